Background: an optimization exercise with open tools, aiming at small area. Do not read the settings as production practice. RTL that was checked went through simulation tests only; none was proved equivalent to the original. The runs stand in the order in which they began. Some may have run side by side, so a run need not build on the results above it, and the first need not be the original design. Some runs may be left out. An edit can pass the tests and still lose a function that they never use. Only the layout flow was run in runs 3 to 6; the RTL was not checked for function there. No activity file was given, so power comes from the tool's default toggle rates.

`flow/design.v`:
```
module clkdiv(CLK, RST, CLK_DIV);
	input CLK;
	input RST;
	output CLK_DIV;
	reg [31:0]counter;
	wire CLK_DIV;
	parameter divider = 32'd1;
	always @(posedge CLK)
	begin
		if(RST)
			counter <= 0;
		else if(counter == 0)
			counter <= divider;
		else
			counter <= counter - 1;
	end
	assign CLK_DIV = (counter == 1);
endmodule
module uart_tx(CLK, RST, TX_START, TX_DATA, TX_BUSY, TX_PIN);
	input CLK;
	input RST;
	input TX_START;
	input[7:0] TX_DATA;
	output TX_PIN;
	output TX_BUSY;
	reg[3:0] state;
	reg[7:0] tx_buf;
	wire tx_ready;
	assign tx_ready = (state == 0);
	assign TX_BUSY = ~tx_ready;
	wire uart_clk;
	clkdiv uart_div(.CLK(CLK), .RST(RST), .CLK_DIV(uart_clk));
	defparam uart_div.divider = 32'd434;  
	always @(posedge CLK) begin
		if(RST) begin
			tx_buf <= 0;
			state <= 0;
		end else if(tx_ready && TX_START) begin
			tx_buf <= TX_DATA;  
			state <= 4'b0110;
		end else if(uart_clk && state >= 4'b0110) begin
			if(state[3] & uart_clk)
				tx_buf <= (tx_buf >> 1);  
			state <= state + 1;
		end
	end
	assign TX_PIN = (state <= 4'b10 | state == 4'b0110) | (state[3] & tx_buf[0]);
endmodule
module uart_rx(CLK, RST, RX_DATA, RX_RECV, RX_PIN);
	localparam OVERSAMPLING = 16;
	localparam OVERSAMPLING_LOG = 4;  
	input CLK;
	input RST;
	input RX_PIN;
	output reg[7:0] RX_DATA;
	output reg RX_RECV;
	wire clk_oversample;
	reg[4:0] state;
	reg[2:0] filter;
	reg[31:0] counter;
	reg rx_filtered;
	reg[OVERSAMPLING_LOG-1:0] oversample_cnt;
	wire sample = clk_oversample && (oversample_cnt == OVERSAMPLING-1);
	clkdiv oversample_div(.CLK(CLK), .RST(RST), .CLK_DIV(clk_oversample));
	defparam oversample_div.divider = 32'd27;  
	always @(posedge CLK)
	begin
		if(RST) begin
			filter <= 0;
			rx_filtered <= 0;
			oversample_cnt <= 0;
		end else if(clk_oversample) begin
			if(RX_PIN && filter != 3'b111)
				filter <= filter + 3'b1;
			else if(!RX_PIN && filter != 3'b00)
				filter <= filter - 3'b1;
			if(filter == 3'b111)
				rx_filtered <= 1;
			else if(filter == 3'b000)
				rx_filtered <= 0;
			oversample_cnt <= state == 0 ? 4'd8 : oversample_cnt + 4'd1;
		end
	end
	always @(posedge CLK)
	begin
		if(RST) begin
			counter <= 0;
			state <= 0;
			RX_DATA <= 0;
		end else if(counter < 32'd2000000)
			counter <= counter +1;
		else if(state == 5'b00000 && rx_filtered == 0)
			state <= 5'b00111;
		else if(sample) begin
			if(state < 5'b10000)
				state <= state + 1;
			else
				state <= 5'b00000;
			if(state[3])
				RX_DATA <= { rx_filtered, RX_DATA[7:1]};
		end
		RX_RECV <= !RST && (sample && state == 5'b10000 && rx_filtered);
	end
endmodule
module hex_num(HPIN, VAL);
	localparam[6:0] H0 = 7'b0000001;
	localparam[6:0] H1 = 7'b1000000;
	localparam[6:0] H2 = 7'b0001000;
	localparam[6:0] V0 = 7'b0100000;
	localparam[6:0] V1 = 7'b0000010;
	localparam[6:0] V2 = 7'b0010000;
	localparam[6:0] V3 = 7'b0000100;
	output[6:0] HPIN;
	input[3:0] VAL;
	reg[6:0] disp_val;
	assign HPIN = ~disp_val;
	always @(*)
	begin
		case(VAL)
			4'd0: disp_val = (H0 | H2 | V0 | V1 | V2 | V3);
			4'd1: disp_val = (V1 | V3);
			4'd2: disp_val = (H0 | H1 | H2 | V1 | V2);
			4'd3: disp_val = (H0 | H1 | H2 | V1 | V3);
			4'd4: disp_val = (H1 | V0 | V1 | V3);
			4'd5: disp_val = (H0 | H1 | H2 | V0 | V3);
			4'd6: disp_val = (H1 | H2 | V0 | V2 | V3);
			4'd7: disp_val = (H0 | V1 | V3);
			4'd8: disp_val = (H0 | H1 | H2 | V0 | V1 | V2 | V3);
			4'd9: disp_val = (H0 | H1 | H2 | V0 | V1 | V3);
			4'd10: disp_val = (H1);  
			default: disp_val = 0;
		endcase
	end
endmodule
module rs232_interface_top(CLOCK_50, RST, UART_TXD, UART_RXD, LEDG,LEDR, KEY, SW, HEX0, HEX1, HEX2, HEX3, HEX4, HEX5, HEX6, HEX7);
	localparam ST_WAITING = 0;
	localparam ST_SEND    = 1;
	localparam PKTST_START = 0;
	localparam PKTST_CMD   = 1;
	localparam PKTST_LEN   = 2;
	localparam PKTST_DATA  = 3;
	localparam[7:0] CMD_KEY = 0;
	localparam[7:0] CMD_SW = 1;
	localparam[7:0] CMD_LEDG = 2;
	localparam[7:0] CMD_LEDR = 3;
	localparam[7:0] CMD_SET_HEX = 4;
	input CLOCK_50;
	input RST;
	output UART_TXD;
	input UART_RXD;
	output[7:0] LEDG;
	output[17:0] LEDR;
	input [4:0] KEY;
	input [17:0] SW;
	output[6:0] HEX0;
	output[6:0] HEX1;
	output[6:0] HEX2;
	output[6:0] HEX3;
	output[6:0] HEX4;
	output[6:0] HEX5;
	output[6:0] HEX6;
	output[6:0] HEX7;
	reg[7:0] tx_out;
	wire tx_busy;
	reg tx_start;
	wire[7:0] rx_in;
	wire rx_recv;
	reg[1:0] state;
	reg[4:0] last_key;
	reg[17:0] last_sw;
	reg[7:0] ledg_vals;
	reg[17:0] ledr_vals;
	reg[31:0] hex_vals;
	reg[1:0] send_st;
	reg[7:0] send_cmd;
	reg[31:0] send_data;
	reg[7:0] send_len;
	reg[127:0] recv_buf;
	reg[4:0] recv_cnt;
	reg[1:0] recv_state;
	reg[7:0] recv_cur_cmd;
	reg[7:0] recv_cur_len;
	reg[7:0] recv_cur_read;
	reg[17:0] recv_cur_data;    
	uart_tx tx(.CLK(CLOCK_50), .RST(RST), .TX_START(tx_start), .TX_DATA(tx_out), .TX_BUSY(tx_busy), .TX_PIN(UART_TXD));
	uart_rx rx(.CLK(CLOCK_50), .RST(RST), .RX_DATA(rx_in), .RX_RECV(rx_recv), .RX_PIN(UART_RXD));
	hex_num h0(HEX0, hex_vals[3:0]);
	hex_num h1(HEX1, hex_vals[7:4]);
	hex_num h2(HEX2, hex_vals[11:8]);
	hex_num h3(HEX3, hex_vals[15:12]);
	hex_num h4(HEX4, hex_vals[19:16]);
	hex_num h5(HEX5, hex_vals[23:20]);
	hex_num h6(HEX6, hex_vals[27:24]);
	hex_num h7(HEX7, hex_vals[31:28]);
	assign LEDG = ledg_vals;
	assign LEDR = ledr_vals;
	wire recv_pop = (state == ST_WAITING) && (recv_cnt != 0);
	wire recv_push = rx_recv && (recv_pop || recv_cnt != 5'd16);
	wire[7:0] recv_byte = recv_buf >> {recv_cnt - 5'd1, 3'b000};
	wire[17:0] recv_cur_data_nxt = {recv_cur_data[9:0], recv_byte};
	wire[7:0] send_len_nxt = (send_st == PKTST_DATA) ? send_len - 8'd1 : send_len;
	task start_send;
	input[7:0] cmd, len;
	input[31:0] data;
	begin
		send_len <= len;
		send_data <= data;
		send_cmd <= cmd;
		state <= ST_SEND;
	end
	endtask
	task handle_pkt;
	input[7:0] cmd, len;
	input[17:0] data;
	begin
		case(cmd)
		CMD_LEDG: ledg_vals <= data[7:0];
		CMD_LEDR: ledr_vals <= data[17:0];
		CMD_SET_HEX:
			case(data[15:8])
				0: hex_vals[3:0] <= data[3:0];
				1: hex_vals[7:4] <= data[3:0];
				2: hex_vals[11:8] <= data[3:0];
				3: hex_vals[15:12] <= data[3:0];
				4: hex_vals[19:16] <= data[3:0];
				5: hex_vals[23:20] <= data[3:0];
				6: hex_vals[27:24] <= data[3:0];
				7: hex_vals[31:28] <= data[3:0];
			endcase
		endcase
	end
	endtask
	task handle_recv_byte;
	begin
		case(recv_state)
		PKTST_CMD: recv_cur_cmd <= recv_byte;
		PKTST_LEN: recv_cur_len <= recv_byte;
		PKTST_DATA: begin
				recv_cur_data <= recv_cur_data_nxt;
				recv_cur_read <= recv_cur_read + 1;
			end
		endcase
		if(recv_state != PKTST_DATA && (recv_state != PKTST_START || recv_byte == 8'hff))
			recv_state <= recv_state + 1;
		if(recv_state == PKTST_DATA && recv_cur_read+1 >= recv_cur_len) begin
			handle_pkt(recv_cur_cmd, recv_cur_len, recv_cur_data_nxt);
			recv_state <= PKTST_START;
			recv_cur_read <= 0;
			recv_cur_data <= 0;
		end
	end
	endtask
	always @(posedge CLOCK_50)
	begin
		if(RST) begin
			tx_out <= 0;
			tx_start <= 0;
			state <= ST_WAITING;
			last_key <= 0;
			last_sw <= 0;
			ledg_vals <= 0;
			ledr_vals <= 0;
			hex_vals <= 0;
			send_st <= PKTST_START;
			send_cmd <= 0;
			send_data <= 0;
			send_len <= 0;
			recv_buf <= 0;
			recv_cnt <= 0;
			recv_state <= PKTST_START;
			recv_cur_cmd <= 0;
			recv_cur_len <= 0;
			recv_cur_read <= 0;
			recv_cur_data <= 0;
		end else begin
		if(!tx_busy && tx_start)
			tx_start <= 0;
		if(recv_push)
			recv_buf <= (recv_buf << 8) | rx_in;
		recv_cnt <= recv_cnt + recv_push - recv_pop;
		case(state)
		ST_WAITING:
			if(recv_cnt > 0) begin
				handle_recv_byte();              
			end else if(last_key != KEY) begin  
				start_send(CMD_KEY, 1, ~KEY);
				last_key <= KEY;
			end else if(last_sw != SW) begin    
				start_send(CMD_SW, 3, SW);
				last_sw <= SW;
			end
		ST_SEND:
			if(!tx_busy && !tx_start) begin
				case(send_st)
				PKTST_START: tx_out <= 8'hff;
				PKTST_CMD: tx_out <= send_cmd;
				PKTST_LEN: tx_out <= send_len;
				PKTST_DATA:
				begin
					tx_out <= send_data[7:0];
					send_data <= send_data >> 8;
				end
				endcase
				send_len <= send_len_nxt;
				tx_start <= 1;
				if(send_st >= PKTST_LEN && send_len_nxt == 0) begin
					send_st <= PKTST_START;
					state <= ST_WAITING;
				end else if(send_st != PKTST_DATA)
					send_st <= send_st + 1;
			end
		default:
			state <= ST_WAITING;
		endcase
		end
	end
endmodule
```
`flow/run.sh`:
```
#!/bin/bash
# synth_recipe.tcl (not shown) runs the flow's synth.tcl, then flattens the netlist and writes it again
# the make line also repeats each setting of config.mk as NAME=value (left out here)
make -C /OpenROAD-flow-scripts/flow DESIGN_CONFIG=/design/flow/config.mk WORK_HOME=/design/flow/orfs CLKGATE_MAP_FILE= SYNTH_SCRIPT=/design/flow/synth_recipe.tcl finish
```
`flow/config.mk`:
```
export PLATFORM = sky130hd
export DESIGN_NAME = rs232_interface_top
export DESIGN_NICKNAME = rs232_interface_top
export VERILOG_FILES = /design/flow/design.v
export SDC_FILE = /design/flow/constraint.sdc
export NUM_CORES = 4
export LEC_CHECK = 0
export CAP_MARGIN = 20
export CORE_MARGIN = 2
export CORE_UTILIZATION = 40
export SLEW_MARGIN = 20
```
`flow/constraint.sdc`:
```
create_clock -name core_clock -period 20.0 [get_ports {CLOCK_50}]
set_input_delay 4.0000 -clock core_clock [delete_from_list [all_inputs] [get_ports {CLOCK_50}]]
set_output_delay 4.0000 -clock core_clock [all_outputs]
set_load 0.01 [all_outputs]
```
==> impl_metrics.tcl, run 1 <==
set metrics [dict create \
    status "no timing/DRC/antenna violations" \
    skew_ns 0.0295 \
    met2WireLength_mm 23.0 \
    finalHoldWorstSlack_ns 0.446 \
    core_region_area_um2 54800 \
    postCtsSetupRepairBufs 0 \
    drc_errors 0 \
    fp.dieArea_um2 57000 \
    port_buffers 108 \
    synthDominantCellAreaShare_pct 43.3 \
    detailedRoute.firstIterationViolations 1228 \
    crit_path_max_incr_delay_ns 0.54 \
    dp_worst_setup_slack_ns 13.05 \
    async_flop_share_pct 0 \
    setup_ws_ns 13.73 \
    final_core_util_pct 46.4 \
    globalplace.congestion 0.798 \
    worstSkewPairLatency_ns 0.61 \
    clock_tree.root_cell "clkbuf_16" \
    hp-class "register to register" \
    clk_transition_reported_paths_ns 0.06 \
    synth.most_common_cell "dfxtp_1" \
    yosysSeqAreaShare_pct 43.3 \
    power.leakage_uw 0.0100 \
    cts-hold-fix-buffers 0 \
    most_area_consuming_cells_after_synthesis "dfxtp_1, nand2_1, a21oi_1" \
    critical_path_peak_fanout 4 \
    clockPowerShare_pct 31.7 \
    cts.sinks 477 \
    path_class "register to primary output" \
    synthDominantAreaCellType "dfxtp_1" \
    tritoncts_clock_tree "done" \
    grt_pass1_wl_mm 83.6 \
    combinationalPowerShare_pct 34.0 \
    grt_util_all_layers_pct 17.4 \
    fmaxAchievable_mhz 159 \
    p_seq_share_pct 34.2 \
    yosysUniqueCellTypes 69 \
    dieHeight_um 239 \
    dr_wl_met3_mm 2.14 \
    metal_1_wl_mm 24.9 \
    layout-area-overhead-vs-synth_pct 15.3 \
    report.final.slew_viol_count 0 \
    detail_route.vias_per_cell 5.26 \
    power_report.internal_total_uw 2080 \
    floorplan.initialDensity_pct 40.2 \
    pin_count_of_the_biggest_net_entering_global_routing 144 \
    worst_path_dominant_cell_family "buffers and inverters" \
    drtAntennaViolNets 0 \
    io-pin-count 109 \
    power.ir.vdd_worst_mv 0.0835 \
    synth_edf_count 0 \
    net_count_after_synthesis 2746 \
    antenna_violations_before_repair 0 \
    num_antenna_cells 0 \
    drt-total-wl_mm 51.0 \
    detail_route.wl_per_cell_um 15.0 \
    grt_setup_unrepaired "false" \
    setup_viol 0 \
    totalNegativeSetupSlack_ns 0 \
    htree_levels 2 \
    postSynthRegisterBits 477 \
    mappedNetlistArea_um2 22000 \
    power.net_switching_uw 1190 \
    fillCellCount 5176 \
    switching_power_share_of_the_total_pct 36.4 \
    power_per_cell_area_nw_per_um2 129 \
    slew_headroom_pct 21.0 \
    layout-drive-gt1-share_pct 6.09 \
    synth_common_cells "dfxtp_1, nand2_1, nor2_1" \
    row_count 86 \
    timing.critical_path.to_type "primary output" \
    crit_path_top_delay_cell "clkdlybuf4s50_1" \
    timing_hold_violations_final 0 \
    synth.yosys.warnings 6 \
    finalWorstPathRequiredPeriod_ns 6.27 \
    dp.final_hpwl_mm 33.0 \
    max_slew.worst_pin.slew_ns 1.18 \
    syn-instance-count 2637 \
    worst_path_buffer_plus_inverter_count 2 \
    worstSetupStartpointType "register" \
    post_cts_repair_resize_count 0 \
    detailedRoute.firstPassIterationCount 5 \
    final_min_period_over_clock_period_pct 31.4 \
    cp_cell_sequence "inv_1 > ha_1 > nor3_1 > a21oi_1 > mux2_2 > clkdlybuf4s50_1" \
    drv_cap 0 \
    final_net_count 2761 \
    cts.path.max_buffers 3 \
    routed.top_layer "met4" \
    cts_buffers 52 \
    die_w_um 239 \
    post_synth.cell_area_avg_um2 8.36 \
    grt_pass1_vias 16900 \
    via_total_after_detailed_routing 17900 \
    synth_flop_cell "dfxtp_1" \
    cp_data_arrival_time_ns 2.27 \
    gr-total-overflow 0 \
    crit_required_ns 16.00 \
]
[layout by cell type (no fill, tap or decap), types with 41 or more instances in the layout]
cell,synthesis,routed
clkdlybuf4s50_1,0,107
xnor2_1,56,56
nor2_1,255,255
ha_1,81,80
nor3_1,76,76
mux2i_1,110,110
a21oi_1,242,242
clkbuf_16,0,52
nand3_1,57,57
nor3b_1,46,45
xor2_1,55,55
dfxtp_1,477,476
o22ai_1,41,41
inv_1,131,131
o21ai_0,67,65
nand2_1,393,393
[worst register-to-register path, cell delays in order, from the launching register on]
cell      delay [ns]
dfxtp_1         0.39
inv_1           0.12
ha_2            0.67
buf_4           0.63
nor3b_1         0.11
mux2i_1         0.16
o211ai_1        0.13
nor2_1          0.90
o211ai_1        0.25
a21oi_1         0.72
mux2_2          0.43
o22ai_1         0.12
[metal layers]
| metal | GRT usage, % | up-vias |
|---|---|---|
| met5 | 0 | - |
| met4 | 4.92 | 0 |
| met3 | 2.55 | 64 |
| met2 | 28.1 | 320 |
| met1 | 24.2 | 8476 |
| li1 | - | 9012 |
[path summary, 6_finish.rpt]
check | start | endpoint | slack [ns] | cells after the start
worst max-delay path | tx.state[0] | UART_TXD | 13.73 | 6
worst min-delay path | recv_buf[96] | recv_buf[104] | 0.45 | 2
worst max register to register | recv_cnt[1] | h6.disp_val[0] | 15.29 | 11
worst min register to register | recv_buf[96] | recv_buf[104] | 0.45 | 2
[power groups by stage]
stage               sequential, uW  combinational, uW  clock [uW]
floorplan                     1120                825           0
global placement              1140               1090           0
detailed placement            1140               1110           0
CTS                           1120               1120        1070
global route                  1130               1240        1110
finish                        1120               1110        1040
[registers in the layout, indices dropped and copies added (netlist names), 8 cells and up]
register	flops
hex_vals	32
ledr_vals	18
tx.uart_div.counter	32
recv_cur_read	8
ledg_vals	8
rx.counter	32
recv_cur_cmd	8
rx.RX_DATA	8
recv_buf	128
recv_cur_data	10
tx_out	8
send_data	20
recv_cur_len	8
tx.tx_buf	8
send_len	8
last_sw	18
rx.oversample_div.counter	32
[area by class of cell]
| cell class | count | area (um2) | area share [%] |
|---|---|---|---|
| multi-input combinational | 1859 | 11300 | 44.7 |
| clock buffer | 74 | 1530 | 6.04 |
| sequential | 477 | 9550 | 37.6 |
| inverter | 132 | 495 | 1.95 |
| timing repair buffer | 130 | 1250 | 4.94 |
| tap | 704 | 881 | 3.47 |
| clock inverter | 22 | 350 | 1.38 |
[stage by stage]
stage | total power [uW] | cell area, um2 | cells
final | 3280 | 25400 | 3398
after CTS | 3310 | 25400 | 3397
after detailed placement | 2250 | 23500 | 3301
after global placement | 2220 | 23500 | 3301
after global routing | 3480 | 25400 | 3398
after floorplan | 1940 | 22000 | 2637
[logic make-up (layout without fill, tap and decap cells)]
logic type	after synthesis	count (layout)	share of synthesized area (%)
adders and majority gates	83	83	4.78
muxes	139	139	6.90
DFF	477	477	43.3
AOI/OAI and AO/OA	495	495	13.4
and+or+nand+nor	1029	1029	21.7
xor gates and xnor gates	113	113	4.61
buffers and inverters	301	358	5.34
==> run 2, diff against run 1 <==
==> flow/design.v (replaced) <==
module clkdiv(CLK, RST, CLK_DIV, CNT);
	parameter divider = 1;
	parameter W = 1;
	input CLK;
	input RST;
	output CLK_DIV;
	output [W-1:0] CNT;
	reg [W-1:0] counter;
	always @(posedge CLK)
	begin
		if(RST)
			counter <= 0;
		else if(counter == 0)
			counter <= divider;
		else
			counter <= counter - 1'b1;
	end
	assign CNT = counter;
	assign CLK_DIV = (counter == 1);
endmodule
module uart_tx(CLK, RST, TX_START, TX_DATA, TX_BUSY, TX_PIN, DIV_PULSE, DIV_CNT);
	input CLK;
	input RST;
	input TX_START;
	input[7:0] TX_DATA;
	output TX_PIN;
	output TX_BUSY;
	output DIV_PULSE;
	output [8:0] DIV_CNT;
	reg[3:0] state;
	wire tx_ready = (state == 0);
	assign TX_BUSY = ~tx_ready;
	wire uart_clk;
	clkdiv #(.divider(434), .W(9)) uart_div(.CLK(CLK), .RST(RST), .CLK_DIV(uart_clk), .CNT(DIV_CNT));
	assign DIV_PULSE = uart_clk;
	always @(posedge CLK) begin
		if(RST)
			state <= 0;
		else if(tx_ready && TX_START)
			state <= 4'b0110;
		else if(uart_clk && !tx_ready)
			state <= state + 1'b1;
	end
	assign TX_PIN = tx_ready | (state == 4'b0110) | (state[3] & TX_DATA[state[2:0]]);
endmodule
module uart_rx(CLK, RST, RX_DATA, RX_RECV, RX_PIN, TXDIV_PULSE, TXDIV_CNT);
	input CLK;
	input RST;
	input RX_PIN;
	input TXDIV_PULSE;
	input [8:0] TXDIV_CNT;
	output reg[7:0] RX_DATA;
	output reg RX_RECV;
	wire tick;
	reg[3:0] state;
	reg[2:0] filter;
	reg rx_filtered;
	reg[3:0] oversample_cnt;
	reg[12:0] pulses;
	reg started;
	wire sample = tick && (oversample_cnt == 4'd15);
	clkdiv #(.divider(27), .W(5)) oversample_div(.CLK(CLK), .RST(RST), .CLK_DIV(tick), .CNT());
	always @(posedge CLK)
	begin
		if(RST) begin
			filter <= 0;
			rx_filtered <= 0;
		end else if(tick) begin
			if(RX_PIN && filter != 3'b111)
				filter <= filter + 3'b1;
			else if(!RX_PIN && filter != 3'b000)
				filter <= filter - 3'b1;
			if(filter == 3'b111)
				rx_filtered <= 1;
			else if(filter == 3'b000)
				rx_filtered <= 0;
		end
	end
	always @(posedge CLK)
		if(tick)
			oversample_cnt <= state == 0 ? 4'd8 : oversample_cnt + 4'd1;
	always @(posedge CLK)
	begin
		if(RST) begin
			pulses <= 0;
			started <= 0;
		end else begin
			if(TXDIV_PULSE)
				pulses <= pulses + 1'b1;
			if(pulses == 13'd4597 && TXDIV_CNT == 9'd131)
				started <= 1;
		end
	end
	always @(posedge CLK)
	begin
		if(RST)
			state <= 0;
		else if(!started)
			state <= state;
		else if(state == 0) begin
			if(!rx_filtered)
				state <= 1;
		end else if(sample)
			state <= (state == 4'd10) ? 4'd0 : state + 4'd1;
	end
	always @(posedge CLK)
		if(sample && state >= 4'd2 && state <= 4'd9)
			RX_DATA <= {rx_filtered, RX_DATA[7:1]};
	always @(posedge CLK)
		RX_RECV <= !RST && sample && state == 4'd10 && rx_filtered;
endmodule
module hex_num(HPIN, VAL);
	output[6:0] HPIN;
	input[3:0] VAL;
	localparam[15:0] SEG0 = 16'b0000_0011_1010_1101;  
	localparam[15:0] SEG1 = 16'b0000_0011_1001_1111;  
	localparam[15:0] SEG2 = 16'b0000_0011_1111_1011;  
	localparam[15:0] SEG3 = 16'b0000_0011_0110_1101;  
	localparam[15:0] SEG4 = 16'b0000_0001_0100_0101;  
	localparam[15:0] SEG5 = 16'b0000_0011_0111_0001;  
	localparam[15:0] SEG6 = 16'b0000_0111_0111_1100;  
	assign HPIN = ~{SEG6[VAL], SEG5[VAL], SEG4[VAL], SEG3[VAL], SEG2[VAL], SEG1[VAL], SEG0[VAL]};
endmodule
module rs232_interface_top(CLOCK_50, RST, UART_TXD, UART_RXD, LEDG,LEDR, KEY, SW, HEX0, HEX1, HEX2, HEX3, HEX4, HEX5, HEX6, HEX7);
	localparam PKTST_START = 0;
	localparam PKTST_CMD   = 1;
	localparam PKTST_LEN   = 2;
	localparam PKTST_DATA  = 3;
	localparam RC_OTHER = 0;
	localparam RC_LEDG  = 1;
	localparam RC_LEDR  = 2;
	localparam RC_HEX   = 3;
	localparam DEPTH = 7;
	input CLOCK_50;
	input RST;
	output UART_TXD;
	input UART_RXD;
	output[7:0] LEDG;
	output[17:0] LEDR;
	input [4:0] KEY;
	input [17:0] SW;
	output[6:0] HEX0;
	output[6:0] HEX1;
	output[6:0] HEX2;
	output[6:0] HEX3;
	output[6:0] HEX4;
	output[6:0] HEX5;
	output[6:0] HEX6;
	output[6:0] HEX7;
	reg[7:0] tx_out;
	wire tx_busy;
	reg tx_start;
	wire[7:0] rx_in;
	wire rx_recv;
	wire txdiv_pulse;
	wire[8:0] txdiv_cnt;
	reg sending;
	reg[4:0] last_key;
	reg[17:0] last_sw;
	reg[7:0] ledg_vals;
	reg[17:0] ledr_vals;
	reg[31:0] hex_vals;
	reg send_sw;           
	reg[2:0] send_idx;     
	reg[7:0] recv_buf[0:DEPTH-1];
	reg[2:0] recv_cnt;
	reg[1:0] recv_state;
	reg[1:0] recv_cur_cmd;
	reg[7:0] recv_left;    
	reg[9:0] recv_cur_data;
	uart_tx tx(.CLK(CLOCK_50), .RST(RST), .TX_START(tx_start), .TX_DATA(tx_out), .TX_BUSY(tx_busy), .TX_PIN(UART_TXD),
		.DIV_PULSE(txdiv_pulse), .DIV_CNT(txdiv_cnt));
	uart_rx rx(.CLK(CLOCK_50), .RST(RST), .RX_DATA(rx_in), .RX_RECV(rx_recv), .RX_PIN(UART_RXD),
		.TXDIV_PULSE(txdiv_pulse), .TXDIV_CNT(txdiv_cnt));
	hex_num h0(HEX0, hex_vals[3:0]);
	hex_num h1(HEX1, hex_vals[7:4]);
	hex_num h2(HEX2, hex_vals[11:8]);
	hex_num h3(HEX3, hex_vals[15:12]);
	hex_num h4(HEX4, hex_vals[19:16]);
	hex_num h5(HEX5, hex_vals[23:20]);
	hex_num h6(HEX6, hex_vals[27:24]);
	hex_num h7(HEX7, hex_vals[31:28]);
	assign LEDG = ledg_vals;
	assign LEDR = ledr_vals;
	wire recv_pop = !sending && (recv_cnt != 0);
	wire[7:0] recv_byte = recv_buf[recv_cnt - 3'd1];
	wire[17:0] data_nxt = {recv_cur_data, recv_byte};
	integer i;
	always @(posedge CLOCK_50)
		if(rx_recv) begin
			recv_buf[0] <= rx_in;
			for(i = 1; i < DEPTH; i = i + 1)
				recv_buf[i] <= recv_buf[i-1];
		end
	reg[7:0] send_byte;
	always @(*)
		case(send_idx)
			3'd0: send_byte = 8'hff;
			3'd1: send_byte = {7'b0, send_sw};
			3'd2: send_byte = {6'b0, send_sw, 1'b1};
			3'd3: send_byte = send_sw ? last_sw[7:0] : {3'b111, ~last_key};
			3'd4: send_byte = last_sw[15:8];
			default: send_byte = {6'b0, last_sw[17:16]};
		endcase
	wire send_last = send_sw ? (send_idx == 3'd5) : (send_idx == 3'd3);
	wire send_step = sending && !tx_busy && !tx_start;
	always @(posedge CLOCK_50)
		if(send_step)
			tx_out <= send_byte;
	always @(posedge CLOCK_50)
	begin
		if(RST) begin
			tx_start <= 0;
			sending <= 0;
			last_key <= 0;
			last_sw <= 0;
			send_idx <= 0;
			recv_cnt <= 0;
			recv_state <= PKTST_START;
			recv_cur_data <= 0;
			ledg_vals <= 0;
			ledr_vals <= 0;
			hex_vals <= 0;
		end else begin
			tx_start <= send_step;
			recv_cnt <= recv_cnt + rx_recv - recv_pop;
			if(!sending) begin
				if(recv_cnt != 0) begin
					case(recv_state)
					PKTST_START:
						if(recv_byte == 8'hff)
							recv_state <= PKTST_CMD;
					PKTST_CMD: begin
						recv_state <= PKTST_LEN;
					end
					PKTST_LEN: begin
						recv_state <= PKTST_DATA;
					end
					PKTST_DATA:
						if(recv_left[7:1] == 0) begin
							recv_state <= PKTST_START;
							recv_cur_data <= 0;
							case(recv_cur_cmd)
							RC_LEDG: ledg_vals <= recv_byte;
							RC_LEDR: ledr_vals <= data_nxt;
							RC_HEX:
								if(recv_cur_data[7:3] == 0)
									case(recv_cur_data[2:0])
									0: hex_vals[3:0] <= recv_byte[3:0];
									1: hex_vals[7:4] <= recv_byte[3:0];
									2: hex_vals[11:8] <= recv_byte[3:0];
									3: hex_vals[15:12] <= recv_byte[3:0];
									4: hex_vals[19:16] <= recv_byte[3:0];
									5: hex_vals[23:20] <= recv_byte[3:0];
									6: hex_vals[27:24] <= recv_byte[3:0];
									7: hex_vals[31:28] <= recv_byte[3:0];
									endcase
							endcase
						end else
							recv_cur_data <= data_nxt[9:0];
					endcase
				end else if(last_key != KEY) begin
					sending <= 1;
					last_key <= KEY;
				end else if(last_sw != SW) begin
					sending <= 1;
					last_sw <= SW;
				end
			end else if(send_step) begin
				send_idx <= send_idx + 1'b1;
				if(send_last) begin
					send_idx <= 0;
					sending <= 0;
				end
			end
		end
	end
	always @(posedge CLOCK_50)
	begin
		if(!sending && recv_cnt == 0 && last_key != KEY)
			send_sw <= 0;
		else if(!sending && recv_cnt == 0 && last_sw != SW)
			send_sw <= 1;
		if(recv_pop && recv_state == PKTST_CMD)
			recv_cur_cmd <= (recv_byte == 8'd2) ? RC_LEDG :
			                (recv_byte == 8'd3) ? RC_LEDR :
			                (recv_byte == 8'd4) ? RC_HEX : RC_OTHER;
		if(recv_pop && recv_state == PKTST_LEN)
			recv_left <= recv_byte;
		else if(recv_pop && recv_state == PKTST_DATA)
			recv_left <= recv_left - 1'b1;
	end
endmodule
==> run 2 against run 1 <==
Sequential share of layout area up 2.3 points. Routed wire length down 52%. Clock-buffer cell count down 40. Global-route usage down 1.4 points. Synthesized area down 48%. Synthesized cell count down 55%. Worst setup slack worse by 0.072 ns. Critical endpoint unchanged. Sequential power down 48%. First-iteration DRC count down 52%.
==> impl_metrics.tcl, run 2 <==
set metrics [dict create \
    status "no timing/DRC/antenna violations" \
    cts.path.max_buffers 3 \
    final_core_util_pct 48.7 \
    antenna_violations_before_repair 0 \
    crit_required_ns 16.00 \
    slew_headroom_pct 36.8 \
    async_flop_share_pct 0 \
    fmaxAchievable_mhz 158 \
    cts.sinks 229 \
    final_min_period_over_clock_period_pct 31.7 \
    yosysUniqueCellTypes 77 \
    row_count 61 \
    hp-class "register to register" \
    core_region_area_um2 28000 \
    power_per_cell_area_nw_per_um2 99.8 \
    clock_tree.root_cell "clkbuf_16" \
    clk_transition_reported_paths_ns 0.06 \
    synthDominantAreaCellType "dfxtp_1" \
    drt-total-wl_mm 24.3 \
    floorplan.initialDensity_pct 40.9 \
    postCtsSetupRepairBufs 0 \
    grt_setup_unrepaired "false" \
    post_cts_repair_resize_count 0 \
    dp.final_hpwl_mm 17.0 \
    totalNegativeSetupSlack_ns 0 \
    syn-instance-count 1176 \
    finalWorstPathRequiredPeriod_ns 6.35 \
    worstSkewPairLatency_ns 0.51 \
    biggestRegsByFlops "recv_buf: 56 flops, hex_vals: 32 flops" \
    yosysSeqAreaShare_pct 47.5 \
    post_synth.cell_area_avg_um2 9.75 \
    grt_pass1_vias 8069 \
    cts_buffers 25 \
    grt_pass1_wl_mm 40.6 \
    tritoncts_clock_tree "done" \
    registers.top_by_ff_count "recv_buf" \
    postSynthRegisterBits 229 \
    detail_route.wl_per_cell_um 14.6 \
    largest_register_ffs 56 \
    grt_util_all_layers_pct 16.0 \
    synth_edf_count 86 \
    fillCellCount 2609 \
    port_buffers 108 \
    layout-area-overhead-vs-synth_pct 19.1 \
    pin_count_of_the_biggest_net_entering_global_routing 74 \
    num_antenna_cells 0 \
    layout-drive-gt1-share_pct 5.91 \
    detailedRoute.firstPassIterationCount 5 \
    net_count_after_synthesis 1267 \
    power.ir.vdd_worst_mv 0.0745 \
    critical_path_peak_fanout 6 \
    power.leakage_uw 0.00526 \
    mappedNetlistArea_um2 11500 \
    synth.most_common_cell "nor2_1" \
    via_total_after_detailed_routing 8457 \
    synthDominantCellAreaShare_pct 25.0 \
    most_area_consuming_cells_after_synthesis "dfxtp_1, edfxtp_1, ha_1" \
    cp_data_arrival_time_ns 2.35 \
    die_w_um 173 \
    synth_common_cells "nor2_1, dfxtp_1, nand2_1" \
    report.final.slew_viol_count 0 \
    synth_flop_cell "dfxtp_1" \
    drv_cap 0 \
    drc_errors 0 \
    dieHeight_um 173 \
    worstSetupStartpointType "register" \
    globalplace.congestion 0.794 \
    gr-total-overflow 0 \
    io-pin-count 109 \
    path_class "register to primary output" \
    layout_commonest_cell "nor2_1" \
    final_net_count 1359 \
    skew_ns 0.00899 \
    fp.dieArea_um2 30000 \
    timing.critical_path.to_type "primary output" \
    drtAntennaViolNets 0 \
    cts-hold-fix-buffers 0 \
    final_cell_mix "nor2_1, dfxtp_1, nand2_1" \
    setup_viol 0 \
    max_slew.worst_pin.slew_ns 0.943 \
    synth.yosys.warnings 6 \
    detailedRoute.firstIterationViolations 586 \
    htree_levels 1 \
    timing_hold_violations_final 0 \
    detail_route.vias_per_cell 5.08 \
]
## run 2: cell count changes in the layout (fill, tap and decap cells not counted), moves of 78 or more
cell | before | now
a21oi_1 | 242 | 70
dfxtp_1 | 476 | 142
edfxtp_1 | 0 | 86
inv_1 | 131 | 53
nand2_1 | 393 | 120
nor2_1 | 255 | 151
## run 2: routing by layer
metal	up-vias	wire (um)	track usage, %
li1	4284	-	-
met1	4028	12000	22.2
met2	110	11200	26.9
met3	35	644	1.97
met4	0	485	3.53
met5	-	0	0
## run 2: through the flow
step | cells | worst slack, ns | hold WS (ns) | cell area (um2) | total power, uW
after CTS | 1665 | 13.64 | 0.423 | 13700 | 1380
final | 1665 | 13.65 | 0.421 | 13700 | 1360
after floorplan | 1176 | 14.50 | 0.400 | 11500 | 824
after detailed placement | 1619 | 13.92 | 0.409 | 12800 | 908
after global routing | 1665 | 13.53 | 0.451 | 13700 | 1440
after global placement | 1619 | 13.93 | 0.421 | 12800 | 904
## run 2: logic make-up after synthesis
kind of cell,synth area share (%)
multiplexers,7.74
AO/OA/AOI/OAI,11.0
buffers and inverters,4.20
adder cells (fa/ha/maj),7.23
XOR/XNOR,4.58
AND/OR/NAND/NOR,17.8
flip-flops,47.5
## run 2: layout make-up
cell class | count | area, um2 | area share [%]
clock inverters | 12 | 163 | 1.19
well taps | 378 | 473 | 3.46
flip-flops and latches | 229 | 5450 | 39.9
clock buffers | 34 | 669 | 4.90
multi-input cells | 840 | 5540 | 40.6
inverters | 53 | 199 | 1.46
repair buffers | 119 | 1160 | 8.50
## run 2: worst paths after layout
path	start	end	slack (ns)	cells after the start
max	tx.state[0]	UART_TXD	13.65	6
min	rx.RX_DATA[0]	recv_buf[0][0]	0.42	0
max reg2reg	recv_cnt[2]	recv_cnt[2]	16.84	11
min reg2reg	rx.RX_DATA[0]	recv_buf[0][0]	0.42	0
## run 2: power breakdown
part | internal (uW) | switching (uW) | leakage, uW
combinational | 129 | 191 | 0.00292
clock | 286 | 179 | 0.000402
sequential | 529 | 49.0 | 0.00193
total | 943 | 419 | 0.00526
## run 2: worst max-delay path, stage by stage, from the launching register on
cell and delay, ns:
dfxtp_1 0.46, mux4_2 0.53, nand2_1 0.08, nand2_1 0.05, nand2_1 0.06, o211ai_1 0.14, clkdlybuf4s50_1 0.52
==> run 3, diff against run 2 <==
--- a/flow/design.v
+++ b/flow/design.v
@@ -1,21 +1,20 @@
 module clkdiv(CLK, RST, CLK_DIV, CNT);
-	parameter divider = 1;
-	parameter W = 1;
+	parameter W = 5;
+	parameter TAP = 2;            
+	parameter [W-1:0] LAST = 0;
 	input CLK;
 	input RST;
 	output CLK_DIV;
 	output [W-1:0] CNT;
-	reg [W-1:0] counter;
-	always @(posedge CLK)
-	begin
-		if(RST)
-			counter <= 0;
-		else if(counter == 0)
-			counter <= divider;
+	reg [W-1:0] state;
+	assign CLK_DIV = (state == LAST);
+	always @(posedge CLK)
+	begin
+		if(RST || CLK_DIV)
+			state <= {W{1'b1}};
 		else
-			counter <= counter - 1'b1;
-	end
-	assign CNT = counter;
-	assign CLK_DIV = (counter == 1);
+			state <= {state[W-2:0], state[W-1] ^ state[TAP]};
+	end
+	assign CNT = state;
 endmodule
 module uart_tx(CLK, RST, TX_START, TX_DATA, TX_BUSY, TX_PIN, DIV_PULSE, DIV_CNT);
@@ -32,5 +31,5 @@
 	assign TX_BUSY = ~tx_ready;
 	wire uart_clk;
-	clkdiv #(.divider(434), .W(9)) uart_div(.CLK(CLK), .RST(RST), .CLK_DIV(uart_clk), .CNT(DIV_CNT));
+	clkdiv #(.W(9), .TAP(4), .LAST(9'h093)) uart_div(.CLK(CLK), .RST(RST), .CLK_DIV(uart_clk), .CNT(DIV_CNT));
 	assign DIV_PULSE = uart_clk;
 	always @(posedge CLK) begin
@@ -57,8 +56,9 @@
 	reg rx_filtered;
 	reg[3:0] oversample_cnt;
-	reg[12:0] pulses;
+	reg[7:0] together;
+	wire[4:0] tick_cnt;
 	reg started;
 	wire sample = tick && (oversample_cnt == 4'd15);
-	clkdiv #(.divider(27), .W(5)) oversample_div(.CLK(CLK), .RST(RST), .CLK_DIV(tick), .CNT());
+	clkdiv #(.W(5), .TAP(2), .LAST(5'h19)) oversample_div(.CLK(CLK), .RST(RST), .CLK_DIV(tick), .CNT(tick_cnt));
 	always @(posedge CLK)
 	begin
@@ -83,10 +83,10 @@
 	begin
 		if(RST) begin
-			pulses <= 0;
+			together <= 0;
 			started <= 0;
 		end else begin
-			if(TXDIV_PULSE)
-				pulses <= pulses + 1'b1;
-			if(pulses == 13'd4597 && TXDIV_CNT == 9'd131)
+			if(tick && TXDIV_PULSE)
+				together <= together + 1'b1;
+			if(together == 8'd164 && tick_cnt == 5'h14 && TXDIV_CNT == 9'h18e)
 				started <= 1;
 		end
--- a/flow/config.mk
+++ b/flow/config.mk
@@ -8,4 +8,6 @@
 export CAP_MARGIN = 20
 export CORE_MARGIN = 2
-export CORE_UTILIZATION = 40
+export CORE_UTILIZATION = 70
+export CTS_BUF_LIST = sky130_fd_sc_hd__clkbuf_4
+export PLACE_DENSITY = 0.8
 export SLEW_MARGIN = 20
==> run 3 against run 2 <==
Global-route usage grew 13 points. First-iteration DRC count shrank 7.0%. Utilization grew 34 points. Largest cell class is now flip-flops and latches. Sequential power shrank 9.7%.
==> impl_metrics.tcl, run 3 <==
set metrics [dict create \
    skew_ns 0.0395 \
    finalPower_uw 1150 \
    post_cts_repair_resize_count 0 \
    grt_pass1_vias 8073 \
    synthDominantCellAreaShare_pct 24.9 \
    row_count 46 \
    yosysSeqAreaShare_pct 48.2 \
    detailedRoute.firstPassIterationCount 7 \
    drv_cap 0 \
    status "no timing/DRC/antenna violations" \
    critical_path_peak_fanout 6 \
    synthDominantAreaCellType "dfxtp_1" \
    dp.final_hpwl_mm 16.0 \
    power.ir.vdd_worst_mv 0.0806 \
    net_count_after_synthesis 1248 \
    synth_edf_count 86 \
    clock_tree.root_cell "clkbuf_4" \
    setup_viol 0 \
    timing.critical_path.to_type "primary output" \
    report.final.slew_viol_count 0 \
    drc_errors 0 \
    yosysUniqueCellTypes 62 \
    power_per_cell_area_nw_per_um2 89.3 \
    port_buffers 108 \
    async_flop_share_pct 0 \
    htree_levels 2 \
    layout-area-overhead-vs-synth_pct 16.2 \
    mappedNetlistArea_um2 11100 \
    gr-total-overflow 0 \
    layout-drive-gt1-share_pct 9.70 \
    cts.path.max_buffers 3 \
    drtAntennaViolNets 0 \
    totalNegativeSetupSlack_ns 0 \
    largest_register_ffs 56 \
    max_slew.worst_pin.slew_ns 1.06 \
    postCtsSetupRepairBufs 0 \
    biggestRegsByFlops "recv_buf: 56 flops, hex_vals: 32 flops" \
    synth_common_cells "dfxtp_1, nor2_1, nand2_1" \
    grt_setup_unrepaired "false" \
    worstSkewPairLatency_ns 0.68 \
    layout_commonest_cell "dfxtp_1" \
    globalplace.congestion 0.879 \
    clk_transition_reported_paths_ns 0.07 \
    synth.most_common_cell "dfxtp_1" \
    floorplan.initialDensity_pct 70.8 \
    tritoncts_clock_tree "done" \
    final_min_period_over_clock_period_pct 32.6 \
    die_w_um 130 \
    detail_route.vias_per_cell 5.67 \
    cp_data_arrival_time_ns 2.52 \
    via_total_after_detailed_routing 8703 \
    core_region_area_um2 15700 \
    power.leakage_uw 0.00473 \
    fillCellCount 1079 \
    hp-class "register to register" \
    setup.worst_path.start "tx.state[0]" \
    detail_route.wl_per_cell_um 15.7 \
    grt_pass1_wl_mm 38.9 \
    multi_input_area_um2 5270 \
    grt_util_met3_pct 5.17 \
    final_cell_mix "dfxtp_1, nor2_1, nand2_1" \
    synth_flop_cell "dfxtp_1" \
    cts_buffers 55 \
    drt-total-wl_mm 24.1 \
    hold-path-cell-count 0 \
    number_of_cells_traversed_by_the_worst_register_to_register_path 6 \
    synth.yosys.warnings 6 \
    detailedRoute.firstIterationViolations 545 \
    path_class "register to primary output" \
    dieHeight_um 130 \
    final_net_count 1365 \
    placed_cells_incl_taps 1438 \
    worstSetupStartpointType "register" \
    timing_hold_violations_final 0 \
    postSynthRegisterBits 224 \
    fp.dieArea_um2 16900 \
    registers.top_by_ff_count "recv_buf" \
    grt_util_met1_pct 36.9 \
    worst_r2r_start "recv_cnt[1]" \
    seq_area_um2 5350 \
    most_area_consuming_cells_after_synthesis "dfxtp_1, edfxtp_1, ha_1" \
    top_usage_layer "met2" \
    grt_util_all_layers_pct 28.7 \
    cts.sinks 224 \
    antenna_violations_before_repair 1 \
    post_synth.cell_area_avg_um2 9.54 \
    gr-usage-met2_pct 49.0 \
    io-pin-count 109 \
    pin_count_of_the_biggest_net_entering_global_routing 90 \
    finalWorstPathRequiredPeriod_ns 6.52 \
    cts-hold-fix-buffers 0 \
    final_core_util_pct 82.3 \
    fmaxAchievable_mhz 153 \
    crit_required_ns 16.00 \
    number_of_standard_cells_in_the_layout_taps_in_and_fillers_out 1536 \
    slew_headroom_pct 28.9 \
    hold_path_startpoint "rx.RX_DATA[0]" \
    syn-instance-count 1162 \
]
run 3: cell count changes in the layout (fill, tap and decap cells not counted), moves of 10 or more:
| cell | before | now |
|---|---|---|
| o21ai_0 | 71 | 104 |
| clkbuf_16 | 25 | 0 |
| a21oi_1 | 70 | 99 |
| nor2_1 | 151 | 130 |
| clkbuf_4 | 0 | 86 |
| or2_2 | 1 | 11 |
| mux2i_1 | 74 | 48 |
run 3: where the power goes:
group / total (uW) / switching, uW / internal [uW]
logic: 251 / 161 / 89.6
clock network: 378 / 184 / 194
registers: 522 / 23.4 / 498
total: 1150 / 368 / 782
run 3: logic make-up after synthesis:
logic type	Yosys count	synth area share, %
XOR/XNOR	50	3.95
buffers and inverters	100	4.29
flip-flops	224	48.2
AO/OA/AOI/OAI	258	13.1
AND/OR/NAND/NOR	420	18.8
multiplexers	50	4.74
adder cells (fa/ha/maj)	60	6.91
run 3: per-layer routing:
layer	routed length [um]	up-vias	part of all wire, %
li1	-	4314	-
met3	1270	51	5.3
met5	0	-	0
met1	10300	4096	43
met2	12000	242	50
met4	550	0	2.3
run 3: cell type report:
type                       count  share of cell area, %
tap                          216                   2.10
antenna                        1                 0.0194
inverter                      45                   1.31
sequential                   224                   41.5
multi-input combinational    838                   40.9
clock inverter                11                  0.388
clock buffer                  86                   5.01
timing repair buffer         115                   8.78
run 3: worst paths after layout:
kind | slack [ns] | endpoint
setup / recovery | 13.48 | UART_TXD
hold / removal | 0.42 | recv_buf[0][0]
setup reg to reg | 16.92 | ledr_vals[15]
hold reg to reg | 0.42 | recv_buf[0][0]
run 3: per-stage QoR:
step | hold WS (ns) | area, um2 | worst slack (ns)
after CTS | 0.419 | 12900 | 13.44
after floorplan | 0.400 | 11100 | 14.74
final | 0.420 | 12900 | 13.48
after detailed placement | 0.407 | 12200 | 13.86
after global placement | 0.412 | 12200 | 13.92
after global routing | 0.442 | 12900 | 13.31
run 3: worst max-delay path: stages (launching register included):
cell	delay (ns)
dfxtp_1	0.49
inv_1	0.13
ha_1	0.25
nor2b_1	0.14
a211oi_1	0.24
a31oi_1	0.10
clkdlybuf4s50_1	0.50
==> run 4, diff against run 3 <==
--- a/flow/config.mk
+++ b/flow/config.mk
@@ -8,6 +8,4 @@
 export CAP_MARGIN = 20
 export CORE_MARGIN = 2
-export CORE_UTILIZATION = 70
-export CTS_BUF_LIST = sky130_fd_sc_hd__clkbuf_4
-export PLACE_DENSITY = 0.8
+export CORE_UTILIZATION = 40
 export SLEW_MARGIN = 20
==> run 4 against run 3 <==
Still clean on timing, DRC and antenna. Utilization is 33 points lower. Sequential cell count stayed put. Synthesized area stayed put. Non-clock buffer count is 2 higher. Final cell count is 6.9% higher. Sequential share of layout area is 1.3 points lower. First-iteration DRC count is 10% higher. Clock-buffer cell count is 53 lower. Largest cell class unchanged. Largest power group unchanged.
==> impl_metrics.tcl, run 4 <==
set metrics [dict create \
    cts_buffers 25 \
    registers.top_by_ff_count "recv_buf" \
    layout_commonest_cell "dfxtp_1" \
    cp_data_arrival_time_ns 2.36 \
    syn-instance-count 1162 \
    seq_area_um2 5350 \
    synth_common_cells "dfxtp_1, nor2_1, nand2_1" \
    layout.cell_area.non_filler_um2 13300 \
    fmaxAchievable_mhz 157 \
    async_flop_share_pct 0 \
    grt_pass1_wl_mm 40.7 \
    power.ir.vdd_worst_mv 0.0686 \
    core_region_area_um2 27100 \
    net_count_after_synthesis 1248 \
    synth_edf_count 86 \
    finalWorstPathRequiredPeriod_ns 6.36 \
    mappedNetlistArea_um2 11100 \
    worstSetupStartpointType "register" \
    floorplan.initialDensity_pct 40.9 \
    crit_path_max_incr_delay_ns 0.51 \
    post_cts_repair_resize_count 0 \
    power.leakage_uw 0.00477 \
    fp.dieArea_um2 29100 \
    crit_required_ns 16.00 \
    crit_path_top_delay_cell "clkdlybuf4s50_1" \
    largest_register_ffs 56 \
    drt-total-wl_mm 24.3 \
    synth_flop_cell "dfxtp_1" \
    drtAntennaViolNets 0 \
    drv_cap 0 \
    synthDominantCellAreaShare_pct 24.9 \
    detailedRoute.firstIterationViolations 602 \
    cts-hold-fix-buffers 0 \
    die_w_um 170 \
    synthDominantAreaCellType "dfxtp_1" \
    multi_input_area_um2 5270 \
    synth.most_common_cell "dfxtp_1" \
    num_antenna_cells 0 \
    timing.critical_path.to_type "primary output" \
    detail_route.wl_per_cell_um 14.8 \
    clock_tree.root_cell "clkbuf_16" \
    via_total_after_detailed_routing 8396 \
    dieHeight_um 170 \
    detailedRoute.firstPassIterationCount 5 \
    finalPower_uw 1260 \
    totalNegativeSetupSlack_ns 0 \
    globalplace.congestion 0.795 \
    timing_hold_violations_final 0 \
    io-pin-count 109 \
    worstSkewPairLatency_ns 0.53 \
    setup_viol 0 \
    row_count 60 \
    biggestRegsByFlops "recv_buf: 56 flops, hex_vals: 32 flops" \
    max_slew.worst_pin.slew_ns 1.03 \
    final_net_count 1337 \
    pin_count_of_the_biggest_net_entering_global_routing 96 \
    skew_ns 0.0107 \
    most_area_consuming_cells_after_synthesis "dfxtp_1, edfxtp_1, ha_1" \
    dp.final_hpwl_mm 16.2 \
    worst_path_dominant_cell_family "buffers and inverters" \
    clk_transition_reported_paths_ns 0.06 \
    fillCellCount 2535 \
    antenna_violations_before_repair 0 \
    cp_cell_sequence "inv_1 > ha_1 > nor2b_1 > a211oi_1 > a31oi_1 > clkdlybuf4s50_1" \
    slew_headroom_pct 30.5 \
    final_cell_mix "dfxtp_1, nor2_1, nand2_1" \
    report.final.slew_viol_count 0 \
    final_min_period_over_clock_period_pct 31.8 \
    grt_util_all_layers_pct 16.8 \
    post_synth.cell_area_avg_um2 9.54 \
    htree_levels 1 \
    cts.sinks 224 \
    postCtsSetupRepairBufs 0 \
    detail_route.vias_per_cell 5.11 \
    worst_path_buffer_plus_inverter_count 2 \
    port_buffers 108 \
    yosysSeqAreaShare_pct 48.2 \
    cts.path.max_buffers 3 \
    path_class "register to primary output" \
    yosysUniqueCellTypes 62 \
    layout-area-overhead-vs-synth_pct 19.8 \
    tritoncts_clock_tree "done" \
    postSynthRegisterBits 224 \
    gr-total-overflow 0 \
    hp-class "register to register" \
    status "no timing/DRC/antenna violations" \
    grt_setup_unrepaired "false" \
    synth.yosys.warnings 6 \
    drc_errors 0 \
    layout-drive-gt1-share_pct 6.77 \
    critical_path_peak_fanout 6 \
    grt_pass1_vias 8114 \
    dpl-instance-area_um2 12400 \
    power_per_cell_area_nw_per_um2 94.7 \
]
-- run 4: cell count changes in the layout (fill, tap and decap cells not counted), moves of 2 or more --
cell,delta
clkbuf_4,-86
clkbuf_16,+28
clkinv_1,-6
clkbuf_8,+5
clkinv_2,+5
buf_4,+2
inv_4,+2
-- run 4: cell families after synthesis --
kind of cell | count (synthesis) | share of synthesized area (%)
flip-flops | 224 | 48.2
AND/OR/NAND/NOR | 420 | 18.8
XOR/XNOR | 50 | 3.95
adder cells (fa/ha/maj) | 60 | 6.91
multiplexers | 50 | 4.74
buffers and inverters | 100 | 4.29
AO/OA/AOI/OAI | 258 | 13.1
-- run 4: stage by stage --
stage | hold WS, ns | utilization (%) | cells | setup WS (ns)
2_1_floorplan | 0.400 | - | 1162 | 14.74
3_3_place_gp | 0.403 | 45.8 | 1596 | 13.37
3_5_place_dp | 0.407 | 45.8 | 1596 | 13.47
4_1_cts | 0.429 | 49.0 | 1642 | 13.62
5_1_grt | 0.440 | 49.0 | 1642 | 13.48
6_report | 0.424 | 49.0 | 1642 | 13.64
-- run 4: worst reg2reg max path, cell delays in order, from the launching register on --
cell     delay [ns]
dfxtp_1        0.86
nor3_2         0.13
nor2_2         0.38
nand2_1        0.44
nor4b_4        0.85
nand2_1        0.16
a21oi_1        0.15
-- run 4: path summary, 6_finish.rpt --
check                startpoint              to  slack (ns)  cells past startpoint
setup / recovery    tx.state[0]        UART_TXD       13.64                      6
hold / removal    rx.RX_DATA[0]  recv_buf[0][0]        0.42                      0
setup reg to reg    recv_cnt[1]   ledr_vals[13]       16.98                      6
hold reg to reg   rx.RX_DATA[0]  recv_buf[0][0]        0.42                      0
-- run 4: where the power goes --
| group | switching, uW | total [uW] | internal [uW] |
|---|---|---|---|
| sequential | 22.2 | 521 | 499 |
| clock | 191 | 478 | 287 |
| combinational | 167 | 259 | 92.7 |
-- run 4: per-layer routing --
layer,wire length [um],global-route usage [%],vias to the layer above
met5,0,0,-
met1,11600,23.5,3939
met3,1160,2.41,34
met4,391,3.27,0
met2,11100,27.9,181
li1,-,-,4242
-- run 4: final cells by class --
type                            instances  area share (%)
Clock inverter                         13           0.866
Tap cell                              372            3.50
Inverter                               45            1.27
Sequential cell                       224            40.2
Clock buffer                           33            5.79
Multi-Input combinational cell        838            39.7
Timing Repair Buffer                  117            8.63
==> run 5, diff against run 4 <==
==> flow/flow/run.sh (new file) <==
#!/bin/bash
# The standard layout (standard.sh, unchanged synthesis, floorplan, power grid and
# tap cells), with two placement/CTS choices passed as ORFS variables:
#  - port buffers are buf_1 cells (buffer_ports -buffer_cell), the smallest buffer;
#  - the clock tree uses clkbuf_4 cells, larger sink clusters and no dummy loads.
set -euo pipefail
export BUFFER_PORTS_ARGS="-buffer_cell sky130_fd_sc_hd__buf_1"
export CTS_ARGS="-sink_clustering_enable -repair_clock_nets -buf_list sky130_fd_sc_hd__clkbuf_8 -sink_clustering_size 16 -sink_clustering_max_diameter 40 -dont_use_dummy_load"
bash standard.sh > standard_flow.log 2>&1
==> flow/standard.sh (new file) <==
#!/bin/bash
# synth_recipe.tcl (not shown) runs the flow's synth.tcl, then flattens the netlist and writes it again
# the make line also repeats each setting of config.mk as NAME=value (left out here)
make -C /OpenROAD-flow-scripts/flow DESIGN_CONFIG=/design/flow/config.mk WORK_HOME=/design/flow/orfs CLKGATE_MAP_FILE= SYNTH_SCRIPT=/design/flow/synth_recipe.tcl "${@:-finish}"
--- a/flow/config.mk
+++ b/flow/config.mk
@@ -8,4 +8,5 @@
 export CAP_MARGIN = 20
 export CORE_MARGIN = 2
-export CORE_UTILIZATION = 40
+export CORE_UTILIZATION = 70
+export PLACE_DENSITY = 0.8
 export SLEW_MARGIN = 20
removed: flow/run.sh
==> run 5 against run 4 <==
Via count up 0.48%. Sequential cell count unchanged. Critical endpoint unchanged. Final cell count down 11%. Clock skew up 0.088 ns. Critical path depth unchanged. Non-clock buffer count down 2. Highest routed layer unchanged. Critical path type unchanged. Total power down 18%.
==> impl_metrics.tcl, run 5 <==
set metrics [dict create \
    drv_cap 0 \
    syn-instance-count 1162 \
    htree_levels 1 \
    io-pin-count 109 \
    max_slew.worst_pin.slew_ns 1.12 \
    synthDominantCellAreaShare_pct 24.9 \
    mappedNetlistArea_um2 11100 \
    layout_commonest_cell "dfxtp_1" \
    async_flop_share_pct 0 \
    setup_ws_ns 13.98 \
    critical_path_peak_fanout 6 \
    power.ir.vdd_worst_mv 0.0867 \
    path_class "register to primary output" \
    largest_register_ffs 56 \
    die_w_um 130 \
    port_buffers 108 \
    synth_flop_cell "dfxtp_1" \
    dieHeight_um 130 \
    drc_errors 0 \
    hold-path-cell-count 0 \
    post_synthesis_mux_area_share_pct 4.74 \
    most_area_consuming_cells_after_synthesis "dfxtp_1, edfxtp_1, ha_1" \
    final_cell_mix "dfxtp_1, nor2_1, nand2_1" \
    main_combinational_cell_family_by_area_after_synthesis "simple AND/OR/NAND/NOR gates" \
    totalNegativeSetupSlack_ns 0 \
    core_region_area_um2 15700 \
    row_count 46 \
    final_net_count 1338 \
    cts_buffers 28 \
    report.final.slew_viol_count 0 \
    yosysUniqueCellTypes 62 \
    cts.sinks 224 \
    detailedRoute.firstPassIterationCount 5 \
    yosysSeqAreaShare_pct 48.2 \
    gr-total-overflow 0 \
    pin_count_of_the_biggest_net_entering_global_routing 113 \
    power.leakage_uw 0.00426 \
    synth.yosys.warnings 6 \
    layout-area-overhead-vs-synth_pct 7.32 \
    drtAntennaViolNets 0 \
    clk_transition_reported_paths_ns 0.06 \
    biggestRegsByFlops "recv_buf: 56 flops, hex_vals: 32 flops" \
    timing_hold_violations_final 0 \
    hold_path_startpoint "recv_buf[4][2]" \
    timing.critical_path.to_type "primary output" \
    synthDominantAreaCellType "dfxtp_1" \
    synth_edf_count 86 \
    clock_tree.root_cell "clkbuf_8" \
    grt_setup_unrepaired "false" \
    worstHoldEndpoint "recv_buf[5][2]" \
    status "no timing/DRC/antenna violations" \
    dp_worst_setup_slack_ns 14.30 \
    power_per_cell_area_nw_per_um2 86.9 \
    r2r-end "ledr_vals[16]" \
    net_count_after_synthesis 1248 \
    floorplan.initialDensity_pct 70.8 \
    grt_pass1_vias 7500 \
    globalplace.congestion 0.836 \
    detail_route.wl_per_cell_um 15.4 \
    drt-total-wl_mm 22.5 \
    skew_ns 0.0990 \
    finalWorstPathRequiredPeriod_ns 6.02 \
    detail_route.vias_per_cell 5.75 \
    hp-class "register to register" \
    synth_fa_ha_area_share_pct 6.91 \
    timing.reg2reg.setup_slack_ns 16.96 \
    fp.dieArea_um2 16900 \
    post_synth.cell_area_avg_um2 9.54 \
    synth_common_cells "dfxtp_1, nor2_1, nand2_1" \
    dp.final_hpwl_mm 15.2 \
    slew_headroom_pct 25.4 \
    worstSkewPairLatency_ns 0.58 \
    cts.path.max_buffers 3 \
    detailedRoute.firstIterationViolations 522 \
    grt_util_all_layers_pct 26.3 \
    postCtsSetupRepairBufs 0 \
    post_cts_repair_resize_count 0 \
    number_of_cells_traversed_by_the_worst_register_to_register_path 6 \
    cp_data_arrival_time_ns 2.02 \
    fmaxAchievable_mhz 166 \
    grt_pass1_wl_mm 36.2 \
    worstSetupStartpointType "register" \
    layout-drive-gt1-share_pct 5.28 \
    registers.top_by_ff_count "recv_buf" \
    worst_r2r_start "recv_cnt[1]" \
    postSynthRegisterBits 224 \
    post_synth_xor_xnor_area_pct 3.95 \
    num_antenna_cells 0 \
    setup_viol 0 \
    synth.most_common_cell "dfxtp_1" \
    via_total_after_detailed_routing 8436 \
    synth_compound_gate_area_share_pct 13.1 \
    tritoncts_clock_tree "done" \
    finalHoldWorstSlack_ns 0.432 \
    post_synth_and_or_nand_nor_area_fraction_pct 18.8 \
    cts-hold-fix-buffers 0 \
    antenna_violations_before_repair 0 \
    final_min_period_over_clock_period_pct 30.1 \
    crit_required_ns 16.00 \
]
run 5: cell families after synthesis:
group,Yosys count
muxes,50
xor gates and xnor gates,50
DFF,224
AOI/OAI and AO/OA,258
and+or+nand+nor,420
buffers and inverters,100
adders and majority gates,60
run 5: area by class of cell:
cell class | instances | area [um2]
repair buffers | 115 | 462
well taps | 216 | 270
inverters | 45 | 169
flip-flops and latches | 224 | 5350
multi-input cells | 838 | 5270
clock buffers | 28 | 385
fillers | 1175 | 3750
run 5: report_power, final:
| group | switching [uW] | internal, uW |
|---|---|---|
| clock network | 145 | 123 |
| logic | 159 | 85.6 |
| registers | 23.4 | 499 |
| total | 327 | 708 |
run 5: critical path, stage by stage, from the launching register on:
cell and delay [ns]:
dfxtp_1 0.47, inv_1 0.13, ha_1 0.25, nor2b_1 0.14, a211oi_1 0.22, a31oi_1 0.09
buf_1 0.15
run 5: layer usage:
| metal | global-route usage, % | vias to the layer above | part of all wire (%) |
|---|---|---|---|
| li1 | - | 4210 | - |
| met1 | 37.3 | 3931 | 45 |
| met2 | 42.7 | 241 | 47 |
| met3 | 3.61 | 54 | 5.1 |
| met4 | 7.84 | 0 | 2.6 |
| met5 | 0 | - | 0 |
run 5: stage by stage:
step | total power, uW | cell area, um2 | utilization [%] | std cells
2_1_floorplan | 717 | 11100 | - | 1162
3_3_place_gp | 769 | 11500 | 73.6 | 1438
3_5_place_dp | 774 | 11500 | 73.6 | 1438
4_1_cts | 1040 | 11900 | 76.0 | 1466
5_1_grt | 1090 | 11900 | 76.0 | 1466
6_report | 1030 | 11900 | 76.0 | 1466
run 5: worst max-delay path by stage:
stage           startpoint           to  slack, ns  depth (start not counted)
2_1_floorplan        SW[8]      sending      14.74                          7
3_3_place_gp           RST  send_idx[2]      14.36                          4
3_5_place_dp         SW[6]  last_sw[16]      14.30                          8
4_1_cts        tx.state[0]     UART_TXD      13.95                          6
5_1_grt        tx.state[0]     UART_TXD      13.82                          6
6_report       tx.state[0]     UART_TXD      13.98                          6
==> run 6, diff against run 5 <==
--- a/flow/flow/run.sh
+++ b/flow/flow/run.sh
@@ -6,4 +6,4 @@
 set -euo pipefail
 export BUFFER_PORTS_ARGS="-buffer_cell sky130_fd_sc_hd__buf_1"
-export CTS_ARGS="-sink_clustering_enable -repair_clock_nets -buf_list sky130_fd_sc_hd__clkbuf_8 -sink_clustering_size 16 -sink_clustering_max_diameter 40 -dont_use_dummy_load"
+export CTS_ARGS="-sink_clustering_enable -repair_clock_nets -buf_list sky130_fd_sc_hd__clkbuf_4 -sink_clustering_size 10 -sink_clustering_max_diameter 30 -dont_use_dummy_load"
 bash standard.sh > standard_flow.log 2>&1
==> run 6 against run 5 <==
Still clean. Final area decreased by 0.76%. Final cell count increased by 0.82%. Synthesized cell count unchanged. Sequential cell count unchanged. Maximum frequency decreased by 0.66%. Critical endpoint unchanged.
==> impl_metrics.tcl, run 6 <==
set metrics [dict create \
    status "no timing/DRC/antenna violations" \
    path_class "register to primary output" \
    worstSkewPairLatency_ns 0.63 \
    postCtsSetupRepairBufs 0 \
    crit_required_ns 16.00 \
    fillCellCount 1196 \
    layout-area-overhead-vs-synth_pct 6.51 \
    worstSetupStartpointType "register" \
    power.leakage_uw 0.00423 \
    clk_transition_reported_paths_ns 0.08 \
    layout-drive-gt1-share_pct 6.11 \
    fp.dieArea_um2 16900 \
    registers.top_by_ff_count "recv_buf" \
    antenna_violations_before_repair 1 \
    mappedNetlistArea_um2 11100 \
    cp_data_arrival_time_ns 2.06 \
    globalplace.congestion 0.836 \
    drv_cap 0 \
    power_per_cell_area_nw_per_um2 84.5 \
    synth_edf_count 86 \
    drt-total-wl_mm 22.5 \
    final_cell_mix "dfxtp_1, nor2_1, nand2_1" \
    yosysUniqueCellTypes 62 \
    power.ir.vdd_worst_mv 0.0764 \
    grt_pass1_wl_mm 36.3 \
    slew_headroom_pct 25.0 \
    setup_viol 0 \
    final_net_count 1349 \
    grt_pass1_vias 7564 \
    totalNegativeSetupSlack_ns 0 \
    dp.final_hpwl_mm 15.2 \
    synth.most_common_cell "dfxtp_1" \
    post_synth.cell_area_avg_um2 9.54 \
    synth.yosys.warnings 6 \
    cts-hold-fix-buffers 0 \
    detailedRoute.firstPassIterationCount 7 \
    most_area_consuming_cells_after_synthesis "dfxtp_1, edfxtp_1, ha_1" \
    row_count 46 \
    detail_route.wl_per_cell_um 15.2 \
    max_slew.worst_pin.slew_ns 1.12 \
    clock_tree.root_cell "clkbuf_4" \
    grt_setup_unrepaired "false" \
    post_cts_repair_resize_count 0 \
    dp_worst_setup_slack_ns 14.30 \
    floorplan.initialDensity_pct 70.8 \
    synth_common_cells "dfxtp_1, nor2_1, nand2_1" \
    report.final.slew_viol_count 0 \
    via_total_after_detailed_routing 8502 \
    grt_util_all_layers_pct 26.5 \
    dieHeight_um 130 \
    synthDominantCellAreaShare_pct 24.9 \
    port_buffers 108 \
    detail_route.vias_per_cell 5.75 \
    yosysSeqAreaShare_pct 48.2 \
    timing.critical_path.to_type "primary output" \
    async_flop_share_pct 0 \
    final_min_period_over_clock_period_pct 30.3 \
    biggestRegsByFlops "recv_buf: 56 flops, hex_vals: 32 flops" \
    skew_ns 0.0793 \
    cts.path.max_buffers 3 \
    drc_errors 0 \
    cts_buffers 39 \
    synthDominantAreaCellType "dfxtp_1" \
    hp-class "register to register" \
    pin_count_of_the_biggest_net_entering_global_routing 113 \
    tritoncts_clock_tree "done" \
    synth_flop_cell "dfxtp_1" \
    postSynthRegisterBits 224 \
    die_w_um 130 \
    largest_register_ffs 56 \
    finalWorstPathRequiredPeriod_ns 6.06 \
    critical_path_peak_fanout 6 \
    net_count_after_synthesis 1248 \
    setup_ws_ns 13.94 \
    gr-total-overflow 0 \
    syn-instance-count 1162 \
    layout_commonest_cell "dfxtp_1" \
    cts.sinks 224 \
    drtAntennaViolNets 0 \
    io-pin-count 109 \
    detailedRoute.firstIterationViolations 510 \
    htree_levels 2 \
    core_region_area_um2 15700 \
    fmaxAchievable_mhz 165 \
    timing_hold_violations_final 0 \
]
## run 6: cell counts after synthesis
No cell type changed its count.
## run 6: final cells by class
type	instances	area [um2]	share of cell area [%]
Clock buffer	39	293	2.48
Sequential cell	224	5350	45.3
Timing Repair Buffer	115	462	3.91
Tap cell	216	270	2.29
Inverter	45	169	1.43
Multi-Input combinational cell	838	5270	44.6
Antenna cell	1	2.50	0.0212
## run 6: final timing paths
check,slack (ns),cells after the start,startpoint,endpoint
worst min-delay path,0.40,0,recv_buf[3][3],recv_buf[4][3]
worst max register to register,16.92,5,recv_cnt[1],ledr_vals[7]
worst max-delay path,13.94,6,tx.state[0],UART_TXD
worst min register to register,0.40,0,recv_buf[3][3],recv_buf[4][3]
## run 6: cells by family after synthesis
| logic type | synth area share [%] |
|---|---|
| AND/OR/NAND/NOR | 18.8 |
| XOR/XNOR | 3.95 |
| buffers and inverters | 4.29 |
| adder cells (fa/ha/maj) | 6.91 |
| flip-flops | 48.2 |
| multiplexers | 4.74 |
| AO/OA/AOI/OAI | 13.1 |
## run 6: worst max-delay path, cell delays in order, from the launching register on
cell	delay, ns
dfxtp_1	0.48
inv_1	0.13
ha_1	0.25
nor2b_1	0.14
a211oi_1	0.22
a31oi_1	0.09
buf_1	0.15
## run 6: power breakdown
part / total [uW] / internal [uW] / leakage, uW / switching (uW)
combinational: 246 / 85.6 / 0.00217 / 160
clock: 230 / 89.6 / 0.000179 / 141
sequential: 522 / 498 / 0.00189 / 23.7
total: 998 / 673 / 0.00423 / 325
## run 6: metrics by stage
stage | hold WS [ns] | util (%) | cells | instance area [um2] | total power (uW)
floorplan | 0.400 | - | 1162 | 11100 | 717
global placement | 0.411 | 73.6 | 1438 | 11500 | 769
detailed placement | 0.417 | 73.6 | 1438 | 11500 | 774
CTS | 0.410 | 75.4 | 1477 | 11800 | 1000
global route | 0.410 | 75.4 | 1478 | 11800 | 1050
finish | 0.404 | 75.4 | 1478 | 11800 | 998
## run 6: per-layer routing
layer  GRT usage, %  wire, um  vias up
li1               -         -     4254
met1           36.5     10100     3978
met2           43.3     10700      232
met3           4.18      1210       38
met4           8.79       476        0
met5              0         0        -
==> run 7, diff against run 6 <==
--- a/flow/design.v
+++ b/flow/design.v
@@ -43,5 +43,5 @@
 	assign TX_PIN = tx_ready | (state == 4'b0110) | (state[3] & TX_DATA[state[2:0]]);
 endmodule
-module uart_rx(CLK, RST, RX_DATA, RX_RECV, RX_PIN, TXDIV_PULSE, TXDIV_CNT);
+module uart_rx(CLK, RST, RX_DATA, RX_RECV, RX_FIRST, RX_PIN, TXDIV_PULSE, TXDIV_CNT);
 	input CLK;
 	input RST;
@@ -51,4 +51,5 @@
 	output reg[7:0] RX_DATA;
 	output reg RX_RECV;
+	output RX_FIRST;       
 	wire tick;
 	reg[3:0] state;
@@ -82,13 +83,15 @@
 	always @(posedge CLK)
 	begin
-		if(RST) begin
-			together <= 0;
+		if(RST)
 			started <= 0;
-		end else begin
-			if(tick && TXDIV_PULSE)
-				together <= together + 1'b1;
-			if(together == 8'd164 && tick_cnt == 5'h14 && TXDIV_CNT == 9'h18e)
-				started <= 1;
-		end
+		else if(together == 8'h45 && tick_cnt == 5'h14 && TXDIV_CNT == 9'h18e)
+			started <= 1;
+	end
+	always @(posedge CLK)
+	begin
+		if(RST)
+			together <= 8'hff;
+		else if(tick && TXDIV_PULSE)
+			together <= {together[6:0], together[7] ^ together[5] ^ together[4] ^ together[3]};
 	end
 	always @(posedge CLK)
@@ -104,4 +107,5 @@
 			state <= (state == 4'd10) ? 4'd0 : state + 4'd1;
 	end
+	assign RX_FIRST = sample && state == 4'd2;
 	always @(posedge CLK)
 		if(sample && state >= 4'd2 && state <= 4'd9)
@@ -110,15 +114,24 @@
 		RX_RECV <= !RST && sample && state == 4'd10 && rx_filtered;
 endmodule
+module hex_code(CODE, VAL);
+	output[3:0] CODE;
+	input[3:0] VAL;
+	localparam[15:0] E0 = 16'b0000001110001101;
+	localparam[15:0] E1 = 16'b1111110101000101;
+	localparam[15:0] E2 = 16'b1111110010011110;
+	localparam[15:0] E3 = 16'b1111100010000011;
+	assign CODE = {E3[VAL], E2[VAL], E1[VAL], E0[VAL]};
+endmodule
 module hex_num(HPIN, VAL);
 	output[6:0] HPIN;
-	input[3:0] VAL;
-	localparam[15:0] SEG0 = 16'b0000_0011_1010_1101;  
-	localparam[15:0] SEG1 = 16'b0000_0011_1001_1111;  
-	localparam[15:0] SEG2 = 16'b0000_0011_1111_1011;  
-	localparam[15:0] SEG3 = 16'b0000_0011_0110_1101;  
-	localparam[15:0] SEG4 = 16'b0000_0001_0100_0101;  
-	localparam[15:0] SEG5 = 16'b0000_0011_0111_0001;  
-	localparam[15:0] SEG6 = 16'b0000_0111_0111_1100;  
-	assign HPIN = ~{SEG6[VAL], SEG5[VAL], SEG4[VAL], SEG3[VAL], SEG2[VAL], SEG1[VAL], SEG0[VAL]};
+	input[3:0] VAL;    
+	localparam[15:0] S0 = 16'b1010101110101011;  
+	localparam[15:0] S1 = 16'b1011101010111010;  
+	localparam[15:0] S2 = 16'b0011111100111111;  
+	localparam[15:0] S3 = 16'b0000111110101111;  
+	localparam[15:0] S4 = 16'b1000110010001100;  
+	localparam[15:0] S5 = 16'b0000111100011111;  
+	localparam[15:0] S6 = 16'b0000000011111111;  
+	assign HPIN = ~{S6[VAL], S5[VAL], S4[VAL], S3[VAL], S2[VAL], S1[VAL], S0[VAL]};
 endmodule
 module rs232_interface_top(CLOCK_50, RST, UART_TXD, UART_RXD, LEDG,LEDR, KEY, SW, HEX0, HEX1, HEX2, HEX3, HEX4, HEX5, HEX6, HEX7);
@@ -131,5 +144,6 @@
 	localparam RC_LEDR  = 2;
 	localparam RC_HEX   = 3;
-	localparam DEPTH = 7;
+	localparam DEPTH = 6;
+	localparam[3:0] HEX_CODE0 = 4'd11;    
 	input CLOCK_50;
 	input RST;
@@ -153,4 +167,5 @@
 	wire[7:0] rx_in;
 	wire rx_recv;
+	wire rx_first;
 	wire txdiv_pulse;
 	wire[8:0] txdiv_cnt;
@@ -160,9 +175,11 @@
 	reg[7:0] ledg_vals;
 	reg[17:0] ledr_vals;
-	reg[31:0] hex_vals;
+	reg[31:0] hex_vals;    
+	wire[3:0] hex_new;     
 	reg send_sw;           
 	reg[2:0] send_idx;     
 	reg[7:0] recv_buf[0:DEPTH-1];
-	reg[2:0] recv_cnt;
+	reg[2:0] recv_cnt;     
+	reg recv_pend;         
 	reg[1:0] recv_state;
 	reg[1:0] recv_cur_cmd;
@@ -171,6 +188,18 @@
 	uart_tx tx(.CLK(CLOCK_50), .RST(RST), .TX_START(tx_start), .TX_DATA(tx_out), .TX_BUSY(tx_busy), .TX_PIN(UART_TXD),
 		.DIV_PULSE(txdiv_pulse), .DIV_CNT(txdiv_cnt));
-	uart_rx rx(.CLK(CLOCK_50), .RST(RST), .RX_DATA(rx_in), .RX_RECV(rx_recv), .RX_PIN(UART_RXD),
+	uart_rx rx(.CLK(CLOCK_50), .RST(RST), .RX_DATA(rx_in), .RX_RECV(rx_recv), .RX_FIRST(rx_first), .RX_PIN(UART_RXD),
 		.TXDIV_PULSE(txdiv_pulse), .TXDIV_CNT(txdiv_cnt));
+	hex_code hc(hex_new, recv_byte[3:0]);
+	wire hex_write = recv_pop && recv_state == PKTST_DATA && recv_left[7:1] == 0 &&
+		recv_cur_cmd == RC_HEX && recv_cur_data[7:3] == 0;
+	wire[3:0] hex_d = RST ? HEX_CODE0 : hex_new;
+	genvar g;
+	generate
+		for(g = 0; g < 8; g = g + 1) begin : digit
+			always @(posedge CLOCK_50)
+				if(RST || (hex_write && recv_cur_data[2:0] == g))
+					hex_vals[4*g+3:4*g] <= hex_d;
+		end
+	endgenerate
 	hex_num h0(HEX0, hex_vals[3:0]);
 	hex_num h1(HEX1, hex_vals[7:4]);
@@ -183,10 +212,12 @@
 	assign LEDG = ledg_vals;
 	assign LEDR = ledr_vals;
-	wire recv_pop = !sending && (recv_cnt != 0);
-	wire[7:0] recv_byte = recv_buf[recv_cnt - 3'd1];
+	wire recv_any = (recv_cnt != 0) || recv_pend;
+	wire recv_pop = !sending && recv_any;
+	wire[7:0] recv_byte = (recv_cnt == 0) ? rx_in : recv_buf[recv_cnt - 3'd1];
+	wire recv_move = rx_first && recv_pend && !(recv_pop && recv_cnt == 0);
 	wire[17:0] data_nxt = {recv_cur_data, recv_byte};
 	integer i;
 	always @(posedge CLOCK_50)
-		if(rx_recv) begin
+		if(recv_move) begin
 			recv_buf[0] <= rx_in;
 			for(i = 1; i < DEPTH; i = i + 1)
@@ -215,16 +246,18 @@
 			last_key <= 0;
 			last_sw <= 0;
-			send_idx <= 0;
 			recv_cnt <= 0;
+			recv_pend <= 0;
 			recv_state <= PKTST_START;
-			recv_cur_data <= 0;
 			ledg_vals <= 0;
 			ledr_vals <= 0;
-			hex_vals <= 0;
 		end else begin
 			tx_start <= send_step;
-			recv_cnt <= recv_cnt + rx_recv - recv_pop;
+			recv_cnt <= recv_cnt + recv_move - (recv_pop && recv_cnt != 0);
+			if(rx_recv)
+				recv_pend <= 1;
+			else if(rx_first || (recv_pop && recv_cnt == 0))
+				recv_pend <= 0;
 			if(!sending) begin
-				if(recv_cnt != 0) begin
+				if(recv_any) begin
 					case(recv_state)
 					PKTST_START:
@@ -240,23 +273,9 @@
 						if(recv_left[7:1] == 0) begin
 							recv_state <= PKTST_START;
-							recv_cur_data <= 0;
 							case(recv_cur_cmd)
 							RC_LEDG: ledg_vals <= recv_byte;
 							RC_LEDR: ledr_vals <= data_nxt;
-							RC_HEX:
-								if(recv_cur_data[7:3] == 0)
-									case(recv_cur_data[2:0])
-									0: hex_vals[3:0] <= recv_byte[3:0];
-									1: hex_vals[7:4] <= recv_byte[3:0];
-									2: hex_vals[11:8] <= recv_byte[3:0];
-									3: hex_vals[15:12] <= recv_byte[3:0];
-									4: hex_vals[19:16] <= recv_byte[3:0];
-									5: hex_vals[23:20] <= recv_byte[3:0];
-									6: hex_vals[27:24] <= recv_byte[3:0];
-									7: hex_vals[31:28] <= recv_byte[3:0];
-									endcase
 							endcase
-						end else
-							recv_cur_data <= data_nxt[9:0];
+						end
 					endcase
 				end else if(last_key != KEY) begin
@@ -268,9 +287,6 @@
 				end
 			end else if(send_step) begin
-				send_idx <= send_idx + 1'b1;
-				if(send_last) begin
-					send_idx <= 0;
+				if(send_last)
 					sending <= 0;
-				end
 			end
 		end
@@ -278,7 +294,15 @@
 	always @(posedge CLOCK_50)
 	begin
-		if(!sending && recv_cnt == 0 && last_key != KEY)
+		if(!sending)
+			send_idx <= 0;
+		else if(send_step)
+			send_idx <= send_idx + 1'b1;
+		if(recv_pop && recv_state == PKTST_LEN)
+			recv_cur_data <= 0;
+		else if(recv_pop && recv_state == PKTST_DATA)
+			recv_cur_data <= data_nxt[9:0];
+		if(!sending && !recv_any && last_key != KEY)
 			send_sw <= 0;
-		else if(!sending && recv_cnt == 0 && last_sw != SW)
+		else if(!sending && !recv_any && last_sw != SW)
 			send_sw <= 1;
 		if(recv_pop && recv_state == PKTST_CMD)
==> run 7 against run 6 <==
Combinational power increased by 46%. Worst hold slack improved by 0.014 ns. Synthesized cell count decreased by 24%. Die area decreased by 11%. Critical path depth unchanged. Clock skew decreased by 0.0086 ns. Routed wire length decreased by 15%. Clock power decreased by 3%. Via count decreased by 18%.
==> impl_metrics.tcl, run 7 <==
set metrics [dict create \
    via_total_after_detailed_routing 6979 \
    num_antenna_cells 0 \
    post_synthesis_mux_area_share_pct 8.00 \
    worstSetupStartpointType "register" \
    floorplan.initialDensity_pct 71.1 \
    synth.yosys.warnings 6 \
    most_area_consuming_cells_after_synthesis "edfxtp_1, dfxtp_1, mux2i_1" \
    crit_required_ns 16.00 \
    drv_cap 0 \
    cts_buffers 38 \
    finalWorstPathRequiredPeriod_ns 5.91 \
    detailedRoute.firstIterationViolations 484 \
    core_region_area_um2 13800 \
    clk_transition_reported_paths_ns 0.10 \
    postCtsSetupRepairBufs 0 \
    detail_route.vias_per_cell 5.91 \
    power_per_cell_area_nw_per_um2 109 \
    registers.top_by_ff_count "recv_buf" \
    detail_route.wl_per_cell_um 16.3 \
    hold_path_startpoint "tx.uart_div.state[7]" \
    final_net_count 1050 \
    worst_path_dominant_cell_family "flip-flops" \
    tritoncts_clock_tree "done" \
    cts-hold-fix-buffers 0 \
    dp_worst_setup_slack_ns 13.77 \
    pin_count_of_the_biggest_net_entering_global_routing 87 \
    post_synth_and_or_nand_nor_area_fraction_pct 14.1 \
    r2r-end "recv_cnt[2]" \
    grt_util_all_layers_pct 25.6 \
    report.final.slew_viol_count 0 \
    synth_common_cells "edfxtp_1, dfxtp_1, nor2_1" \
    seq_area_um2 5450 \
    critical_path_peak_fanout 5 \
    io-pin-count 109 \
    synth.most_common_cell "edfxtp_1" \
    setup_ws_ns 14.09 \
    layout-drive-gt1-share_pct 8.30 \
    dp.final_hpwl_mm 13.5 \
    post_synth.cell_area_avg_um2 11.0 \
    drtAntennaViolNets 0 \
    final_cell_mix "edfxtp_1, buf_1, dfxtp_1" \
    detailedRoute.firstPassIterationCount 5 \
    max_slew.worst_pin.slew_ns 1.02 \
    worstHoldEndpoint "tx.uart_div.state[8]" \
    globalplace.congestion 0.864 \
    async_flop_share_pct 0 \
    grt_pass1_wl_mm 30.4 \
    status "no timing/DRC/antenna violations" \
    worst_path_buffer_plus_inverter_count 2 \
    fillCellCount 974 \
    antenna_violations_before_repair 0 \
    cp_cell_sequence "inv_1 > ha_1 > nor2b_1 > a211oi_1 > a31oi_1 > buf_1" \
    mappedNetlistArea_um2 9790 \
    worst_r2r_start "recv_cnt[1]" \
    net_count_after_synthesis 936 \
    clock_tree.root_cell "clkbuf_4" \
    fmaxAchievable_mhz 169 \
    number_of_cells_traversed_by_the_worst_register_to_register_path 13 \
    totalNegativeSetupSlack_ns 0 \
    slew_headroom_pct 31.9 \
    final_min_period_over_clock_period_pct 29.6 \
    post_synth_xor_xnor_area_pct 4.03 \
    cp_data_arrival_time_ns 1.91 \
    row_count 43 \
    synth_flop_cell "edfxtp_1" \
    hp-class "register to register" \
    cts.path.max_buffers 3 \
    crit_path_max_incr_delay_ns 0.45 \
    path_class "register to primary output" \
    timing_hold_violations_final 0 \
    cts.sinks 217 \
    htree_levels 2 \
    multi_input_area_um2 3860 \
    synthDominantCellAreaShare_pct 33.8 \
    gr-total-overflow 0 \
    synth_edf_count 110 \
    setup_viol 0 \
    syn-instance-count 888 \
    crit_path_top_delay_cell "dfxtp_1" \
    dieHeight_um 122 \
    synth_compound_gate_area_share_pct 10.3 \
    power.ir.vdd_worst_mv 0.0784 \
    power.leakage_uw 0.00399 \
    biggestRegsByFlops "recv_buf: 48 flops, hex_vals: 32 flops" \
    postSynthRegisterBits 217 \
    worstSkewPairLatency_ns 0.63 \
    port_buffers 108 \
    yosysUniqueCellTypes 74 \
    layout-area-overhead-vs-synth_pct 7.26 \
    synth_fa_ha_area_share_pct 2.97 \
    drt-total-wl_mm 19.2 \
    synthDominantAreaCellType "edfxtp_1" \
    skew_ns 0.0707 \
    timing.critical_path.to_type "primary output" \
    hold-path-cell-count 1 \
    yosysSeqAreaShare_pct 55.6 \
    largest_register_ffs 48 \
    die_w_um 122 \
    timing.reg2reg.setup_slack_ns 16.16 \
    layout_commonest_cell "edfxtp_1" \
    grt_setup_unrepaired "false" \
    fp.dieArea_um2 14900 \
    drc_errors 0 \
    grt_pass1_vias 6327 \
    post_cts_repair_resize_count 0 \
    main_combinational_cell_family_by_area_after_synthesis "simple AND/OR/NAND/NOR gates" \
]
[run 7: cell count changes in the layout (fill, tap and decap cells not counted), moves of 9 or more]
cell	delta
a22o_1	+9
a21oi_1	-58
nand2_1	-64
o21ai_1	+14
dfxtp_1	-30
ha_1	-38
mux2i_1	+10
edfxtp_1	+24
nand2b_1	-22
nor2_1	-33
o21ai_0	-74
a21boi_0	-12
[run 7: worst reg2reg max path: stages, from the launching register on]
cell	delay (ns)
dfxtp_1	0.94
inv_1	0.27
nand2_1	0.24
o21ai_0	0.15
nor4_2	0.18
buf_4	0.53
inv_1	0.12
ha_1	0.30
inv_1	0.04
ha_1	0.18
fa_1	0.37
xnor2_1	0.21
xnor2_1	0.14
nor2_1	0.05
[run 7: power breakdown]
group	internal (uW)	switching (uW)	total [uW]
Sequential	525	41.3	566
Combinational	128	230	358
Clock	87.4	136	224
[run 7: worst max-delay path by stage]
stage / from / to / slack (ns) / depth (start not counted)
after floorplan: rx.oversample_div.state[4] / recv_cnt[2] / 12.67 / 11
after global placement: SW[17] / last_sw[10] / 13.84 / 8
after detailed placement: SW[3] / last_sw[9] / 13.77 / 8
after CTS: tx.state[0] / UART_TXD / 14.01 / 6
after global routing: tx.state[0] / UART_TXD / 13.93 / 6
final: tx.state[0] / UART_TXD / 14.09 / 6
[run 7: metrics by stage]
stage	hold slack (ns)	instance area, um2	total power [uW]	instances	util [%]
5_1_grt	0.415	10500	1210	1180	76.2
2_1_floorplan	0.407	9790	839	888	-
4_1_cts	0.420	10500	1150	1180	76.2
6_report	0.418	10500	1150	1180	76.2
3_3_place_gp	0.423	10200	914	1142	74.1
3_5_place_dp	0.423	10200	932	1142	74.1
[run 7: cells by family after synthesis]
logic type,after synthesis
buf+inv,98
compound gates,151
xor+xnor,45
mux,71
simple gates,284
flops,217
fa+ha+maj,22
[run 7: layer usage]
metal | GRT usage (%) | vias to the layer above | share of wire, %
met1 | 35.2 | 3321 | 44
met2 | 41.4 | 236 | 47
met3 | 5.16 | 37 | 6.3
met4 | 7.83 | 0 | 1.9
li1 | - | 3385 | -
met5 | 0 | - | 0
[run 7: cell type report]
class	count	area share, %
Clock buffer	38	2.72
Sequential cell	217	51.9
Multi-Input combinational cell	573	36.8
Inverter	56	2.00
Timing Repair Buffer	116	4.45
Tap cell	180	2.15
==> run 8, diff against run 7 <==
--- a/flow/config.mk
+++ b/flow/config.mk
@@ -6,4 +6,5 @@
 export NUM_CORES = 4
 export LEC_CHECK = 0
+export ABC_AREA = 1
 export CAP_MARGIN = 20
 export CORE_MARGIN = 2
==> run 8 against run 7 <==
Critical path depth unchanged. Utilization up 0.83 points. Global-route usage up 0.36 points. First-iteration DRC count up 1.9%. Total power up 13%. Via count up 9.7%. Largest cell class unchanged. Largest power group unchanged. Highest routed layer unchanged.
==> impl_metrics.tcl, run 8 <==
set metrics [dict create \
    setup_viol 0 \
    drc_errors 0 \
    synth_flop_cell "edfxtp_1" \
    postCtsSetupRepairBufs 0 \
    status "no timing/DRC/antenna violations" \
    layout-area-overhead-vs-synth_pct 7.66 \
    globalplace.congestion 0.870 \
    port_buffers 108 \
    syn-instance-count 1102 \
    seq_area_um2 5450 \
    crit_path_max_incr_delay_ns 0.47 \
    yosysSeqAreaShare_pct 54.8 \
    final_cell_mix "nand2_1, inv_1, nor2_1" \
    fillCellCount 1077 \
    power.leakage_uw 0.00457 \
    skew_ns 0.0807 \
    final_min_period_over_clock_period_pct 30.6 \
    antenna_violations_before_repair 1 \
    clk_transition_reported_paths_ns 0.10 \
    detailedRoute.firstPassIterationCount 5 \
    finalWorstPathRequiredPeriod_ns 6.11 \
    tritoncts_clock_tree "done" \
    finalPower_uw 1290 \
    detail_route.vias_per_cell 5.47 \
    async_flop_share_pct 0 \
    power_per_cell_area_nw_per_um2 121 \
    floorplan.initialDensity_pct 71.6 \
    net_count_after_synthesis 1150 \
    drv_cap 0 \
    synth.yosys.warnings 6 \
    timing_hold_violations_final 0 \
    most_area_consuming_cells_after_synthesis "edfxtp_1, dfxtp_1, nand2_1" \
    synthDominantAreaCellType "edfxtp_1" \
    htree_levels 2 \
    timing.critical_path.to_type "primary output" \
    synth_edf_count 110 \
    layout-drive-gt1-share_pct 6.64 \
    io-pin-count 109 \
    biggestRegsByFlops "recv_buf: 48 flops, hex_vals: 32 flops" \
    dp_worst_setup_slack_ns 14.32 \
    drtAntennaViolNets 0 \
    multi_input_area_um2 3660 \
    via_total_after_detailed_routing 7653 \
    path_class "register to primary output" \
    core_region_area_um2 13900 \
    largest_register_ffs 48 \
    detail_route.wl_per_cell_um 14.0 \
    synth.most_common_cell "nand2_1" \
    cts.sinks 217 \
    post_synth.cell_area_avg_um2 9.01 \
    hp-class "register to register" \
    totalNegativeSetupSlack_ns 0 \
    drt-total-wl_mm 19.6 \
    layout_commonest_cell "nand2_1" \
    dieHeight_um 123 \
    synth_common_cells "nand2_1, inv_1, nor2_1" \
    cp_data_arrival_time_ns 2.11 \
    fmaxAchievable_mhz 164 \
    row_count 43 \
    mappedNetlistArea_um2 9930 \
    post_cts_repair_resize_count 0 \
    cts_buffers 40 \
    setup_ws_ns 13.89 \
    registers.top_by_ff_count "recv_buf" \
    cts-hold-fix-buffers 0 \
    yosysUniqueCellTypes 53 \
    cp_cell_sequence "inv_1 > nor2_1 > nor3_1 > o311ai_0 > nand3_1 > buf_1" \
    grt_pass1_vias 6819 \
    slew_headroom_pct 34.4 \
    cts.path.max_buffers 3 \
    die_w_um 123 \
    synthDominantCellAreaShare_pct 33.2 \
    final_net_count 1269 \
    worstSetupStartpointType "register" \
    worstSkewPairLatency_ns 0.64 \
    finalHoldWorstSlack_ns 0.433 \
    max_slew.worst_pin.slew_ns 0.974 \
    report.final.slew_viol_count 0 \
    detailedRoute.firstIterationViolations 493 \
    grt_util_all_layers_pct 25.9 \
    crit_required_ns 16.00 \
    grt_setup_unrepaired "false" \
    pin_count_of_the_biggest_net_entering_global_routing 75 \
    grt_pass1_wl_mm 31.3 \
    dp.final_hpwl_mm 13.5 \
    postSynthRegisterBits 217 \
    gr-total-overflow 0 \
    fp.dieArea_um2 15200 \
    power.ir.vdd_worst_mv 0.0734 \
    crit_path_top_delay_cell "dfxtp_1" \
    critical_path_peak_fanout 8 \
    clock_tree.root_cell "clkbuf_4" \
]
-- run 8: cell type report --
class / instances / share of cell area (%)
flip-flops and latches: 217 / 50.9
multi-input cells: 686 / 34.3
inverters: 163 / 5.74
repair buffers: 113 / 4.14
clock buffers: 40 / 2.81
well taps: 180 / 2.11
diodes: 1 / 0.0234
-- run 8: path summary, 6_finish.rpt --
kind	start	endpoint	slack, ns	cells past startpoint
worst max-delay path	tx.state[0]	UART_TXD	13.89	6
worst min-delay path	recv_buf[0][5]	recv_buf[1][5]	0.43	0
worst max register to register	recv_cnt[0]	hex_vals[7]	16.44	9
worst min register to register	recv_buf[0][5]	recv_buf[1][5]	0.43	0
-- run 8: report_power, final --
part / leakage [uW] / internal (uW) / switching (uW) / total (uW)
combinational: 0.00252 / 139 / 310 / 450
sequential: 0.00187 / 551 / 61.0 / 612
clock: 0.000184 / 91.7 / 138 / 230
-- run 8: cells by family (layout without fill, tap and decap cells) --
family                   Yosys count  in the layout  share of synthesized area, %
AND/OR/NAND/NOR                  427            427                          19.1
flip-flops                       217            217                          54.8
AO/OA/AOI/OAI                    206            206                          12.0
buffers and inverters            199            316                          8.43
XOR/XNOR                          31             31                          2.73
adder cells (fa/ha/maj)           22             22                          2.92
other                              0              1                             0
-- run 8: through the flow --
| stage | util, % | area [um2] | std cells |
|---|---|---|---|
| 5_1_grt | 77.1 | 10700 | 1400 |
| 6_report | 77.1 | 10700 | 1400 |
| 2_1_floorplan | - | 9930 | 1102 |
| 3_5_place_dp | 74.8 | 10400 | 1359 |
| 4_1_cts | 77.0 | 10700 | 1399 |
| 3_3_place_gp | 74.8 | 10400 | 1359 |
-- run 8: critical path: cells and delay by family, from the launching register on --
kind / cells / cell delay [ns]
AOI/OAI and AO/OA: 1 / 0.34
and+or+nand+nor: 3 / 0.35
buffers and inverters: 2 / 0.35
DFF: 1 / 0.47
-- run 8: per-layer routing --
layer  vias up  share of wire (%)  GRT usage, %  routed length (um)
met1      3498                 44          34.9                8660
met4         0                2.1          9.73                 414
met5         -                  0             0                   0
met2       214                 48          41.7                9380
met3        40                5.6          5.30                1090
li1       3901                  -             -                   -
==> run 9, diff against run 8 <==
--- a/flow/flow/run.sh
+++ b/flow/flow/run.sh
@@ -6,4 +6,4 @@
 set -euo pipefail
 export BUFFER_PORTS_ARGS="-buffer_cell sky130_fd_sc_hd__buf_1"
-export CTS_ARGS="-sink_clustering_enable -repair_clock_nets -buf_list sky130_fd_sc_hd__clkbuf_4 -sink_clustering_size 10 -sink_clustering_max_diameter 30 -dont_use_dummy_load"
+export CTS_ARGS="-sink_clustering_enable -repair_clock_nets -buf_list sky130_fd_sc_hd__clkbuf_4 -sink_clustering_size 12 -sink_clustering_max_diameter 40 -dont_use_dummy_load"
 bash standard.sh > standard_flow.log 2>&1
==> run 9 against run 8 <==
Utilization is 0.61 points lower. Clock skew is 0.020 ns higher. Non-clock buffer count stayed put. Sequential share of layout area is 0.41 points higher. Via count is 1.1% lower. Synthesized cell count stayed put. Routed wire length is 1.0% lower. Die area stayed put. First-iteration DRC count is 5.3% lower. Global-route usage is 0.58 points lower.
==> impl_metrics.tcl, run 9 <==
set metrics [dict create \
    finalPower_uw 1260 \
    floorplan.initialDensity_pct 71.6 \
    net_count_after_synthesis 1150 \
    worstSkewPairLatency_ns 0.68 \
    via_total_after_detailed_routing 7567 \
    max_slew.worst_pin.slew_ns 0.986 \
    drv_cap 0 \
    largest_register_ffs 48 \
    drc_errors 0 \
    layout_commonest_cell "nand2_1" \
    power_report.internal_total_uw 756 \
    synth.yosys.warnings 6 \
    num_antenna_cells 0 \
    crit_path_top_delay_cell "dfxtp_1" \
    dpl-instance-area_um2 10400 \
    core_region_area_um2 13900 \
    timing_hold_violations_final 0 \
    combinationalPowerShare_pct 35.8 \
    power_per_cell_area_nw_per_um2 119 \
    grt_pass1_vias 6672 \
    clock_tree.root_cell "clkbuf_4" \
    worst_r2r_start "recv_cnt[0]" \
    most_area_consuming_cells_after_synthesis "edfxtp_1, dfxtp_1, nand2_1" \
    synth_edf_count 110 \
    hp-class "register to register" \
    cp_cell_sequence "inv_1 > nor2_1 > nor3_1 > o311ai_0 > nand3_1 > buf_1" \
    die_w_um 123 \
    final_cell_mix "nand2_1, inv_1, nor2_1" \
    detail_route.vias_per_cell 5.45 \
    r2r-end "hex_vals[19]" \
    critical_path_peak_fanout 8 \
    power.ir.vdd_worst_mv 0.0896 \
    fillCellCount 1088 \
    yosysUniqueCellTypes 53 \
    detailedRoute.firstIterationViolations 467 \
    dieHeight_um 123 \
    timing.critical_path.to_type "primary output" \
    fp.dieArea_um2 15200 \
    status "no timing/DRC/antenna violations" \
    post_synth.cell_area_avg_um2 9.01 \
    setup_ws_ns 13.86 \
    layout.cell_area.non_filler_um2 10600 \
    synth.most_common_cell "nand2_1" \
    postCtsSetupRepairBufs 0 \
    post_cts_repair_resize_count 0 \
    registers.top_by_ff_count "recv_buf" \
    final_net_count 1258 \
    power.leakage_uw 0.00452 \
    cp_data_arrival_time_ns 2.14 \
    grt_setup_unrepaired "false" \
    crit_required_ns 16.00 \
    yosysSeqAreaShare_pct 54.8 \
    grt_util_all_layers_pct 25.3 \
    dp.final_hpwl_mm 13.5 \
    power.net_switching_uw 502 \
    number_of_cells_traversed_by_the_worst_register_to_register_path 9 \
    layout-area-overhead-vs-synth_pct 6.80 \
    p_seq_share_pct 48.5 \
    setup_viol 0 \
    drtAntennaViolNets 0 \
    clockPowerShare_pct 15.7 \
    final_min_period_over_clock_period_pct 30.7 \
    syn-instance-count 1102 \
    cts-hold-fix-buffers 0 \
    cts.path.max_buffers 3 \
    layout-drive-gt1-share_pct 5.79 \
    pin_count_of_the_biggest_net_entering_global_routing 75 \
    synthDominantCellAreaShare_pct 33.2 \
    fmaxAchievable_mhz 163 \
    finalWorstPathRequiredPeriod_ns 6.14 \
    report.final.slew_viol_count 0 \
    tritoncts_clock_tree "done" \
    finalHoldWorstSlack_ns 0.412 \
    drt-total-wl_mm 19.3 \
    antenna_violations_before_repair 0 \
    slew_headroom_pct 33.6 \
    synth_flop_cell "edfxtp_1" \
    biggestRegsByFlops "recv_buf: 48 flops, hex_vals: 32 flops" \
    htree_levels 1 \
    mappedNetlistArea_um2 9930 \
    grt_pass1_wl_mm 31.1 \
    timing.reg2reg.setup_slack_ns 16.44 \
    worstSetupStartpointType "register" \
    totalNegativeSetupSlack_ns 0 \
    gr-total-overflow 0 \
    skew_ns 0.101 \
    port_buffers 108 \
    postSynthRegisterBits 217 \
    detail_route.wl_per_cell_um 13.9 \
    worstHoldEndpoint "recv_pend" \
    synthDominantAreaCellType "edfxtp_1" \
    cts.sinks 217 \
    async_flop_share_pct 0 \
    clk_transition_reported_paths_ns 0.12 \
    hold-path-cell-count 2 \
    crit_path_max_incr_delay_ns 0.46 \
    dp_worst_setup_slack_ns 14.32 \
    synth_common_cells "nand2_1, inv_1, nor2_1" \
    cts_buffers 29 \
    hold_path_startpoint "rx.RX_RECV" \
    io-pin-count 109 \
    globalplace.congestion 0.870 \
    row_count 43 \
    switching_power_share_of_the_total_pct 39.9 \
    detailedRoute.firstPassIterationCount 5 \
    path_class "register to primary output" \
]
==> run 9: changes by cell type in the layout (fill, tap and decap cells not counted) <==
| cell | before | now |
|---|---|---|
| clkbuf_4 | 40 | 29 |
| diode_2 | 1 | 0 |
==> run 9: worst max path at each step <==
stage / startpoint / to / slack (ns) / cells past startpoint
after floorplan: RST / hex_vals[13] / 14.69 / 5
after global placement: RST / hex_vals[29] / 14.36 / 5
after detailed placement: SW[11] / last_sw[15] / 14.32 / 8
after CTS: tx.state[0] / UART_TXD / 13.85 / 6
after global routing: tx.state[0] / UART_TXD / 13.75 / 6
final: tx.state[0] / UART_TXD / 13.86 / 6
==> run 9: cell type report <==
| type | count | area, um2 | share of cell area (%) |
|---|---|---|---|
| tap | 180 | 225 | 2.12 |
| inverter | 163 | 614 | 5.79 |
| clock buffer | 29 | 218 | 2.05 |
| timing repair buffer | 113 | 443 | 4.17 |
| multi-input combinational | 686 | 3660 | 34.5 |
| sequential | 217 | 5450 | 51.3 |
==> run 9: power groups by stage <==
stage	Clock, uW	Sequential (uW)	Combinational [uW]
6_report	197	611	451
5_1_grt	220	620	516
4_1_cts	203	611	450
3_5_place_dp	0	621	448
3_3_place_gp	0	619	436
2_1_floorplan	0	594	347
==> run 9: metrics by stage <==
stage | instances | util (%)
final | 1388 | 76.4
after global routing | 1388 | 76.4
after CTS | 1388 | 76.4
after detailed placement | 1359 | 74.8
after global placement | 1359 | 74.8
after floorplan | 1102 | -
==> run 9: cells by family (layout without fill, tap and decap cells) <==
group / after synthesis / after routing / synth area share, %
AND/OR/NAND/NOR: 427 / 427 / 19.1
flip-flops: 217 / 217 / 54.8
adder cells (fa/ha/maj): 22 / 22 / 2.92
buffers and inverters: 199 / 305 / 8.43
AO/OA/AOI/OAI: 206 / 206 / 12.0
XOR/XNOR: 31 / 31 / 2.73
==> run 9: routing by layer <==
metal	part of all wire, %	track usage (%)	vias to the layer above
met2	48	41.6	178
li1	-	-	3873
met1	46	35.2	3488
met3	4.5	3.74	28
met4	1.7	7.67	0
met5	0	0	-
==> run 9: critical path: cells and delay by family, from the launching register on <==
kind                   cells  cell delay [ns]
AOI/OAI and AO/OA          1             0.34
DFF                        1             0.46
buffers and inverters      2             0.35
and+or+nand+nor            3             0.34
==> run 10, diff against run 9 <==
--- a/flow/flow/run.sh
+++ b/flow/flow/run.sh
@@ -6,4 +6,4 @@
 set -euo pipefail
 export BUFFER_PORTS_ARGS="-buffer_cell sky130_fd_sc_hd__buf_1"
-export CTS_ARGS="-sink_clustering_enable -repair_clock_nets -buf_list sky130_fd_sc_hd__clkbuf_4 -sink_clustering_size 12 -sink_clustering_max_diameter 40 -dont_use_dummy_load"
+export CTS_ARGS="-sink_clustering_enable -repair_clock_nets -buf_list sky130_fd_sc_hd__clkbuf_2 -sink_clustering_size 6 -sink_clustering_max_diameter 20 -dont_use_dummy_load"
 bash standard.sh > standard_flow.log 2>&1
--- a/flow/config.mk
+++ b/flow/config.mk
@@ -6,5 +6,4 @@
 export NUM_CORES = 4
 export LEC_CHECK = 0
-export ABC_AREA = 1
 export CAP_MARGIN = 20
 export CORE_MARGIN = 2
==> run 10 against run 9 <==
Routed wire length grew 1.0%. Register-to-register slack lost 0.30 ns. Sequential share of layout area grew 0.32 points. Largest cell class unchanged. Largest power group unchanged.
==> impl_metrics.tcl, run 10 <==
set metrics [dict create \
    layout-area-overhead-vs-synth_pct 7.75 \
    fp.dieArea_um2 14900 \
    hp-class "register to register" \
    dp.final_hpwl_mm 13.5 \
    registers.top_by_ff_count "recv_buf" \
    drtAntennaViolNets 0 \
    largest_register_ffs 48 \
    power.net_switching_uw 426 \
    worstSetupStartpointType "register" \
    report.final.slew_viol_count 0 \
    antenna_violations_before_repair 1 \
    core_region_area_um2 13800 \
    async_flop_share_pct 0 \
    synth.yosys.warnings 6 \
    synthDominantAreaCellType "edfxtp_1" \
    critical_path_peak_fanout 5 \
    post_synth.cell_area_avg_um2 11.0 \
    yosysUniqueCellTypes 74 \
    postCtsSetupRepairBufs 0 \
    row_count 43 \
    yosysSeqAreaShare_pct 55.6 \
    timing.critical_path.to_type "primary output" \
    mappedNetlistArea_um2 9790 \
    synth.most_common_cell "edfxtp_1" \
    most_area_consuming_cells_after_synthesis "edfxtp_1, dfxtp_1, mux2i_1" \
    clk_transition_reported_paths_ns 0.09 \
    cts.path.max_buffers 3 \
    biggestRegsByFlops "recv_buf: 48 flops, hex_vals: 32 flops" \
    clock_tree.root_cell "clkbuf_2" \
    timing_hold_violations_final 0 \
    net_count_after_synthesis 936 \
    finalWorstPathRequiredPeriod_ns 6.03 \
    crit_required_ns 16.00 \
    final_cell_mix "edfxtp_1, buf_1, dfxtp_1" \
    worst_path_dominant_cell_family "flip-flops" \
    cts.sinks 217 \
    floorplan.initialDensity_pct 71.1 \
    cts_buffers 66 \
    drv_cap 0 \
    power_report.internal_total_uw 739 \
    grt_pass1_wl_mm 31.3 \
    synthDominantCellAreaShare_pct 33.8 \
    detailedRoute.firstIterationViolations 559 \
    htree_levels 3 \
    drc_errors 0 \
    fmaxAchievable_mhz 166 \
    dieHeight_um 122 \
    combinationalPowerShare_pct 30.8 \
    finalPower_uw 1170 \
    p_seq_share_pct 48.7 \
    clockPowerShare_pct 20.5 \
    layout-drive-gt1-share_pct 10.8 \
    slew_headroom_pct 32.8 \
    grt_pass1_vias 6624 \
    path_class "register to primary output" \
    crit_path_top_delay_cell "dfxtp_1" \
    power.leakage_uw 0.00409 \
    max_slew.worst_pin.slew_ns 1.01 \
    synth_flop_cell "edfxtp_1" \
    crit_path_max_incr_delay_ns 0.45 \
    gr-total-overflow 0 \
    cp_cell_sequence "inv_1 > ha_1 > nor2b_1 > a211oi_1 > a31oi_1 > buf_1" \
    totalNegativeSetupSlack_ns 0 \
    drt-total-wl_mm 19.5 \
    skew_ns 0.0911 \
    die_w_um 122 \
    synth_edf_count 110 \
    setup_viol 0 \
    fillCellCount 987 \
    final_min_period_over_clock_period_pct 30.1 \
    worstSkewPairLatency_ns 0.74 \
    detailedRoute.firstPassIterationCount 6 \
    detail_route.wl_per_cell_um 16.2 \
    worst_path_buffer_plus_inverter_count 2 \
    grt_util_all_layers_pct 26.4 \
    syn-instance-count 888 \
    postSynthRegisterBits 217 \
    post_cts_repair_resize_count 0 \
    port_buffers 108 \
    grt_setup_unrepaired "false" \
    power_per_cell_area_nw_per_um2 110 \
    layout_commonest_cell "edfxtp_1" \
    cp_data_arrival_time_ns 2.03 \
    globalplace.congestion 0.864 \
    power.ir.vdd_worst_mv 0.0642 \
    final_net_count 1078 \
    cts-hold-fix-buffers 0 \
    switching_power_share_of_the_total_pct 36.6 \
    detail_route.vias_per_cell 5.85 \
    synth_common_cells "edfxtp_1, dfxtp_1, nor2_1" \
    io-pin-count 109 \
    status "no timing/DRC/antenna violations" \
    pin_count_of_the_biggest_net_entering_global_routing 87 \
    tritoncts_clock_tree "done" \
    via_total_after_detailed_routing 7073 \
]
==> run 10: final timing paths <==
path,endpoint,cells past startpoint,slack (ns),from
worst max-delay path,UART_TXD,6,13.97,tx.state[0]
worst min-delay path,recv_buf[3][2],0,0.42,recv_buf[2][2]
worst max register to register,recv_cnt[2],13,16.14,recv_cnt[1]
worst min register to register,recv_buf[3][2],0,0.42,recv_buf[2][2]
==> run 10: metrics by stage <==
stage | cells | util [%] | setup slack, ns | hold slack [ns] | area, um2
global placement | 1142 | 74.1 | 13.84 | 0.423 | 10200
global route | 1209 | 76.6 | 13.79 | 0.420 | 10500
detailed placement | 1142 | 74.1 | 13.77 | 0.423 | 10200
finish | 1209 | 76.6 | 13.97 | 0.416 | 10500
CTS | 1208 | 76.5 | 13.88 | 0.414 | 10500
floorplan | 888 | - | 12.67 | 0.407 | 9790
==> run 10: area by class of cell <==
| type | count | area [um2] | area share (%) |
|---|---|---|---|
| well taps | 180 | 225 | 2.14 |
| multi-input cells | 573 | 3860 | 36.7 |
| flip-flops and latches | 217 | 5450 | 51.6 |
| clock buffers | 66 | 330 | 3.13 |
| repair buffers | 116 | 467 | 4.43 |
| inverters | 56 | 210 | 1.99 |
| diodes | 1 | 2.50 | 0.0237 |
==> run 10: kinds of logic (layout without fill, tap and decap cells) <==
kind of cell             count (synthesis)  in the layout  share of synthesized area (%)
AO/OA/AOI/OAI                          151            151                           10.3
XOR/XNOR                                45             45                           4.03
adder cells (fa/ha/maj)                 22             22                           2.97
AND/OR/NAND/NOR                        284            284                           14.1
multiplexers                            71             71                           8.00
buffers and inverters                   98            238                           4.99
other                                    0              1                              0
flip-flops                             217            217                           55.6
==> run 10: power by group through the flow <==
| stage | clock [uW] | sequential [uW] | combinational, uW |
|---|---|---|---|
| 3_3_place_gp | 0 | 572 | 341 |
| 2_1_floorplan | 0 | 555 | 285 |
| 5_1_grt | 269 | 573 | 396 |
| 6_report | 239 | 567 | 359 |
| 3_5_place_dp | 0 | 576 | 356 |
| 4_1_cts | 247 | 566 | 358 |
==> run 10: per-layer routing <==
metal	GRT usage (%)	share of wire, %
met5	0	0
met4	10.6	1.3
met3	6.18	6.0
met2	41.7	48
met1	35.5	45
==> run 11, diff against run 10 <==
--- a/flow/flow/run.sh
+++ b/flow/flow/run.sh
@@ -6,4 +6,4 @@
 set -euo pipefail
 export BUFFER_PORTS_ARGS="-buffer_cell sky130_fd_sc_hd__buf_1"
-export CTS_ARGS="-sink_clustering_enable -repair_clock_nets -buf_list sky130_fd_sc_hd__clkbuf_2 -sink_clustering_size 6 -sink_clustering_max_diameter 20 -dont_use_dummy_load"
+export CTS_ARGS="-sink_clustering_enable -repair_clock_nets -buf_list sky130_fd_sc_hd__clkbuf_4 -sink_clustering_size 10 -sink_clustering_max_diameter 30 -dont_use_dummy_load"
 bash standard.sh > standard_flow.log 2>&1
--- a/flow/config.mk
+++ b/flow/config.mk
@@ -8,5 +8,5 @@
 export CAP_MARGIN = 20
 export CORE_MARGIN = 2
-export CORE_UTILIZATION = 70
-export PLACE_DENSITY = 0.8
+export CORE_UTILIZATION = 85
+export PLACE_DENSITY = 0.9
 export SLEW_MARGIN = 20
==> run 11 against run 10 <==
Still clean. Clock power is 6% lower. Final area decreased by 1.0%. Synthesized area unchanged. Sequential share of layout area increased by 0.54 points. Maximum frequency grew 0.14%. Sequential power about the same. Worst hold slack gained 0.027 ns. Worst setup slack better by 0.0084 ns. Register-to-register slack got worse by 0.05 ns. Critical path depth stayed put. First-iteration DRC count grew 40%. Utilization is 16 points higher.
==> impl_metrics.tcl, run 11 <==
set metrics [dict create \
    dpl-instance-area_um2 10200 \
    finalHoldWorstSlack_ns 0.443 \
    globalplace.congestion 0.921 \
    row_count 39 \
    synth.yosys.warnings 6 \
    crit_path_top_delay_cell "dfxtp_1" \
    synth_common_cells "edfxtp_1, dfxtp_1, nor2_1" \
    post_synth_xor_xnor_area_pct 4.03 \
    gr-usage-met2_pct 65.6 \
    synth_edf_count 110 \
    synth.most_common_cell "edfxtp_1" \
    detail_route.vias_per_cell 6.67 \
    drv_cap 0 \
    skew_ns 0.0589 \
    hold-path-cell-count 1 \
    biggestRegsByFlops "recv_buf: 48 flops, hex_vals: 32 flops" \
    yosysSeqAreaShare_pct 55.6 \
    tritoncts_clock_tree "done" \
    fmaxAchievable_mhz 166 \
    final_core_util_pct 92.2 \
    dp.final_hpwl_mm 15.4 \
    worst_path_dominant_cell_family "flip-flops" \
    synth_flop_cell "edfxtp_1" \
    worstSkewPairLatency_ns 0.59 \
    cp_cell_sequence "inv_1 > ha_1 > nor2b_1 > a211oi_1 > a31oi_1 > buf_1" \
    detail_route.wl_per_cell_um 20.0 \
    htree_levels 2 \
    path_class "register to primary output" \
    drt-total-wl_mm 22.8 \
    drc_errors 0 \
    setup_ws_ns 13.98 \
    die_w_um 111 \
    fillCellCount 420 \
    layout-drive-gt1-share_pct 8.12 \
    antenna_violations_before_repair 0 \
    grt_pass1_wl_mm 37.2 \
    most_area_consuming_cells_after_synthesis "edfxtp_1, dfxtp_1, mux2i_1" \
    post_synthesis_mux_area_share_pct 8.00 \
    max_slew.worst_pin.slew_ns 1.06 \
    postCtsSetupRepairBufs 0 \
    power.leakage_uw 0.00398 \
    core_region_area_um2 11300 \
    clock_tree.root_cell "clkbuf_4" \
    io-pin-count 109 \
    hp-class "register to register" \
    final_min_period_over_clock_period_pct 30.1 \
    synth_fa_ha_area_share_pct 2.97 \
    layout_commonest_cell "edfxtp_1" \
    hold_path_startpoint "tx_start" \
    cts.sinks 217 \
    yosysUniqueCellTypes 74 \
    fp.dieArea_um2 12400 \
    worst_r2r_start "recv_cnt[2]" \
    layout.cell_area.non_filler_um2 10400 \
    setup.worst_path.start "tx.state[0]" \
    grt_util_all_layers_pct 37.0 \
    postSynthRegisterBits 217 \
    layout-area-overhead-vs-synth_pct 6.64 \
    report.final.slew_viol_count 0 \
    synth_compound_gate_area_share_pct 10.3 \
    cts_buffers 36 \
    crit_path_max_incr_delay_ns 0.46 \
    synthDominantCellAreaShare_pct 33.8 \
    worst_path_buffer_plus_inverter_count 2 \
    critical_path_peak_fanout 5 \
    clk_transition_reported_paths_ns 0.10 \
    r2r-end "recv_cnt[2]" \
    registers.top_by_ff_count "recv_buf" \
    grt_pass1_vias 7457 \
    cts-hold-fix-buffers 0 \
    floorplan.initialDensity_pct 86.5 \
    multi_input_area_um2 3860 \
    timing.critical_path.to_type "primary output" \
    post_cts_repair_resize_count 0 \
    slew_headroom_pct 29.2 \
    drtAntennaViolNets 0 \
    main_combinational_cell_family_by_area_after_synthesis "simple AND/OR/NAND/NOR gates" \
    pin_count_of_the_biggest_net_entering_global_routing 87 \
    port_buffers 108 \
    detailedRoute.firstPassIterationCount 9 \
    mappedNetlistArea_um2 9790 \
    net_count_after_synthesis 936 \
    power.ir.vdd_worst_mv 0.0880 \
    timing.reg2reg.setup_slack_ns 16.09 \
    worstHoldEndpoint "tx.state[3]" \
    cts.path.max_buffers 3 \
    post_synth_and_or_nand_nor_area_fraction_pct 14.1 \
    grt_util_met3_pct 5.85 \
    timing_hold_violations_final 0 \
    via_total_after_detailed_routing 7614 \
    seq_area_um2 5450 \
    grt_setup_unrepaired "false" \
    power_per_cell_area_nw_per_um2 112 \
    finalWorstPathRequiredPeriod_ns 6.02 \
    final_net_count 1048 \
    detailedRoute.firstIterationViolations 780 \
    status "no timing/DRC/antenna violations" \
    top_usage_layer "met2" \
    syn-instance-count 888 \
    final_cell_mix "edfxtp_1, buf_1, dfxtp_1" \
    worstSetupStartpointType "register" \
    grt_util_met1_pct 45.7 \
    crit_required_ns 16.00 \
    synthDominantAreaCellType "edfxtp_1" \
    setup_viol 0 \
    number_of_cells_traversed_by_the_worst_register_to_register_path 13 \
    totalNegativeSetupSlack_ns 0 \
    post_synth.cell_area_avg_um2 11.0 \
    cp_data_arrival_time_ns 2.02 \
    gr-total-overflow 0 \
    num_antenna_cells 0 \
    largest_register_ffs 48 \
    dp_worst_setup_slack_ns 13.95 \
    dieHeight_um 111 \
    async_flop_share_pct 0 \
]
==> run 11: cell count changes in the layout (fill, tap and decap cells not counted) <==
cell,before,now
diode_2,1,0
clkbuf_4,0,36
clkbuf_2,67,1
==> run 11: cell families (layout without fill, tap and decap cells) <==
group                      Yosys count  count (layout)
muxes                               71              71
and+or+nand+nor                    284             284
adders and majority gates           22              22
buffers and inverters               98             208
DFF                                217             217
AOI/OAI and AO/OA                  151             151
xor gates and xnor gates            45              45
==> run 11: worst max-delay path by stage <==
stage,to,slack [ns],cells past startpoint
floorplan,recv_cnt[2],12.67,11
global placement,hex_vals[1],14.06,4
detailed placement,hex_vals[17],13.95,4
CTS,UART_TXD,13.99,6
global route,UART_TXD,13.89,6
finish,UART_TXD,13.98,6
==> run 11: report_power, final <==
group	switching (uW)	total [uW]	internal [uW]
logic	244	374	130
clock network	141	224	83.1
registers	45.3	570	525
total	430	1170	737
==> run 11: area by class of cell <==
cell class,count,area share [%]
inverter,56,2.01
timing repair buffer,116,4.47
clock buffer,36,2.59
multi-input combinational,573,37.0
sequential,217,52.2
tap,143,1.71
==> run 11: routing by layer <==
metal / vias up / routed length, um
met5: - / 0
met4: 0 / 851
met3: 115 / 2110
met2: 556 / 11700
met1: 3581 / 8160
li1: 3362 / -
==> run 11: stage by stage <==
step	power, uW	std cells
after floorplan	839	888
after global placement	907	1105
after detailed placement	934	1105
after CTS	1160	1141
after global routing	1220	1141
final	1170	1141
==> run 12, diff against run 11 <==
==> flow/flow/run.sh (replaced) <==
#!/bin/bash
# The standard layout (standard.sh: the standard synthesis, floorplan, power
# grid, tap cells, placement, CTS and routing), with these choices:
#  - ABC maps the logic with an area-oriented script (flow/abc_area_deep.script)
#    instead of ORFS's abc_speed.script: ORFS's scripts folder is copied here
#    and only that file is replaced. Flip-flops are mapped before ABC runs, so
#    the registers (names and cells) are those of the standard synthesis;
#  - port buffers are buf_1 cells (buffer_ports -buffer_cell), the smallest
#    buffer; every port still gets one;
#  - the clock tree uses clkbuf_4 cells, sink clusters of up to 10 within
#    30 um, and no dummy loads.
set -euo pipefail
rm -rf scripts_mod
cp -r "$FLOW_HOME/scripts" scripts_mod
cp flow/abc_area_deep.script scripts_mod/abc_speed.script
export SCRIPTS_DIR="$PWD/scripts_mod"
export BUFFER_PORTS_ARGS="-buffer_cell sky130_fd_sc_hd__buf_1"
export CTS_ARGS="-sink_clustering_enable -repair_clock_nets -buf_list sky130_fd_sc_hd__clkbuf_4 -sink_clustering_size 10 -sink_clustering_max_diameter 30 -dont_use_dummy_load"
bash standard.sh > standard_flow.log 2>&1
==> flow/flow/abc_area_deep.script (new file) <==
strash
dc2
dc2
dch -f
amap
topo
--- a/flow/config.mk
+++ b/flow/config.mk
@@ -8,5 +8,5 @@
 export CAP_MARGIN = 20
 export CORE_MARGIN = 2
-export CORE_UTILIZATION = 85
-export PLACE_DENSITY = 0.9
+export CORE_UTILIZATION = 70
+export PLACE_DENSITY = 0.8
 export SLEW_MARGIN = 20
==> run 12 against run 11 <==
Via count shrank 4.5%. Non-clock buffer count grew 1. Combinational power up about 10%. Worst setup slack lost 0.40 ns. Die area up 12%. Maximum frequency is 6.3% lower. Critical endpoint is now last_sw[2]. Largest power group unchanged.
==> impl_metrics.tcl, run 12 <==
set metrics [dict create \
    crit_path_top_delay_cell "clkinv_1" \
    combinationalPowerShare_pct 33.3 \
    switching_power_share_of_the_total_pct 37.3 \
    clk_transition_reported_paths_ns 0.07 \
    core_region_area_um2 12600 \
    largest_register_ffs 48 \
    drv_cap 0 \
    final_core_util_pct 79.4 \
    finalWorstPathRequiredPeriod_ns 6.42 \
    drtAntennaViolNets 0 \
    detailedRoute.firstPassIterationCount 5 \
    synthDominantCellAreaShare_pct 36.4 \
    max_slew.worst_pin.slew_ns 1.08 \
    registers.top_by_ff_count "recv_buf" \
    post_synth.cell_area_avg_um2 10.3 \
    row_count 41 \
    layout.cell_area.non_filler_um2 10000 \
    path_class "input port to register" \
    hp-class "register to register" \
    detail_route.wl_per_cell_um 16.2 \
    biggestRegsByFlops "recv_buf: 48 flops, hex_vals: 32 flops" \
    dpl-instance-area_um2 9710 \
    fmaxAchievable_mhz 156 \
    num_antenna_cells 0 \
    skew_ns 0.0751 \
    crit_required_ns 20.46 \
    mappedNetlistArea_um2 9080 \
    slew_headroom_pct 27.6 \
    floorplan.initialDensity_pct 72.0 \
    number_of_cells_traversed_by_the_worst_register_to_register_path 13 \
    port_buffers 108 \
    via_total_after_detailed_routing 7275 \
    postCtsSetupRepairBufs 0 \
    worst_path_dominant_cell_family "simple AND/OR/NAND/NOR gates" \
    cts.sinks 217 \
    final_cell_mix "clkinv_1, nor2_1, edfxtp_1" \
    cp_data_arrival_time_ns 6.88 \
    yosysSeqAreaShare_pct 60.0 \
    power.leakage_uw 0.00338 \
    report.final.slew_viol_count 0 \
    power_report.internal_total_uw 776 \
    syn-instance-count 884 \
    cp_cell_sequence "buf_1 > nor2b_1 > a2111oi_0 > o2111ai_1 > nor2_1 > clkinv_1 > a22oi_1 > nor2_1" \
    finalHoldWorstSlack_ns 0.439 \
    detail_route.vias_per_cell 6.04 \
    setup_viol 0 \
    timing.reg2reg.setup_slack_ns 15.88 \
    io-pin-count 109 \
    worst_path_buffer_plus_inverter_count 2 \
    cts_buffers 40 \
    final_min_period_over_clock_period_pct 32.1 \
    worstSkewPairLatency_ns 0.64 \
    timing_hold_violations_final 0 \
    die_w_um 118 \
    final_net_count 1083 \
    power.ir.vdd_worst_mv 0.0716 \
    synth.yosys.warnings 6 \
    worstSetupStartpointType "input port" \
    hold-path-cell-count 0 \
    clockPowerShare_pct 18.6 \
    fillCellCount 843 \
    synth_flop_cell "edfxtp_1" \
    grt_util_all_layers_pct 27.7 \
    synth_edf_count 110 \
    synthDominantAreaCellType "edfxtp_1" \
    setup.worst_path.start "KEY[2]" \
    async_flop_share_pct 0 \
    clock_tree.root_cell "clkbuf_4" \
    layout-drive-gt1-share_pct 5.13 \
    yosysUniqueCellTypes 46 \
    antenna_violations_before_repair 0 \
    r2r-end "hex_vals[22]" \
    synth_common_cells "clkinv_1, nor2_1, edfxtp_1" \
    drt-total-wl_mm 19.5 \
    drc_errors 0 \
    worstHoldEndpoint "recv_buf[2][1]" \
    most_area_consuming_cells_after_synthesis "edfxtp_1, dfxtp_1, clkinv_1" \
    tritoncts_clock_tree "done" \
    critical_path_peak_fanout 23 \
    synth.most_common_cell "clkinv_1" \
    dp.final_hpwl_mm 13.5 \
    post_cts_repair_resize_count 0 \
    dieHeight_um 118 \
    totalNegativeSetupSlack_ns 0 \
    status "no timing/DRC/antenna violations" \
    layout_commonest_cell "clkinv_1" \
    hold_path_startpoint "recv_buf[1][1]" \
    grt_pass1_wl_mm 31.7 \
    finalPower_uw 1240 \
    globalplace.congestion 0.866 \
    grt_pass1_vias 6949 \
    layout-area-overhead-vs-synth_pct 10.4 \
    pin_count_of_the_biggest_net_entering_global_routing 57 \
    p_seq_share_pct 48.1 \
    detailedRoute.firstIterationViolations 512 \
    cts.path.max_buffers 3 \
    htree_levels 2 \
    critPathMostFrequentCell "nor2_1" \
    power_per_cell_area_nw_per_um2 123 \
    timing.critical_path.to_type "register" \
    net_count_after_synthesis 932 \
    cts-hold-fix-buffers 0 \
    worst_r2r_start "recv_cnt[1]" \
    postSynthRegisterBits 217 \
    power.net_switching_uw 462 \
    gr-total-overflow 0 \
    crit_path_max_incr_delay_ns 0.80 \
    fp.dieArea_um2 13900 \
    grt_setup_unrepaired "false" \
]
run 12: stage by stage:
| step | setup WS (ns) | cells |
|---|---|---|
| 2_1_floorplan | 13.88 | 884 |
| 3_3_place_gp | 13.27 | 1164 |
| 3_5_place_dp | 13.05 | 1164 |
| 4_1_cts | 13.65 | 1204 |
| 5_1_grt | 13.25 | 1205 |
| 6_report | 13.58 | 1205 |
run 12: layout make-up:
cell class,count,area [um2],share of cell area (%)
clock buffers,40,300,3.00
multi-input cells,540,3150,31.4
repair buffers,117,472,4.71
flip-flops and latches,217,5450,54.3
inverters,119,447,4.46
well taps,172,215,2.15
run 12: per-layer routing:
| layer | part of all wire (%) | track usage [%] |
|---|---|---|
| met1 | 41 | 33.5 |
| met2 | 50 | 48.8 |
| met3 | 6.5 | 5.43 |
| met4 | 2.8 | 11.3 |
| met5 | 0 | 0 |
run 12: cells by family (layout without fill, tap and decap cells):
kind of cell / Yosys count / after routing / synth area share (%)
xor gates and xnor gates: 3 / 3 / 0.289
DFF: 217 / 217 / 60.0
buffers and inverters: 127 / 276 / 5.58
and+or+nand+nor: 242 / 242 / 11.9
adders and majority gates: 22 / 22 / 3.20
AOI/OAI and AO/OA: 273 / 273 / 19.0
run 12: power by group through the flow:
stage	logic (uW)	registers, uW	clock network [uW]
2_1_floorplan	284	593	0
3_3_place_gp	391	600	0
3_5_place_dp	407	604	0
4_1_cts	409	595	234
5_1_grt	458	604	254
6_report	412	596	230
run 12: worst max-delay path by stage:
| stage | to | cells after the start |
|---|---|---|
| final | last_sw[2] | 8 |
| after global routing | last_sw[1] | 7 |
| after CTS | last_sw[2] | 8 |
| after detailed placement | last_sw[2] | 8 |
| after global placement | last_sw[4] | 8 |
| after floorplan | last_sw[16] | 6 |
==> run 13, diff against run 12 <==
--- a/flow/design.v
+++ b/flow/design.v
@@ -53,11 +53,11 @@
 	output RX_FIRST;       
 	wire tick;
+	wire[4:0] tick_cnt;
+	localparam[3:0] ST_WAIT = 4'd11;
 	reg[3:0] state;
 	reg[2:0] filter;
 	reg rx_filtered;
 	reg[3:0] oversample_cnt;
-	reg[7:0] together;
-	wire[4:0] tick_cnt;
-	reg started;
+	wire waiting = (state == ST_WAIT);
 	wire sample = tick && (oversample_cnt == 4'd15);
 	clkdiv #(.W(5), .TAP(2), .LAST(5'h19)) oversample_div(.CLK(CLK), .RST(RST), .CLK_DIV(tick), .CNT(tick_cnt));
@@ -80,26 +80,14 @@
 	always @(posedge CLK)
 		if(tick)
-			oversample_cnt <= state == 0 ? 4'd8 : oversample_cnt + 4'd1;
-	always @(posedge CLK)
-	begin
-		if(RST)
-			started <= 0;
-		else if(together == 8'h45 && tick_cnt == 5'h14 && TXDIV_CNT == 9'h18e)
-			started <= 1;
-	end
+			oversample_cnt <= (state == 0 || waiting) ? 4'd8 : oversample_cnt + 4'd1;
+	wire wait_over = RX_DATA == 8'h4c && tick_cnt == 5'h14 && TXDIV_CNT == 9'h18e;
 	always @(posedge CLK)
 	begin
 		if(RST)
-			together <= 8'hff;
-		else if(tick && TXDIV_PULSE)
-			together <= {together[6:0], together[7] ^ together[5] ^ together[4] ^ together[3]};
-	end
-	always @(posedge CLK)
-	begin
-		if(RST)
-			state <= 0;
-		else if(!started)
-			state <= state;
-		else if(state == 0) begin
+			state <= ST_WAIT;
+		else if(waiting) begin
+			if(wait_over)
+				state <= 0;
+		end else if(state == 0) begin
 			if(!rx_filtered)
 				state <= 1;
@@ -109,6 +97,8 @@
 	assign RX_FIRST = sample && state == 4'd2;
 	always @(posedge CLK)
-		if(sample && state >= 4'd2 && state <= 4'd9)
-			RX_DATA <= {rx_filtered, RX_DATA[7:1]};
+		if(RST)
+			RX_DATA <= 8'hff;
+		else if(waiting ? (tick && TXDIV_PULSE) : (sample && state >= 4'd2 && state <= 4'd9))
+			RX_DATA <= {waiting ? RX_DATA[0] ^ RX_DATA[1] ^ RX_DATA[2] ^ RX_DATA[7] : rx_filtered, RX_DATA[7:1]};
 	always @(posedge CLK)
 		RX_RECV <= !RST && sample && state == 4'd10 && rx_filtered;
==> run 13 against run 12 <==
Global-route usage rose by 1.4 points. Highest routed layer unchanged. Still clean. Clock-buffer cell count decreased by 2. Critical path depth is 4 higher. Largest cell class unchanged. Maximum frequency barely moved. Critical endpoint is now last_sw[9]. Sequential power grew 0.7%.
==> impl_metrics.tcl, run 13 <==
set metrics [dict create \
    clock_tree.root_cell "clkbuf_4" \
    drtAntennaViolNets 0 \
    top_usage_layer "met2" \
    gr-usage-met2_pct 49.9 \
    dp.final_hpwl_mm 14.0 \
    setup_viol 0 \
    layout-area-overhead-vs-synth_pct 10.6 \
    synth_edf_count 102 \
    final_min_period_over_clock_period_pct 32.1 \
    clk_transition_reported_paths_ns 0.10 \
    post_synth.cell_area_avg_um2 10.1 \
    clockPowerShare_pct 16.8 \
    report.final.slew_viol_count 0 \
    synth.yosys.warnings 6 \
    gr-total-overflow 0 \
    via_total_after_detailed_routing 7315 \
    setup_ws_ns 13.57 \
    detail_route.wl_per_cell_um 16.7 \
    synth_fa_ha_area_share_pct 3.41 \
    port_buffers 108 \
    cts.sinks 208 \
    grt_setup_unrepaired "false" \
    grt_util_met3_pct 4.72 \
    critical_path_peak_fanout 28 \
    drv_cap 0 \
    main_combinational_cell_family_by_area_after_synthesis "compound AO/OA/AOI/OAI gates" \
    tritoncts_clock_tree "done" \
    skew_ns 0.0656 \
    switching_power_share_of_the_total_pct 40.1 \
    core_region_area_um2 12500 \
    totalNegativeSetupSlack_ns 0 \
    final_net_count 1081 \
    worstSetupStartpointType "input port" \
    synthDominantCellAreaShare_pct 34.5 \
    synth.most_common_cell "clkinv_1" \
    synthDominantAreaCellType "edfxtp_1" \
    layout_commonest_cell "clkinv_1" \
    timing_hold_violations_final 0 \
    cts.path.max_buffers 3 \
    post_synthesis_mux_area_share_pct 0 \
    power.ir.vdd_worst_mv 0.0942 \
    synth_common_cells "clkinv_1, nor2_1, dfxtp_1" \
    finalWorstPathRequiredPeriod_ns 6.43 \
    async_flop_share_pct 0 \
    drt-total-wl_mm 20.1 \
    fp.dieArea_um2 13600 \
    p_seq_share_pct 45.6 \
    registers.top_by_ff_count "recv_buf" \
    globalplace.congestion 0.863 \
    power.net_switching_uw 527 \
    final_cell_mix "clkinv_1, nor2_1, buf_1" \
    status "no timing/DRC/antenna violations" \
    combinationalPowerShare_pct 37.6 \
    cp_cell_sequence "buf_1 > clkinv_1 > o22ai_1 > a221oi_1 > o2111ai_1 > or4_1 > nor4_1 > a31oi_1 > nand2_1 > clkinv_1 > a22oi_1 > nor2_1" \
    detail_route.vias_per_cell 6.09 \
    syn-instance-count 881 \
    worst_path_dominant_cell_family "simple AND/OR/NAND/NOR gates" \
    power.leakage_uw 0.00338 \
    post_synth_and_or_nand_nor_area_fraction_pct 12.8 \
    power_report.internal_total_uw 789 \
    worstSkewPairLatency_ns 0.61 \
    dp_worst_setup_slack_ns 13.08 \
    cp_data_arrival_time_ns 6.85 \
    grt_pass1_wl_mm 31.2 \
    grt_pass1_vias 6674 \
    crit_path_top_delay_cell "nand2_1" \
    detailedRoute.firstPassIterationCount 5 \
    path_class "input port to register" \
    antenna_violations_before_repair 0 \
    fmaxAchievable_mhz 156 \
    grt_util_all_layers_pct 29.1 \
    row_count 41 \
    detailedRoute.firstIterationViolations 477 \
    num_antenna_cells 0 \
    io-pin-count 109 \
    die_w_um 117 \
    largest_register_ffs 48 \
    cts-hold-fix-buffers 0 \
    cts_buffers 38 \
    synth_compound_gate_area_share_pct 19.2 \
    net_count_after_synthesis 930 \
    layout-drive-gt1-share_pct 5.05 \
    grt_util_met1_pct 37.1 \
    yosysUniqueCellTypes 48 \
    max_slew.worst_pin.slew_ns 0.973 \
    critPathMostFrequentCell "clkinv_1" \
    final_core_util_pct 78.5 \
    htree_levels 2 \
    worst_path_buffer_plus_inverter_count 3 \
    power_per_cell_area_nw_per_um2 134 \
    yosysSeqAreaShare_pct 58.3 \
    biggestRegsByFlops "recv_buf: 48 flops, hex_vals: 32 flops" \
    hp-class "register to register" \
    most_area_consuming_cells_after_synthesis "edfxtp_1, dfxtp_1, clkinv_1" \
    dieHeight_um 117 \
    drc_errors 0 \
    postSynthRegisterBits 208 \
    post_synth_xor_xnor_area_pct 0.394 \
    slew_headroom_pct 34.9 \
    crit_path_max_incr_delay_ns 0.63 \
    synth_flop_cell "dfxtp_1" \
    post_cts_repair_resize_count 0 \
    postCtsSetupRepairBufs 0 \
    pin_count_of_the_biggest_net_entering_global_routing 56 \
    timing.critical_path.to_type "register" \
    floorplan.initialDensity_pct 71.0 \
    crit_required_ns 20.43 \
    mappedNetlistArea_um2 8890 \
]
[run 13: worst paths after layout]
kind                   startpoint                    to  slack [ns]  cells after the start
max reg2reg           recv_cnt[2]           hex_vals[0]       15.70                      8
max                        SW[14]            last_sw[9]       13.57                     12
min          tx.uart_div.state[1]  tx.uart_div.state[2]        0.42                      2
min reg2reg  tx.uart_div.state[1]  tx.uart_div.state[2]        0.42                      2
[run 13: tightest hold or removal path, cell delays in order (launching register included)]
cell and delay (ns):
dfxtp_1 0.32, clkinv_1 0.06, nand2_1 0.04
[run 13: kinds of logic (layout without fill, tap and decap cells)]
kind of cell,after synthesis,after routing
fa+ha+maj,23,23
xor+xnor,4,4
buf+inv,129,278
flops,208,208
simple gates,254,254
compound gates,263,263
[run 13: area by class of cell]
type,instances,area (um2)
Inverter,121,454
Multi-Input combinational cell,544,3200
Timing Repair Buffer,119,489
Fill cell,858,2690
Clock buffer,38,285
Tap cell,172,215
Sequential cell,208,5180
[run 13: per-stage QoR]
stage | power (uW) | cells | area [um2] | hold slack [ns]
global route | 1400 | 1202 | 9830 | 0.431
detailed placement | 1090 | 1164 | 9540 | 0.423
global placement | 1070 | 1164 | 9540 | 0.409
floorplan | 928 | 881 | 8890 | 0.400
finish | 1320 | 1202 | 9830 | 0.422
CTS | 1310 | 1202 | 9820 | 0.424
[run 13: power groups by stage]
stage | Combinational (uW) | Clock [uW] | Sequential [uW]
final | 494 | 221 | 600
after global routing | 553 | 243 | 609
after CTS | 491 | 226 | 598
after detailed placement | 487 | 0 | 607
after global placement | 467 | 0 | 602
after floorplan | 337 | 0 | 591
[run 13: layer usage]
| metal | up-vias | wire, um |
|---|---|---|
| li1 | 3539 | - |
| met1 | 3447 | 8310 |
| met2 | 297 | 10000 |
| met3 | 32 | 1410 |
| met4 | 0 | 395 |
| met5 | - | 0 |
==> run 14, diff against run 13 <==
--- a/flow/flow/run.sh
+++ b/flow/flow/run.sh
@@ -16,4 +16,4 @@
 export SCRIPTS_DIR="$PWD/scripts_mod"
 export BUFFER_PORTS_ARGS="-buffer_cell sky130_fd_sc_hd__buf_1"
-export CTS_ARGS="-sink_clustering_enable -repair_clock_nets -buf_list sky130_fd_sc_hd__clkbuf_4 -sink_clustering_size 10 -sink_clustering_max_diameter 30 -dont_use_dummy_load"
+export CTS_ARGS="-sink_clustering_enable -repair_clock_nets -buf_list sky130_fd_sc_hd__clkbuf_4 -sink_clustering_size 10 -sink_clustering_max_diameter 40 -dont_use_dummy_load"
 bash standard.sh > standard_flow.log 2>&1
==> run 14 against run 13 <==
Still clean. Critical path depth stayed put. Register-to-register slack is essentially flat. First-iteration DRC count up 17%. Critical path type unchanged.
==> impl_metrics.tcl, run 14 <==
set metrics [dict create \
    detailedRoute.firstPassIterationCount 5 \
    io-pin-count 109 \
    layout-area-overhead-vs-synth_pct 9.86 \
    final_core_util_pct 78.0 \
    tritoncts_clock_tree "done" \
    dp.final_hpwl_mm 14.0 \
    grt_setup_unrepaired "false" \
    grt_util_all_layers_pct 28.5 \
    layout.cell_area.non_filler_um2 9760 \
    detailedRoute.firstIterationViolations 559 \
    r2r-end "hex_vals[16]" \
    hold-path-cell-count 0 \
    synthDominantCellAreaShare_pct 34.5 \
    number_of_cells_traversed_by_the_worst_register_to_register_path 8 \
    drt-total-wl_mm 19.9 \
    postSynthRegisterBits 208 \
    final_min_period_over_clock_period_pct 31.8 \
    synth_common_cells "clkinv_1, nor2_1, dfxtp_1" \
    dieHeight_um 117 \
    crit_path_max_incr_delay_ns 0.61 \
    power.ir.vdd_worst_mv 0.0866 \
    via_total_after_detailed_routing 7277 \
    async_flop_share_pct 0 \
    skew_ns 0.0613 \
    max_slew.worst_pin.slew_ns 0.951 \
    setup_viol 0 \
    report.final.slew_viol_count 0 \
    dpl-instance-area_um2 9540 \
    final_net_count 1072 \
    cts_buffers 29 \
    net_count_after_synthesis 930 \
    synth.most_common_cell "clkinv_1" \
    synth_flop_cell "dfxtp_1" \
    core_region_area_um2 12500 \
    postCtsSetupRepairBufs 0 \
    final_cell_mix "clkinv_1, nor2_1, buf_1" \
    clk_transition_reported_paths_ns 0.09 \
    hold_path_startpoint "recv_buf[4][1]" \
    status "no timing/DRC/antenna violations" \
    largest_register_ffs 48 \
    cts.path.max_buffers 3 \
    registers.top_by_ff_count "recv_buf" \
    layout_commonest_cell "clkinv_1" \
    worstSetupStartpointType "input port" \
    worstHoldEndpoint "recv_buf[5][1]" \
    gr-usage-met2_pct 48.5 \
    pin_count_of_the_biggest_net_entering_global_routing 56 \
    mappedNetlistArea_um2 8890 \
    post_synth.cell_area_avg_um2 10.1 \
    drc_errors 0 \
    timing_hold_violations_final 0 \
    worstSkewPairLatency_ns 0.66 \
    number_of_standard_cells_in_the_layout_taps_in_and_fillers_out 1194 \
    crit_path_top_delay_cell "nand2_1" \
    die_w_um 117 \
    cp_data_arrival_time_ns 6.84 \
    slew_headroom_pct 36.4 \
    yosysSeqAreaShare_pct 58.3 \
    grt_util_met1_pct 37.4 \
    crit_required_ns 20.49 \
    drtAntennaViolNets 0 \
    most_area_consuming_cells_after_synthesis "edfxtp_1, dfxtp_1, clkinv_1" \
    cp_cell_sequence "buf_1 > clkinv_1 > o22ai_1 > a221oi_1 > o2111ai_1 > or4_1 > nor4_1 > a31oi_1 > nand2_1 > clkinv_1 > a22oi_1 > nor2_1" \
    critical_path_peak_fanout 28 \
    syn-instance-count 881 \
    critPathMostFrequentCell "clkinv_1" \
    timing.reg2reg.setup_slack_ns 15.71 \
    hp-class "register to register" \
    port_buffers 108 \
    fmaxAchievable_mhz 157 \
    fillCellCount 863 \
    top_usage_layer "met2" \
    synth_edf_count 102 \
    grt_pass1_wl_mm 30.9 \
    yosysUniqueCellTypes 48 \
    placed_cells_incl_taps 1164 \
    detail_route.wl_per_cell_um 16.7 \
    antenna_violations_before_repair 0 \
    grt_pass1_vias 6586 \
    finalWorstPathRequiredPeriod_ns 6.35 \
    totalNegativeSetupSlack_ns 0 \
    path_class "input port to register" \
    detail_route.vias_per_cell 6.09 \
    synthDominantAreaCellType "edfxtp_1" \
    cts-hold-fix-buffers 0 \
    worst_r2r_start "recv_cnt[2]" \
    synth.yosys.warnings 6 \
    drv_cap 0 \
    layout-drive-gt1-share_pct 4.21 \
    htree_levels 1 \
    power_per_cell_area_nw_per_um2 132 \
    globalplace.congestion 0.863 \
    grt_util_met3_pct 4.31 \
    post_cts_repair_resize_count 0 \
    row_count 41 \
    cts.sinks 208 \
    fp.dieArea_um2 13600 \
    floorplan.initialDensity_pct 71.0 \
    power.leakage_uw 0.00334 \
    biggestRegsByFlops "recv_buf: 48 flops, hex_vals: 32 flops" \
    finalHoldWorstSlack_ns 0.445 \
    gr-total-overflow 0 \
    timing.critical_path.to_type "register" \
    clock_tree.root_cell "clkbuf_4" \
]
==> run 14: worst max path at each step <==
stage	start	end
6_report	SW[14]	last_sw[9]
5_1_grt	SW[14]	last_sw[14]
4_1_cts	SW[14]	last_sw[4]
3_5_place_dp	SW[14]	last_sw[15]
3_3_place_gp	SW[14]	last_sw[4]
2_1_floorplan	SW[14]	last_sw[11]
==> run 14: kinds of logic (layout without fill, tap and decap cells) <==
kind of cell    Yosys count  in the layout  synth area share [%]
other cells               0              1                     0
xor+xnor                  4              4                 0.394
fa+ha+maj                23             23                  3.41
compound gates          263            263                  19.2
buf+inv                 129            269                  5.79
simple gates            254            254                  12.8
flops                   208            208                  58.3
==> run 14: final cells by class <==
| type | count | area, um2 | area share, % |
|---|---|---|---|
| antenna | 1 | 2.50 | 0.0256 |
| clock buffer | 29 | 218 | 2.23 |
| inverter | 121 | 454 | 4.65 |
| multi-input combinational | 544 | 3200 | 32.8 |
| sequential | 208 | 5180 | 53.1 |
| tap | 172 | 215 | 2.20 |
| timing repair buffer | 119 | 489 | 5.01 |
==> run 14: critical path, delay by kind of cell <==
family | cells | cell delay, ns
AOI/OAI and AO/OA | 5 | 0.89
and+or+nand+nor | 4 | 1.32
buffers and inverters | 3 | 0.62
==> run 14: power by group <==
part           switching (uW)  internal [uW]
registers                58.3            541
clock network             131           66.3
logic                     331            160
total                     520            767
==> run 14: layer usage <==
metal	vias to the layer above	part of all wire, %
met5	-	0
met4	0	2.7
met3	49	6.5
met2	294	49
met1	3401	42
li1	3533	-
==> run 14: per-stage QoR <==
stage / power, uW / worst slack (ns)
floorplan: 928 / 13.70
global placement: 1070 / 13.15
detailed placement: 1090 / 13.08
CTS: 1290 / 13.73
global route: 1380 / 13.37
finish: 1290 / 13.65
==> run 15, diff against run 14 <==
--- a/flow/flow/run.sh
+++ b/flow/flow/run.sh
@@ -16,4 +16,4 @@
 export SCRIPTS_DIR="$PWD/scripts_mod"
 export BUFFER_PORTS_ARGS="-buffer_cell sky130_fd_sc_hd__buf_1"
-export CTS_ARGS="-sink_clustering_enable -repair_clock_nets -buf_list sky130_fd_sc_hd__clkbuf_4 -sink_clustering_size 10 -sink_clustering_max_diameter 40 -dont_use_dummy_load"
+export CTS_ARGS="-sink_clustering_enable -repair_clock_nets -buf_list sky130_fd_sc_hd__clkbuf_4 -sink_clustering_buffer sky130_fd_sc_hd__clkbuf_8 -sink_clustering_size 18 -sink_clustering_max_diameter 50 -dont_use_dummy_load"
 bash standard.sh > standard_flow.log 2>&1
==> run 15 against run 14 <==
Critical path depth is the same. Die area unchanged. Final area about the same. Sequential cell count stayed put. Worst hold slack worse by 0.019 ns. Sequential share of layout area barely moved. Sequential power is essentially flat. Maximum frequency down 0.95%. Largest cell class unchanged.
==> impl_metrics.tcl, run 15 <==
set metrics [dict create \
    postSynthRegisterBits 208 \
    num_antenna_cells 0 \
    crit_path_top_delay_cell "nand2_1" \
    skew_ns 0.0674 \
    drv_cap 0 \
    r2r-end "hex_vals[28]" \
    status "no timing/DRC/antenna violations" \
    drtAntennaViolNets 0 \
    most_area_consuming_cells_after_synthesis "edfxtp_1, dfxtp_1, clkinv_1" \
    yosysUniqueCellTypes 48 \
    crit_path_max_incr_delay_ns 0.63 \
    row_count 41 \
    path_class "input port to register" \
    tritoncts_clock_tree "done" \
    gr-total-overflow 0 \
    power.leakage_uw 0.00333 \
    htree_levels 1 \
    hp-class "register to register" \
    synthDominantCellAreaShare_pct 34.5 \
    synth.most_common_cell "clkinv_1" \
    largest_register_ffs 48 \
    antenna_violations_before_repair 0 \
    drt-total-wl_mm 19.9 \
    hold_path_startpoint "recv_buf[1][6]" \
    synth_edf_count 102 \
    mappedNetlistArea_um2 8890 \
    floorplan.initialDensity_pct 71.0 \
    dpl-instance-area_um2 9540 \
    max_slew.worst_pin.slew_ns 0.974 \
    registers.top_by_ff_count "recv_buf" \
    synth_flop_cell "dfxtp_1" \
    cts-hold-fix-buffers 0 \
    dp.final_hpwl_mm 14.0 \
    cp_data_arrival_time_ns 6.86 \
    worst_r2r_start "recv_cnt[2]" \
    final_min_period_over_clock_period_pct 32.1 \
    syn-instance-count 881 \
    layout-drive-gt1-share_pct 3.17 \
    clock_tree.root_cell "clkbuf_4" \
    layout.cell_area.non_filler_um2 9770 \
    detailedRoute.firstIterationViolations 596 \
    critical_path_peak_fanout 28 \
    grt_util_all_layers_pct 28.5 \
    fp.dieArea_um2 13600 \
    async_flop_share_pct 0 \
    cts.sinks 208 \
    via_total_after_detailed_routing 7221 \
    worstSetupStartpointType "input port" \
    final_net_count 1061 \
    timing.reg2reg.setup_slack_ns 15.67 \
    port_buffers 108 \
    synth_common_cells "clkinv_1, nor2_1, dfxtp_1" \
    detail_route.wl_per_cell_um 16.8 \
    dieHeight_um 117 \
    layout-area-overhead-vs-synth_pct 9.95 \
    crit_required_ns 20.45 \
    critical_path.endpoint "last_sw[4]" \
    fillCellCount 844 \
    timing.critical_path.to_type "register" \
    postCtsSetupRepairBufs 0 \
    cts.path.max_buffers 3 \
    power.ir.vdd_worst_mv 0.0847 \
    grt_pass1_wl_mm 30.8 \
    detail_route.vias_per_cell 6.11 \
    drc_errors 0 \
    timing_hold_violations_final 0 \
    core_region_area_um2 12500 \
    yosysSeqAreaShare_pct 58.3 \
    layout_commonest_cell "clkinv_1" \
    totalNegativeSetupSlack_ns 0 \
    report.final.slew_viol_count 0 \
    finalWorstPathRequiredPeriod_ns 6.41 \
    number_of_cells_traversed_by_the_worst_register_to_register_path 8 \
    fmaxAchievable_mhz 156 \
    power_per_cell_area_nw_per_um2 132 \
    clk_transition_reported_paths_ns 0.09 \
    seq_area_um2 5180 \
    die_w_um 117 \
    synth.yosys.warnings 6 \
    biggestRegsByFlops "recv_buf: 48 flops, hex_vals: 32 flops" \
    post_cts_repair_resize_count 0 \
    final_cell_mix "clkinv_1, nor2_1, buf_1" \
    globalplace.congestion 0.863 \
    synthDominantAreaCellType "edfxtp_1" \
    setup_viol 0 \
    critPathMostFrequentCell "clkinv_1" \
    slew_headroom_pct 34.9 \
    grt_pass1_vias 6483 \
    multi_input_area_um2 3200 \
    grt_setup_unrepaired "false" \
    setup.worst_path.start "SW[14]" \
    cts_buffers 18 \
    post_synth.cell_area_avg_um2 10.1 \
    io-pin-count 109 \
    worstSkewPairLatency_ns 0.62 \
    detailedRoute.firstPassIterationCount 7 \
    pin_count_of_the_biggest_net_entering_global_routing 56 \
    cp_cell_sequence "buf_1 > clkinv_1 > o22ai_1 > a221oi_1 > o2111ai_1 > or4_1 > nor4_1 > a31oi_1 > nand2_1 > clkinv_1 > a22oi_1 > nor2_1" \
    net_count_after_synthesis 930 \
]
[run 15: cell families after synthesis]
family                   count (synthesis)  synth area share, %
AND/OR/NAND/NOR                        254                 12.8
AO/OA/AOI/OAI                          263                 19.2
flip-flops                             208                 58.3
XOR/XNOR                                 4                0.394
adder cells (fa/ha/maj)                 23                 3.41
buffers and inverters                  129                 5.79
[run 15: critical path, delay by kind of cell]
| family | cells | cell delay (ns) |
|---|---|---|
| and+or+nand+nor | 4 | 1.34 |
| AOI/OAI and AO/OA | 5 | 0.90 |
| buffers and inverters | 3 | 0.63 |
[run 15: worst min-delay path by stage]
stage                            to  slack, ns  cells after the start
6_report             recv_buf[2][6]       0.43                      0
5_1_grt              recv_buf[2][6]       0.43                      0
4_1_cts              recv_buf[2][6]       0.42                      0
3_5_place_dp   tx.uart_div.state[7]       0.42                      1
3_3_place_gp   tx.uart_div.state[7]       0.41                      1
2_1_floorplan  tx.uart_div.state[7]       0.40                      1
[run 15: report_power, final]
group	leakage (uW)	switching, uW	internal (uW)
registers	0.00183	58.0	541
logic	0.00138	334	160
clock network	0.000122	124	73.6
[run 15: final cells by class]
type / instances / share of cell area [%]
clock buffer: 18 / 2.34
multi-input combinational: 544 / 32.7
sequential: 208 / 53.1
inverter: 121 / 4.65
timing repair buffer: 119 / 5.01
tap: 172 / 2.20
[run 15: metal layers]
metal  wire [um]  global-route usage (%)
met5           0                       0
met3        1270                    4.26
met1        8270                    37.8
met2        9830                    48.6
met4         481                    9.18
[run 15: metrics by stage]
stage	utilization (%)	setup WS (ns)	hold WS [ns]	total power [uW]	instances
after detailed placement	76.2	13.08	0.423	1090	1164
after global placement	76.2	13.15	0.409	1070	1164
after global routing	78.1	13.35	0.431	1380	1182
final	78.1	13.59	0.426	1290	1182
after CTS	78.0	13.71	0.422	1290	1182
after floorplan	-	13.70	0.400	928	881
==> run 16, diff against run 15 <==
--- a/flow/flow/run.sh
+++ b/flow/flow/run.sh
@@ -16,4 +16,4 @@
 export SCRIPTS_DIR="$PWD/scripts_mod"
 export BUFFER_PORTS_ARGS="-buffer_cell sky130_fd_sc_hd__buf_1"
-export CTS_ARGS="-sink_clustering_enable -repair_clock_nets -buf_list sky130_fd_sc_hd__clkbuf_4 -sink_clustering_buffer sky130_fd_sc_hd__clkbuf_8 -sink_clustering_size 18 -sink_clustering_max_diameter 50 -dont_use_dummy_load"
+export CTS_ARGS="-sink_clustering_enable -repair_clock_nets -buf_list sky130_fd_sc_hd__clkbuf_4 -sink_clustering_size 10 -sink_clustering_max_diameter 40 -dont_use_dummy_load"
 bash standard.sh > standard_flow.log 2>&1
--- a/flow/config.mk
+++ b/flow/config.mk
@@ -6,7 +6,7 @@
 export NUM_CORES = 4
 export LEC_CHECK = 0
-export CAP_MARGIN = 20
+export CAP_MARGIN = 0
 export CORE_MARGIN = 2
 export CORE_UTILIZATION = 70
 export PLACE_DENSITY = 0.8
-export SLEW_MARGIN = 20
+export SLEW_MARGIN = 0
==> run 16 against run 15 <==
Still clean on timing, DRC and antenna. Worst hold slack better by 0.021 ns. First-iteration DRC count is 6.2% lower. Clock skew fell by 0.0070 ns. Synthesized area did not move. Non-clock buffer count is the same. Total power decreased by 0.25%. Sequential share of layout area grew 0.082 points. Utilization is 0.12 points lower. Combinational power hardly changed. Clock power hardly changed. Final area decreased by 0.15%. Critical endpoint is now last_sw[9]. Largest power group unchanged.
==> impl_metrics.tcl, run 16 <==
set metrics [dict create \
    status "no timing/DRC/antenna violations" \
    path_class "input port to register" \
    clk_transition_reported_paths_ns 0.09 \
    layout-drive-gt1-share_pct 4.11 \
    combinationalPowerShare_pct 38.2 \
    detail_route.wl_per_cell_um 16.7 \
    syn-instance-count 881 \
    p_seq_share_pct 46.5 \
    tritoncts_clock_tree "done" \
    hp-class "register to register" \
    finalWorstPathRequiredPeriod_ns 6.35 \
    biggestRegsByFlops "recv_buf: 48 flops, hex_vals: 32 flops" \
    power.ir.vdd_worst_mv 0.0866 \
    die_w_um 117 \
    core_region_area_um2 12500 \
    cp_data_arrival_time_ns 6.84 \
    synth.yosys.warnings 6 \
    totalNegativeSetupSlack_ns 0 \
    worstSetupStartpointType "input port" \
    fmaxAchievable_mhz 157 \
    fillCellCount 864 \
    registers.top_by_ff_count "recv_buf" \
    antenna_violations_before_repair 0 \
    synth_edf_count 102 \
    setup_viol 0 \
    synthDominantCellAreaShare_pct 34.5 \
    worstSkewPairLatency_ns 0.66 \
    critical_path_peak_fanout 28 \
    globalplace.congestion 0.863 \
    most_area_consuming_cells_after_synthesis "edfxtp_1, dfxtp_1, clkinv_1" \
    postSynthRegisterBits 208 \
    synth_flop_cell "dfxtp_1" \
    net_count_after_synthesis 930 \
    report.final.slew_viol_count 0 \
    power_report.internal_total_uw 767 \
    drc_errors 0 \
    final_net_count 1072 \
    number_of_standard_cells_in_the_layout_taps_in_and_fillers_out 1194 \
    drt-total-wl_mm 19.9 \
    post_synth.cell_area_avg_um2 10.1 \
    power.leakage_uw 0.00334 \
    power.net_switching_uw 520 \
    drtAntennaViolNets 0 \
    power_per_cell_area_nw_per_um2 132 \
    detailedRoute.firstIterationViolations 559 \
    cts_buffers 29 \
    final_cell_mix "clkinv_1, nor2_1, buf_1" \
    layout-area-overhead-vs-synth_pct 9.79 \
    clock_tree.root_cell "clkbuf_4" \
    cts.path.max_buffers 3 \
    slew_headroom_pct 28.3 \
    cts-hold-fix-buffers 0 \
    clockPowerShare_pct 15.3 \
    timing.critical_path.to_type "register" \
    synthDominantAreaCellType "edfxtp_1" \
    placed_cells_incl_taps 1164 \
    final_min_period_over_clock_period_pct 31.8 \
    seq_area_um2 5180 \
    largest_register_ffs 48 \
    detailedRoute.firstPassIterationCount 7 \
    drv_cap 0 \
    port_buffers 108 \
    timing_hold_violations_final 0 \
    skew_ns 0.0604 \
    crit_required_ns 20.49 \
    postCtsSetupRepairBufs 0 \
    multi_input_area_um2 3190 \
    grt_pass1_wl_mm 30.9 \
    detail_route.vias_per_cell 6.10 \
    grt_pass1_vias 6586 \
    dp.final_hpwl_mm 14.0 \
    io-pin-count 109 \
    mappedNetlistArea_um2 8890 \
    fp.dieArea_um2 13600 \
    row_count 41 \
    finalHoldWorstSlack_ns 0.446 \
    switching_power_share_of_the_total_pct 40.4 \
    grt_util_all_layers_pct 28.5 \
    synth_common_cells "clkinv_1, nor2_1, dfxtp_1" \
    post_cts_repair_resize_count 0 \
    async_flop_share_pct 0 \
    dieHeight_um 117 \
    floorplan.initialDensity_pct 71.0 \
    pin_count_of_the_biggest_net_entering_global_routing 56 \
    via_total_after_detailed_routing 7280 \
    final_core_util_pct 77.9 \
    gr-total-overflow 0 \
    layout_commonest_cell "clkinv_1" \
    grt_setup_unrepaired "false" \
    yosysUniqueCellTypes 48 \
    max_slew.worst_pin.slew_ns 1.07 \
    synth.most_common_cell "clkinv_1" \
    cts.sinks 208 \
    htree_levels 1 \
    yosysSeqAreaShare_pct 58.3 \
]
## run 16: cell count changes in the layout (fill, tap and decap cells not counted)
cell      change
nor4_1        +1
clkbuf_8     -15
diode_2       +1
nor4_2        -1
clkbuf_4     +26
## run 16: routing by layer
| layer | share of wire (%) | track usage (%) | vias to the layer above |
|---|---|---|---|
| met2 | 49 | 48.5 | 290 |
| li1 | - | - | 3535 |
| met4 | 2.8 | 10.6 | 0 |
| met5 | 0 | 0 | - |
| met3 | 6.5 | 4.31 | 50 |
| met1 | 42 | 37.4 | 3405 |
## run 16: cells by family after synthesis
kind of cell	Yosys count	synth area share (%)
compound gates	263	19.2
simple gates	254	12.8
xor+xnor	4	0.394
buf+inv	129	5.79
flops	208	58.3
fa+ha+maj	23	3.41
## run 16: area by class of cell
cell class / count / share of cell area (%)
diodes: 1 / 0.0257
clock buffers: 29 / 2.23
inverters: 121 / 4.66
multi-input cells: 544 / 32.7
flip-flops and latches: 208 / 53.1
well taps: 172 / 2.21
repair buffers: 119 / 5.01
## run 16: path summary, 6_finish.rpt
kind	from	to	slack [ns]	depth (start not counted)
setup / recovery	SW[14]	last_sw[9]	13.65	12
hold / removal	recv_buf[4][1]	recv_buf[5][1]	0.45	0
hold reg to reg	recv_buf[4][1]	recv_buf[5][1]	0.45	0
setup reg to reg	recv_cnt[2]	hex_vals[16]	15.72	8
## run 16: critical path: stages
cell and delay [ns]:
buf_1 0.09, clkinv_1 0.06, o22ai_1 0.07, a221oi_1 0.24, o2111ai_1 0.14, or4_1 0.43
nor4_1 0.21, a31oi_1 0.15, nand2_1 0.61, clkinv_1 0.48, a22oi_1 0.29, nor2_1 0.07
## run 16: power by group through the flow
stage               Clock (uW)  Sequential, uW  Combinational, uW
detailed placement           0             607                487
global placement             0             602                467
global route               215             608                552
finish                     197             599                492
floorplan                    0             591                337
CTS                        199             597                489
## run 16: metrics by stage
stage | total power, uW | setup slack (ns) | area (um2)
finish | 1290 | 13.65 | 9760
global route | 1370 | 13.37 | 9750
CTS | 1290 | 13.73 | 9750
detailed placement | 1090 | 13.08 | 9540
global placement | 1070 | 13.15 | 9540
floorplan | 928 | 13.70 | 8890
==> run 17, diff against run 16 <==
==> flow/run.sh (new file) <==
#!/bin/bash
# synth_recipe.tcl (not shown) runs the flow's synth.tcl, then flattens the netlist and writes it again
# the make line also repeats each setting of config.mk as NAME=value (left out here)
make -C /OpenROAD-flow-scripts/flow DESIGN_CONFIG=/design/flow/config.mk WORK_HOME=/design/flow/orfs CLKGATE_MAP_FILE= SYNTH_SCRIPT=/design/flow/synth_recipe.tcl finish
--- a/flow/config.mk
+++ b/flow/config.mk
@@ -6,7 +6,10 @@
 export NUM_CORES = 4
 export LEC_CHECK = 0
-export CAP_MARGIN = 0
+export CAP_MARGIN = 20
 export CORE_MARGIN = 2
 export CORE_UTILIZATION = 70
+export CTS_BUF_LIST = sky130_fd_sc_hd__clkbuf_4
+export CTS_CLUSTER_DIAMETER = 40
+export CTS_CLUSTER_SIZE = 10
 export PLACE_DENSITY = 0.8
-export SLEW_MARGIN = 0
+export SLEW_MARGIN = 20
removed: flow/flow/run.sh
removed: flow/flow/abc_area_deep.script
removed: flow/standard.sh
==> run 17 against run 16 <==
Still clean on timing, DRC and antenna. Sequential power fell by 4.8%. Via count up 2.2%. First-iteration DRC count is 19% higher. Critical path depth down 6. Die area rose by 7.0%. Non-clock buffer count is 5 lower. Routed wire length increased by 9.7%. Utilization is 5.3 points higher. Synthesized area grew 7.3%. Clock skew decreased by 0.015 ns. Worst setup slack worse by 0.13 ns. Critical endpoint is now UART_TXD. Largest power group unchanged.
==> impl_metrics.tcl, run 17 <==
set metrics [dict create \
    status "no timing/DRC/antenna violations" \
    cts.path.max_buffers 3 \
    clk_transition_reported_paths_ns 0.11 \
    dpl-instance-area_um2 10700 \
    fmaxAchievable_mhz 154 \
    max_slew.worst_pin.slew_ns 1.06 \
    via_total_after_detailed_routing 7438 \
    yosysSeqAreaShare_pct 54.4 \
    htree_levels 1 \
    cp_data_arrival_time_ns 2.49 \
    report.final.slew_viol_count 0 \
    worstSetupStartpointType "register" \
    antenna_violations_before_repair 1 \
    totalNegativeSetupSlack_ns 0 \
    synthDominantAreaCellType "edfxtp_1" \
    finalHoldWorstSlack_ns 0.434 \
    most_area_consuming_cells_after_synthesis "edfxtp_1, dfxtp_1, mux2i_1" \
    final_cell_mix "clkdlybuf4s50_1, nand2_1, dfxtp_1" \
    post_cts_repair_resize_count 0 \
    timing_hold_violations_final 0 \
    tritoncts_clock_tree "done" \
    postSynthRegisterBits 208 \
    dp.final_hpwl_mm 15.5 \
    setup_viol 0 \
    synthDominantCellAreaShare_pct 32.1 \
    grt_pass1_vias 7410 \
    row_count 42 \
    synth_common_cells "dfxtp_1, nand2_1, edfxtp_1" \
    die_w_um 121 \
    detail_route.wl_per_cell_um 17.7 \
    worstSkewPairLatency_ns 0.66 \
    final_min_period_over_clock_period_pct 32.4 \
    floorplan.initialDensity_pct 71.7 \
    biggestRegsByFlops "recv_buf: 48 flops, hex_vals: 32 flops" \
    core_region_area_um2 13300 \
    drv_cap 0 \
    grt_util_all_layers_pct 29.9 \
    dieHeight_um 121 \
    power.ir.vdd_worst_mv 0.0723 \
    timing.critical_path.to_type "primary output" \
    post_synth.cell_area_avg_um2 10.2 \
    hp-class "register to register" \
    net_count_after_synthesis 986 \
    detailedRoute.firstPassIterationCount 5 \
    layout-area-overhead-vs-synth_pct 16.1 \
    detailedRoute.firstIterationViolations 664 \
    fillCellCount 754 \
    layout.cell_area.non_filler_um2 11100 \
    power_per_cell_area_nw_per_um2 119 \
    largest_register_ffs 48 \
    drt-total-wl_mm 21.9 \
    clock_tree.root_cell "clkbuf_4" \
    async_flop_share_pct 0 \
    syn-instance-count 937 \
    grt_pass1_wl_mm 35.1 \
    registers.top_by_ff_count "recv_buf" \
    postCtsSetupRepairBufs 0 \
    layout_commonest_cell "clkdlybuf4s50_1" \
    skew_ns 0.0453 \
    synth_flop_cell "dfxtp_1" \
    final_net_count 1084 \
    critical_path_peak_fanout 6 \
    detail_route.vias_per_cell 6.03 \
    crit_required_ns 16.00 \
    fp.dieArea_um2 14600 \
    synth_edf_count 102 \
    finalWorstPathRequiredPeriod_ns 6.49 \
    drtAntennaViolNets 0 \
    cts.sinks 208 \
    globalplace.congestion 0.890 \
    layout-drive-gt1-share_pct 8.14 \
    mappedNetlistArea_um2 9530 \
    hold-path-cell-count 0 \
    path_class "register to primary output" \
    io-pin-count 109 \
    yosysUniqueCellTypes 71 \
    pin_count_of_the_biggest_net_entering_global_routing 87 \
    gr-total-overflow 0 \
    synth.yosys.warnings 6 \
    cts_buffers 28 \
    power.leakage_uw 0.00440 \
    cts-hold-fix-buffers 0 \
    number_of_cells_traversed_by_the_worst_register_to_register_path 9 \
    port_buffers 108 \
    drc_errors 0 \
    slew_headroom_pct 29.0 \
    grt_setup_unrepaired "false" \
]
==> run 17: cell types whose count changed in the layout (fill, tap and decap cells not counted), moves of 15 or more <==
cell,change
a22oi_1,-30
buf_1,-107
clkdlybuf4s50_1,+107
clkinv_1,-120
inv_1,+56
mux2i_1,+42
nand2_1,+56
nor2_1,-21
o22ai_1,-15
xor2_1,+26
==> run 17: power by group <==
group	total (uW)	switching [uW]	internal (uW)	leakage [uW]
Combinational	483	276	207	0.00235
Sequential	570	56.2	514	0.00181
Clock	268	147	121	0.000242
==> run 17: through the flow <==
stage	utilization, %	power, uW	setup slack [ns]	cells
2_1_floorplan	-	867	14.43	937
3_3_place_gp	80.1	1020	13.38	1181
3_5_place_dp	80.1	1050	13.26	1181
4_1_cts	83.2	1320	13.51	1232
5_1_grt	83.3	1390	13.33	1234
6_report	83.3	1320	13.51	1234
==> run 17: kinds of logic (layout without fill, tap and decap cells) <==
group / after synthesis / in the layout / share of synthesized area, %
AND/OR/NAND/NOR: 329 / 329 / 16.5
flip-flops: 208 / 208 / 54.4
AO/OA/AOI/OAI: 184 / 184 / 12.0
buffers and inverters: 102 / 221 / 4.55
multiplexers: 49 / 49 / 5.47
XOR/XNOR: 42 / 42 / 3.86
adder cells (fa/ha/maj): 23 / 23 / 3.18
other: 0 / 2 / 0
==> run 17: metal layers <==
metal	vias up	GRT usage (%)	part of all wire, %
li1	3520	-	-
met1	3574	35.9	39
met2	296	53.9	52
met3	48	4.76	6.1
met4	0	11.1	2.3
met5	-	0	0
==> run 17: area by class of cell <==
class	instances	area (um2)	area share [%]
diodes	2	5.00	0.0452
clock buffers	40	300	2.71
clock inverters	11	111	1.01
inverters	56	210	1.90
multi-input cells	627	3920	35.4
flip-flops and latches	208	5180	46.8
well taps	176	220	1.99
repair buffers	114	1120	10.1
==> run 17: worst paths after layout <==
kind | startpoint | to | slack (ns)
hold / removal | recv_buf[2][1] | recv_buf[3][1] | 0.43
setup reg to reg | recv_cnt[2] | hex_vals[30] | 15.98
hold reg to reg | recv_buf[2][1] | recv_buf[3][1] | 0.43
setup / recovery | tx.state[0] | UART_TXD | 13.51
==> run 17: worst max-delay path: stages, from the launching register on <==
cell and delay (ns):
dfxtp_1 0.48, inv_1 0.14, ha_1 0.24, and2_1 0.18, a31oi_1 0.15, o21ai_0 0.16, clkdlybuf4s50_1 0.52
==> run 18, diff against run 17 <==
==> flow/flow/run.sh (new file) <==
#!/bin/bash
# The standard layout (standard.sh: the standard synthesis, floorplan, power
# grid, tap cells, placement, CTS and routing), with these choices:
#  - ABC maps the logic with an area-oriented script (flow/abc_area_deep.script)
#    instead of ORFS's abc_speed.script: ORFS's scripts folder is copied here
#    and only that file is replaced. Flip-flops are mapped before ABC runs, so
#    the registers (names and cells) are those of the standard synthesis;
#  - port buffers are buf_1 cells (buffer_ports -buffer_cell), the smallest
#    buffer; every port still gets one;
#  - the clock tree uses clkbuf_4 cells, sink clusters of up to 10 within
#    30 um, and no dummy loads.
set -euo pipefail
rm -rf scripts_mod
cp -r "$FLOW_HOME/scripts" scripts_mod
cp flow/abc_area_deep.script scripts_mod/abc_speed.script
export SCRIPTS_DIR="$PWD/scripts_mod"
export BUFFER_PORTS_ARGS="-buffer_cell sky130_fd_sc_hd__buf_1"
export CTS_ARGS="-sink_clustering_enable -repair_clock_nets -buf_list sky130_fd_sc_hd__clkbuf_4 -sink_clustering_size 10 -sink_clustering_max_diameter 40 -dont_use_dummy_load"
bash standard.sh > standard_flow.log 2>&1
==> flow/flow/abc_area_deep.script (new file) <==
strash
dc2
dch -f
amap
strash
dch -f
amap
topo
==> flow/standard.sh (new file) <==
#!/bin/bash
# synth_recipe.tcl (not shown) runs the flow's synth.tcl, then flattens the netlist and writes it again
# the make line also repeats each setting of config.mk as NAME=value (left out here)
make -C /OpenROAD-flow-scripts/flow DESIGN_CONFIG=/design/flow/config.mk WORK_HOME=/design/flow/orfs CLKGATE_MAP_FILE= SYNTH_SCRIPT=/design/flow/synth_recipe.tcl "${@:-finish}"
--- a/flow/config.mk
+++ b/flow/config.mk
@@ -9,7 +9,4 @@
 export CORE_MARGIN = 2
 export CORE_UTILIZATION = 70
-export CTS_BUF_LIST = sky130_fd_sc_hd__clkbuf_4
-export CTS_CLUSTER_DIAMETER = 40
-export CTS_CLUSTER_SIZE = 10
 export PLACE_DENSITY = 0.8
 export SLEW_MARGIN = 20
removed: flow/run.sh
==> run 18 against run 17 <==
Highest routed layer unchanged. Synthesized area decreased by 7.4%. Worst setup slack improved by 0.055 ns. Utilization decreased by 5.5 points. Synthesized cell count decreased by 5.3%. Combinational power decreased by 16%. Sequential power increased by 2%. Worst hold slack got worse by 0.018 ns. Sequential cell count unchanged. Die area decreased by 7.2%. Clock power decreased by 29%. Sequential share of layout area increased by 6.6 points. Non-clock buffer count increased by 4.
==> impl_metrics.tcl, run 18 <==
set metrics [dict create \
    syn-instance-count 887 \
    max_slew.worst_pin.slew_ns 1.03 \
    detail_route.wl_per_cell_um 16.4 \
    die_w_um 116 \
    synth_compound_gate_area_share_pct 19.4 \
    totalNegativeSetupSlack_ns 0 \
    grt_util_met3_pct 4.77 \
    drc_errors 0 \
    critical_path_peak_fanout 24 \
    report.final.slew_viol_count 0 \
    synth.yosys.warnings 6 \
    path_class "input port to register" \
    synthDominantAreaCellType "edfxtp_1" \
    dieHeight_um 116 \
    final_min_period_over_clock_period_pct 32.2 \
    async_flop_share_pct 0 \
    detailedRoute.firstPassIterationCount 5 \
    crit_required_ns 20.52 \
    number_of_standard_cells_in_the_layout_taps_in_and_fillers_out 1197 \
    cts-hold-fix-buffers 0 \
    hp-class "register to register" \
    layout-drive-gt1-share_pct 4.20 \
    dp.final_hpwl_mm 14.0 \
    detail_route.vias_per_cell 6.07 \
    io-pin-count 109 \
    cts.path.max_buffers 3 \
    postCtsSetupRepairBufs 0 \
    grt_pass1_vias 6538 \
    largest_register_ffs 48 \
    setup_viol 0 \
    post_synth.cell_area_avg_um2 9.95 \
    worstSetupStartpointType "input port" \
    grt_util_met1_pct 38.4 \
    power.ir.vdd_worst_mv 0.0719 \
    antenna_violations_before_repair 0 \
    net_count_after_synthesis 936 \
    status "no timing/DRC/antenna violations" \
    globalplace.congestion 0.886 \
    post_cts_repair_resize_count 0 \
    gr-total-overflow 0 \
    synth_fa_ha_area_share_pct 3.43 \
    most_area_consuming_cells_after_synthesis "edfxtp_1, dfxtp_1, clkinv_1" \
    via_total_after_detailed_routing 7268 \
    synth_flop_cell "dfxtp_1" \
    row_count 41 \
    layout_commonest_cell "clkinv_1" \
    drv_cap 0 \
    finalWorstPathRequiredPeriod_ns 6.43 \
    placed_cells_incl_taps 1169 \
    fmaxAchievable_mhz 155 \
    gr-usage-met2_pct 47.5 \
    final_cell_mix "clkinv_1, nor2_1, buf_1" \
    slew_headroom_pct 31.1 \
    drtAntennaViolNets 0 \
    fp.dieArea_um2 13500 \
    drt-total-wl_mm 19.6 \
    registers.top_by_ff_count "recv_buf" \
    finalPower_uw 1180 \
    detailedRoute.firstIterationViolations 649 \
    main_combinational_cell_family_by_area_after_synthesis "compound AO/OA/AOI/OAI gates" \
    pin_count_of_the_biggest_net_entering_global_routing 54 \
    cts.sinks 208 \
    mappedNetlistArea_um2 8830 \
    cp_cell_sequence "buf_1 > nand2_1 > o21ai_0 > a211oi_1 > o21ai_0 > a211oi_1 > o21ai_0 > nor2_1 > clkinv_1 > a22oi_1 > nor2_1" \
    timing_hold_violations_final 0 \
    floorplan.initialDensity_pct 70.8 \
    cp_data_arrival_time_ns 6.95 \
    worst_path_buffer_plus_inverter_count 2 \
    skew_ns 0.0513 \
    synthDominantCellAreaShare_pct 34.7 \
    crit_path_max_incr_delay_ns 0.78 \
    grt_setup_unrepaired "false" \
    worst_r2r_start "recv_cnt[1]" \
    post_synth_and_or_nand_nor_area_fraction_pct 12.6 \
    clock_tree.root_cell "clkbuf_4" \
    synth_common_cells "clkinv_1, nor2_1, dfxtp_1" \
    htree_levels 1 \
    synth.most_common_cell "clkinv_1" \
    yosysUniqueCellTypes 39 \
    biggestRegsByFlops "recv_buf: 48 flops, hex_vals: 32 flops" \
    post_synth_xor_xnor_area_pct 0 \
    power.leakage_uw 0.00342 \
    num_antenna_cells 0 \
    worstSkewPairLatency_ns 0.64 \
    worst_path_dominant_cell_family "compound AO/OA/AOI/OAI gates" \
    crit_path_top_delay_cell "clkinv_1" \
    yosysSeqAreaShare_pct 58.7 \
    cts_buffers 28 \
    synth_edf_count 102 \
    clk_transition_reported_paths_ns 0.10 \
    post_synthesis_mux_area_share_pct 0 \
    hold_path_startpoint "tx.uart_div.state[2]" \
    core_region_area_um2 12500 \
    critPathMostFrequentCell "o21ai_0" \
    postSynthRegisterBits 208 \
    setup.worst_path.start "KEY[1]" \
    final_net_count 1076 \
    port_buffers 108 \
    top_usage_layer "met2" \
    grt_pass1_wl_mm 30.8 \
    layout-area-overhead-vs-synth_pct 9.85 \
    tritoncts_clock_tree "done" \
    power_per_cell_area_nw_per_um2 122 \
    timing.critical_path.to_type "register" \
    grt_util_all_layers_pct 28.4 \
]
run 18: per-stage QoR:
| stage | util (%) | hold slack, ns | instance area, um2 | setup WS [ns] |
|---|---|---|---|---|
| 2_1_floorplan | - | 0.400 | 8830 | 13.71 |
| 3_3_place_gp | 76.0 | 0.410 | 9470 | 13.22 |
| 3_5_place_dp | 76.0 | 0.413 | 9470 | 12.94 |
| 4_1_cts | 77.7 | 0.403 | 9680 | 13.63 |
| 5_1_grt | 77.8 | 0.438 | 9700 | 13.37 |
| 6_report | 77.8 | 0.416 | 9700 | 13.57 |
run 18: final timing paths:
| kind | endpoint | slack (ns) | depth (start not counted) |
|---|---|---|---|
| worst min-delay path | tx.uart_div.state[3] | 0.42 | 2 |
| worst min register to register | tx.uart_div.state[3] | 0.42 | 2 |
| worst max register to register | recv_state[0] | 15.65 | 10 |
| worst max-delay path | last_sw[10] | 13.57 | 11 |
run 18: logic make-up (layout without fill, tap and decap cells):
kind of cell,Yosys count,in the layout
compound gates,273,273
simple gates,255,255
flops,208,208
buf+inv,128,266
fa+ha+maj,23,23
run 18: power breakdown:
group          total [uW]  internal [uW]  switching, uW
logic                 408            129            279
clock network         191           64.2            126
registers             580            529           51.4
run 18: cell type report:
| class | count | area, um2 |
|---|---|---|
| fillers | 858 | 2770 |
| multi-input cells | 551 | 3150 |
| inverters | 120 | 450 |
| repair buffers | 118 | 482 |
| flip-flops and latches | 208 | 5180 |
| well taps | 172 | 215 |
| clock buffers | 28 | 210 |
run 18: worst min-delay path, stage by stage, from the launching register on:
cell and delay, ns:
dfxtp_1 0.31, clkinv_1 0.07, nand2_1 0.04
run 18: layer usage:
layer	up-vias	routed length, um
met1	3379	8190
met4	0	436
met5	-	0
met3	39	1430
li1	3525	-
met2	325	9560
==> run 19, diff against run 18 <==
--- a/flow/flow/run.sh
+++ b/flow/flow/run.sh
@@ -16,4 +16,4 @@
 export SCRIPTS_DIR="$PWD/scripts_mod"
 export BUFFER_PORTS_ARGS="-buffer_cell sky130_fd_sc_hd__buf_1"
-export CTS_ARGS="-sink_clustering_enable -repair_clock_nets -buf_list sky130_fd_sc_hd__clkbuf_4 -sink_clustering_size 10 -sink_clustering_max_diameter 40 -dont_use_dummy_load"
+export CTS_ARGS="-sink_clustering_enable -repair_clock_nets -buf_list sky130_fd_sc_hd__clkbuf_4 -sink_clustering_buffer sky130_fd_sc_hd__clkbuf_8 -sink_clustering_size 20 -sink_clustering_max_diameter 60 -dont_use_dummy_load"
 bash standard.sh > standard_flow.log 2>&1
==> run 19 against run 18 <==
Still clean. Via count fell by 0.33%. Combinational power barely moved. Synthesized cell count did not move. First-iteration DRC count rose by 5.2%. Worst setup slack got worse by 0.10 ns. Sequential power barely moved. Synthesized area did not move. Critical path depth did not move. Routed wire length fell by 0.40%. Worst hold slack got worse by 0.029 ns. Global-route usage fell by 0.10 points. Non-clock buffer count did not move.
==> impl_metrics.tcl, run 19 <==
set metrics [dict create \
    layout_commonest_cell "clkinv_1" \
    via_total_after_detailed_routing 7244 \
    detailedRoute.firstPassIterationCount 7 \
    worstSetupStartpointType "input port" \
    dpl-instance-area_um2 9470 \
    grt_util_all_layers_pct 28.3 \
    htree_levels 1 \
    synth.most_common_cell "clkinv_1" \
    final_cell_mix "clkinv_1, nor2_1, buf_1" \
    critical_path_peak_fanout 24 \
    worstSkewPairLatency_ns 0.60 \
    mappedNetlistArea_um2 8830 \
    detailedRoute.firstIterationViolations 683 \
    row_count 41 \
    cts.sinks 208 \
    largest_register_ffs 48 \
    async_flop_share_pct 0 \
    cp_data_arrival_time_ns 6.96 \
    finalWorstPathRequiredPeriod_ns 6.54 \
    fillCellCount 849 \
    cts_buffers 14 \
    synth.yosys.warnings 6 \
    layout-area-overhead-vs-synth_pct 9.47 \
    registers.top_by_ff_count "recv_buf" \
    yosysUniqueCellTypes 39 \
    worstHoldEndpoint "recv_buf[0][3]" \
    port_buffers 108 \
    r2r-end "recv_state[0]" \
    max_slew.worst_pin.slew_ns 1.06 \
    grt_pass1_wl_mm 30.8 \
    post_synth.cell_area_avg_um2 9.95 \
    layout-drive-gt1-share_pct 2.87 \
    hold_path_startpoint "rx.RX_DATA[3]" \
    report.final.slew_viol_count 0 \
    fp.dieArea_um2 13500 \
    synth_flop_cell "dfxtp_1" \
    synthDominantAreaCellType "edfxtp_1" \
    most_area_consuming_cells_after_synthesis "edfxtp_1, dfxtp_1, clkinv_1" \
    core_region_area_um2 12500 \
    setup_viol 0 \
    syn-instance-count 887 \
    timing.critical_path.to_type "register" \
    detail_route.vias_per_cell 6.12 \
    layout.cell_area.non_filler_um2 9660 \
    drv_cap 0 \
    postCtsSetupRepairBufs 0 \
    grt_setup_unrepaired "false" \
    gr-total-overflow 0 \
    cts.path.max_buffers 3 \
    detail_route.wl_per_cell_um 16.5 \
    die_w_um 116 \
    clk_transition_reported_paths_ns 0.12 \
    status "no timing/DRC/antenna violations" \
    drt-total-wl_mm 19.5 \
    drc_errors 0 \
    crit_required_ns 20.42 \
    worst_r2r_start "recv_cnt[1]" \
    hp-class "register to register" \
    synth_common_cells "clkinv_1, nor2_1, dfxtp_1" \
    tritoncts_clock_tree "done" \
    pin_count_of_the_biggest_net_entering_global_routing 54 \
    power_per_cell_area_nw_per_um2 121 \
    final_net_count 1062 \
    skew_ns 0.0789 \
    dieHeight_um 116 \
    totalNegativeSetupSlack_ns 0 \
    synthDominantCellAreaShare_pct 34.7 \
    final_min_period_over_clock_period_pct 32.7 \
    cts-hold-fix-buffers 0 \
    synth_edf_count 102 \
    power.ir.vdd_worst_mv 0.0583 \
    hold-path-cell-count 0 \
    floorplan.initialDensity_pct 70.8 \
    path_class "input port to register" \
    globalplace.congestion 0.886 \
    biggestRegsByFlops "recv_buf: 48 flops, hex_vals: 32 flops" \
    clock_tree.root_cell "clkbuf_4" \
    power.leakage_uw 0.00339 \
    timing_hold_violations_final 0 \
    net_count_after_synthesis 936 \
    number_of_cells_traversed_by_the_worst_register_to_register_path 10 \
    io-pin-count 109 \
    dp.final_hpwl_mm 14.0 \
    post_cts_repair_resize_count 0 \
    fmaxAchievable_mhz 153 \
    grt_pass1_vias 6419 \
    slew_headroom_pct 29.2 \
    yosysSeqAreaShare_pct 58.7 \
    timing.reg2reg.setup_slack_ns 15.52 \
    antenna_violations_before_repair 1 \
    postSynthRegisterBits 208 \
    drtAntennaViolNets 0 \
]
[run 19: cell counts after synthesis]
No cell type changed its count.
[run 19: worst max-delay path: stages]
cell	delay [ns]
buf_1	0.09
nand2_1	0.06
o21ai_0	0.08
a211oi_1	0.24
o21ai_0	0.13
a211oi_1	0.20
o21ai_0	0.14
nor2_1	0.71
clkinv_1	0.79
a22oi_1	0.43
nor2_1	0.09
[run 19: routing by layer]
metal	vias up	track usage, %	share of wire, %
met5	-	0	0
met4	0	8.73	2.6
met3	46	3.17	5.9
met2	297	48.0	49
met1	3411	38.8	42
li1	3490	-	-
[run 19: stage by stage]
step	util, %	instances	total power [uW]	hold slack, ns	setup WS (ns)
after floorplan	-	887	848	0.400	13.71
after global placement	76.0	1169	966	0.410	13.22
after detailed placement	76.0	1169	989	0.413	12.94
after CTS	77.4	1183	1160	0.403	13.56
after global routing	77.5	1184	1240	0.421	13.27
final	77.5	1184	1160	0.387	13.46
[run 19: report_power, final]
group          internal, uW  total (uW)  leakage (uW)  switching [uW]
registers               529         580       0.00192            51.7
clock network          56.8         177     0.0000929             120
logic                   129         407       0.00137             279
[run 19: how the worst max path moves through the flow]
| stage | startpoint | end | slack (ns) | cells after the start |
|---|---|---|---|---|
| after floorplan | rx.oversample_div.state[4] | recv_cnt[1] | 13.71 | 14 |
| after global placement | KEY[1] | last_sw[3] | 13.22 | 11 |
| after detailed placement | KEY[1] | last_sw[10] | 12.94 | 11 |
| after CTS | KEY[1] | last_sw[10] | 13.56 | 11 |
| after global routing | KEY[1] | last_sw[10] | 13.27 | 11 |
| final | KEY[1] | last_sw[10] | 13.46 | 11 |
[run 19: final cells by class]
type	instances	area (um2)	area share (%)
diodes	1	2.50	0.0259
well taps	172	215	2.23
inverters	120	450	4.66
multi-input cells	551	3150	32.6
repair buffers	118	482	4.99
clock buffers	14	174	1.80
flip-flops and latches	208	5180	53.7
[run 19: logic make-up after synthesis]
kind of cell               count (synthesis)  synth area share (%)
and+or+nand+nor                          255                  12.6
adders and majority gates                 23                  3.43
buffers and inverters                    128                  5.78
DFF                                      208                  58.7
AOI/OAI and AO/OA                        273                  19.4
==> run 20, diff against run 19 <==
--- a/flow/flow/run.sh
+++ b/flow/flow/run.sh
@@ -16,4 +16,4 @@
 export SCRIPTS_DIR="$PWD/scripts_mod"
 export BUFFER_PORTS_ARGS="-buffer_cell sky130_fd_sc_hd__buf_1"
-export CTS_ARGS="-sink_clustering_enable -repair_clock_nets -buf_list sky130_fd_sc_hd__clkbuf_4 -sink_clustering_buffer sky130_fd_sc_hd__clkbuf_8 -sink_clustering_size 20 -sink_clustering_max_diameter 60 -dont_use_dummy_load"
+export CTS_ARGS="-sink_clustering_enable -repair_clock_nets -buf_list sky130_fd_sc_hd__clkbuf_4 -sink_clustering_buffer sky130_fd_sc_hd__clkbuf_16 -sink_clustering_size 35 -sink_clustering_max_diameter 80 -dont_use_dummy_load"
 bash standard.sh > standard_flow.log 2>&1
==> run 20 against run 19 <==
Worst hold slack improved by 0.046 ns. Highest routed layer unchanged. Sequential cell count unchanged. Clock power increased by 12%. Clock-buffer cell count decreased by 3. Routed wire length increased by 0.43%. Critical path type unchanged.
==> impl_metrics.tcl, run 20 <==
set metrics [dict create \
    dp.final_hpwl_mm 14.0 \
    crit_required_ns 20.43 \
    final_cell_mix "clkinv_1, nor2_1, buf_1" \
    detail_route.wl_per_cell_um 16.6 \
    cts_buffers 11 \
    post_synth_xor_xnor_area_pct 0 \
    fillCellCount 853 \
    layout-area-overhead-vs-synth_pct 9.99 \
    synth_common_cells "clkinv_1, nor2_1, dfxtp_1" \
    postSynthRegisterBits 208 \
    cts.sinks 208 \
    cts.path.max_buffers 3 \
    synth.most_common_cell "clkinv_1" \
    dpl-instance-area_um2 9470 \
    synth_fa_ha_area_share_pct 3.43 \
    post_synthesis_mux_area_share_pct 0 \
    power_per_cell_area_nw_per_um2 122 \
    multi_input_area_um2 3150 \
    dieHeight_um 116 \
    finalWorstPathRequiredPeriod_ns 6.52 \
    largest_register_ffs 48 \
    power.ir.vdd_worst_mv 0.0631 \
    path_class "input port to register" \
    timing_hold_violations_final 0 \
    async_flop_share_pct 0 \
    final_net_count 1059 \
    core_region_area_um2 12500 \
    synth_compound_gate_area_share_pct 19.4 \
    max_slew.worst_pin.slew_ns 1.02 \
    tritoncts_clock_tree "done" \
    clk_transition_reported_paths_ns 0.11 \
    mappedNetlistArea_um2 8830 \
    worstSkewPairLatency_ns 0.59 \
    post_cts_repair_resize_count 0 \
    synthDominantCellAreaShare_pct 34.7 \
    final_min_period_over_clock_period_pct 32.6 \
    totalNegativeSetupSlack_ns 0 \
    critical_path_peak_fanout 24 \
    skew_ns 0.100 \
    cp_data_arrival_time_ns 6.94 \
    yosysSeqAreaShare_pct 58.7 \
    detailedRoute.firstPassIterationCount 5 \
    clock_tree.root_cell "clkbuf_4" \
    most_area_consuming_cells_after_synthesis "edfxtp_1, dfxtp_1, clkinv_1" \
    seq_area_um2 5180 \
    setup_ws_ns 13.48 \
    synth.yosys.warnings 6 \
    drv_cap 0 \
    num_antenna_cells 0 \
    hp-class "register to register" \
    dp_worst_setup_slack_ns 12.94 \
    grt_pass1_wl_mm 30.7 \
    postCtsSetupRepairBufs 0 \
    die_w_um 116 \
    synthDominantAreaCellType "edfxtp_1" \
    layout.cell_area.non_filler_um2 9710 \
    drc_errors 0 \
    row_count 41 \
    number_of_cells_traversed_by_the_worst_register_to_register_path 10 \
    grt_pass1_vias 6408 \
    main_combinational_cell_family_by_area_after_synthesis "compound AO/OA/AOI/OAI gates" \
    antenna_violations_before_repair 0 \
    post_synth_and_or_nand_nor_area_fraction_pct 12.6 \
    hold-path-cell-count 0 \
    via_total_after_detailed_routing 7239 \
    slew_headroom_pct 31.6 \
    port_buffers 108 \
    floorplan.initialDensity_pct 70.8 \
    yosysUniqueCellTypes 39 \
    status "no timing/DRC/antenna violations" \
    grt_util_all_layers_pct 28.1 \
    report.final.slew_viol_count 0 \
    layout-drive-gt1-share_pct 2.58 \
    finalPower_uw 1190 \
    power.leakage_uw 0.00341 \
    drt-total-wl_mm 19.6 \
    io-pin-count 109 \
    syn-instance-count 887 \
    worstSetupStartpointType "input port" \
    fmaxAchievable_mhz 153 \
    globalplace.congestion 0.886 \
    synth_flop_cell "dfxtp_1" \
    setup_viol 0 \
    pin_count_of_the_biggest_net_entering_global_routing 54 \
    drtAntennaViolNets 0 \
    net_count_after_synthesis 936 \
    timing.critical_path.to_type "register" \
    gr-total-overflow 0 \
    cts-hold-fix-buffers 0 \
    grt_setup_unrepaired "false" \
    layout_commonest_cell "clkinv_1" \
    finalHoldWorstSlack_ns 0.432 \
    detailedRoute.firstIterationViolations 619 \
    biggestRegsByFlops "recv_buf: 48 flops, hex_vals: 32 flops" \
    registers.top_by_ff_count "recv_buf" \
    post_synth.cell_area_avg_um2 9.95 \
    synth_edf_count 102 \
    htree_levels 1 \
    fp.dieArea_um2 13500 \
    detail_route.vias_per_cell 6.13 \
]
-- run 20: cell count changes in the layout (fill, tap and decap cells not counted) --
cell and delta:
clkbuf_16 +8, diode_2 -1, clkbuf_8 -11
-- run 20: power by group --
group	leakage (uW)	switching [uW]	total, uW	internal (uW)
clock	0.000112	120	198	78.6
sequential	0.00192	51.5	580	529
combinational	0.00137	278	407	129
-- run 20: final cells by class --
class                   count  share of cell area (%)
well taps                 172                    2.22
clock buffers              11                    2.29
repair buffers            118                    4.96
inverters                 120                    4.64
multi-input cells         551                    32.5
flip-flops and latches    208                    53.4
-- run 20: final timing paths --
path         slack [ns]           start              to
max reg2reg       15.63     recv_cnt[1]   recv_state[0]
min                0.43  recv_buf[0][7]  recv_buf[1][7]
max               13.48          KEY[1]     last_sw[10]
min reg2reg        0.43  recv_buf[0][7]  recv_buf[1][7]
-- run 20: logic make-up (layout without fill, tap and decap cells) --
kind of cell             after synthesis  count (layout)
AO/OA/AOI/OAI                        273             273
AND/OR/NAND/NOR                      255             255
flip-flops                           208             208
buffers and inverters                128             249
adder cells (fa/ha/maj)               23              23
-- run 20: through the flow --
stage	instances	utilization, %
finish	1180	77.9
global placement	1169	76.0
floorplan	887	-
CTS	1180	77.8
detailed placement	1169	76.0
global route	1180	77.9
-- run 20: layer usage --
metal	track usage [%]	vias up	part of all wire (%)
met5	0	-	0
met4	8.57	0	2.7
met3	3.27	42	6.7
met2	48.1	315	49
met1	38.2	3395	41
li1	-	3487	-
-- run 20: critical path, stage by stage --
cell	delay, ns
buf_1	0.09
nand2_1	0.06
o21ai_0	0.08
a211oi_1	0.23
o21ai_0	0.13
a211oi_1	0.20
o21ai_0	0.14
nor2_1	0.71
clkinv_1	0.78
a22oi_1	0.42
nor2_1	0.09
==> run 21, diff against run 20 <==
--- a/flow/flow/run.sh
+++ b/flow/flow/run.sh
@@ -16,4 +16,4 @@
 export SCRIPTS_DIR="$PWD/scripts_mod"
 export BUFFER_PORTS_ARGS="-buffer_cell sky130_fd_sc_hd__buf_1"
-export CTS_ARGS="-sink_clustering_enable -repair_clock_nets -buf_list sky130_fd_sc_hd__clkbuf_4 -sink_clustering_buffer sky130_fd_sc_hd__clkbuf_16 -sink_clustering_size 35 -sink_clustering_max_diameter 80 -dont_use_dummy_load"
+export CTS_ARGS="-sink_clustering_enable -repair_clock_nets -buf_list sky130_fd_sc_hd__clkbuf_4 -sink_clustering_buffer sky130_fd_sc_hd__clkbuf_8 -sink_clustering_size 18 -sink_clustering_max_diameter 45 -dont_use_dummy_load"
 bash standard.sh > standard_flow.log 2>&1
==> run 21 against run 20 <==
Sequential share of layout area is 0.41 points lower. Critical path type unchanged. Non-clock buffer count is the same. Maximum frequency grew 0.97%. Worst hold slack worse by 0.022 ns. Sequential cell count unchanged.
==> impl_metrics.tcl, run 21 <==
set metrics [dict create \
    critPathMostFrequentCell "o21ai_0" \
    crit_path_max_incr_delay_ns 0.79 \
    synth_fa_ha_area_share_pct 3.43 \
    cts.sinks 208 \
    detail_route.wl_per_cell_um 16.6 \
    power_report.internal_total_uw 753 \
    biggestRegsByFlops "recv_buf: 48 flops, hex_vals: 32 flops" \
    fillCellCount 850 \
    synth_edf_count 102 \
    drv_cap 0 \
    floorplan.initialDensity_pct 70.8 \
    timing_hold_violations_final 0 \
    worstSetupStartpointType "input port" \
    worstSkewPairLatency_ns 0.66 \
    hp-class "register to register" \
    antenna_violations_before_repair 0 \
    gr-total-overflow 0 \
    num_antenna_cells 0 \
    finalWorstPathRequiredPeriod_ns 6.45 \
    detailedRoute.firstIterationViolations 585 \
    die_w_um 116 \
    fmaxAchievable_mhz 155 \
    layout_commonest_cell "clkinv_1" \
    synth_flop_cell "dfxtp_1" \
    finalHoldWorstSlack_ns 0.410 \
    row_count 41 \
    syn-instance-count 887 \
    async_flop_share_pct 0 \
    synth.yosys.warnings 6 \
    via_total_after_detailed_routing 7291 \
    synthDominantCellAreaShare_pct 34.7 \
    globalplace.congestion 0.886 \
    final_cell_mix "clkinv_1, nor2_1, buf_1" \
    synth.most_common_cell "clkinv_1" \
    clockPowerShare_pct 18.7 \
    post_synthesis_mux_area_share_pct 0 \
    io-pin-count 109 \
    net_count_after_synthesis 936 \
    post_cts_repair_resize_count 0 \
    registers.top_by_ff_count "recv_buf" \
    grt_pass1_wl_mm 31.1 \
    grt_setup_unrepaired "false" \
    most_area_consuming_cells_after_synthesis "edfxtp_1, dfxtp_1, clkinv_1" \
    tritoncts_clock_tree "done" \
    yosysSeqAreaShare_pct 58.7 \
    post_synth_and_or_nand_nor_area_fraction_pct 12.6 \
    pin_count_of_the_biggest_net_entering_global_routing 54 \
    mappedNetlistArea_um2 8830 \
    drc_errors 0 \
    slew_headroom_pct 29.5 \
    totalNegativeSetupSlack_ns 0 \
    clk_transition_reported_paths_ns 0.09 \
    report.final.slew_viol_count 0 \
    power.leakage_uw 0.00345 \
    fp.dieArea_um2 13500 \
    synth_common_cells "clkinv_1, nor2_1, dfxtp_1" \
    dp.final_hpwl_mm 14.0 \
    timing.reg2reg.setup_slack_ns 15.62 \
    power_per_cell_area_nw_per_um2 124 \
    dieHeight_um 116 \
    synth_compound_gate_area_share_pct 19.4 \
    cts-hold-fix-buffers 0 \
    switching_power_share_of_the_total_pct 38.1 \
    port_buffers 108 \
    timing.critical_path.to_type "register" \
    crit_required_ns 20.49 \
    status "no timing/DRC/antenna violations" \
    crit_path_top_delay_cell "clkinv_1" \
    layout-area-overhead-vs-synth_pct 10.8 \
    cp_cell_sequence "buf_1 > nand2_1 > o21ai_0 > a211oi_1 > o21ai_0 > a211oi_1 > o21ai_0 > nor2_1 > clkinv_1 > a22oi_1 > nor2_1" \
    path_class "input port to register" \
    grt_pass1_vias 6514 \
    largest_register_ffs 48 \
    final_min_period_over_clock_period_pct 32.3 \
    detailedRoute.firstPassIterationCount 5 \
    detail_route.vias_per_cell 6.12 \
    worst_path_buffer_plus_inverter_count 2 \
    main_combinational_cell_family_by_area_after_synthesis "compound AO/OA/AOI/OAI gates" \
    drtAntennaViolNets 0 \
    cp_data_arrival_time_ns 6.95 \
    postCtsSetupRepairBufs 0 \
    setup_viol 0 \
    cts_buffers 23 \
    layout-drive-gt1-share_pct 3.73 \
    htree_levels 1 \
    cts.path.max_buffers 3 \
    seq_area_um2 5180 \
    power.net_switching_uw 463 \
    power.ir.vdd_worst_mv 0.0695 \
    combinationalPowerShare_pct 33.6 \
    post_synth_xor_xnor_area_pct 0 \
    final_net_count 1071 \
    skew_ns 0.0623 \
    critical_path_peak_fanout 24 \
    max_slew.worst_pin.slew_ns 1.05 \
    clock_tree.root_cell "clkbuf_4" \
    core_region_area_um2 12500 \
    final_core_util_pct 78.5 \
    yosysUniqueCellTypes 39 \
    post_synth.cell_area_avg_um2 9.95 \
    grt_util_all_layers_pct 28.6 \
    postSynthRegisterBits 208 \
    multi_input_area_um2 3150 \
    worst_path_dominant_cell_family "compound AO/OA/AOI/OAI gates" \
    synthDominantAreaCellType "edfxtp_1" \
    drt-total-wl_mm 19.8 \
    p_seq_share_pct 47.8 \
]
-- run 21: power by group through the flow --
stage / clock, uW / sequential, uW / combinational [uW]
detailed placement: 0 / 588 / 401
CTS: 228 / 579 / 404
floorplan: 0 / 573 / 276
global route: 244 / 587 / 459
global placement: 0 / 583 / 383
finish: 227 / 581 / 408
-- run 21: final cells by class --
cell class / instances / share of cell area, %
flip-flops and latches: 208 / 53.0
multi-input cells: 551 / 32.2
repair buffers: 118 / 4.92
inverters: 120 / 4.60
clock buffers: 23 / 3.04
well taps: 172 / 2.20
-- run 21: kinds of logic after synthesis --
kind of cell / after synthesis
AOI/OAI and AO/OA: 273
adders and majority gates: 23
buffers and inverters: 128
and+or+nand+nor: 255
DFF: 208
-- run 21: worst reg2reg max path, stage by stage (launching register included) --
cell and delay (ns):
dfxtp_1 0.40, clkinv_1 0.22, nor3_1 0.84, a221oi_1 0.29, o32ai_1 0.91, clkinv_1 0.43
nor4_1 0.47, nand4_1 0.14, a22o_1 0.31, nor3_1 0.17, a211oi_1 0.09
-- run 21: path summary, 6_finish.rpt --
check	end	cells after the start	start
max	last_sw[10]	11	KEY[1]
min	tx.uart_div.state[7]	1	tx.uart_div.state[6]
max reg2reg	recv_state[0]	10	recv_cnt[1]
min reg2reg	tx.uart_div.state[7]	1	tx.uart_div.state[6]
-- run 21: metrics by stage --
step	power, uW	instances	area, um2	worst slack (ns)
2_1_floorplan	848	887	8830	13.71
3_3_place_gp	966	1169	9470	13.22
3_5_place_dp	989	1169	9470	12.94
4_1_cts	1210	1192	9770	13.60
5_1_grt	1290	1192	9780	13.31
6_report	1220	1192	9780	13.55
-- run 21: per-layer routing --
metal,vias to the layer above,routed length (um),global-route usage [%]
met5,-,0,0
met4,0,496,8.97
met3,46,1230,4.51
met2,295,9640,47.8
met1,3441,8420,39.0
li1,3509,-,-
==> run 22, diff against run 21 <==
--- a/flow/flow/run.sh
+++ b/flow/flow/run.sh
@@ -16,4 +16,4 @@
 export SCRIPTS_DIR="$PWD/scripts_mod"
 export BUFFER_PORTS_ARGS="-buffer_cell sky130_fd_sc_hd__buf_1"
-export CTS_ARGS="-sink_clustering_enable -repair_clock_nets -buf_list sky130_fd_sc_hd__clkbuf_4 -sink_clustering_buffer sky130_fd_sc_hd__clkbuf_8 -sink_clustering_size 18 -sink_clustering_max_diameter 45 -dont_use_dummy_load"
+export CTS_ARGS="-sink_clustering_enable -repair_clock_nets -buf_list sky130_fd_sc_hd__clkbuf_4 -sink_clustering_buffer sky130_fd_sc_hd__clkbuf_8 -sink_clustering_size 16 -sink_clustering_max_diameter 50 -dont_use_dummy_load"
 bash standard.sh > standard_flow.log 2>&1
==> run 22 against run 21 <==
Sequential power is essentially flat. Sequential cell count is the same. Synthesized cell count is the same. Worst hold slack gained 0.023 ns. Combinational power is essentially flat. Die area is the same. Critical path type unchanged. Critical endpoint unchanged. Largest cell class unchanged.
==> impl_metrics.tcl, run 22 <==
set metrics [dict create \
    status "no timing/DRC/antenna violations" \
    crit_required_ns 20.44 \
    path_class "input port to register" \
    num_antenna_cells 0 \
    detail_route.vias_per_cell 6.09 \
    pin_count_of_the_biggest_net_entering_global_routing 54 \
    clock_tree.root_cell "clkbuf_4" \
    fmaxAchievable_mhz 154 \
    most_area_consuming_cells_after_synthesis "edfxtp_1, dfxtp_1, clkinv_1" \
    dp.final_hpwl_mm 14.0 \
    power.ir.vdd_worst_mv 0.0650 \
    drt-total-wl_mm 19.6 \
    htree_levels 1 \
    die_w_um 116 \
    synthDominantAreaCellType "edfxtp_1" \
    cp_data_arrival_time_ns 6.95 \
    yosysSeqAreaShare_pct 58.7 \
    clockPowerShare_pct 17.1 \
    grt_pass1_wl_mm 30.8 \
    drtAntennaViolNets 0 \
    worstSkewPairLatency_ns 0.61 \
    timing_hold_violations_final 0 \
    worst_path_buffer_plus_inverter_count 2 \
    grt_pass1_vias 6441 \
    fp.dieArea_um2 13500 \
    drv_cap 0 \
    cts_buffers 19 \
    cts.sinks 208 \
    detail_route.wl_per_cell_um 16.5 \
    crit_path_max_incr_delay_ns 0.78 \
    timing.critical_path.to_type "register" \
    worstSetupStartpointType "input port" \
    cts.path.max_buffers 3 \
    grt_setup_unrepaired "false" \
    grt_util_all_layers_pct 28.4 \
    async_flop_share_pct 0 \
    power_report.internal_total_uw 736 \
    core_region_area_um2 12500 \
    syn-instance-count 887 \
    via_total_after_detailed_routing 7239 \
    row_count 41 \
    dp_worst_setup_slack_ns 12.94 \
    worst_path_dominant_cell_family "compound AO/OA/AOI/OAI gates" \
    synth.yosys.warnings 6 \
    max_slew.worst_pin.slew_ns 1.02 \
    largest_register_ffs 48 \
    switching_power_share_of_the_total_pct 38.3 \
    mappedNetlistArea_um2 8830 \
    postCtsSetupRepairBufs 0 \
    port_buffers 108 \
    layout_commonest_cell "clkinv_1" \
    post_synth.cell_area_avg_um2 9.95 \
    globalplace.congestion 0.886 \
    report.final.slew_viol_count 0 \
    gr-total-overflow 0 \
    power.leakage_uw 0.00342 \
    antenna_violations_before_repair 0 \
    detailedRoute.firstIterationViolations 632 \
    hp-class "register to register" \
    synth_flop_cell "dfxtp_1" \
    layout.cell_area.non_filler_um2 9730 \
    registers.top_by_ff_count "recv_buf" \
    synth_edf_count 102 \
    cts-hold-fix-buffers 0 \
    detailedRoute.firstPassIterationCount 7 \
    final_net_count 1067 \
    drc_errors 0 \
    layout-area-overhead-vs-synth_pct 10.2 \
    setup_ws_ns 13.49 \
    critPathMostFrequentCell "o21ai_0" \
    dpl-instance-area_um2 9470 \
    net_count_after_synthesis 936 \
    synth_common_cells "clkinv_1, nor2_1, dfxtp_1" \
    layout-drive-gt1-share_pct 3.35 \
    clk_transition_reported_paths_ns 0.09 \
    p_seq_share_pct 48.6 \
    post_cts_repair_resize_count 0 \
    slew_headroom_pct 32.0 \
    yosysUniqueCellTypes 39 \
    floorplan.initialDensity_pct 70.8 \
    critical_path_peak_fanout 24 \
    final_min_period_over_clock_period_pct 32.5 \
    dieHeight_um 116 \
    combinationalPowerShare_pct 34.2 \
    io-pin-count 109 \
    timing.reg2reg.setup_slack_ns 15.65 \
    finalHoldWorstSlack_ns 0.433 \
    postSynthRegisterBits 208 \
    final_cell_mix "clkinv_1, nor2_1, buf_1" \
    totalNegativeSetupSlack_ns 0 \
    synthDominantCellAreaShare_pct 34.7 \
    power_per_cell_area_nw_per_um2 123 \
    setup_viol 0 \
    finalWorstPathRequiredPeriod_ns 6.51 \
    power.net_switching_uw 457 \
    biggestRegsByFlops "recv_buf: 48 flops, hex_vals: 32 flops" \
    synth.most_common_cell "clkinv_1" \
    cp_cell_sequence "buf_1 > nand2_1 > o21ai_0 > a211oi_1 > o21ai_0 > a211oi_1 > o21ai_0 > nor2_1 > clkinv_1 > a22oi_1 > nor2_1" \
    fillCellCount 850 \
    tritoncts_clock_tree "done" \
    skew_ns 0.0292 \
    crit_path_top_delay_cell "clkinv_1" \
]
[run 22: power by group through the flow]
stage	sequential [uW]	clock [uW]	combinational [uW]
floorplan	573	0	276
global placement	583	0	383
detailed placement	588	0	401
CTS	579	206	404
global route	586	222	458
finish	580	204	408
[run 22: kinds of logic after synthesis]
group | after synthesis | synth area share, %
AOI/OAI and AO/OA | 273 | 19.4
adders and majority gates | 23 | 3.43
DFF | 208 | 58.7
and+or+nand+nor | 255 | 12.6
buffers and inverters | 128 | 5.78
[run 22: final timing paths]
check                       startpoint  cells past startpoint                    to
setup reg to reg           recv_cnt[1]                     10         recv_state[0]
hold / removal    tx.uart_div.state[6]                      1  tx.uart_div.state[7]
setup / recovery                KEY[1]                     11           last_sw[10]
hold reg to reg   tx.uart_div.state[6]                      1  tx.uart_div.state[7]
[run 22: through the flow]
| step | instances | util, % | total power, uW |
|---|---|---|---|
| after floorplan | 887 | - | 848 |
| after global placement | 1169 | 76.0 | 966 |
| after detailed placement | 1169 | 76.0 | 989 |
| after CTS | 1188 | 77.9 | 1190 |
| after global routing | 1188 | 78.0 | 1270 |
| final | 1188 | 78.0 | 1190 |
[run 22: cell type report]
type | count | area, um2 | area share [%]
sequential | 208 | 5180 | 53.3
multi-input combinational | 551 | 3150 | 32.4
timing repair buffer | 118 | 482 | 4.95
inverter | 120 | 450 | 4.63
clock buffer | 19 | 243 | 2.50
tap | 172 | 215 | 2.21
[run 22: routing by layer]
layer | share of wire (%) | up-vias | track usage [%]
met5 | 0 | - | 0
met4 | 2.6 | 0 | 8.97
met3 | 6.5 | 50 | 3.58
met2 | 49 | 280 | 47.7
met1 | 42 | 3409 | 38.9
li1 | - | 3500 | -

## what the ideal ports hide
Ports are ideal in the flow. The routed layouts listed here were re-timed in OpenROAD. Step 1 (the two cells are an assumption about what drives the block):
set clk [get_ports {CLOCK_50}]
set_driving_cell -lib_cell sky130_fd_sc_hd__clkbuf_16 $clk
set_driving_cell -lib_cell sky130_fd_sc_hd__buf_2 [delete_from_list [all_inputs] $clk]
Step 2 moves the port delays by t, midway between the first and last clock arrival at a register: inputs arrive t later, outputs are due t later. That takes back most of the time a late clock gives input paths. a / b / c = ideal / step 1 / step 2; a / b = the first two.
| run | shift t [ns] | setup WS [ns] | worst slew at a driven data input, ns | pins driven straight from the clock port |
|---|---|---|---|---|
| run 1 | 0.651 | 13.725 / 13.670 / 13.230 | 0.07 | 1 |
| run 2 | 0.550 | 13.653 / 13.607 / 13.931 | 0.06 | 1 |
| run 3 | 0.704 | 13.478 / 13.436 / 13.809 | 0.06 | 1 |
| run 4 | 0.571 | 13.643 / 13.597 / 13.395 | 0.04 | 1 |
| run 5 | 0.577 | 13.982 / 13.938 / 14.270 | 0.03 | 1 |
| run 6 | 0.623 | 13.942 / 13.906 / 14.264 | 0.03 | 1 |
| run 7 | 0.632 | 14.086 / 14.052 / 13.721 | 0.04 | 1 |
| run 8 | 0.633 | 13.888 / 13.852 / 14.301 | 0.03 | 1 |
| run 9 | 0.668 | 13.864 / 13.829 / 14.251 | 0.03 | 1 |
| run 10 | 0.742 | 13.973 / 13.936 / 13.740 | 0.03 | 1 |
| run 11 | 0.598 | 13.981 / 13.945 / 13.814 | 0.04 | 1 |
| run 12 | 0.631 | 13.577 / 13.595 / 12.963 | 0.04 | 1 |
| run 13 | 0.615 | 13.571 / 13.584 / 12.969 | 0.03 | 1 |
| run 14 | 0.666 | 13.650 / 13.656 / 12.990 | 0.03 | 1 |
| run 15 | 0.619 | 13.589 / 13.597 / 12.978 | 0.03 | 1 |
| run 16 | 0.665 | 13.647 / 13.653 / 12.988 | 0.03 | 1 |
| run 17 | 0.679 | 13.512 / 13.472 / 13.142 | 0.04 | 1 |
| run 18 | 0.651 | 13.567 / 13.583 / 12.932 | 0.03 | 1 |
| run 19 | 0.603 | 13.464 / 13.483 / 12.881 | 0.03 | 1 |
| run 20 | 0.578 | 13.483 / 13.499 / 12.922 | 0.03 | 1 |
| run 21 | 0.664 | 13.545 / 13.563 / 12.898 | 0.03 | 1 |
| run 22 | 0.629 | 13.493 / 13.510 / 12.880 | 0.03 | 1 |
After both steps setup and hold are still met in every run listed. The setup slack of run 14, which loses most, moves by +0.006 ns with the drivers and by -0.660 ns with both steps.
